Background: an optimization exercise with open tools, aiming at small area. Do not read the settings as production practice. RTL that was checked went through simulation tests only; none was proved equivalent to the original. Order is by start time. A run may have started before the one above it ended, and the first run may already hold edits. Not every run is shown, and edits may drop behaviour that the tests do not exercise. Function not checked in runs 1, 4 and 20: the RTL went through the layout flow alone. The clock cells of runs 9 to 20 come from the design's own scripts or RTL, not from TritonCTS. The clock input has no modelled driver; a real chip could not lean on it and would need a root buffer or a full tree. No activity file was given, so power comes from the tool's default toggle rates.

==> flow/design.v <==
module mem512b
(
	input  wire clk,
	input  wire re,
	input  wire [8:0] rdaddr,
	output reg  [7:0] dataout,
	input  wire we,
	input  wire [8:0] wraddr,
	input  wire [7:0] datain
);
	reg [7:0] mem[0:15];  
	always @(posedge clk)
	if( re )
		dataout <= mem[rdaddr[3:0]];
	always @(posedge clk)
	if( we )
		mem[wraddr[3:0]] <= datain;
endmodule
module sound_dac(
	clock,          
	reset,          
	dac_clock,      
	dac_leftright,  
	dac_data,       
	load,           
	datain          
);
	input clock;
	input reset;
	output dac_clock;
	output dac_leftright;
	output dac_data;
	output reg load;
	input [15:0] datain;
	reg [16:0] data;  
	reg [2:0] fifth;  
	reg [6:0] sync;  
	wire load_int;
	always @(posedge clock)
	begin
		if( reset )
			fifth <= 3'b000;
		else if( fifth[2] )
			fifth <= 3'b000;
		else
			fifth <= fifth + 3'd1;
	end
	always @(posedge clock)
	begin
		if( reset )
			sync <= 7'd0;
		else if( fifth[2] )  sync <= sync + 7'd1;
	end
	assign load_int = fifth[2] & (&sync[5:0]);
	always @(posedge clock)
	begin
		if( reset )
			load <= 1'b0;
		else
			load <= load_int;
	end
	always @(posedge clock)
	begin
		if( reset )
			data <= 17'd0;
		else if( fifth[2] && sync[0] )
		begin
			if( load_int )
				data[15:0] <= datain;
			else
				data[15:0] <= { data[14:0], 1'b0 };  
			data[16] <= data[15];
		end
	end
	assign dac_leftright = sync[6];
	assign dac_clock = sync[0];
	assign dac_data  = data[16];
endmodule
module sound_mulacc(
	clock,    
	vol_in,   
	dat_in,   
	mode_inv7b,  
	load,     
	clr_sum,  
	ready,    
	sum_out   
);
	input clock;
	input [5:0] vol_in;
	input [7:0] dat_in;
	input mode_inv7b;
	input load;
	input clr_sum;
	output reg ready;
	output reg [15:0] sum_out;
	wire [5:0] add_data;
	wire [6:0] sum_unreg;
	reg [6:0] sum_reg;
	reg [7:0] shifter;
	reg [5:0] adder;
	wire   mul_out;
	reg [3:0] counter;
	reg clr_sum_reg;
	wire [1:0] temp_sum;
	wire carry_in;
	wire old_data_in;
	reg old_carry;
	always @(posedge clock)
	begin
		if( load )
			ready <= 1'b0;
		if( counter[3:0] == 4'd15 )
			ready <= 1'b1;
		if( load )
			counter <= 4'd0;
		else
			counter <= counter + 4'd1;
	end
	assign add_data = ( shifter[0] ) ? adder : 6'd0;  
	assign sum_unreg[6:0] = sum_reg[6:1] + add_data[5:0];  
	assign mul_out = sum_unreg[0];
	always @(posedge clock)
	begin
		if( !load )  
		begin
			sum_reg[6:0] <= sum_unreg[6:0];
			shifter[6:0] <= shifter[7:1];
		end
		else  
		begin
			sum_reg[6:0] <= 7'd0;
			shifter[7]   <= ~(mode_inv7b^dat_in[7]);    
			shifter[6:0] <=  dat_in[6:0];
			adder <= vol_in;
		end
	end
	always @(posedge clock)
	begin
		if( load )
			clr_sum_reg <= clr_sum;
	end
	assign carry_in = (counter==4'd0) ? 1'b0 : old_carry;
	assign old_data_in = (clr_sum_reg) ? 1'b0 : sum_out[0];
	assign temp_sum[1:0] = carry_in + mul_out + old_data_in;
	always @(posedge clock)
	begin
		if( !ready )
		begin
			sum_out[15:0] <= { temp_sum[0], sum_out[15:1] };
			old_carry <= temp_sum[1];
		end
	end
endmodule
module sound_main(
	clock,          
	reset,          
	mode_8chans,    
	mode_pan4ch,    
	mode_inv7b,     
	in_wrtoggle,    
	in_datnvol,    
	in_wraddr,     
	in_data,       
	dac_clock,      
	dac_leftright,  
	dac_data        
);
	input clock;
	input reset;
	input mode_8chans;
	input mode_pan4ch;
	input mode_inv7b;
	input in_wrtoggle;
	input in_datnvol;
	input [2:0] in_wraddr;
	input [7:0] in_data;
	output dac_clock;
	output dac_leftright;
	output dac_data;
	reg mem_read;  
	reg datnvol;
	reg [5:0] vol;  
	reg mem_we;  
	reg wrtgl1, wrtgl2, wrtgl3;  
	reg do_write;  
	reg [2:0] bf_wraddr;
	reg [7:0] bf_data;
	reg       bf_datnvol;
	wire dac_load;  
	wire [15:0] dac_pardata;  
	reg mulacc_load;    
	reg mulacc_clrsum;  
	wire mulacc_ready;  
	wire [7:0] mem_do;  
	reg [8:0] mem_rdaddr;   
	reg int_mode_8chans;   
	reg sync_mode_8chans; 
	reg int_mode_pan4ch,sync_mode_pan4ch;  
	reg int_mode_inv7b, sync_mode_inv7b;   
	reg [1:0] chanptr;  
	reg lrptr;          
	reg [2:0] cur_st,nxt_st;
	sound_dac my_dac( .clock(clock),
	                  .reset(reset),
	                  .dac_clock(dac_clock),
	                  .dac_leftright(dac_leftright),
	                  .dac_data(dac_data),
	                  .load(dac_load),
	                  .datain(dac_pardata) );
	sound_mulacc my_mulacc( .clock(clock),
	                        .vol_in(vol),
	                        .dat_in(mem_do),
	                        .mode_inv7b(int_mode_inv7b),
	                        .load(mulacc_load),
	                        .clr_sum(mulacc_clrsum),
	                        .ready(mulacc_ready),
	                        .sum_out(dac_pardata) );
	mem512b my_mem( .clk(clock),
	                .re(1'b1),
	                .rdaddr(mem_rdaddr),
	                .dataout(mem_do),
	                .wraddr({5'b0,bf_datnvol,bf_wraddr}),
	                .datain(bf_data),
	                .we(mem_we) );
	always @(posedge clock)
	begin
		{ int_mode_8chans,sync_mode_8chans } <= { sync_mode_8chans, mode_8chans };
		{ int_mode_pan4ch,sync_mode_pan4ch } <= { sync_mode_pan4ch, mode_pan4ch };
		{ int_mode_inv7b ,sync_mode_inv7b  } <= { sync_mode_inv7b,  mode_inv7b  };
	end
	always @(posedge clock)
	begin
		if( dac_load )
			lrptr <= ~dac_leftright;
	end
	always @*
	begin
		mem_rdaddr[8:4] <= 5'd0;
		if( int_mode_8chans )
		begin
			mem_rdaddr[3]   <= datnvol;
			mem_rdaddr[2]   <= chanptr[1];
			mem_rdaddr[1]   <= lrptr;
			mem_rdaddr[0]   <= chanptr[0];
		end
		else if( int_mode_pan4ch )
		begin
			mem_rdaddr[3] <= datnvol;
			if( datnvol )  
			begin
				mem_rdaddr[2] <= 1'b0;
				mem_rdaddr[1] <= chanptr[1];
				mem_rdaddr[0] <= chanptr[0];
			end
			else  
			begin
				mem_rdaddr[2]   <= chanptr[1];  
				mem_rdaddr[1]   <= lrptr;
				mem_rdaddr[0]   <= chanptr[0];
			end
		end
		else  
		begin
			mem_rdaddr[3]   <= datnvol;
			mem_rdaddr[2]   <= 1'b0;
			mem_rdaddr[1]   <= lrptr;
			mem_rdaddr[0]   <= chanptr[0];
		end
	end
	always @(posedge clock)
	begin
		if( dac_load )
			mulacc_clrsum <= 1'b1;      
		else if( mulacc_load )
			mulacc_clrsum <= 1'b0;      
	end
	localparam START      = 0;
	localparam LOAD_VOL   = 1;
	localparam LOAD_VOL2  = 2;
	localparam LOAD_DAT   = 3;
	localparam LOAD_DAT2  = 4;
	localparam START_MUL  = 5;
	localparam WAIT_STOP  = 6;
	localparam LOOP       = 7;
	always @(posedge clock)
	begin
		if( reset )
			cur_st <= START;
		else if( dac_load )
			cur_st <= START;
		else
			cur_st <= nxt_st;
	end
	always @*
	begin
		case( cur_st )
		START:
			nxt_st <= LOAD_VOL;
		LOAD_VOL:
			nxt_st <= LOAD_VOL2;
		LOAD_VOL2:
			nxt_st <= LOAD_DAT;
		LOAD_DAT:
			nxt_st <= LOAD_DAT2;
		LOAD_DAT2:
			nxt_st <= START_MUL;
		START_MUL:
			nxt_st <= WAIT_STOP;
		WAIT_STOP:
			if( (!mulacc_ready) || (chanptr == 2'd3) )
				nxt_st <= WAIT_STOP;
			else
				nxt_st <= LOOP;
		LOOP:
			nxt_st <= LOAD_VOL;
		endcase
	end
	always @(posedge clock)
	begin
		case( cur_st )
		START:
		begin
			chanptr <= 2'd0;
			mulacc_load <= 1'b0;
			mem_read <= 1'b0;
		end
		LOAD_VOL:
		begin
			mem_read <= 1'b1;
			datnvol <= 1'b0;
		end
		LOAD_VOL2:
		begin
			mem_read <= 1'b0;
		end
		LOAD_DAT:
		begin
			vol <= mem_do[5:0];
			mem_read <= 1'b1;
			datnvol <= 1'b1;
		end
		LOAD_DAT2:
		begin
			mem_read <= 1'b0;
			mulacc_load <= 1'b1;
		end
		START_MUL:
		begin
			mulacc_load <= 1'b0;
		end
		LOOP:
		begin
			chanptr <= chanptr + 2'd1;
		end
		endcase
	end
	always @(negedge clock)
		wrtgl1 <= in_wrtoggle;
	always @(posedge clock)
		{wrtgl3,wrtgl2} <= {wrtgl2,wrtgl1};
	always @(posedge clock)
	begin
		if( reset )
		begin
			bf_wraddr  <= 3'd0;
			bf_data    <= 8'd0;
			bf_datnvol <= 1'b0;
			do_write <= 1'b0;
		end
		else if( wrtgl3!=wrtgl2 )
		begin
			bf_wraddr  <= in_wraddr;
			bf_data    <= in_data;
			bf_datnvol <= in_datnvol;
			do_write <= 1'b1;
		end
		else if( mem_we )
		begin
			do_write <= 1'b0;
		end
	end
	always @*
	begin
		mem_we <= do_write & (~mem_read);
	end
endmodule
==> flow/run.sh <==
#!/bin/bash
# synth_recipe.tcl (not shown) runs the flow's synth.tcl, then flattens the netlist and writes it again
# the make line also repeats each setting of config.mk as NAME=value (left out here)
make -C /OpenROAD-flow-scripts/flow DESIGN_CONFIG=/design/flow/config.mk WORK_HOME=/design/flow/orfs CLKGATE_MAP_FILE= SYNTH_SCRIPT=/design/flow/synth_recipe.tcl finish
==> flow/config.mk <==
export PLATFORM = sky130hd
export DESIGN_NAME = sound_main
export DESIGN_NICKNAME = sound_main
export VERILOG_FILES = /design/flow/design.v
export SDC_FILE = /design/flow/constraint.sdc
export NUM_CORES = 4
export LEC_CHECK = 0
export CAP_MARGIN = 20
export CORE_MARGIN = 2
export CORE_UTILIZATION = 40
export SLEW_MARGIN = 20
==> flow/constraint.sdc <==
create_clock -name core_clock -period 5.0 [get_ports {clock}]
set_input_delay 1.0000 -clock core_clock [delete_from_list [all_inputs] [get_ports {clock}]]
set_output_delay 1.0000 -clock core_clock [all_outputs]
set_load 0.01 [all_outputs]
==> flow_summary_export.csv, run 1 <==
group,metric,value,unit
detailed_routing,drt_wl_total,19300,microns
synth,synth_seq_cells,245,
clocking,ctsResizeCount,0,
die,die_width,160,microns
critical_path,critical_path.max_stage_delay,400,ps
synth,ys.flop_type,"edfxtp_1",
pwr,ir_worst_vdd,0.264,mV
critical_path,path_max_fanout,1,
synth,ys_types,61,
global_routing,track_usage,0.151,
cells_and_area,syn2layout_area_growth,14.0,%
synth,synth_nets,734,
pwr,clockPowerShare,0.399,
clocking,clock_latency,580,ps
clocking,cts_made_buffers,26,
critical_path,slowest_stage,"clkdlybuf4s50_1",
synth,synth_area,0.00971,sq mm
critical_path,worstSetupStartpoint,"in_wrtoggle",
critical_path,critPathKind,"input pin to flip-flop",
sta,rsz0062_at_grt,"no",
cells_and_area,final_cell_area,0.0111,sq mm
die,core,0.0241,sq mm
cells_and_area,drive_gt1_frac,0.149,
clocking,root_buffer,"clkbuf_16",
critical_path,worst-r2r-cell-count,6,
clocking,cts_max_level,1,
synth,synth_cells,703,
detailed_routing,ant_nets,0,
hold_path,min_path_cells,0,
pwr,p_int,0.00370,W
critical_path,worstPathRequired,2960,ps
pwr,seqPwrFrac,0.519,
cells_and_area,antenna_cells,0,
global_routing,grt_overflow,0,
hold_path,hold_class,"flip-flop to flip-flop",
detailed_routing,drc,0,
sta,fin_setup_tns,0,ps
critical_path,rr_endpoint,"my_mem.dataout[3]$_DFF_P_",
global_routing,antenna_found_initial,0,
die,pin_count,21,
synth,synth_edf_count,165,
cells_and_area,layout_commonest_cell,"edfxtp_1",
cells_and_area,nFillCells,2175,
pwr,power_frac_comb,0.082,
detailed_routing,wire_per_inst,18.1,microns
die,die_area,0.0255,sq mm
placement,dpl_cell_area,0.0102,sq mm
global_routing,grt_max_degree,31,
synth,syn_avg_cell_area,13.8,sq um
die,die_h,160,microns
pwr,power_density,435,mW/mm^2
clocking,cts_tree,"built",
die,initial_core_util,0.403,
status,outcome,"no timing/DRC/antenna violations",
clocking,clockBufferDepth,3,
critical_path,cp.depth,1,
critical_path,endpoint,"wrtgl1$_DFF_N_",
flow_run,maxCapViolations,0,
sta,tightest_slew,1140,ps
synth,async_flop_share,0,
die,rows,57,
critical_path,r2r_setup_slack,2020,ps
placement,io_buffers,20,
placement,dpl.hpwl,12600,microns
sta,drv_slew,0,
critical_path,startpoint_type,"input pin",
detailed_routing,drt_iter0_markers,270,
sta,hold_viol,0,
synth,ys_seq_area_frac,0.675,
placement,place_congestion,0.805,
sta,relSlewSlack,0.242,
critical_path,cp_top_family,"buffers and inverters",
sta,setup_violations,0,
synth,ys_warn_count,4,
critical_path,arrival,1400,ps
cells_and_area,nets,755,
critical_path,path_buf_inv,1,
pwr,p_total,0.00482,W
cells_and_area,largest_reg_flops,128,
pwr,p_leak,3.91,nW
clocking,cts_num_sinks,245,
detailed_routing,vias_per_cell,5.17,
critical_path,worstReg2RegStart,"datnvol$_DFFE_PP_",
cells_and_area,finish.utilization,0.459,
clocking,cts_hold_buf,0,
critical_path,cp_cell_sequence,"clkdlybuf4s50_1",
clocking,clkTransAtPathRegs,60,ps
clocking,post_cts_buffers,0,
detailed_routing,firstDrtPassIters,4,
sta,fin_worst_skew,48.1,ps
detailed_routing,num_vias,5520,
pwr,p_sw_frac,0.232,
global_routing,first_global_vias,5618,
pwr,p_sw,0.00112,W
global_routing,grt_pass1_wl,30400,microns
critical_path,endpoint_kind,"flip-flop",
cells_and_area,final_cell_mix,"edfxtp_1, nand2_1, dfxtp_1, mux2i_1, nor2_1",
## cell usage after synthesis, types with 6 or more instances
cell type / number / area share
nor2_1: 41 / 0.016
clkbuf_1: 16 / 0.0062
buf_2: 9 / 0.0046
nand2_1: 82 / 0.032
a221o_1: 6 / 0.0062
dfxtp_1: 80 / 0.16
a32o_1: 7 / 0.0072
xnor2_1: 7 / 0.0063
mux2i_1: 45 / 0.046
o22ai_1: 6 / 0.0039
nand2b_1: 15 / 0.0097
a21oi_1: 21 / 0.011
mux2_2: 20 / 0.023
a221oi_1: 7 / 0.0063
nand3_1: 6 / 0.0031
mux2_4: 6 / 0.0093
ha_1: 11 / 0.014
a221oi_2: 8 / 0.012
xor2_1: 6 / 0.0054
edfxtp_1: 165 / 0.51
inv_1: 20 / 0.0077
nor4_2: 6 / 0.0077
nor3_1: 11 / 0.0057
o21ai_0: 28 / 0.014
## layer usage
metal | vias to the layer above | GRT usage | part of all wire
met4 | 0 | 0.0647 | 0.038
met3 | 45 | 0.0249 | 0.041
met5 | - | 0 | 0
met2 | 122 | 0.263 | 0.50
li1 | 2643 | - | -
met1 | 2710 | 0.187 | 0.42
## metrics by stage
step                      setup WS, ps  hold slack, ps  std cells
after global routing              1560             344       1068
after detailed placement           963             314       1020
final                             1560             330       1068
after floorplan                   1400             310        703
after CTS                         1560             335       1068
after global placement             988             320       1019
## logic make-up after synthesis
family / synth area share
mux: 0.0835
xor+xnor: 0.0117
fa+ha+maj: 0.0183
flops: 0.675
buf+inv: 0.0282
simple gates: 0.104
compound gates: 0.0790
## how the worst min path moves through the flow
stage	from	slack, ps	endpoint
after global placement	sync_mode_pan4ch$_DFF_P_	320	int_mode_pan4ch$_DFF_P_
final	sync_mode_pan4ch$_DFF_P_	330	int_mode_pan4ch$_DFF_P_
after global routing	sync_mode_pan4ch$_DFF_P_	340	int_mode_pan4ch$_DFF_P_
after detailed placement	sync_mode_pan4ch$_DFF_P_	310	int_mode_pan4ch$_DFF_P_
after floorplan	sync_mode_8chans$_DFF_P_	310	int_mode_8chans$_DFF_P_
after CTS	sync_mode_pan4ch$_DFF_P_	330	int_mode_pan4ch$_DFF_P_
## power groups by stage
stage               sequential, W   clock [W]  combinational [W]
floorplan                 0.00247  0.00000250           0.000317
global placement          0.00253  0.00000250           0.000371
detailed placement        0.00254  0.00000250           0.000396
CTS                       0.00250     0.00196           0.000400
global route              0.00253     0.00204           0.000440
finish                    0.00250     0.00192           0.000395
## final cells by class
cell class,count,area [sq um],area share
sequential,245,6560,0.592
multi-input combinational,402,2890,0.261
clock buffer,30,707,0.0639
tap,324,405,0.0366
timing repair buffer,29,268,0.0242
clock inverter,19,171,0.0155
inverter,19,71.3,0.00644
==> run 2: changes to the inputs <==
==> flow/design.v (replaced) <==
module sound_main(
	input  wire       clock,
	input  wire       reset,
	input  wire       mode_8chans,
	input  wire       mode_pan4ch,
	input  wire       mode_inv7b,
	input  wire       in_wrtoggle,
	input  wire       in_datnvol,
	input  wire [2:0] in_wraddr,
	input  wire [7:0] in_data,
	output wire       dac_clock,
	output wire       dac_leftright,
	output wire       dac_data
);
	reg [2:0] fifth;
	reg [6:0] sync;
	wire f4 = fifth[2];
	always @(posedge clock)
	if( reset )
		fifth <= 3'd0;
	else if( f4 )
		fifth <= 3'd0;
	else
		fifth <= fifth + 3'd1;
	always @(posedge clock)
	if( reset )
		sync <= 7'd0;
	else if( f4 )
		sync <= sync + 7'd1;
	assign dac_clock     = sync[0];
	assign dac_leftright = sync[6];
	wire [5:0] s   = sync[5:0];
	wire       lrp = ~sync[6];
	wire [1:0] c   = s[3:2];  
	wire [2:0] psi = {s[2]^s[0], s[1], s[0]} + fifth;
	wire ev_vol = (s[5:4]==2'd0) & (
	              (s[3:0]==4'd0  & fifth==3'd1) |
	              (s[3:0]==4'd4  & fifth==3'd4) |
	              (s[3:0]==4'd9  & fifth==3'd2) |
	              (s[3:0]==4'd14 & fifth==3'd0) );
	wire ev_dat = (s[5:4]==2'd0) & (
	              (s[3:0]==4'd0  & fifth==3'd3) |
	              (s[3:0]==4'd5  & fifth==3'd1) |
	              (s[3:0]==4'd9  & fifth==3'd4) |
	              (s[3:0]==4'd14 & fifth==3'd2) );
	wire ev_first = (s[5:4]==2'd0) & (
	              (s[3:0]==4'd0  & fifth==3'd4) |
	              (s[3:0]==4'd5  & fifth==3'd2) |
	              (s[3:0]==4'd10 & fifth==3'd0) |
	              (s[3:0]==4'd14 & fifth==3'd3) );
	wire active = (s < 6'd18);           
	wire clr0   = (s[5:2] == 4'd0);      
	wire load_int = f4 & (&s);
	reg        p1;
	reg        pend;
	reg [47:0] rv;  
	reg [63:0] rd;  
	wire       wreq = in_wrtoggle ^ p1;
	wire [2:0] tgt  = in_wraddr + psi;
	wire       at7  = (tgt == 3'd7);
	wire       land = (wreq | pend) & at7;
	always @(posedge clock)
	begin
		p1   <= in_wrtoggle;
		pend <= ~reset & (wreq | pend) & ~at7;
	end
	wire [5:0] ins_v = (land & ~in_datnvol) ? in_data[5:0] : rv[47:42];
	wire [7:0] ins_d = (land &  in_datnvol) ? in_data      : rd[63:56];
	always @(posedge clock)
	begin
		rv <= { rv[41:0], ins_v };
		rd <= { rd[55:0], ins_d };
	end
	wire       hv = c[1] & (mode_8chans | mode_pan4ch);
	wire [1:0] qv = {hv, 1'b0} + {1'b0, lrp} - {1'b0, c[1]};
	wire [1:0] qd = mode_8chans ? ( {1'b0, c[1]} + {1'b0, lrp} + 2'd1 ) :
	                mode_pan4ch ? 2'd1 :
	                              ( {1'b0, lrp} - {1'b0, c[1]} + 2'd1 );
	reg [5:0] vol_rd;
	reg [7:0] dat_rd;
	always @*
	begin
		case( qv )
		2'd0: vol_rd = rv[11:6];
		2'd1: vol_rd = rv[23:18];
		2'd2: vol_rd = rv[35:30];
		default: vol_rd = rv[47:42];
		endcase
		case( qd )
		2'd0: dat_rd = rd[15:8];
		2'd1: dat_rd = rd[31:24];
		2'd2: dat_rd = rd[47:40];
		default: dat_rd = rd[63:56];
		endcase
	end
	wire fwd_v = pend & ~in_datnvol & (tgt == {qv, 1'b1});
	wire fwd_d = pend &  in_datnvol & (tgt == {qd, 1'b1});
	reg  [5:0] vol;
	reg  [7:0] sh;
	reg  [6:0] sr;
	reg        cy;
	reg [22:0] ring;
	reg [15:0] word;
	always @(posedge clock)
	if( ev_vol )
		vol <= fwd_v ? in_data[5:0] : vol_rd;
	wire [5:0] add = sh[0] ? vol : 6'd0;
	wire [6:0] su  = sr[6:1] + add;
	wire sgn = sh[7] ^ (ev_first & ~mode_inv7b);
	always @(posedge clock)
	begin
		sr <= ev_dat ? 7'd0 : su;
		if( ev_dat )
			sh <= fwd_d ? in_data : dat_rd;
		else
			sh <= { sgn, sgn, sh[6:1] };
	end
	wire       mo = su[0] & active;
	wire       od = ring[0] & ~clr0;
	wire [1:0] ts = {1'b0, cy} + {1'b0, mo} + {1'b0, od};
	always @(posedge clock)
	begin
		ring <= { ts[0], ring[22:1] };
		cy   <= ts[1] & active & ~ev_dat;
	end
	always @(posedge clock)
	if( load_int )
		word <= ring[22:7];
	wire [4:0] j = sync[5:1];
	wire [3:0] bi = 4'd0 - j[3:0];
	assign dac_data = ( (j != 5'd0) && (j <= 5'd16) ) ? word[bi] : 1'b0;
endmodule
==> run 2 against run 1 <==
Synthesized cell count down 38%. Non-clock buffer count down 7. First-iteration DRC count down 66%. Flip-flop and latch count down 61. Register-to-register slack worse by 580 ps. Clock power down 34%. Clock skew down 42 ps. Combinational power up 9.9%. Clock-buffer cell count down 10. Sequential power down 16%. Sequential share of layout area down 2.8 points. Critical path depth up 6.
==> flow_summary_export.csv, run 2 <==
group,metric,value,unit
synth,synth_edf_count,22,
cells_and_area,nets,503,
critical_path,cp_cell_sequence,"inv_1, ha_1, mux4_2, mux2_2, nor2_1, a211oi_1, clkdlybuf4s50_1",
cells_and_area,final_cell_mix,"dfxtp_1, nor2_1, ha_1, edfxtp_1, nand2_1",
cells_and_area,layout_commonest_cell,"dfxtp_1",
sta,fin_worst_skew,6.20,ps
global_routing,grtUsageMet3,0.0413,
detailed_routing,drt_iter0_markers,91,
die,core,0.0146,sq mm
pwr,p_sw_frac,0.239,
global_routing,met2_usage,0.221,
synth,async_flop_share,0,
pwr,power_frac_comb,0.114,
clocking,clock_latency,420,ps
clocking,cts_num_sinks,184,
synth,synth_cells,433,
sta,period_share,0.817,
pwr,p_leak,2.75,nW
clocking,cts_hold_buf,0,
status,outcome,"no timing/DRC/antenna violations",
sta,drv_slew,0,
placement,dpl.hpwl,6910,microns
sta,setup_violations,0,
detailed_routing,vias_per_cell,4.86,
global_routing,grt_pass1_wl,17300,microns
hold_path,hold_class,"flip-flop to flip-flop",
synth,syn_avg_cell_area,13.8,sq um
critical_path,arrival,3080,ps
synth,yosys.area.top_type,"dfxtp_1",
cells_and_area,multiInputGateArea,0.00196,sq mm
cells_and_area,syn2layout_area_growth,15.6,%
clocking,cts_tree,"built",
clocking,post_cts_buffers,0,
global_routing,grt_max_degree,23,
synth,synth_most_common_cell,"dfxtp_1",
detailed_routing,ant_nets,0,
die,die_h,126,microns
cells_and_area,nFillCells,1268,
die,rows,44,
flow_run,maxCapViolations,0,
clocking,root_buffer,"clkbuf_16",
critical_path,path_max_fanout,9,
synth,synth_area_leaders,"dfxtp_1, edfxtp_1, ha_1",
sta,hold_viol,0,
critical_path,endpoint_kind,"output pin",
sta,fin_setup_tns,0,ps
placement,place_congestion,0.799,
sta,period_needed,4080,ps
global_routing,gr-usage-met1,0.180,
sta,rsz0062_at_grt,"no",
hold_path,holdCritStartpoint,"rd[37]$_DFF_P_",
clocking,cts_made_buffers,17,
placement,io_buffers,20,
synth,ys.flop_type,"dfxtp_1",
pwr,seqPwrFrac,0.554,
detailed_routing,wire_per_inst,15.8,microns
cells_and_area,antenna_cells,0,
die,die_width,126,microns
pwr,p_sw,0.000912,W
synth,ys_seq_area_frac,0.652,
clocking,ctsResizeCount,0,
pwr,p_int,0.00290,W
pwr,clockPowerShare,0.332,
cells_and_area,drive_gt1_frac,0.136,
sta,tightest_slew,992,ps
die,pin_count,21,
pwr,power_density,551,mW/mm^2
global_routing,first_global_vias,3324,
die,die_area,0.0160,sq mm
pwr,ir_worst_vdd,0.335,mV
detailed_routing,drc,0,
detailed_routing,num_vias,3188,
critical_path,critical_path.max_stage_delay,650,ps
synth,ys_types,49,
cells_and_area,finish.utilization,0.474,
clocking,clockBufferDepth,2,
critical_path,worstReg2RegStart,"sync[1]$_SDFFE_PP0P_",
global_routing,track_usage,0.141,
synth,synth_nets,477,
critical_path,r2r_setup_slack,1440,ps
sta,relSlewSlack,0.339,
global_routing,antenna_found_initial,0,
cells_and_area,seqCellArea,0.00390,sq mm
cells_and_area,largest_reg_flops,64,
global_routing,grt_overflow,0,
synth,synth_seq_cells,184,
synth,ys_warn_count,1,
detailed_routing,firstDrtPassIters,4,
hold_path,min_path_cells,0,
global_routing,busiest_layer,"met2",
critical_path,rr_endpoint,"vol[4]$_DFFE_PP_",
synth,synth_area,0.00599,sq mm
sta,fmax,245,MHz
synth,synthTopCellsByCount,"dfxtp_1, edfxtp_1, ha_1, nor2_1, nand2_1",
detailed_routing,drt_wl_total,10400,microns
critical_path,worstPathRequired,4000,ps
clocking,cts_max_level,4,
die,initial_core_util,0.411,
synth,synth_top_area_frac,0.541,
critical_path,worst-r2r-cell-count,9,
critical_path,critPathKind,"flip-flop to output pin",
clocking,clkTransAtPathRegs,70,ps
critical_path,startpoint_type,"flip-flop",
hold_path,hold_path_end,"rd[45]$_DFF_P_",
critical_path,slowest_stage,"dfxtp_1",
## run 2: kinds of logic (layout without fill, tap and decap cells)
group / count (synthesis) / in the layout / share of synthesized area
AND/OR/NAND/NOR: 82 / 82 / 0.0683
flip-flops: 184 / 184 / 0.652
XOR/XNOR: 21 / 21 / 0.0345
adder cells (fa/ha/maj): 26 / 26 / 0.0593
buffers and inverters: 29 / 68 / 0.0226
multiplexers: 34 / 34 / 0.0953
AO/OA/AOI/OAI: 57 / 57 / 0.0683
## run 2: worst max-delay path by stage
stage                         startpoint                to  slack (ps)  depth (start not counted)
floorplan                   in_wraddr[1]  vol[0]$_DFFE_PP_        1490                         10
global placement            in_wraddr[1]  vol[4]$_DFFE_PP_         860                         10
detailed placement          in_wraddr[1]  vol[4]$_DFFE_PP_         840                         10
CTS                 sync[1]$_SDFFE_PP0P_          dac_data         800                          7
global route        sync[1]$_SDFFE_PP0P_          dac_data         630                          7
finish              sync[1]$_SDFFE_PP0P_          dac_data         920                          7
## run 2: stage by stage
| step | instance area (sq um) | cells | worst slack [ps] | hold slack [ps] | total power, W |
|---|---|---|---|---|---|
| after floorplan | 5990 | 433 | 1490 | 310 | 0.00242 |
| after global placement | 6360 | 624 | 865 | 310 | 0.00255 |
| after detailed placement | 6360 | 624 | 842 | 312 | 0.00257 |
| after CTS | 6920 | 656 | 796 | 322 | 0.00385 |
| after global routing | 6920 | 656 | 629 | 324 | 0.00401 |
| final | 6920 | 656 | 915 | 320 | 0.00381 |
## run 2: worst max-delay path: cells and delay by family (launching register included)
kind / cells / cell delay (ps)
mux: 2 / 380
fa+ha+maj: 1 / 470
flops: 1 / 650
buf+inv: 2 / 860
simple gates: 1 / 40
compound gates: 1 / 270
## run 2: layout make-up
type	instances	area share
Inverter	14	0.00759
Multi-Input combinational cell	220	0.283
Sequential cell	184	0.564
Timing Repair Buffer	22	0.0311
Clock inverter	12	0.0170
Tap cell	184	0.0333
Clock buffer	20	0.0645
## run 2: power by group through the flow
stage / Combinational, W / Sequential (W) / Clock (W)
after floorplan: 0.000353 / 0.00207 / 0
after global placement: 0.000419 / 0.00213 / 0
after detailed placement: 0.000433 / 0.00214 / 0
after CTS: 0.000438 / 0.00212 / 0.00130
after global routing: 0.000491 / 0.00216 / 0.00136
final: 0.000434 / 0.00211 / 0.00127
## run 2: routing by layer
layer / share of wire / routed length, microns / vias to the layer above
li1: - / - / 1571
met1: 0.49 / 5110 / 1558
met2: 0.46 / 4740 / 39
met3: 0.027 / 283 / 20
met4: 0.022 / 230 / 0
met5: 0 / 0 / -
==> run 3: changes to the inputs <==
--- a/flow/config.mk
+++ b/flow/config.mk
@@ -5,7 +5,11 @@
 export SDC_FILE = /design/flow/constraint.sdc
 export NUM_CORES = 4
 export LEC_CHECK = 0
+export ABC_AREA = 1
 export CAP_MARGIN = 20
 export CORE_MARGIN = 2
-export CORE_UTILIZATION = 40
+export CORE_UTILIZATION = 60
+export CTS_BUF_LIST = sky130_fd_sc_hd__clkbuf_8
+export CTS_CLUSTER_DIAMETER = 100
+export CTS_CLUSTER_SIZE = 40
 export SLEW_MARGIN = 20
==> run 3 against run 2 <==
Worst hold slack improved by 12 ps. Non-clock buffer count did not move. Combinational power down 2%. Critical path type unchanged. Sequential share of layout area down 0.34 points. Synthesized area is 4.3% higher. Via count is 29% higher.
==> flow_summary_export.csv, run 3 <==
group,metric,value,unit
status,outcome,"no timing/DRC/antenna violations",
synth,ys.flop_type,"dfxtp_1",
pwr,ir_worst_vdd,0.367,mV
clocking,cts_made_buffers,17,
synth,ys_types,37,
flow_run,maxCapViolations,0,
synth,synth_most_common_cell,"dfxtp_1",
sta,fin_setup_tns,0,ps
detailed_routing,drc,0,
sta,period_needed,3980,ps
detailed_routing,drt_wl_total,11300,microns
detailed_routing,wire_per_inst,14.1,microns
sta,period_share,0.795,
critical_path,worstReg2RegStart,"sync[1]$_SDFFE_PP0P_",
placement,dpl.hpwl,8150,microns
synth,ys_seq_area_frac,0.625,
sta,rsz0062_at_grt,"no",
sta,drv_slew,0,
die,pin_count,21,
synth,yosys.area_share.adder,0.0569,
synth,async_flop_share,0,
synth,synthXorXnorAreaFrac,0.00561,
detailed_routing,vias_per_cell,5.12,
synth,yosys.area.top_type,"dfxtp_1",
synth,ys_warn_count,1,
sta,relSlewSlack,0.462,
sta,setup_violations,0,
clocking,ctsResizeCount,0,
sta,tightest_slew,803,ps
sta,finalWorstSetupSlack,1020,ps
clocking,cts_tree,"built",
synth,synth_top_family_by_area,"simple AND/OR/NAND/NOR gates",
detailed_routing,firstDrtPassIters,4,
clocking,clockBufferDepth,2,
global_routing,grt_pass1_wl,19400,microns
critical_path,endpoint_kind,"output pin",
global_routing,track_usage,0.226,
die,initial_core_util,0.610,
cells_and_area,final_cell_mix,"dfxtp_1, nand2_1, nand3_1, inv_1, nor2_1",
global_routing,grt_max_degree,19,
cells_and_area,syn2layout_area_growth,11.5,%
die,die_width,106,microns
clocking,cts_max_level,4,
cells_and_area,largest_reg_flops,64,
synth,synth_area_leaders,"dfxtp_1, edfxtp_1, nand2_1",
synth,syn_avg_cell_area,9.98,sq um
die,rows,37,
critical_path,r2r_setup_slack,2000,ps
global_routing,grt_overflow,0,
synth,synth_edf_count,22,
hold_path,hold_path_end,"rv[30]$_DFF_P_",
placement,dpl_cell_area,0.00656,sq mm
global_routing,first_global_vias,3994,
clocking,clkTransAtPathRegs,90,ps
pwr,p_sw,0.000936,W
clocking,root_buffer,"clkbuf_8",
synth,synth_nets,670,
critical_path,arrival,2980,ps
pwr,p_leak,3.01,nW
pwr,p_sw_frac,0.270,
cells_and_area,drive_gt1_frac,0.103,
critical_path,worst-r2r-cell-count,10,
die,die_h,106,microns
hold_path,holdCritStartpoint,"rv[24]$_DFF_P_",
placement,dp_slack,1390,ps
clocking,cts_num_sinks,184,
clocking,post_cts_buffers,0,
hold_path,hold_class,"flip-flop to flip-flop",
die,die_area,0.0112,sq mm
critical_path,startpoint_type,"flip-flop",
synth,synth_seq_cells,184,
detailed_routing,drt_iter0_markers,171,
synth,synth_cells,626,
hold_path,min_path_cells,0,
pwr,p_int,0.00253,W
sta,hold_viol,0,
cells_and_area,nets,700,
placement,io_buffers,20,
pwr,clockPowerShare,0.284,
critical_path,path_max_fanout,15,
synth,synth_compound_area_frac,0.0621,
global_routing,antenna_found_initial,0,
cells_and_area,final_cell_area,0.00696,sq mm
pwr,p_total,0.00346,W
placement,place_congestion,0.895,
die,core,0.0102,sq mm
detailed_routing,ant_nets,0,
critical_path,worstPathRequired,4000,ps
synth,synth_area,0.00624,sq mm
critical_path,worstSetupStartpoint,"sync[1]$_SDFFE_PP0P_",
pwr,power_density,498,mW/mm^2
clocking,clock_latency,460,ps
detailed_routing,num_vias,4122,
cells_and_area,layout_commonest_cell,"dfxtp_1",
pwr,seqPwrFrac,0.593,
clocking,cts_hold_buf,0,
critical_path,critPathKind,"flip-flop to output pin",
synth,synth_simple_gate_area_frac,0.201,
sta,fmax,251,MHz
critical_path,rr_endpoint,"sh[3]$_DFF_P_",
pwr,power_frac_comb,0.123,
cells_and_area,antenna_cells,0,
sta,fin_worst_skew,10.2,ps
synth,synthTopCellsByCount,"dfxtp_1, nand2_1, nand3_1, inv_1, nor2_1",
synth,synth_top_area_frac,0.519,
synth,synth_mux_area_frac,0,
==> run 3: cell count changes after synthesis, moves of 10 or more <==
cell     before  now
inv_1        14   59
mux2_4       14    0
nand2_1      21  124
nand3_1       3   67
nand4_1       1   13
nor2_1       22   45
o21ai_0       5   24
o21ai_2       1   14
xnor2_1      12    2
==> run 3: cell type report <==
class | instances | area, sq um
flip-flops and latches | 184 | 3900
multi-input cells | 368 | 2030
repair buffers | 22 | 215
fillers | 813 | 3270
clock inverters | 15 | 166
clock buffers | 17 | 234
well taps | 136 | 170
inverters | 63 | 241
==> run 3: worst max path at each step <==
stage | endpoint | slack [ps] | cells past startpoint
floorplan | dac_data | 2120 | 8
global placement | sh[0]$_DFF_P_ | 1410 | 11
detailed placement | sh[3]$_DFF_P_ | 1390 | 11
CTS | dac_data | 1030 | 7
global route | dac_data | 750 | 8
finish | dac_data | 1020 | 8
==> run 3: metrics by stage <==
stage	hold slack (ps)	utilization	instances
after CTS	330	0.681	805
after global routing	334	0.681	805
after detailed placement	312	0.642	773
after floorplan	310	-	626
after global placement	311	0.642	773
final	331	0.681	805
==> run 3: logic make-up after synthesis <==
| kind of cell | after synthesis |
|---|---|
| AO/OA/AOI/OAI | 63 |
| XOR/XNOR | 4 |
| adder cells (fa/ha/maj) | 26 |
| buffers and inverters | 74 |
| flip-flops | 184 |
| AND/OR/NAND/NOR | 275 |
==> run 3: metal layers <==
layer / global-route usage / wire, microns
met1: 0.302 / 5430
met2: 0.339 / 5250
met3: 0.0662 / 465
met4: 0.110 / 185
met5: 0 / 0
==> run 3: power groups by stage <==
stage	combinational, W	clock [W]	sequential, W
final	0.000427	0.000983	0.00205
after global routing	0.000491	0.00107	0.00210
after CTS	0.000429	0.00101	0.00206
after detailed placement	0.000424	0	0.00209
after global placement	0.000414	0	0.00207
after floorplan	0.000331	0	0.00203
==> run 3: critical path, cell delays in order, from the launching register on <==
cell and delay [ps]:
dfxtp_1 570, inv_1 330, ha_1 460, nor2_1 150, o21ai_0 100, o211ai_1 110
nand3_1 90, a21oi_1 160, clkdlybuf4s50_1 550
==> run 4: changes to the inputs <==
--- a/flow/design.v
+++ b/flow/design.v
@@ -56,8 +56,7 @@
 	reg [47:0] rv;  
 	reg [63:0] rd;  
 	wire       wreq = in_wrtoggle ^ p1;
-	wire [2:0] tgt  = in_wraddr + psi;
-	wire       at7  = (tgt == 3'd7);
+	wire       at7  = ((in_wraddr ^ psi) == 3'd7);  
 	wire       land = (wreq | pend) & at7;
 	always @(posedge clock)
 	begin
@@ -93,8 +92,12 @@
 		default: dat_rd = rd[63:56];
 		endcase
 	end
-	wire fwd_v = pend & ~in_datnvol & (tgt == {qv, 1'b1});
-	wire fwd_d = pend &  in_datnvol & (tgt == {qd, 1'b1});
+	wire [2:0] av = { hv, lrp, c[0] };
+	wire [2:0] ad = mode_8chans ? { c[1], lrp, c[0] } :
+	                mode_pan4ch ? { 1'b0, c[1], c[0] } :
+	                              { 1'b0, lrp, c[0] };
+	wire fwd_v = pend & ~in_datnvol & (in_wraddr == av);
+	wire fwd_d = pend &  in_datnvol & (in_wraddr == ad);
 	reg  [5:0] vol;
 	reg  [7:0] sh;
 	reg  [6:0] sr;
@@ -123,10 +126,11 @@
 		ring <= { ts[0], ring[22:1] };
 		cy   <= ts[1] & active & ~ev_dat;
 	end
+	integer m;
 	always @(posedge clock)
 	if( load_int )
-		word <= ring[22:7];
+		for( m=0; m<16; m=m+1 )
+			word[m] <= ring[7 + ((16-m)%16)];
 	wire [4:0] j = sync[5:1];
-	wire [3:0] bi = 4'd0 - j[3:0];
-	assign dac_data = ( (j != 5'd0) && (j <= 5'd16) ) ? word[bi] : 1'b0;
+	assign dac_data = ( (j != 5'd0) && (j <= 5'd16) ) ? word[j[3:0]] : 1'b0;
 endmodule
==> flow/config.mk (replaced) <==
export PLATFORM = sky130hd
export DESIGN_NAME = sound_main
export DESIGN_NICKNAME = sound_main
export VERILOG_FILES = /design/flow/design.v
export SDC_FILE = /design/flow/constraint.sdc
export NUM_CORES = 4
export LEC_CHECK = 0
export CAP_MARGIN = 20
export CORE_MARGIN = 2
export CORE_UTILIZATION = 40
export CTS_BUF_LIST = sky130_fd_sc_hd__clkbuf_8
export SLEW_MARGIN = 20
==> run 4 against run 3 <==
Still clean on timing, DRC and antenna. Via count fell by 22%. Highest routed layer unchanged. Wire length fell by 9.1%. Maximum frequency rose by 9.2%. Non-clock buffer count did not move. Synthesized cell count fell by 31%.
==> flow_summary_export.csv, run 4 <==
group,metric,value,unit
synth,ys_warn_count,1,
die,die_h,126,microns
cells_and_area,final_cell_mix,"dfxtp_1, edfxtp_1, inv_1, nor2_1",
detailed_routing,drt_iter0_markers,224,
global_routing,grt_pass1_wl,17200,microns
clocking,cts_max_level,4,
die,die_area,0.0158,sq mm
sta,hold_viol,0,
global_routing,grt_overflow,0,
critical_path,startpoint_type,"flip-flop",
critical_path,worstReg2RegStart,"sync[3]$_SDFFE_PP0P_",
clocking,cts_num_sinks,184,
synth,ys_seq_area_frac,0.657,
cells_and_area,largest_reg_flops,64,
critical_path,r2r_setup_slack,1780,ps
die,die_width,126,microns
critical_path,critPathKind,"flip-flop to output pin",
hold_path,hold_path_end,"rv[7]$_DFF_P_",
clocking,clkTransAtPathRegs,100,ps
critical_path,worstPathRequired,4000,ps
pwr,ir_worst_vdd,0.180,mV
cells_and_area,antenna_cells,0,
cells_and_area,syn2layout_area_growth,12.2,%
detailed_routing,ant_nets,0,
synth,synth_most_common_cell,"dfxtp_1",
synth,synth_compound_area_frac,0.0480,
detailed_routing,drc,0,
die,rows,44,
global_routing,antenna_found_initial,0,
synth,synth_edf_count,22,
pwr,p_leak,2.58,nW
clocking,clock_latency,460,ps
pwr,seqPwrFrac,0.609,
die,initial_core_util,0.409,
placement,dpl_cell_area,0.00631,sq mm
hold_path,holdCritStartpoint,"rv[1]$_DFF_P_",
pwr,p_int,0.00245,W
sta,rsz0062_at_grt,"no",
pwr,p_sw,0.000880,W
global_routing,gr-usage-met1,0.183,
synth,async_flop_share,0,
synth,synth_seq_cells,184,
sta,period_share,0.728,
synth,syn_avg_cell_area,13.8,sq um
global_routing,busiest_layer,"met2",
synth,ys.flop_type,"dfxtp_1",
synth,synth_top_family_by_area,"multiplexers",
clocking,clockBufferDepth,2,
cells_and_area,nFillCells,1328,
pwr,power_density,500,mW/mm^2
synth,synth_cells,430,
detailed_routing,num_vias,3197,
synth,synthXorXnorAreaFrac,0.0288,
synth,yosys.area_share.adder,0.0501,
synth,yosys.area.top_type,"dfxtp_1",
sta,setup_violations,0,
synth,synth_mux_area_frac,0.114,
pwr,p_total,0.00333,W
sta,relSlewSlack,0.283,
sta,drv_slew,0,
global_routing,grt_max_degree,23,
placement,dpl.hpwl,6970,microns
synth,synth_area_leaders,"dfxtp_1, edfxtp_1, ha_1",
synth,synthTopCellsByCount,"dfxtp_1, edfxtp_1, nor2_1, mux2_2",
die,pin_count,21,
synth,synth_area,0.00594,sq mm
pwr,power_frac_comb,0.124,
global_routing,first_global_vias,3274,
sta,period_needed,3640,ps
critical_path,worst-r2r-cell-count,6,
clocking,ctsResizeCount,0,
hold_path,min_path_cells,0,
placement,io_buffers,20,
cells_and_area,final_cell_area,0.00667,sq mm
global_routing,met2_usage,0.217,
clocking,post_cts_buffers,0,
critical_path,endpoint_kind,"output pin",
synth,synth_simple_gate_area_frac,0.0769,
synth,synth_top_area_frac,0.546,
critical_path,rr_endpoint,"sh[7]$_DFF_P_",
sta,fin_worst_skew,14.7,ps
cells_and_area,layout_commonest_cell,"dfxtp_1",
synth,synth_nets,470,
global_routing,grtUsageMet3,0.0476,
detailed_routing,wire_per_inst,15.8,microns
clocking,root_buffer,"clkbuf_8",
cells_and_area,nets,496,
sta,fmax,275,MHz
placement,place_congestion,0.820,
global_routing,track_usage,0.142,
clocking,cts_tree,"built",
flow_run,maxCapViolations,0,
cells_and_area,drive_gt1_frac,0.141,
detailed_routing,firstDrtPassIters,4,
synth,ys_types,48,
die,core,0.0145,sq mm
critical_path,arrival,2640,ps
clocking,cts_hold_buf,0,
pwr,clockPowerShare,0.267,
critical_path,path_max_fanout,21,
hold_path,hold_class,"flip-flop to flip-flop",
sta,fin_setup_tns,0,ps
status,outcome,"no timing/DRC/antenna violations",
sta,tightest_slew,1070,ps
detailed_routing,drt_wl_total,10300,microns
pwr,p_sw_frac,0.264,
detailed_routing,vias_per_cell,4.90,
clocking,cts_made_buffers,17,
==> run 4: changes by cell type after synthesis, sizes merged, moves of 6 or more <==
cell	before	now
mux4	0	17
inv	63	19
nor2	46	21
nand4	15	2
xor2	2	9
o21ai	42	18
xnor2	2	8
or2	6	0
mux2	0	20
nand3	70	13
nand2	131	12
a31oi	1	10
==> run 4: per-layer routing <==
layer	wire, microns	up-vias
li1	-	1570
met4	276	0
met1	5010	1554
met2	4670	50
met5	0	-
met3	352	23
==> run 4: through the flow <==
step                      instances  hold WS (ps)  utilization  worst slack, ps
final                           653           318        0.459             1360
after global routing            653           334        0.459             1190
after CTS                       653           327        0.459             1330
after detailed placement        621           312        0.434             1420
after global placement          621           310        0.434             1500
after floorplan                 430           310            -             2260
==> run 4: critical path, cell delays in order (launching register included) <==
cell	delay (ps)
dfxtp_1	870
mux4_2	420
nand3b_1	100
o21ai_0	100
o21a_1	210
clkdlybuf4s50_1	480
==> run 4: cell type report <==
class                   count  area (sq um)  area share
flip-flops and latches    184          3900       0.586
multi-input cells         212          1890       0.284
repair buffers             22           215      0.0323
clock buffers              17           234      0.0351
clock inverters            15           118      0.0176
inverters                  19          71.3      0.0107
well taps                 184           230      0.0345
==> run 4: logic make-up (layout without fill, tap and decap cells) <==
logic type	Yosys count	in the layout
XOR/XNOR	18	18
flip-flops	184	184
AND/OR/NAND/NOR	85	85
adder cells (fa/ha/maj)	22	22
multiplexers	41	41
AO/OA/AOI/OAI	46	46
buffers and inverters	34	73
==> run 4: worst max path at each step <==
stage,start,endpoint,slack (ps),cells after the start
6_report,sync[3]$_SDFFE_PP0P_,dac_data,1360,5
5_1_grt,sync[3]$_SDFFE_PP0P_,dac_data,1190,5
4_1_cts,sync[3]$_SDFFE_PP0P_,dac_data,1330,5
3_5_place_dp,mode_8chans,vol[3]$_DFFE_PP_,1420,5
3_3_place_gp,mode_pan4ch,vol[3]$_DFFE_PP_,1500,5
2_1_floorplan,mode_pan4ch,vol[0]$_DFFE_PP_,2260,4
==> run 4: power groups by stage <==
stage / Clock [W] / Sequential [W] / Combinational [W]
after floorplan: 0 / 0.00200 / 0.000322
after global placement: 0 / 0.00205 / 0.000393
after detailed placement: 0 / 0.00206 / 0.000410
after CTS: 0.000914 / 0.00203 / 0.000415
after global routing: 0.000979 / 0.00207 / 0.000466
final: 0.000891 / 0.00203 / 0.000414
==> run 5: changes to the inputs <==
--- a/flow/design.v
+++ b/flow/design.v
@@ -38,16 +38,13 @@
 	              (s[3:0]==4'd4  & fifth==3'd4) |
 	              (s[3:0]==4'd9  & fifth==3'd2) |
 	              (s[3:0]==4'd14 & fifth==3'd0) );
-	wire ev_dat = (s[5:4]==2'd0) & (
-	              (s[3:0]==4'd0  & fifth==3'd3) |
-	              (s[3:0]==4'd5  & fifth==3'd1) |
-	              (s[3:0]==4'd9  & fifth==3'd4) |
-	              (s[3:0]==4'd14 & fifth==3'd2) );
-	wire ev_first = (s[5:4]==2'd0) & (
-	              (s[3:0]==4'd0  & fifth==3'd4) |
-	              (s[3:0]==4'd5  & fifth==3'd2) |
-	              (s[3:0]==4'd10 & fifth==3'd0) |
-	              (s[3:0]==4'd14 & fifth==3'd3) );
+	reg ev_vol_d, ev_dat, ev_first;
+	always @(posedge clock)
+	begin
+		ev_vol_d <= ev_vol;
+		ev_dat   <= ev_vol_d;
+		ev_first <= ev_dat;
+	end
 	wire active = (s < 6'd18);           
 	wire clr0   = (s[5:2] == 4'd0);      
 	wire load_int = f4 & (&s);
--- a/flow/config.mk
+++ b/flow/config.mk
@@ -7,6 +7,6 @@
 export LEC_CHECK = 0
 export CAP_MARGIN = 20
 export CORE_MARGIN = 2
-export CORE_UTILIZATION = 40
+export CORE_UTILIZATION = 60
 export CTS_BUF_LIST = sky130_fd_sc_hd__clkbuf_8
 export SLEW_MARGIN = 20
==> run 5 against run 4 <==
Global-route usage rose by 5.3 points. Power decreased by 6.7%. Worst hold slack gained 11 ps. Via count shrank 7.8%. Flip-flop and latch count up 3. Sequential share of layout area increased by 2.1 points. Utilization rose by 24 points. Non-clock buffer count is 1 lower. First-iteration DRC count down 47%. Design area decreased by 2.0%. Cell count fell by 13%.
==> flow_summary_export.csv, run 5 <==
group,metric,value,unit
critical_path,critPathKind,"flip-flop to output pin",
cells_and_area,final_cells,568,
clocking,cts_num_sinks,187,
clocking,cts_made_buffers,17,
synth,synth_most_common_cell,"dfxtp_1",
clocking,root_buffer,"clkbuf_8",
placement,dp_cells,536,
synth,synth_top_area_frac,0.567,
critical_path,startpoint_type,"flip-flop",
pwr,p_leak,2.56,nW
critical_path,worstPathRequired,4000,ps
synth,ys_seq_area_frac,0.680,
placement,io_buffers,20,
die,die_width,103,microns
hold_path,hold_path_end,"rv[47]$_DFF_P_",
critical_path,r2r_setup_slack,1870,ps
detailed_routing,num_vias,2949,
pwr,power_frac_comb,0.074,
cells_and_area,nets,465,
critical_path,endpoint_kind,"output pin",
pwr,p_int,0.00236,W
cells_and_area,largest_reg_flops,64,
critical_path,slowest_stage,"dfxtp_1",
detailed_routing,vias_per_cell,5.19,
critical_path,arrival,2510,ps
cells_and_area,multiInputGateArea,0.00174,sq mm
hold_path,hold_class,"flip-flop to flip-flop",
sta,relSlewSlack,0.339,
sta,drv_slew,0,
clocking,ctsResizeCount,0,
clocking,post_cts_buffers,0,
sta,setup_violations,0,
synth,ys_types,44,
pwr,clockPowerShare,0.308,
cells_and_area,seqCellArea,0.00396,sq mm
detailed_routing,ant_nets,0,
detailed_routing,firstDrtPassIters,4,
synth,syn_avg_cell_area,14.6,sq um
synth,yosys.area.top_type,"dfxtp_1",
synth,async_flop_share,0,
critical_path,path_max_fanout,12,
synth,synth_edf_count,22,
die,pin_count,21,
placement,dpl.hpwl,6130,microns
critical_path,rr_endpoint,"sh[6]$_DFF_P_",
detailed_routing,drc,0,
sta,period_share,0.701,
sta,rsz0062_at_grt,"no",
cells_and_area,layout_commonest_cell,"dfxtp_1",
die,core,0.00933,sq mm
critical_path,cp_cell_sequence,"mux4_2, nand3b_1, o21ai_0, o21a_1, clkdlybuf4s50_1",
die,initial_core_util,0.625,
cells_and_area,syn2layout_area_growth,12.1,%
placement,place_congestion,0.706,
sta,fin_setup_tns,0,ps
die,rows,35,
clocking,clock_latency,440,ps
detailed_routing,drt_wl_total,9040,microns
sta,whs,329,ps
global_routing,first_global_vias,3009,
cells_and_area,antenna_cells,0,
clocking,clockBufferDepth,2,
clocking,cts_hold_buf,0,
synth,ys_warn_count,1,
global_routing,antenna_found_initial,0,
sta,fin_worst_skew,11.1,ps
status,outcome,"no timing/DRC/antenna violations",
pwr,seqPwrFrac,0.617,
hold_path,holdCritStartpoint,"rv[41]$_DFF_P_",
synth,synth_area_leaders,"dfxtp_1, edfxtp_1, mux4_2",
pwr,ir_worst_vdd,0.392,mV
critical_path,critical_path.max_stage_delay,660,ps
hold_path,min_path_cells,0,
flow_run,maxCapViolations,0,
sta,tightest_slew,987,ps
cells_and_area,final_cell_mix,"dfxtp_1, edfxtp_1, clkdlybuf4s50_1, inv_1, ha_1",
synth,synth_seq_cells,187,
cells_and_area,finish.utilization,0.700,
sta,fmax,285,MHz
clocking,cts_max_level,4,
global_routing,grt_pass1_wl,15000,microns
critical_path,worst-r2r-cell-count,5,
synth,synth_nets,438,
detailed_routing,drt_iter0_markers,118,
global_routing,grt_overflow,0,
detailed_routing,wire_per_inst,15.9,microns
pwr,p_sw,0.000752,W
global_routing,grt_max_degree,19,
synth,synth_cells,399,
sta,period_needed,3510,ps
clocking,cts_tree,"built",
die,die_h,103,microns
synth,synthTopCellsByCount,"dfxtp_1, edfxtp_1, ha_1, inv_1, mux4_2",
critical_path,worstReg2RegStart,"sync[3]$_SDFFE_PP0P_",
pwr,p_sw_frac,0.242,
die,die_area,0.0105,sq mm
sta,hold_viol,0,
global_routing,track_usage,0.195,
cells_and_area,drive_gt1_frac,0.150,
cells_and_area,nFillCells,654,
synth,synth_area,0.00583,sq mm
clocking,clkTransAtPathRegs,100,ps
synth,ys.flop_type,"dfxtp_1",
pwr,power_density,476,mW/mm^2
[run 5: layout make-up]
cell class	instances	area share
well taps	129	0.0247
inverters	19	0.0109
clock buffers	17	0.0358
clock inverters	15	0.0241
repair buffers	21	0.0318
flip-flops and latches	187	0.607
multi-input cells	180	0.266
[run 5: how the worst max path moves through the flow]
stage | from | to | slack [ps] | depth (start not counted)
after floorplan | mode_pan4ch | vol[0]$_DFFE_PP_ | 2360 | 4
after global placement | in_wraddr[2] | rd[3]$_DFF_P_ | 1650 | 6
after detailed placement | mode_8chans | vol[3]$_DFFE_PP_ | 1640 | 5
after CTS | sync[1]$_SDFFE_PP0P_ | dac_data | 1450 | 5
after global routing | sync[1]$_SDFFE_PP0P_ | dac_data | 1330 | 5
final | sync[1]$_SDFFE_PP0P_ | dac_data | 1490 | 5
[run 5: kinds of logic (layout without fill, tap and decap cells)]
group	count (synthesis)	count (layout)	share of synthesized area
buffers and inverters	32	72	0.0217
muxes	42	42	0.117
xor gates and xnor gates	18	18	0.0307
adders and majority gates	21	21	0.0490
and+or+nand+nor	68	68	0.0636
DFF	187	187	0.680
AOI/OAI and AO/OA	31	31	0.0378
[run 5: critical path: cells and delay by family (launching register included)]
family	cells	cell delay [ps]
AO/OA/AOI/OAI	2	280
multiplexers	1	580
AND/OR/NAND/NOR	1	90
buffers and inverters	1	470
flip-flops	1	660
[run 5: metrics by stage]
step | setup WS [ps] | power (W) | cell area [sq um]
floorplan | 2360 | 0.00208 | 5830
global placement | 1650 | 0.00217 | 6140
detailed placement | 1640 | 0.00218 | 6140
CTS | 1450 | 0.00314 | 6530
global route | 1330 | 0.00325 | 6530
finish | 1490 | 0.00311 | 6530
[run 5: power groups by stage]
stage / clock [W] / combinational [W] / sequential, W
6_report: 0.000958 / 0.000231 / 0.00192
5_1_grt: 0.00105 / 0.000257 / 0.00195
2_1_floorplan: 0 / 0.000176 / 0.00190
3_3_place_gp: 0 / 0.000223 / 0.00194
3_5_place_dp: 0 / 0.000231 / 0.00195
4_1_cts: 0.000983 / 0.000233 / 0.00192
[run 5: per-layer routing]
metal  vias to the layer above  track usage  share of wire
met5                         -            0              0
met4                         0       0.0974          0.018
met3                        14       0.0529          0.036
met2                        43        0.283           0.45
met1                      1452        0.274           0.50
li1                       1440            -              -
==> run 6: changes to the inputs <==
==> flow/flow/run.sh (new file) <==
#!/bin/bash
# Standard ORFS layout (standard.sh), with two changes:
#  - port buffers use the smallest buffer cell, buf_1
#  - CTS without dummy loads, clkbuf_8 buffers
set -euo pipefail
export BUFFER_PORTS_ARGS="-buffer_cell sky130_fd_sc_hd__buf_1"
export CTS_ARGS="-sink_clustering_enable -repair_clock_nets -dont_use_dummy_load -buf_list sky130_fd_sc_hd__clkbuf_8"
bash standard.sh > standard_flow.log 2>&1
==> flow/standard.sh (new file) <==
#!/bin/bash
# synth_recipe.tcl (not shown) runs the flow's synth.tcl, then flattens the netlist and writes it again
# the make line also repeats each setting of config.mk as NAME=value (left out here)
make -C /OpenROAD-flow-scripts/flow DESIGN_CONFIG=/design/flow/config.mk WORK_HOME=/design/flow/orfs CLKGATE_MAP_FILE= SYNTH_SCRIPT=/design/flow/synth_recipe.tcl "${@:-finish}"
--- a/flow/config.mk
+++ b/flow/config.mk
@@ -8,5 +8,4 @@
 export CAP_MARGIN = 20
 export CORE_MARGIN = 2
 export CORE_UTILIZATION = 60
-export CTS_BUF_LIST = sky130_fd_sc_hd__clkbuf_8
 export SLEW_MARGIN = 20
removed: flow/run.sh
==> run 6 against run 5 <==
Critical path depth unchanged. Utilization is 3.0 points lower. Via count shrank 2.8%. Synthesized area is the same. Non-clock buffer count is the same. Flip-flop and latch count stayed put. Largest cell class unchanged. Maximum frequency up 12%. Power shrank 8.3%. Clock power down 26%.
==> flow_summary_export.csv, run 6 <==
group,metric,value,unit
hold_path,min_path_cells,0,
detailed_routing,drt_wl_total,8840,microns
cells_and_area,nFillCells,706,
critical_path,worstPathRequired,4000,ps
synth,synth_most_common_cell,"dfxtp_1",
synth,syn_avg_cell_area,14.6,sq um
synth,synth_nets,438,
detailed_routing,num_vias,2865,
synth,synth_seq_cells,187,
clocking,ctsResizeCount,0,
global_routing,first_global_vias,2880,
placement,dp_slack,1980,ps
synth,yosys.area_share.adder,0.0490,
critical_path,startpoint_type,"flip-flop",
sta,setup_violations,0,
clocking,cts_num_sinks,187,
detailed_routing,drt_iter0_markers,81,
hold_path,hold_path_end,"rd[24]$_DFF_P_",
status,outcome,"no timing/DRC/antenna violations",
sta,whs,314,ps
synth,synth_edf_count,22,
sta,rsz0062_at_grt,"no",
pwr,p_total,0.00285,W
synth,synth_cells,399,
clocking,clockBufferDepth,2,
critical_path,critical_path.max_stage_delay,640,ps
synth,ys_types,44,
sta,drv_slew,0,
die,initial_core_util,0.625,
critical_path,cp_cell_sequence,"mux4_2, nand3b_1, o21ai_0, o21a_1, buf_1",
die,core,0.00933,sq mm
detailed_routing,ant_nets,0,
detailed_routing,drc,0,
sta,period_share,0.626,
placement,io_buffers,20,
cells_and_area,multiInputGateArea,0.00174,sq mm
pwr,ir_worst_vdd,0.401,mV
critical_path,slowest_stage,"dfxtp_1",
synth,yosys.area.top_type,"dfxtp_1",
die,die_h,103,microns
synth,synth_mux_area_frac,0.117,
cells_and_area,syn2layout_area_growth,7.35,%
clocking,post_cts_buffers,0,
cells_and_area,antenna_cells,0,
critical_path,path_buf_inv,1,
synth,synth_top_family_by_area,"multiplexers",
detailed_routing,wire_per_inst,16.0,microns
die,pin_count,21,
pwr,p_leak,2.43,nW
critical_path,worstReg2RegStart,"sync[3]$_SDFFE_PP0P_",
hold_path,hold_class,"flip-flop to flip-flop",
critical_path,path_max_fanout,12,
clocking,cts_max_level,4,
synth,synth_area,0.00583,sq mm
cells_and_area,final_cell_mix,"dfxtp_1, edfxtp_1, buf_1, inv_1, ha_1",
die,die_width,103,microns
placement,dpl.hpwl,6220,microns
cells_and_area,seqCellArea,0.00396,sq mm
global_routing,grt_pass1_wl,14700,microns
critical_path,cp_top_family,"flip-flops",
synth,synth_top_area_frac,0.567,
hold_path,holdCritStartpoint,"rd[16]$_DFF_P_",
sta,fin_worst_skew,29.7,ps
cells_and_area,nets,465,
critical_path,critPathKind,"flip-flop to output pin",
flow_run,maxCapViolations,0,
global_routing,track_usage,0.191,
critical_path,worst-r2r-cell-count,5,
synth,synth_simple_gate_area_frac,0.0636,
sta,fmax,320,MHz
critical_path,endpoint_kind,"output pin",
clocking,clock_latency,440,ps
sta,relSlewSlack,0.356,
sta,fin_setup_tns,0,ps
synth,synthXorXnorAreaFrac,0.0307,
clocking,cts_hold_buf,0,
synth,ys_warn_count,1,
synth,ys_seq_area_frac,0.680,
cells_and_area,largest_reg_flops,64,
critical_path,arrival,2130,ps
synth,synthTopCellsByCount,"dfxtp_1, edfxtp_1, ha_1, inv_1, mux4_2",
cells_and_area,drive_gt1_frac,0.125,
placement,place_congestion,0.721,
global_routing,antenna_found_initial,0,
clocking,root_buffer,"clkbuf_8",
pwr,power_density,456,mW/mm^2
synth,synth_compound_area_frac,0.0378,
critical_path,rr_endpoint,"sh[6]$_DFF_P_",
cells_and_area,layout_commonest_cell,"dfxtp_1",
detailed_routing,firstDrtPassIters,5,
global_routing,grt_overflow,0,
synth,async_flop_share,0,
synth,ys.flop_type,"dfxtp_1",
sta,tightest_slew,962,ps
detailed_routing,vias_per_cell,5.18,
critical_path,r2r_setup_slack,2000,ps
sta,period_needed,3130,ps
clocking,cts_tree,"built",
die,die_area,0.0105,sq mm
clocking,cts_made_buffers,17,
global_routing,grt_max_degree,20,
sta,hold_viol,0,
die,rows,35,
clocking,clkTransAtPathRegs,80,ps
sta,finalWorstSetupSlack,1870,ps
synth,synth_area_leaders,"dfxtp_1, edfxtp_1, mux4_2",
==> run 6: cell types whose count changed in the layout (fill, tap and decap cells not counted) <==
cell             before  now
inv_8                 4    0
clkinv_1              1    0
clkinv_2              2    0
bufinv_16             1    0
buf_1                 0   20
inv_6                 3    0
clkdlybuf4s50_1      20    0
nor3_1                6    5
clkinv_4              3    0
nor3_2                1    2
clkinv_8              1    0
==> run 6: area by class of cell <==
type	instances	area share
inverter	19	0.0114
clock buffer	17	0.0374
tap	129	0.0258
timing repair buffer	21	0.0132
multi-input combinational	180	0.278
sequential	187	0.634
==> run 6: worst register-to-register path, stage by stage, from the launching register on <==
cell and delay (ps):
dfxtp_1 700, inv_1 240, ha_1 490, nor2_1 700, mux4_2 420, a221o_1 350
==> run 6: worst max-delay path by stage <==
stage | start | endpoint | cells past startpoint | slack [ps]
after floorplan | mode_pan4ch | vol[0]$_DFFE_PP_ | 4 | 2360
after global placement | in_wraddr[2] | rd[4]$_DFF_P_ | 6 | 1980
after detailed placement | sync[3]$_SDFFE_PP0P_ | sh[6]$_DFF_P_ | 5 | 1980
after CTS | sync[1]$_SDFFE_PP0P_ | dac_data | 5 | 1840
after global routing | sync[1]$_SDFFE_PP0P_ | dac_data | 5 | 1700
final | sync[1]$_SDFFE_PP0P_ | dac_data | 5 | 1870
==> run 6: stage by stage <==
| stage | util | cells | instance area [sq um] |
|---|---|---|---|
| final | 0.670 | 553 | 6250 |
| after global placement | 0.645 | 536 | 6010 |
| after detailed placement | 0.645 | 536 | 6010 |
| after CTS | 0.670 | 553 | 6250 |
| after floorplan | - | 399 | 5830 |
| after global routing | 0.670 | 553 | 6250 |
==> run 6: power by group <==
group	internal (W)	total [W]	leakage, nW	switching (W)
sequential	0.00181	0.00192	1.56	0.000111
clock	0.000301	0.000709	0.122	0.000408
combinational	0.000123	0.000220	0.751	0.0000967
total	0.00223	0.00285	2.43	0.000615
==> run 6: cells by family after synthesis <==
kind of cell / Yosys count
AO/OA/AOI/OAI: 31
XOR/XNOR: 18
adder cells (fa/ha/maj): 21
buffers and inverters: 32
flip-flops: 187
multiplexers: 42
AND/OR/NAND/NOR: 68
==> run 6: per-layer routing <==
metal,share of wire,vias up,global-route usage,wire length [microns]
met5,0,-,0,0
met4,0.0092,0,0.0646,81
met3,0.024,7,0.0617,210
met2,0.46,33,0.284,4030
met1,0.51,1401,0.268,4520
li1,-,1424,-,-
==> run 7: changes to the inputs <==
--- a/flow/config.mk
+++ b/flow/config.mk
@@ -7,5 +7,5 @@
 export LEC_CHECK = 0
 export CAP_MARGIN = 20
 export CORE_MARGIN = 2
-export CORE_UTILIZATION = 60
+export CORE_UTILIZATION = 75
 export SLEW_MARGIN = 20
==> run 7 against run 6 <==
Still clean on timing, DRC and antenna. Register-to-register slack improved by 90 ps. Design area down 0.54%. Critical path depth unchanged. Clock-buffer cell count did not move. Utilization is 15 points higher. First-iteration DRC count rose to 2.8 times the previous value. Synthesized cell count unchanged. Clock skew increased by 27 ps. Die area shrank 19%. Via count grew 4.3%. Maximum frequency rose by 1.7%. Critical endpoint unchanged.
==> flow_summary_export.csv, run 7 <==
group,metric,value,unit
sta,fin_worst_skew,56.7,ps
critical_path,endpoint_kind,"output pin",
global_routing,track_usage,0.251,
synth,synth_nets,438,
die,die_area,0.00849,sq mm
synth,ys_seq_area_frac,0.680,
synth,synth_area_leaders,"dfxtp_1, edfxtp_1, mux4_2",
synth,ys_types,44,
synth,synth_seq_cells,187,
clocking,ctsResizeCount,0,
critical_path,startpoint_type,"flip-flop",
detailed_routing,drc,0,
detailed_routing,drt_wl_total,9560,microns
synth,synthTopCellsByCount,"dfxtp_1, edfxtp_1, ha_1, inv_1, mux4_2",
synth,synth_edf_count,22,
pwr,clockPowerShare,0.249,
cells_and_area,final_cell_area,0.00622,sq mm
synth,synth_cells,399,
clocking,post_cts_buffers,0,
status,outcome,"no timing/DRC/antenna violations",
pwr,p_total,0.00287,W
synth,syn_avg_cell_area,14.6,sq um
hold_path,hold_class,"flip-flop to flip-flop",
sta,drv_slew,0,
detailed_routing,wire_per_inst,18.2,microns
placement,io_buffers,20,
global_routing,grt_max_degree,22,
sta,period_share,0.615,
detailed_routing,drt_iter0_markers,230,
pwr,p_leak,2.43,nW
sta,period_needed,3080,ps
clocking,root_buffer,"clkbuf_8",
sta,hold_viol,0,
placement,dpl.hpwl,6580,microns
synth,yosys.area.top_type,"dfxtp_1",
die,initial_core_util,0.766,
clocking,clkTransAtPathRegs,110,ps
pwr,seqPwrFrac,0.673,
critical_path,r2r_setup_slack,2090,ps
pwr,p_sw_frac,0.221,
global_routing,antenna_found_initial,0,
synth,synth_most_common_cell,"dfxtp_1",
die,die_width,92.1,microns
clocking,cts_num_sinks,187,
critical_path,worstReg2RegStart,"sync[3]$_SDFFE_PP0P_",
detailed_routing,ant_nets,0,
clocking,cts_hold_buf,0,
synth,synth_area,0.00583,sq mm
clocking,cts_tree,"built",
critical_path,path_max_fanout,12,
global_routing,grt_pass1_wl,15700,microns
placement,place_congestion,0.812,
pwr,p_int,0.00224,W
sta,setup_violations,0,
synth,ys_warn_count,1,
critical_path,path_buf_inv,1,
critical_path,cp_top_family,"flip-flops",
critical_path,critPathKind,"flip-flop to output pin",
synth,async_flop_share,0,
die,pin_count,21,
sta,relSlewSlack,0.375,
clocking,clock_latency,440,ps
pwr,power_frac_comb,0.078,
cells_and_area,syn2layout_area_growth,6.77,%
critical_path,worstSetupStartpoint,"sync[1]$_SDFFE_PP0P_",
placement,dpl_cell_area,0.00598,sq mm
critical_path,slowest_stage,"dfxtp_1",
die,die_h,92.1,microns
cells_and_area,drive_gt1_frac,0.125,
hold_path,holdCritStartpoint,"rv[15]$_DFF_P_",
critical_path,endpoint,"dac_data",
clocking,cts_made_buffers,17,
global_routing,grt_overflow,0,
pwr,p_sw,0.000634,W
detailed_routing,firstDrtPassIters,4,
sta,fin_setup_tns,0,ps
cells_and_area,seqCellArea,0.00396,sq mm
cells_and_area,nFillCells,412,
clocking,cts_max_level,4,
critical_path,arrival,2080,ps
die,rows,32,
pwr,power_density,461,mW/mm^2
critical_path,cp_cell_sequence,"mux4_2, nand3b_1, o21ai_0, o21a_1, buf_1",
detailed_routing,num_vias,2989,
detailed_routing,vias_per_cell,5.68,
die,core,0.00761,sq mm
critical_path,cp.depth,5,
critical_path,worst-r2r-cell-count,5,
cells_and_area,multiInputGateArea,0.00174,sq mm
sta,finalWorstSetupSlack,1920,ps
critical_path,critical_path.max_stage_delay,620,ps
cells_and_area,nets,465,
cells_and_area,antenna_cells,0,
cells_and_area,final_cell_mix,"dfxtp_1, edfxtp_1, buf_1, inv_1, ha_1",
pwr,ir_worst_vdd,0.454,mV
cells_and_area,largest_reg_flops,64,
clocking,clockBufferDepth,2,
flow_run,maxCapViolations,0,
sta,fmax,325,MHz
cells_and_area,layout_commonest_cell,"dfxtp_1",
cells_and_area,finish.utilization,0.818,
synth,ys.flop_type,"dfxtp_1",
placement,dp_slack,2010,ps
synth,synth_top_area_frac,0.567,
sta,tightest_slew,933,ps
critical_path,worstPathRequired,4000,ps
sta,rsz0062_at_grt,"no",
critical_path,rr_endpoint,"sh[3]$_DFF_P_",
global_routing,first_global_vias,3084,
==> run 7: cell counts after synthesis <==
Identical to the previous run, type by type.
==> run 7: cell families after synthesis <==
group	share of synthesized area
DFF	0.680
and+or+nand+nor	0.0636
muxes	0.117
buffers and inverters	0.0217
AOI/OAI and AO/OA	0.0378
adders and majority gates	0.0490
xor gates and xnor gates	0.0307
==> run 7: worst min-delay path by stage <==
| stage | endpoint | slack, ps | cells past startpoint |
|---|---|---|---|
| after detailed placement | rd[45]$_DFF_P_ | 310 | 0 |
| after floorplan | ev_dat$_DFF_P_ | 310 | 0 |
| after CTS | rd[40]$_DFF_P_ | 310 | 0 |
| after global placement | rd[11]$_DFF_P_ | 310 | 0 |
| final | rv[21]$_DFF_P_ | 310 | 0 |
| after global routing | rv[21]$_DFF_P_ | 320 | 0 |
==> run 7: worst reg2reg max path, cell delays in order (launching register included) <==
cell and delay, ps:
dfxtp_1 710, inv_1 230, ha_1 480, nor2_1 640, mux4_2 420, a221o_1 320
==> run 7: power groups by stage <==
| stage | registers, W | logic (W) | clock network (W) |
|---|---|---|---|
| 2_1_floorplan | 0.00190 | 0.000176 | 0 |
| 3_3_place_gp | 0.00194 | 0.000211 | 0 |
| 3_5_place_dp | 0.00196 | 0.000221 | 0 |
| 4_1_cts | 0.00193 | 0.000225 | 0.000727 |
| 5_1_grt | 0.00196 | 0.000251 | 0.000788 |
| 6_report | 0.00193 | 0.000223 | 0.000714 |
==> run 7: layer usage <==
| metal | part of all wire | vias to the layer above | GRT usage |
|---|---|---|---|
| met1 | 0.48 | 1484 | 0.352 |
| met2 | 0.48 | 69 | 0.394 |
| met3 | 0.027 | 11 | 0.0551 |
| met4 | 0.014 | 0 | 0.0871 |
| met5 | 0 | - | 0 |
| li1 | - | 1425 | - |
==> run 7: per-stage QoR <==
step	hold slack (ps)	cells
after floorplan	310	399
after global placement	310	509
after detailed placement	312	509
after CTS	309	526
after global routing	317	526
final	309	526
==> run 7: final cells by class <==
cell class / count / share of cell area
repair buffers: 21 / 0.0133
clock buffers: 17 / 0.0376
inverters: 19 / 0.0115
flip-flops and latches: 187 / 0.637
well taps: 102 / 0.0205
multi-input cells: 180 / 0.280
==> run 8: changes to the inputs <==
--- a/flow/config.mk
+++ b/flow/config.mk
@@ -7,5 +7,6 @@
 export LEC_CHECK = 0
 export CAP_MARGIN = 20
 export CORE_MARGIN = 2
-export CORE_UTILIZATION = 75
+export CORE_UTILIZATION = 85
+export PLACE_DENSITY = 0.9
 export SLEW_MARGIN = 20
==> run 8 against run 7 <==
Clock-buffer cell count unchanged. Utilization increased by 10 points. Highest routed layer unchanged. Power increased by 3.4%. Clock skew decreased by 22 ps. Still clean. Combinational power increased by 12%. Flip-flop and latch count unchanged. Global-route usage increased by 15 points. Worst hold slack got worse by 8.0 ps. Non-clock buffer count unchanged.
==> flow_summary_export.csv, run 8 <==
group,metric,value,unit
global_routing,busiest_layer,"met2",
placement,io_buffers,20,
detailed_routing,drt_iter0_markers,409,
critical_path,path_max_fanout,12,
detailed_routing,drt_wl_total,13900,microns
clocking,post_cts_buffers,0,
critical_path,startpoint_type,"flip-flop",
clocking,cts_tree,"built",
synth,synth_most_common_cell,"dfxtp_1",
cells_and_area,final_cell_area,0.00619,sq mm
clocking,cts_made_buffers,17,
synth,synth_edf_count,22,
clocking,cts_max_level,4,
detailed_routing,drc,0,
global_routing,gr-usage-met1,0.511,
sta,setup_violations,0,
clocking,clkTransAtPathRegs,90,ps
critical_path,cp_cell_sequence,"mux4_2, nand3b_1, o21ai_0, o21a_1, buf_1",
die,die_width,86.8,microns
synth,yosys.area_share.adder,0.0490,
sta,period_needed,3350,ps
synth,ys_types,44,
status,outcome,"no timing/DRC/antenna violations",
global_routing,track_usage,0.400,
die,rows,30,
synth,syn_avg_cell_area,14.6,sq um
cells_and_area,largest_reg_flops,64,
clocking,clock_latency,450,ps
detailed_routing,firstDrtPassIters,5,
global_routing,grt_pass1_wl,21000,microns
sta,period_share,0.670,
detailed_routing,wire_per_inst,27.7,microns
synth,synth_top_family_by_area,"multiplexers",
global_routing,antenna_found_initial,0,
critical_path,arrival,2350,ps
cells_and_area,syn2layout_area_growth,6.29,%
sta,relSlewSlack,0.275,
cells_and_area,finish.utilization,0.922,
pwr,p_sw_frac,0.246,
pwr,ir_worst_vdd,0.399,mV
die,core,0.00672,sq mm
sta,hold_viol,0,
pwr,p_int,0.00224,W
pwr,p_leak,2.43,nW
synth,synth_simple_gate_area_frac,0.0636,
clocking,clockBufferDepth,2,
placement,dpl_cell_area,0.00595,sq mm
synth,synth_cells,399,
global_routing,grt_max_degree,20,
detailed_routing,num_vias,3418,
synth,synth_area,0.00583,sq mm
sta,fmax,299,MHz
placement,place_congestion,0.818,
synth,synthTopCellsByCount,"dfxtp_1, edfxtp_1, ha_1, inv_1, mux4_2",
die,die_area,0.00753,sq mm
clocking,ctsResizeCount,0,
cells_and_area,antenna_cells,0,
global_routing,grtUsageMet3,0.0933,
clocking,cts_num_sinks,187,
synth,async_flop_share,0,
critical_path,critical_path.max_stage_delay,700,ps
pwr,power_frac_comb,0.084,
die,initial_core_util,0.867,
pwr,clockPowerShare,0.252,
cells_and_area,nets,465,
pwr,seqPwrFrac,0.663,
synth,synth_top_area_frac,0.567,
critical_path,worstPathRequired,4000,ps
synth,ys_warn_count,1,
critical_path,endpoint_kind,"output pin",
sta,fin_worst_skew,34.5,ps
synth,synth_seq_cells,187,
critical_path,slowest_stage,"dfxtp_1",
synth,ys.flop_type,"dfxtp_1",
sta,drv_slew,0,
synth,synth_area_leaders,"dfxtp_1, edfxtp_1, mux4_2",
global_routing,met2_usage,0.643,
hold_path,hold_class,"flip-flop to flip-flop",
clocking,root_buffer,"clkbuf_8",
global_routing,first_global_vias,3526,
flow_run,maxCapViolations,0,
sta,fin_setup_tns,0,ps
cells_and_area,drive_gt1_frac,0.125,
sta,tightest_slew,1080,ps
placement,dpl.hpwl,8190,microns
synth,yosys.area.top_type,"dfxtp_1",
synth,synth_compound_area_frac,0.0378,
synth,synthXorXnorAreaFrac,0.0307,
cells_and_area,final_cell_mix,"dfxtp_1, edfxtp_1, buf_1, inv_1, ha_1",
synth,ys_seq_area_frac,0.680,
synth,synth_nets,438,
pwr,power_density,479,mW/mm^2
cells_and_area,layout_commonest_cell,"dfxtp_1",
detailed_routing,ant_nets,0,
pwr,p_sw,0.000729,W
detailed_routing,vias_per_cell,6.78,
critical_path,r2r_setup_slack,1770,ps
sta,rsz0062_at_grt,"no",
synth,synth_mux_area_frac,0.117,
global_routing,grt_overflow,0,
die,die_h,86.8,microns
critical_path,critPathKind,"flip-flop to output pin",
die,pin_count,21,
clocking,cts_hold_buf,0,
run 8: cell counts in the layout (fill, tap and decap cells not counted):
No cell type changed its count.
run 8: routing by layer:
layer  wire (microns)  vias to the layer above
li1                 -                     1427
met1             5090                     1621
met2             6730                      301
met3             1400                       69
met4              716                        0
met5                0                        -
run 8: power by group through the flow:
stage,logic [W],registers (W),clock network [W]
4_1_cts,0.000245,0.00196,0.000749
3_5_place_dp,0.000232,0.00197,0
6_report,0.000250,0.00197,0.000749
3_3_place_gp,0.000208,0.00194,0
5_1_grt,0.000263,0.00198,0.000797
2_1_floorplan,0.000176,0.00190,0
run 8: kinds of logic (layout without fill, tap and decap cells):
family / count (synthesis) / after routing
simple gates: 68 / 68
mux: 42 / 42
compound gates: 31 / 31
xor+xnor: 18 / 18
fa+ha+maj: 21 / 21
buf+inv: 32 / 57
flops: 187 / 187
run 8: through the flow:
step	hold WS (ps)	cells	power, W	setup WS, ps
final	301	504	0.00297	1650
after global routing	306	504	0.00304	1590
after CTS	303	504	0.00295	1670
after detailed placement	312	487	0.00220	1870
after global placement	310	487	0.00215	2050
after floorplan	310	399	0.00208	2360
run 8: final timing paths:
kind                        startpoint             to  cells after the start
hold reg to reg          rd[0]$_DFF_P_  rd[8]$_DFF_P_                      0
setup reg to reg  sync[3]$_SDFFE_PP0P_  sh[0]$_DFF_P_                      5
hold / removal           rd[0]$_DFF_P_  rd[8]$_DFF_P_                      0
setup / recovery  sync[1]$_SDFFE_PP0P_       dac_data                      5
run 8: area by class of cell:
type	instances	area, sq um
clock buffers	17	234
repair buffers	21	82.6
fillers	193	527
multi-input cells	180	1740
well taps	80	100
inverters	19	71.3
flip-flops and latches	187	3960
run 8: critical path: cells and delay by family (launching register included):
family	cells	cell delay (ps)
flip-flops	1	700
AND/OR/NAND/NOR	1	120
buffers and inverters	1	140
multiplexers	1	600
AO/OA/AOI/OAI	2	360
==> run 9: changes to the inputs <==
==> flow/flow/run.sh (replaced) <==
#!/bin/bash
# Standard ORFS layout (standard.sh) with three changes:
#  - port buffers use the smallest buffer cell, buf_1
#  - the clock tree is built by flow/cts.tcl instead of TritonCTS: the clock
#    port drives one clkbuf_16, which drives 12 clkbuf_8, each driving one
#    k-means cluster of registers
#  - everything else (synthesis, floorplan, placement, routing, finishing) is
#    standard.sh's
set -euo pipefail
export BUFFER_PORTS_ARGS="-buffer_cell sky130_fd_sc_hd__buf_1"
bash standard.sh place > flow_place.log 2>&1
openroad -no_init -exit flow/cts.tcl > flow_cts.log 2>&1
bash standard.sh finish > flow_finish.log 2>&1
==> flow/flow/cts.tcl (new file) <==
# Clock tree for the placed design: writes the CTS step's results, which
# standard.sh finish then routes.
set R orfs/results/sky130hd/sound_main/base
read_liberty $::env(FLOW_HOME)/platforms/sky130hd/lib/sky130_fd_sc_hd__tt_025C_1v80.lib
read_db $R/3_place.odb
read_sdc $R/3_place.sdc
source $::env(FLOW_HOME)/platforms/sky130hd/setRC.tcl
source flow/mycts.tcl
mycts_build 12 sky130_fd_sc_hd__clkbuf_8 sky130_fd_sc_hd__clkbuf_16
set_propagated_clock [all_clocks]
estimate_parasitics -placement
detailed_placement
check_placement -verbose
estimate_parasitics -placement
report_clock_skew
report_worst_slack -min
report_worst_slack -max
set worst 0
foreach pin [get_pins -hierarchical */CLK] { set s [get_property $pin slew_max]; if {$s > $worst} {set worst $s} }
puts "worst register clock pin slew: $worst"
write_db $R/4_1_cts.odb
write_sdc -no_timestamp $R/4_cts.sdc
==> flow/flow/mycts.tcl (new file) <==
# Manual clock tree: the clock port drives NLEAF clock buffers, each driving
# the registers of one k-means cluster of register positions.
proc mycts_build { nleaf master_name {root_name ""} } {
  set block [ord::get_db_block]
  set db [ord::get_db]
  set master [$db findMaster $master_name]
  set clknet [$block findNet clock]
  set sinks {}
  foreach it [$clknet getITerms] {
    set inst [$it getInst]
    set bb [$inst getBBox]
    set x [expr {([$bb xMin] + [$bb xMax]) / 2.0}]
    set y [expr {([$bb yMin] + [$bb yMax]) / 2.0}]
    lappend sinks [list $it $x $y]
  }
  set n [llength $sinks]
  # k-means, initial centres spread along the sorted x+y order
  set sorted [lsort -real -index 1 $sinks]
  set cx {}; set cy {}
  for {set k 0} {$k < $nleaf} {incr k} {
    set s [lindex $sorted [expr {int(($k + 0.5) * $n / $nleaf)}]]
    lappend cx [lindex $s 1]; lappend cy [lindex $s 2]
  }
  # grid-ish init: split by x then y for nleaf=4
  if {$nleaf == 4} {
    set xs [lsort -real [lmap s $sinks {lindex $s 1}]]
    set ys [lsort -real [lmap s $sinks {lindex $s 2}]]
    set x1 [lindex $xs [expr {$n/4}]]; set x3 [lindex $xs [expr {3*$n/4}]]
    set y1 [lindex $ys [expr {$n/4}]]; set y3 [lindex $ys [expr {3*$n/4}]]
    set cx [list $x1 $x3 $x1 $x3]; set cy [list $y1 $y1 $y3 $y3]
  }
  for {set iter 0} {$iter < 50} {incr iter} {
    set assign {}
    foreach s $sinks {
      set best 0; set bd 1e30
      for {set k 0} {$k < $nleaf} {incr k} {
        set d [expr {abs([lindex $s 1]-[lindex $cx $k]) + abs([lindex $s 2]-[lindex $cy $k])}]
        if {$d < $bd} {set bd $d; set best $k}
      }
      lappend assign $best
    }
    # balance: cap cluster size
    set ncx {}; set ncy {}
    for {set k 0} {$k < $nleaf} {incr k} {
      set sx 0; set sy 0; set c 0
      foreach s $sinks a $assign { if {$a == $k} { set sx [expr {$sx + [lindex $s 1]}]; set sy [expr {$sy + [lindex $s 2]}]; incr c } }
      if {$c > 0} { lappend ncx [expr {$sx/$c}]; lappend ncy [expr {$sy/$c}] } else { lappend ncx [lindex $cx $k]; lappend ncy [lindex $cy $k] }
    }
    set cx $ncx; set cy $ncy
  }
  set drv $clknet
  if {$root_name ne ""} {
    set rm [$db findMaster $root_name]
    set rinst [odb::dbInst_create $block $rm "mycts_root"]
    set sx 0; set sy 0
    for {set k 0} {$k < $nleaf} {incr k} { set sx [expr {$sx + [lindex $cx $k]}]; set sy [expr {$sy + [lindex $cy $k]}] }
    $rinst setLocation [expr {int($sx/$nleaf - [$rm getWidth]/2)}] [expr {int($sy/$nleaf - [$rm getHeight]/2)}]
    $rinst setPlacementStatus PLACED
    set drv [odb::dbNet_create $block "clknet_mycts_root"]
    $drv setSigType CLOCK
    [$rinst findITerm A] connect $clknet
    [$rinst findITerm X] connect $drv
  }
  for {set k 0} {$k < $nleaf} {incr k} {
    set inst [odb::dbInst_create $block $master "mycts_leaf_$k"]
    set w [$master getWidth]; set h [$master getHeight]
    $inst setLocation [expr {int([lindex $cx $k] - $w/2)}] [expr {int([lindex $cy $k] - $h/2)}]
    $inst setPlacementStatus PLACED
    set net [odb::dbNet_create $block "clknet_mycts_$k"]
    $net setSigType CLOCK
    [$inst findITerm A] connect $drv
    [$inst findITerm X] connect $net
    set c 0
    foreach s $sinks a $assign {
      if {$a == $k} { set it [lindex $s 0]; $it disconnect; $it connect $net; incr c }
    }
    puts "MYCTS leaf $k at [lindex $cx $k] [lindex $cy $k]: $c sinks"
  }
  $clknet setSigType CLOCK
}
--- a/flow/config.mk
+++ b/flow/config.mk
@@ -7,6 +7,5 @@
 export LEC_CHECK = 0
 export CAP_MARGIN = 20
 export CORE_MARGIN = 2
-export CORE_UTILIZATION = 85
-export PLACE_DENSITY = 0.9
+export CORE_UTILIZATION = 60
 export SLEW_MARGIN = 20
==> run 9 against run 8 <==
Still clean. Flip-flop and latch count did not move. Clock skew grew 8.6 ps. Via count fell by 17%. Power decreased by 6.1%. Critical path type unchanged. Largest power group unchanged.
==> flow_summary_export.csv, run 9 <==
group,metric,value,unit
critical_path,endpoint_kind,"output pin",
sta,fin_worst_skew,43.1,ps
detailed_routing,firstDrtPassIters,4,
die,core,0.00933,sq mm
pwr,power_density,449,mW/mm^2
synth,synth_edf_count,22,
synth,ys_warn_count,1,
detailed_routing,ant_nets,0,
die,die_width,103,microns
sta,tightest_slew,947,ps
global_routing,antenna_found_initial,0,
synth,async_flop_share,0,
global_routing,grt_pass1_wl,14300,microns
sta,rsz0062_at_grt,"no",
critical_path,arrival,2070,ps
flow_run,maxCapViolations,0,
sta,hold_viol,0,
synth,synth_area_leaders,"dfxtp_1, edfxtp_1, mux4_2",
hold_path,min_path_cells,0,
global_routing,grt_max_degree,22,
synth,synthTopCellsByCount,"dfxtp_1, edfxtp_1, ha_1, inv_1, mux4_2",
critical_path,critical_path.max_stage_delay,640,ps
global_routing,first_global_vias,2812,
critical_path,cp.depth,5,
die,die_area,0.0105,sq mm
global_routing,track_usage,0.172,
cells_and_area,final_cell_area,0.00621,sq mm
synth,yosys.area_share.adder,0.0490,
sta,finalWorstSetupSlack,1930,ps
synth,synth_nets,438,
sta,fin_setup_tns,0,ps
sta,whs,308,ps
die,rows,35,
synth,ys.flop_type,"dfxtp_1",
critical_path,path_buf_inv,1,
cells_and_area,nets,461,
die,die_h,103,microns
synth,synth_area,0.00583,sq mm
hold_path,hold_class,"flip-flop to flip-flop",
placement,io_buffers,20,
synth,synth_seq_cells,187,
die,initial_core_util,0.625,
cells_and_area,antenna_cells,0,
detailed_routing,drt_iter0_markers,102,
synth,synth_mux_area_frac,0.117,
cells_and_area,syn2layout_area_growth,6.59,%
detailed_routing,drt_wl_total,8700,microns
sta,relSlewSlack,0.366,
clocking,clock_latency,380,ps
detailed_routing,wire_per_inst,15.8,microns
critical_path,worst-r2r-cell-count,5,
placement,dpl_cell_area,0.00601,sq mm
status,outcome,"no timing/DRC/antenna violations",
critical_path,path_max_fanout,12,
sta,setup_violations,0,
placement,dp_slack,1980,ps
synth,synth_cells,399,
sta,drv_slew,0,
synth,yosys.area.top_type,"dfxtp_1",
synth,synth_top_family_by_area,"multiplexers",
placement,dpl.hpwl,6220,microns
cells_and_area,largest_reg_flops,64,
cells_and_area,final_cell_mix,"dfxtp_1, edfxtp_1, buf_1, inv_1, ha_1",
synth,ys_seq_area_frac,0.680,
detailed_routing,num_vias,2834,
synth,synth_top_area_frac,0.567,
pwr,p_leak,2.41,nW
sta,period_share,0.614,
detailed_routing,vias_per_cell,5.16,
detailed_routing,drc,0,
synth,ys_types,44,
synth,syn_avg_cell_area,14.6,sq um
global_routing,grt_overflow,0,
synth,synth_most_common_cell,"dfxtp_1",
placement,place_congestion,0.721,
die,pin_count,21,
critical_path,worstPathRequired,4000,ps
critical_path,critPathKind,"flip-flop to output pin",
critical_path,cp_top_family,"flip-flops",
cells_and_area,drive_gt1_frac,0.117,
synth,synthXorXnorAreaFrac,0.0307,
critical_path,cp_cell_sequence,"mux4_2, nand3b_1, o21ai_0, o21a_1, buf_1",
synth,synth_compound_area_frac,0.0378,
critical_path,startpoint_type,"flip-flop",
clocking,clkTransAtPathRegs,110,ps
pwr,ir_worst_vdd,0.399,mV
critical_path,slowest_stage,"dfxtp_1",
sta,period_needed,3070,ps
synth,synth_simple_gate_area_frac,0.0636,
cells_and_area,layout_commonest_cell,"dfxtp_1",
sta,fmax,326,MHz
[run 9: cell type report]
| class | count | area (sq um) |
|---|---|---|
| Buffer | 13 | 190 |
| Multi-Input combinational cell | 180 | 1740 |
| Fill cell | 709 | 3120 |
| Inverter | 19 | 71.3 |
| Timing Repair Buffer | 21 | 82.6 |
| Sequential cell | 187 | 3960 |
| Tap cell | 129 | 161 |
[run 9: path summary, 6_finish.rpt]
kind / end / slack (ps) / from
max reg2reg: sh[6]$_DFF_P_ / 2060 / sync[3]$_SDFFE_PP0P_
min reg2reg: rv[11]$_DFF_P_ / 310 / rv[5]$_DFF_P_
max: dac_data / 1930 / sync[1]$_SDFFE_PP0P_
min: rv[11]$_DFF_P_ / 310 / rv[5]$_DFF_P_
[run 9: power by group]
part           internal, W  total [W]  switching, W  leakage [nW]
Clock             0.000253   0.000649      0.000396        0.0986
Sequential         0.00181    0.00192      0.000109          1.56
Combinational     0.000123   0.000219     0.0000963         0.751
[run 9: metrics by stage]
step                      utilization  std cells  power, W
after global routing            0.666        549   0.00292
after detailed placement        0.645        536   0.00217
final                           0.666        549   0.00279
after floorplan                     -        399   0.00208
after global placement          0.645        536   0.00216
[run 9: per-layer routing]
metal | share of wire | up-vias | wire, microns | track usage
li1 | - | 1420 | - | -
met1 | 0.51 | 1368 | 4400 | 0.264
met2 | 0.44 | 35 | 3830 | 0.272
met3 | 0.035 | 11 | 305 | 0.0156
met4 | 0.019 | 0 | 167 | 0.0369
met5 | 0 | - | 0 | 0
[run 9: cells by family (layout without fill, tap and decap cells)]
family / after synthesis / count (layout)
XOR/XNOR: 18 / 18
AND/OR/NAND/NOR: 68 / 68
buffers and inverters: 32 / 53
adder cells (fa/ha/maj): 21 / 21
flip-flops: 187 / 187
AO/OA/AOI/OAI: 31 / 31
multiplexers: 42 / 42
==> run 10: changes to the inputs <==
==> flow/flow/run.sh (replaced) <==
#!/bin/bash
# Standard ORFS layout (standard.sh) with two changes:
#  - port buffers use the smallest buffer cell, buf_1
#  - the clock tree is built by flow/cts.tcl instead of TritonCTS: the clock
#    port drives one root clock buffer, which drives one leaf clock buffer per
#    k-means cluster of registers. The configurations below are tried from the
#    smallest up; the first whose worst register clock-pin slew (placement
#    estimate) is at most 115 ps is kept.
# Synthesis, floorplan, placement, routing and finishing are standard.sh's.
set -euo pipefail
export BUFFER_PORTS_ARGS="-buffer_cell sky130_fd_sc_hd__buf_1"
bash standard.sh place > flow_place.log 2>&1
ok=0
n=0
for cfg in \
  "12 sky130_fd_sc_hd__clkbuf_8 sky130_fd_sc_hd__clkbuf_4 sky130_fd_sc_hd__clkbuf_4 10" \
  "12 sky130_fd_sc_hd__clkbuf_8 sky130_fd_sc_hd__clkbuf_4 none 0" \
  "13 sky130_fd_sc_hd__clkbuf_8 sky130_fd_sc_hd__clkbuf_8 none 0" \
  "14 sky130_fd_sc_hd__clkbuf_8 sky130_fd_sc_hd__clkbuf_16 none 0" \
  "16 sky130_fd_sc_hd__clkbuf_8 sky130_fd_sc_hd__clkbuf_16 none 0" \
  "20 sky130_fd_sc_hd__clkbuf_8 sky130_fd_sc_hd__clkbuf_16 none 0" ; do
  n=$((n+1))
  if MYCTS_CFG="$cfg" MYCTS_MAX_SLEW=0.115 openroad -no_init -exit flow/cts.tcl > flow_cts_$n.log 2>&1; then
    ok=1
    break
  fi
done
if [ $ok = 0 ]; then
  # fall back to the standard clock tree
  export CTS_ARGS="-sink_clustering_enable -repair_clock_nets -dont_use_dummy_load -buf_list sky130_fd_sc_hd__clkbuf_8"
fi
bash standard.sh finish > flow_finish.log 2>&1
==> flow/flow/cts.tcl (replaced) <==
# Clock tree for the placed design (configuration in MYCTS_CFG: leaves, leaf
# buffer, root buffer, small-leaf buffer or none, largest cluster given the
# small buffer). Writes the CTS step's results only when the worst register
# clock-pin slew is at most MYCTS_MAX_SLEW (ns); exits with 3 otherwise.
set R orfs/results/sky130hd/sound_main/base
read_liberty $::env(FLOW_HOME)/platforms/sky130hd/lib/sky130_fd_sc_hd__tt_025C_1v80.lib
read_db $R/3_place.odb
read_sdc $R/3_place.sdc
source $::env(FLOW_HOME)/platforms/sky130hd/setRC.tcl
source flow/mycts.tcl
lassign $::env(MYCTS_CFG) nleaf leaf root small smax
if {$small eq "none"} { set small "" }
mycts_build $nleaf $leaf $root $small $smax
set_propagated_clock [all_clocks]
estimate_parasitics -placement
detailed_placement
check_placement -verbose
estimate_parasitics -placement
report_clock_skew
report_worst_slack -min
report_worst_slack -max
set worst 0
foreach pin [get_pins -hierarchical */CLK] { set s [get_property $pin slew_max]; if {$s > $worst} {set worst $s} }
puts "worst register clock pin slew: $worst"
if {$worst > $::env(MYCTS_MAX_SLEW)} {
  puts "slew above the limit: configuration refused"
  exit 3
}
write_db $R/4_1_cts.odb
write_sdc -no_timestamp $R/4_cts.sdc
--- a/flow/flow/mycts.tcl
+++ b/flow/flow/mycts.tcl
@@ -1,6 +1,6 @@
 # Manual clock tree: the clock port drives NLEAF clock buffers, each driving
 # the registers of one k-means cluster of register positions.
-proc mycts_build { nleaf master_name {root_name ""} } {
+proc mycts_build { nleaf master_name {root_name ""} {small_name ""} {small_max 0} } {
   set block [ord::get_db_block]
   set db [ord::get_db]
   set master [$db findMaster $master_name]
@@ -62,6 +62,10 @@
     [$rinst findITerm X] connect $drv
   }
   for {set k 0} {$k < $nleaf} {incr k} {
+    set cnt 0
+    foreach a $assign { if {$a == $k} { incr cnt } }
+    set master [$db findMaster $master_name]
+    if {$small_name ne "" && $cnt <= $small_max} { set master [$db findMaster $small_name] }
     set inst [odb::dbInst_create $block $master "mycts_leaf_$k"]
     set w [$master getWidth]; set h [$master getHeight]
     $inst setLocation [expr {int([lindex $cx $k] - $w/2)}] [expr {int([lindex $cy $k] - $h/2)}]
==> run 10 against run 9 <==
Still clean. Cell count stayed put. Sequential power hardly changed. Critical path depth stayed put. First-iteration DRC count is 0.98% lower. Worst setup slack worse by 210 ps. Synthesized cell count stayed put. Sequential share of layout area is 0.31 points higher. Power is 1.8% lower. Global-route usage hardly changed. Worst hold slack hardly changed. Critical path type unchanged. Largest cell class unchanged.
==> flow_summary_export.csv, run 10 <==
group,metric,value,unit
sta,fin_setup_tns,0,ps
critical_path,worstPathRequired,4000,ps
sta,rsz0062_at_grt,"no",
synth,ys.flop_type,"dfxtp_1",
sta,hold_viol,0,
synth,synth_top_area_frac,0.567,
critical_path,arrival,2270,ps
die,die_area,0.0105,sq mm
critical_path,cp_top_family,"flip-flops",
synth,ys_warn_count,1,
die,rows,35,
critical_path,path_max_fanout,12,
synth,yosys.area.top_type,"dfxtp_1",
synth,synth_edf_count,22,
global_routing,antenna_found_initial,0,
flow_run,maxCapViolations,0,
pwr,p_int,0.00214,W
pwr,p_sw,0.000598,W
global_routing,grt_overflow,0,
die,initial_core_util,0.625,
die,pin_count,21,
synth,synth_nets,438,
sta,period_needed,3270,ps
pwr,p_total,0.00273,W
pwr,p_leak,2.40,nW
pwr,ir_worst_vdd,0.380,mV
detailed_routing,drt_wl_total,8730,microns
sta,finalWorstSetupSlack,1730,ps
synth,synth_area,0.00583,sq mm
detailed_routing,vias_per_cell,5.17,
critical_path,startpoint_type,"flip-flop",
pwr,p_sw_frac,0.219,
detailed_routing,drt_iter0_markers,101,
synth,ys_types,44,
sta,tightest_slew,945,ps
critical_path,endpoint_kind,"output pin",
die,die_h,103,microns
critical_path,critPathKind,"flip-flop to output pin",
synth,synth_area_leaders,"dfxtp_1, edfxtp_1, mux4_2",
global_routing,grt_max_degree,22,
cells_and_area,layout_commonest_cell,"dfxtp_1",
placement,io_buffers,20,
die,die_width,103,microns
global_routing,track_usage,0.173,
cells_and_area,antenna_cells,0,
detailed_routing,drc,0,
cells_and_area,finish.utilization,0.663,
placement,dpl.hpwl,6220,microns
pwr,power_frac_comb,0.080,
placement,place_congestion,0.721,
sta,drv_slew,0,
sta,whs,309,ps
pwr,power_density,442,mW/mm^2
detailed_routing,firstDrtPassIters,4,
detailed_routing,num_vias,2841,
pwr,seqPwrFrac,0.701,
clocking,clock_latency,560,ps
hold_path,hold_class,"flip-flop to flip-flop",
status,outcome,"no timing/DRC/antenna violations",
sta,relSlewSlack,0.367,
cells_and_area,drive_gt1_frac,0.117,
sta,fmax,305,MHz
critical_path,critical_path.max_stage_delay,650,ps
critical_path,path_buf_inv,1,
synth,async_flop_share,0,
placement,dp_slack,1980,ps
synth,synth_cells,399,
synth,syn_avg_cell_area,14.6,sq um
cells_and_area,final_cell_mix,"dfxtp_1, edfxtp_1, buf_1, inv_1, ha_1",
clocking,clkTransAtPathRegs,110,ps
cells_and_area,syn2layout_area_growth,6.08,%
global_routing,first_global_vias,2829,
synth,ys_seq_area_frac,0.680,
cells_and_area,largest_reg_flops,64,
detailed_routing,wire_per_inst,15.9,microns
synth,synthTopCellsByCount,"dfxtp_1, edfxtp_1, ha_1, inv_1, mux4_2",
detailed_routing,ant_nets,0,
pwr,clockPowerShare,0.218,
cells_and_area,nets,461,
critical_path,cp_cell_sequence,"mux4_2, nand3b_1, o21ai_0, o21a_1, buf_1",
synth,synth_seq_cells,187,
synth,synth_most_common_cell,"dfxtp_1",
global_routing,grt_pass1_wl,14400,microns
sta,period_share,0.655,
die,core,0.00933,sq mm
sta,fin_worst_skew,30.6,ps
sta,setup_violations,0,
critical_path,slowest_stage,"dfxtp_1",
## run 10: cell counts after synthesis
Identical to the previous run, type by type.
## run 10: per-layer routing
layer  GRT usage  wire length (microns)  vias to the layer above
li1            -                      -                     1418
met1       0.262                   4360                     1374
met2       0.276                   3880                       36
met3      0.0203                    344                       13
met4      0.0277                    146                        0
met5           0                      0                        -
## run 10: final cells by class
cell class	count	area, sq um
inverters	19	71.3
fillers	714	3150
multi-input cells	180	1740
repair buffers	21	82.6
well taps	129	161
plain buffers	13	160
flip-flops and latches	187	3960
## run 10: power by group through the flow
stage	sequential, W	combinational (W)	clock [W]
floorplan	0.00190	0.000176	0
global placement	0.00194	0.000215	0
detailed placement	0.00195	0.000221	0
global route	0.00195	0.000247	0.000668
finish	0.00192	0.000219	0.000597
## run 10: kinds of logic after synthesis
| group | Yosys count | share of synthesized area |
|---|---|---|
| buffers and inverters | 32 | 0.0217 |
| AOI/OAI and AO/OA | 31 | 0.0378 |
| DFF | 187 | 0.680 |
| and+or+nand+nor | 68 | 0.0636 |
| xor gates and xnor gates | 18 | 0.0307 |
| muxes | 42 | 0.117 |
| adders and majority gates | 21 | 0.0490 |
## run 10: stage by stage
| stage | instance area (sq um) | cells |
|---|---|---|
| after floorplan | 5830 | 399 |
| after global placement | 6010 | 536 |
| after detailed placement | 6010 | 536 |
| after global routing | 6180 | 549 |
| final | 6180 | 549 |
## run 10: path summary, 6_finish.rpt
kind	start	endpoint	slack, ps	cells past startpoint
setup / recovery	sync[1]$_SDFFE_PP0P_	dac_data	1730	5
hold / removal	rv[5]$_DFF_P_	rv[11]$_DFF_P_	310	0
setup reg to reg	sync[3]$_SDFFE_PP0P_	sh[6]$_DFF_P_	2010	5
hold reg to reg	rv[5]$_DFF_P_	rv[11]$_DFF_P_	310	0
==> run 11: changes to the inputs <==
--- a/flow/design.v
+++ b/flow/design.v
@@ -98,31 +98,25 @@
 	reg  [5:0] vol;
 	reg  [7:0] sh;
 	reg  [6:0] sr;
-	reg        cy;
 	reg [22:0] ring;
 	reg [15:0] word;
 	always @(posedge clock)
 	if( ev_vol )
 		vol <= fwd_v ? in_data[5:0] : vol_rd;
-	wire [5:0] add = sh[0] ? vol : 6'd0;
-	wire [6:0] su  = sr[6:1] + add;
+	wire       od  = ring[0] & ~clr0;
+	wire [5:0] add = (sh[0] & active) ? vol : 6'd0;
+	wire [6:0] su  = sr[6:1] + add + {6'd0, od};
 	wire sgn = sh[7] ^ (ev_first & ~mode_inv7b);
 	always @(posedge clock)
 	begin
-		sr <= ev_dat ? 7'd0 : su;
+		sr <= (ev_dat | ~active) ? 7'd0 : su;
 		if( ev_dat )
 			sh <= fwd_d ? in_data : dat_rd;
 		else
 			sh <= { sgn, sgn, sh[6:1] };
 	end
-	wire       mo = su[0] & active;
-	wire       od = ring[0] & ~clr0;
-	wire [1:0] ts = {1'b0, cy} + {1'b0, mo} + {1'b0, od};
 	always @(posedge clock)
-	begin
-		ring <= { ts[0], ring[22:1] };
-		cy   <= ts[1] & active & ~ev_dat;
-	end
+		ring <= { su[0], ring[22:1] };
 	integer m;
 	always @(posedge clock)
 	if( load_int )
==> run 11 against run 10 <==
Worst hold slack better by 17 ps. First-iteration DRC count is 25% lower. Clock power is 3% higher. Synthesized cell count is 2.8% lower. Register-to-register slack worse by 80 ps. Maximum frequency is 1.9% lower. Cell count is 1.6% lower. Critical path type unchanged.
==> flow_summary_export.csv, run 11 <==
group,metric,value,unit
sta,rsz0062_at_grt,"no",
detailed_routing,drt_wl_total,9040,microns
status,outcome,"no timing/DRC/antenna violations",
synth,synthTopCellsByCount,"dfxtp_1, edfxtp_1, ha_1, mux4_2, nor2_1",
pwr,power_density,446,mW/mm^2
pwr,p_leak,2.41,nW
global_routing,antenna_found_initial,0,
detailed_routing,drc,0,
sta,fmax,300,MHz
pwr,ir_worst_vdd,0.328,mV
placement,place_congestion,0.758,
flow_run,maxCapViolations,0,
cells_and_area,final_cell_mix,"dfxtp_1, edfxtp_1, buf_1",
detailed_routing,firstDrtPassIters,4,
cells_and_area,layout_commonest_cell,"dfxtp_1",
clocking,clock_latency,570,ps
global_routing,first_global_vias,2829,
die,die_width,102,microns
sta,period_share,0.668,
critical_path,worstPathRequired,4000,ps
placement,dpl.hpwl,6380,microns
sta,period_needed,3340,ps
sta,fin_worst_skew,24.7,ps
synth,ys_seq_area_frac,0.681,
detailed_routing,vias_per_cell,5.19,
cells_and_area,nFillCells,718,
cells_and_area,largest_reg_flops,64,
cells_and_area,antenna_cells,0,
placement,dp_cells,527,
global_routing,grt_max_degree,22,
die,die_h,102,microns
sta,hold_viol,0,
synth,ys.flop_type,"dfxtp_1",
die,rows,35,
critical_path,cp_cell_sequence,"mux4_2, nand3b_1, o21ai_0, o21a_1, buf_1",
global_routing,track_usage,0.181,
synth,synth_most_common_cell,"dfxtp_1",
critical_path,critPathKind,"flip-flop to output pin",
synth,synth_seq_cells,186,
synth,async_flop_share,0,
synth,synth_edf_count,22,
cells_and_area,nets,451,
cells_and_area,drive_gt1_frac,0.124,
synth,yosys.area.top_type,"dfxtp_1",
cells_and_area,final_cells,540,
critical_path,endpoint_kind,"output pin",
synth,synth_area_leaders,"dfxtp_1, edfxtp_1, mux4_2",
die,pin_count,21,
critical_path,cp_top_family,"flip-flops",
die,initial_core_util,0.624,
detailed_routing,num_vias,2802,
cells_and_area,syn2layout_area_growth,6.20,%
pwr,p_total,0.00274,W
sta,fin_setup_tns,0,ps
critical_path,path_buf_inv,1,
synth,ys_warn_count,1,
die,die_area,0.0105,sq mm
detailed_routing,wire_per_inst,16.7,microns
critical_path,critical_path.max_stage_delay,700,ps
critical_path,arrival,2340,ps
global_routing,grt_pass1_wl,14600,microns
sta,tightest_slew,857,ps
detailed_routing,ant_nets,0,
sta,drv_slew,0,
clocking,clkTransAtPathRegs,110,ps
sta,setup_violations,0,
hold_path,hold_class,"flip-flop to flip-flop",
synth,synth_top_area_frac,0.567,
critical_path,startpoint_type,"flip-flop",
die,core,0.00928,sq mm
detailed_routing,drt_iter0_markers,76,
synth,synth_area,0.00579,sq mm
synth,synth_cells,388,
critical_path,path_max_fanout,12,
sta,relSlewSlack,0.426,
global_routing,grt_overflow,0,
placement,io_buffers,20,
synth,synth_nets,426,
synth,ys_types,42,
critical_path,slowest_stage,"dfxtp_1",
synth,syn_avg_cell_area,14.9,sq um
## run 11: cell count changes after synthesis, moves of 3 or more
cell / previous run / this run
mux2_4: 6 / 14
mux2_2: 6 / 0
and2_1: 5 / 0
and3_1: 2 / 6
inv_1: 18 / 14
nand3_1: 5 / 1
nand2_1: 8 / 11
## run 11: through the flow
| step | utilization | cell area (sq um) | hold slack [ps] | setup slack, ps |
|---|---|---|---|---|
| finish | 0.663 | 6150 | 325 | 1660 |
| global route | 0.663 | 6150 | 327 | 1440 |
| detailed placement | 0.645 | 5980 | 312 | 1880 |
| global placement | 0.644 | 5980 | 310 | 1930 |
| floorplan | - | 5790 | 310 | 2300 |
## run 11: final timing paths
kind / slack, ps / depth (start not counted) / start / to
worst min register to register: 330 / 0 / rd[22]$_DFF_P_ / rd[30]$_DFF_P_
worst min-delay path: 330 / 0 / rd[22]$_DFF_P_ / rd[30]$_DFF_P_
worst max-delay path: 1660 / 5 / sync[1]$_SDFFE_PP0P_ / dac_data
worst max register to register: 1930 / 5 / sync[3]$_SDFFE_PP0P_ / sh[6]$_DFF_P_
## run 11: cell type report
type / count / area (sq um) / area share
buffer: 13 / 166 / 0.0271
multi-input combinational: 176 / 1740 / 0.283
timing repair buffer: 22 / 87.6 / 0.0142
sequential: 186 / 3940 / 0.641
tap: 129 / 161 / 0.0262
inverter: 14 / 52.6 / 0.00854
## run 11: worst reg2reg max path, stage by stage, from the launching register on
cell and delay, ps:
dfxtp_1 750, inv_1 220, ha_1 500, nor2_1 730, mux4_2 410, a221o_1 340
## run 11: report_power, final
group / leakage [nW] / internal [W] / switching, W
clock: 0.0883 / 0.000212 / 0.000400
combinational: 0.771 / 0.000124 / 0.0000863
sequential: 1.55 / 0.00181 / 0.000114
## run 11: logic make-up after synthesis
family,share of synthesized area
compound gates,0.0404
fa+ha+maj,0.0471
flops,0.681
simple gates,0.0594
buf+inv,0.0188
xor+xnor,0.0324
mux,0.121
## run 11: routing by layer
layer | part of all wire | track usage | vias up | wire [microns]
met5 | 0 | 0 | - | 0
met1 | 0.50 | 0.279 | 1356 | 4520
met3 | 0.045 | 0.0267 | 14 | 404
li1 | - | - | 1395 | -
met4 | 0.020 | 0.0338 | 0 | 183
met2 | 0.43 | 0.278 | 37 | 3930
==> run 12: changes to the inputs <==
--- a/flow/flow/run.sh
+++ b/flow/flow/run.sh
@@ -1,6 +1,8 @@
 #!/bin/bash
-# Standard ORFS layout (standard.sh) with two changes:
+# Standard ORFS layout (standard.sh) with three changes:
 #  - port buffers use the smallest buffer cell, buf_1
+#  - after placement, combinational cells go back to their smallest size
+#    where that keeps slew and capacitance within limits (flow/downsize.tcl)
 #  - the clock tree is built by flow/cts.tcl instead of TritonCTS: the clock
 #    port drives one root clock buffer, which drives one leaf clock buffer per
 #    k-means cluster of registers. The configurations below are tried from the
--- a/flow/flow/cts.tcl
+++ b/flow/flow/cts.tcl
@@ -1,4 +1,4 @@
-# Clock tree for the placed design (configuration in MYCTS_CFG: leaves, leaf
+# Downsizing and clock tree for the placed design (configuration in MYCTS_CFG: leaves, leaf
 # buffer, root buffer, small-leaf buffer or none, largest cluster given the
 # small buffer). Writes the CTS step's results only when the worst register
 # clock-pin slew is at most MYCTS_MAX_SLEW (ns); exits with 3 otherwise.
@@ -8,6 +8,17 @@
 read_sdc $R/3_place.sdc
 source $::env(FLOW_HOME)/platforms/sky130hd/setRC.tcl
 source flow/mycts.tcl
+source flow/downsize.tcl
+
+# Area recovery: each combinational cell that synthesis or placement sized up
+# goes back to its family's smallest cell; repair_design then fixes any slew
+# or capacitance violation this makes.
+estimate_parasitics -placement
+puts "cell area before downsizing: [area]"
+downsize_all
+estimate_parasitics -placement
+repair_design -slew_margin 20 -cap_margin 20
+puts "cell area after downsizing: [area]"
 lassign $::env(MYCTS_CFG) nleaf leaf root small smax
 if {$small eq "none"} { set small "" }
 mycts_build $nleaf $leaf $root $small $smax
==> flow/flow/downsize.tcl (new file) <==
proc area {} { set a 0; foreach i [[ord::get_db_block] getInsts] { set m [$i getMaster]; if {[string match "*tap*" [$m getName]] || [string match "*fill*" [$m getName]]} continue; set a [expr $a + [$m getWidth]*[$m getHeight]/1e6] }; return $a }
# smallest-area master of each cell family (name without the _N drive suffix)
proc downsize_all {} {
  set db [ord::get_db]
  set fam [dict create]
  foreach lib [$db getLibs] {
    foreach m [$lib getMasters] {
      set n [$m getName]
      if {![regexp {^(sky130_fd_sc_hd__[a-z0-9]+)_([0-9]+)$} $n -> base drv]} continue
      set a [expr {[$m getWidth]*[$m getHeight]}]
      if {![dict exists $fam $base] || $a < [lindex [dict get $fam $base] 1]} { dict set fam $base [list $n $a] }
    }
  }
  set dont [list]
  catch { set dont $::env(DONT_USE_CELLS) }
  set count 0
  foreach inst [[ord::get_db_block] getInsts] {
    set m [$inst getMaster]; set n [$m getName]
    if {[$m isSequential] || [string match "*clkbuf*" $n] || [string match "*clkinv*" $n] || [string match "*tap*" $n] || [string match "*fill*" $n] || [string match "*decap*" $n]} continue
    if {![regexp {^(sky130_fd_sc_hd__[a-z0-9]+)_([0-9]+)$} $n -> base drv]} continue
    if {![dict exists $fam $base]} continue
    set best [lindex [dict get $fam $base] 0]
    if {$best ne $n} {
      replace_cell [$inst getName] $best
      incr count
    }
  }
  puts "downsized $count instances"
}
==> run 12 against run 11 <==
First-iteration DRC count fell by 2.6%. Design area down 1.4%. Maximum frequency fell by 0.19%. Critical path type unchanged. Synthesized area stayed put. Flip-flop and latch count did not move. Critical path depth stayed put. Clock power about the same. Utilization is 0.94 points lower. Combinational power decreased by 9%. Sequential share of layout area is 0.93 points higher. Still clean on timing, DRC and antenna. Via count up 0.39%. Sequential power is essentially flat.
==> flow_summary_export.csv, run 12 <==
group,metric,value,unit
status,outcome,"no timing/DRC/antenna violations",
sta,relSlewSlack,0.364,
critical_path,startpoint_type,"flip-flop",
detailed_routing,firstDrtPassIters,4,
hold_path,min_path_cells,0,
die,pin_count,21,
synth,synth_top_area_frac,0.567,
die,core,0.00928,sq mm
sta,rsz0062_at_grt,"no",
synth,synth_seq_cells,186,
synth,synth_cells,388,
synth,synth_nets,426,
detailed_routing,ant_nets,0,
detailed_routing,drt_iter0_markers,74,
synth,ys_seq_area_frac,0.681,
placement,dpl.hpwl,6380,microns
global_routing,grt_pass1_wl,14700,microns
clocking,clock_latency,570,ps
cells_and_area,nFillCells,741,
sta,tightest_slew,954,ps
die,die_h,102,microns
cells_and_area,layout_commonest_cell,"dfxtp_1",
die,die_area,0.0105,sq mm
sta,setup_violations,0,
cells_and_area,final_cell_mix,"dfxtp_1, buf_1, edfxtp_1, mux2_1",
cells_and_area,antenna_cells,0,
global_routing,grt_max_degree,22,
critical_path,worstSetupStartpoint,"sync[1]$_SDFFE_PP0P_",
sta,period_needed,3340,ps
sta,drv_slew,0,
placement,io_buffers,20,
critical_path,cp_cell_sequence,"mux4_2, nand3b_1, o21ai_0, o21a_1, buf_1",
cells_and_area,multiInputGateArea,0.00166,sq mm
placement,place_congestion,0.758,
cells_and_area,largest_reg_flops,64,
placement,dp_cells,527,
pwr,ir_worst_vdd,0.328,mV
cells_and_area,seqCellArea,0.00394,sq mm
detailed_routing,wire_per_inst,16.8,microns
cells_and_area,nets,451,
synth,ys.flop_type,"dfxtp_1",
die,initial_core_util,0.624,
synth,synth_area_leaders,"dfxtp_1, edfxtp_1, mux4_2",
critical_path,worst-r2r-cell-count,11,
global_routing,antenna_found_initial,0,
flow_run,maxCapViolations,0,
detailed_routing,vias_per_cell,5.21,
critical_path,rr_endpoint,"sr[6]$_SDFF_PP0_",
sta,fin_setup_tns,0,ps
synth,synth_edf_count,22,
cells_and_area,syn2layout_area_growth,4.69,%
pwr,power_density,450,mW/mm^2
synth,ys_warn_count,1,
detailed_routing,num_vias,2813,
sta,fmax,299,MHz
die,die_width,102,microns
detailed_routing,drt_wl_total,9070,microns
clocking,clkTransAtPathRegs,110,ps
critical_path,path_max_fanout,12,
synth,async_flop_share,0,
die,rows,35,
global_routing,first_global_vias,2852,
sta,fin_worst_skew,25.7,ps
critical_path,worstPathRequired,4000,ps
critical_path,endpoint_kind,"output pin",
global_routing,track_usage,0.181,
critical_path,critical_path.max_stage_delay,700,ps
synth,synth_most_common_cell,"dfxtp_1",
pwr,p_leak,2.37,nW
critical_path,r2r_setup_slack,1940,ps
synth,synthTopCellsByCount,"dfxtp_1, edfxtp_1, ha_1, mux4_2, nor2_1",
hold_path,holdCritStartpoint,"rd[22]$_DFF_P_",
sta,hold_viol,0,
synth,yosys.area.top_type,"dfxtp_1",
cells_and_area,drive_gt1_frac,0.0754,
cells_and_area,final_cells,540,
sta,period_share,0.669,
hold_path,hold_class,"flip-flop to flip-flop",
synth,syn_avg_cell_area,14.9,sq um
hold_path,hold_path_end,"rd[30]$_DFF_P_",
synth,ys_types,42,
synth,synth_area,0.00579,sq mm
critical_path,critPathKind,"flip-flop to output pin",
detailed_routing,drc,0,
critical_path,slowest_stage,"dfxtp_1",
critical_path,worstReg2RegStart,"sync[1]$_SDFFE_PP0P_",
critical_path,arrival,2340,ps
global_routing,grt_overflow,0,
[run 12: cell counts after synthesis]
Identical to the previous run, type by type.
[run 12: power by group]
part | switching (W) | total [W] | internal [W]
Combinational | 0.0000851 | 0.000193 | 0.000108
Sequential | 0.000114 | 0.00192 | 0.00181
Clock | 0.000400 | 0.000613 | 0.000212
Total | 0.000600 | 0.00273 | 0.00213
[run 12: worst max path at each step]
| stage | end | slack [ps] | cells after the start |
|---|---|---|---|
| 2_1_floorplan | sr[6]$_SDFF_PP0_ | 2300 | 12 |
| 3_3_place_gp | sr[6]$_SDFF_PP0_ | 1930 | 11 |
| 3_5_place_dp | sr[6]$_SDFF_PP0_ | 1880 | 11 |
| 5_1_grt | dac_data | 1440 | 5 |
| 6_report | dac_data | 1660 | 5 |
[run 12: per-stage QoR]
stage	utilization	hold slack (ps)	setup slack [ps]	power, W	cell area, sq um
global route	0.653	328	1440	0.00286	6060
floorplan	-	310	2300	0.00207	5790
global placement	0.644	310	1930	0.00215	5980
finish	0.653	325	1660	0.00273	6060
detailed placement	0.645	312	1880	0.00217	5980
[run 12: metal layers]
layer	vias to the layer above	share of wire	global-route usage
li1	1400	-	-
met1	1363	0.51	0.279
met2	36	0.43	0.278
met3	14	0.040	0.0267
met4	0	0.020	0.0338
met5	-	0	0
[run 12: critical path: cells and delay by family, from the launching register on]
kind / cells / cell delay (ps)
buffers and inverters: 1 / 130
and+or+nand+nor: 1 / 90
AOI/OAI and AO/OA: 2 / 270
muxes: 1 / 580
DFF: 1 / 700
[run 12: layout make-up]
cell class,instances,area share
multi-input cells,176,0.273
repair buffers,22,0.0136
flip-flops and latches,186,0.650
well taps,129,0.0266
plain buffers,13,0.0274
inverters,14,0.00867
[run 12: cell families (layout without fill, tap and decap cells)]
| family | Yosys count | count (layout) | synth area share |
|---|---|---|---|
| mux | 41 | 41 | 0.121 |
| flops | 186 | 186 | 0.681 |
| fa+ha+maj | 20 | 20 | 0.0471 |
| compound gates | 31 | 31 | 0.0404 |
| simple gates | 65 | 65 | 0.0594 |
| buf+inv | 26 | 49 | 0.0188 |
| xor+xnor | 19 | 19 | 0.0324 |
==> run 13: changes to the inputs <==
--- a/flow/flow/run.sh
+++ b/flow/flow/run.sh
@@ -1,5 +1,7 @@
 #!/bin/bash
-# Standard ORFS layout (standard.sh) with three changes:
+# Standard ORFS layout (standard.sh) with four changes:
+#  - after the floorplan, the combinational logic is re-mapped for area
+#    (flow/resynth.tcl); the registers are the standard synthesis's
 #  - port buffers use the smallest buffer cell, buf_1
 #  - after placement, combinational cells go back to their smallest size
 #    where that keeps slew and capacitance within limits (flow/downsize.tcl)
@@ -11,6 +13,8 @@
 # Synthesis, floorplan, placement, routing and finishing are standard.sh's.
 set -euo pipefail
 export BUFFER_PORTS_ARGS="-buffer_cell sky130_fd_sc_hd__buf_1"
+bash standard.sh floorplan > flow_floorplan.log 2>&1
+openroad -no_init -exit flow/resynth.tcl > flow_resynth.log 2>&1
 bash standard.sh place > flow_place.log 2>&1
 ok=0
 n=0
==> flow/flow/filter_lib.py (new file) <==
#!/usr/bin/env python3
"""Copy a liberty file without the cells whose names match the given patterns
(the platform's don't-use cells), for restructure's ABC run."""
import fnmatch, re, sys

src, dst, *patterns = sys.argv[1:]
text = open(src).read()
out = []
pos = 0
cell_re = re.compile(r'\n(\s*)cell\s*\(\s*"?([A-Za-z0-9_]+)"?\s*\)\s*\{')
removed = 0
while True:
    m = cell_re.search(text, pos)
    if not m:
        out.append(text[pos:])
        break
    name = m.group(2)
    # find the matching closing brace of this cell group
    depth = 0
    i = m.end() - 1
    while True:
        ch = text[i]
        if ch == '{':
            depth += 1
        elif ch == '}':
            depth -= 1
            if depth == 0:
                break
        i += 1
    end = i + 1
    if any(fnmatch.fnmatch(name, p) for p in patterns):
        out.append(text[pos:m.start()])
        removed += 1
    else:
        out.append(text[pos:end])
    pos = end
open(dst, 'w').write(''.join(out))
print(f"removed {removed} cells")
==> flow/flow/hafix.tcl (new file) <==
# Half adders whose SUM drives nothing compute only COUT = A & B: replace each
# with an and2 cell (same inputs, same output net).
proc fix_dangling_ha {} {
  set db [ord::get_db]
  set block [ord::get_db_block]
  set and2 [$db findMaster sky130_fd_sc_hd__and2_0]
  set n 0
  foreach inst [$block getInsts] {
    set m [$inst getMaster]
    if {![string match "sky130_fd_sc_hd__ha_*" [$m getName]]} continue
    set sum [$inst findITerm SUM]
    set snet [$sum getNet]
    set used 0
    if {$snet ne "NULL"} {
      foreach it [$snet getITerms] { if {$it ne $sum} { set used 1 } }
      if {[llength [$snet getBTerms]] > 0} { set used 1 }
    }
    if {$used} continue
    set a [[$inst findITerm A] getNet]
    set b [[$inst findITerm B] getNet]
    set co [[$inst findITerm COUT] getNet]
    set loc [$inst getLocation]
    set name [$inst getName]
    odb::dbInst_destroy $inst
    if {$snet ne "NULL"} { odb::dbNet_destroy $snet }
    set ni [odb::dbInst_create $block $and2 "${name}_and"]
    $ni setLocation [lindex $loc 0] [lindex $loc 1]
    $ni setPlacementStatus PLACED
    [$ni findITerm A] connect $a
    [$ni findITerm B] connect $b
    [$ni findITerm X] connect $co
    incr n
  }
  puts "replaced $n half adders with and2"
}
==> flow/flow/resynth.tcl (new file) <==
# Area recovery on the floorplanned netlist, before placement:
#  - half adders whose SUM output drives nothing become and2 cells
#  - OpenROAD's restructure re-maps the combinational logic between the
#    registers with ABC for area (registers, ports and nets to them unchanged)
set R orfs/results/sky130hd/sound_main/base
set LIB $::env(FLOW_HOME)/platforms/sky130hd/lib/sky130_fd_sc_hd__tt_025C_1v80.lib
read_liberty $LIB
read_db $R/2_floorplan.odb
read_sdc $R/2_floorplan.sdc
source $::env(FLOW_HOME)/platforms/sky130hd/setRC.tcl
source flow/downsize.tcl
source flow/hafix.tcl
puts "cell area from synthesis: [area]"
fix_dangling_ha
# ABC maps with a copy of the library without the platform's don't-use cells
file mkdir resynth_work
exec python3 flow/filter_lib.py $LIB resynth_work/abc.lib \
  sky130_fd_sc_hd__probe_p_8 sky130_fd_sc_hd__probec_p_8 sky130_fd_sc_hd__lpflow_*
set_dont_use [get_lib_cells {sky130_fd_sc_hd__probe_p_8 sky130_fd_sc_hd__probec_p_8 sky130_fd_sc_hd__lpflow_*}]
restructure -liberty_file resynth_work/abc.lib -target area \
  -tielo_port sky130_fd_sc_hd__conb_1/LO -tiehi_port sky130_fd_sc_hd__conb_1/HI \
  -work_dir resynth_work -abc_logfile resynth_work/abc.log
puts "cell area after restructure: [area]"
write_db $R/2_floorplan.odb
==> run 13 against run 12 <==
Still clean on timing, DRC and antenna. Register-to-register slack got worse by 620 ps. Sequential share of layout area increased by 2.5 points. Clock power grew 7.2%. Utilization is 2.4 points lower. Power down 0.97%. Maximum frequency down 12%. Sequential power is 3% lower. Critical path type unchanged. Critical endpoint unchanged. Largest cell class unchanged.
==> flow_summary_export.csv, run 13 <==
group,metric,value,unit
die,initial_core_util,0.624,
cells_and_area,syn2layout_area_growth,0.886,%
global_routing,grt_max_degree,20,
sta,hold_viol,0,
synth,yosys.area_share.adder,0.0471,
sta,period_needed,3790,ps
placement,place_congestion,0.814,
sta,period_share,0.758,
global_routing,grt_pass1_wl,15800,microns
detailed_routing,num_vias,3325,
die,rows,35,
clocking,clkTransAtPathRegs,90,ps
sta,relSlewSlack,0.332,
synth,synth_nets,426,
cells_and_area,antenna_cells,0,
synth,synth_top_family_by_area,"multiplexers",
placement,dp_cells,584,
synth,yosys.area.top_type,"dfxtp_1",
die,die_h,102,microns
placement,dpl.hpwl,6660,microns
global_routing,antenna_found_initial,0,
synth,synth_cells,388,
critical_path,path_buf_inv,2,
cells_and_area,nets,490,
detailed_routing,vias_per_cell,5.55,
synth,synth_seq_cells,186,
status,outcome,"no timing/DRC/antenna violations",
synth,synth_mux_area_frac,0.121,
critical_path,endpoint_kind,"output pin",
detailed_routing,drc,0,
detailed_routing,ant_nets,0,
clocking,clock_latency,450,ps
synth,synth_edf_count,22,
hold_path,min_path_cells,0,
cells_and_area,layout_commonest_cell,"dfxtp_1",
detailed_routing,drt_iter0_markers,155,
synth,ys_warn_count,1,
critical_path,critical_path.max_stage_delay,770,ps
pwr,p_leak,2.05,nW
sta,tightest_slew,993,ps
critical_path,r2r_setup_slack,1320,ps
critical_path,rr_endpoint,"vol[0]$_DFFE_PP_",
detailed_routing,wire_per_inst,16.3,microns
pwr,power_density,462,mW/mm^2
synth,synth_area,0.00579,sq mm
sta,fmax,264,MHz
die,pin_count,21,
flow_run,maxCapViolations,0,
hold_path,hold_path_end,"rv[20]$_DFF_P_",
global_routing,track_usage,0.190,
synth,ys.flop_type,"dfxtp_1",
critical_path,slowest_stage,"dfxtp_1",
critical_path,path_max_fanout,19,
synth,synthXorXnorAreaFrac,0.0324,
hold_path,holdCritStartpoint,"rv[14]$_DFF_P_",
die,die_area,0.0105,sq mm
cells_and_area,drive_gt1_frac,0.0319,
critical_path,critPathKind,"flip-flop to output pin",
critical_path,worst-r2r-cell-count,7,
sta,whs,313,ps
sta,drv_slew,0,
synth,async_flop_share,0,
synth,synth_compound_area_frac,0.0404,
sta,fin_setup_tns,0,ps
sta,setup_violations,0,
cells_and_area,largest_reg_flops,64,
critical_path,arrival,2790,ps
detailed_routing,firstDrtPassIters,4,
global_routing,first_global_vias,3243,
synth,synth_top_area_frac,0.567,
die,die_width,102,microns
critical_path,worstPathRequired,4000,ps
hold_path,hold_class,"flip-flop to flip-flop",
synth,synth_simple_gate_area_frac,0.0594,
detailed_routing,drt_wl_total,9790,microns
placement,io_buffers,20,
critical_path,cp_cell_sequence,"clkinv_1, a22o_1, o221ai_1, a31oi_1, o22a_1, buf_1",
pwr,ir_worst_vdd,0.325,mV
sta,rsz0062_at_grt,"no",
die,core,0.00928,sq mm
critical_path,worstReg2RegStart,"sync[3]$_SDFFE_PP0P_",
cells_and_area,final_cells,599,
synth,ys_types,42,
critical_path,cp_top_family,"compound AO/OA/AOI/OAI gates",
synth,synth_area_leaders,"dfxtp_1, edfxtp_1, mux4_2",
synth,syn_avg_cell_area,14.9,sq um
critical_path,startpoint_type,"flip-flop",
cells_and_area,final_cell_mix,"dfxtp_1, clkinv_1, o22ai_1, nor2_1, a22oi_1",
synth,synthTopCellsByCount,"dfxtp_1, edfxtp_1, ha_1, mux4_2, nor2_1",
synth,synth_most_common_cell,"dfxtp_1",
sta,fin_worst_skew,28.5,ps
synth,ys_seq_area_frac,0.681,
global_routing,grt_overflow,0,
## run 13: cell counts after synthesis
No cell type changed its count.
## run 13: worst max path at each step
stage / to / cells past startpoint / slack [ps] / start
after floorplan: sr[6]$_SDFF_PP0_ / 12 / 2300 / sync[1]$_SDFFE_PP0P_
after detailed placement: sh[4]$_DFF_P_ / 10 / 1020 / mode_8chans
after global placement: sh[2]$_DFF_P_ / 10 / 1370 / mode_8chans
after global routing: sh[0]$_DFF_P_ / 10 / 970 / sync[3]$_SDFFE_PP0P_
final: dac_data / 6 / 1210 / sync[3]$_SDFFE_PP0P_
## run 13: final cells by class
class	count	area [sq um]
Inverter	40	150
Sequential cell	186	3940
Fill cell	792	3440
Timing Repair Buffer	24	93.8
Tap cell	129	161
Buffer	14	193
Multi-Input combinational cell	206	1300
## run 13: metal layers
layer | GRT usage | share of wire | up-vias
li1 | - | - | 1677
met1 | 0.278 | 0.49 | 1574
met2 | 0.303 | 0.44 | 56
met3 | 0.0301 | 0.046 | 18
met4 | 0.0400 | 0.023 | 0
met5 | 0 | 0 | -
## run 13: cell families (layout without fill, tap and decap cells)
logic type | count (synthesis) | count (layout)
compound gates | 31 | 142
xor+xnor | 19 | 4
fa+ha+maj | 20 | 0
buf+inv | 26 | 78
flops | 186 | 186
mux | 41 | 0
simple gates | 65 | 60
## run 13: power by group
group	internal [W]	switching [W]
clock	0.000249	0.000407
combinational	0.0000762	0.0000938
sequential	0.00177	0.000104
## run 13: stage by stage
stage	power, W	setup WS (ps)	utilization	cell area, sq um
3_3_place_gp	0.00207	1370	0.609	5650
6_report	0.00270	1210	0.629	5840
5_1_grt	0.00282	968	0.629	5840
2_1_floorplan	0.00207	2300	-	5790
3_5_place_dp	0.00208	1020	0.609	5650
==> run 14: changes to the inputs <==
--- a/flow/flow/run.sh
+++ b/flow/flow/run.sh
@@ -19,6 +19,8 @@
 ok=0
 n=0
 for cfg in \
+  "10 sky130_fd_sc_hd__clkbuf_8 sky130_fd_sc_hd__clkbuf_4 sky130_fd_sc_hd__clkbuf_4 10" \
+  "11 sky130_fd_sc_hd__clkbuf_8 sky130_fd_sc_hd__clkbuf_4 sky130_fd_sc_hd__clkbuf_4 10" \
   "12 sky130_fd_sc_hd__clkbuf_8 sky130_fd_sc_hd__clkbuf_4 sky130_fd_sc_hd__clkbuf_4 10" \
   "12 sky130_fd_sc_hd__clkbuf_8 sky130_fd_sc_hd__clkbuf_4 none 0" \
   "13 sky130_fd_sc_hd__clkbuf_8 sky130_fd_sc_hd__clkbuf_8 none 0" \
--- a/flow/config.mk
+++ b/flow/config.mk
@@ -7,5 +7,5 @@
 export LEC_CHECK = 0
 export CAP_MARGIN = 20
 export CORE_MARGIN = 2
-export CORE_UTILIZATION = 60
+export CORE_UTILIZATION = 70
 export SLEW_MARGIN = 20
==> run 14 against run 13 <==
Synthesized area unchanged. Utilization rose by 8.3 points. Clock power is 7.6% lower. Wire length decreased by 0.81%. Combinational power about the same. Clock skew hardly changed. Cell count fell by 4.0%. Via count rose by 0.33%. Sequential share of layout area is 0.61 points higher. Maximum frequency is 1.5% lower. Worst setup slack got worse by 59 ps. Power fell by 1.7%. Largest cell class unchanged. Largest power group unchanged.
==> flow_summary_export.csv, run 14 <==
group,metric,value,unit
sta,fin_setup_tns,0,ps
die,initial_core_util,0.712,
die,rows,33,
global_routing,antenna_found_initial,0,
synth,synth_area,0.00579,sq mm
detailed_routing,num_vias,3336,
sta,rsz0062_at_grt,"no",
pwr,p_leak,2.04,nW
synth,synth_simple_gate_area_frac,0.0594,
pwr,power_density,459,mW/mm^2
detailed_routing,firstDrtPassIters,5,
cells_and_area,antenna_cells,0,
global_routing,first_global_vias,3163,
global_routing,grt_max_degree,21,
status,outcome,"no timing/DRC/antenna violations",
cells_and_area,finish.utilization,0.712,
sta,tightest_slew,927,ps
flow_run,maxCapViolations,0,
synth,ys.flop_type,"dfxtp_1",
die,core,0.00813,sq mm
placement,place_congestion,0.848,
cells_and_area,nets,490,
die,pin_count,21,
sta,fin_worst_skew,28.4,ps
sta,period_needed,3850,ps
critical_path,endpoint_kind,"output pin",
synth,synth_most_common_cell,"dfxtp_1",
sta,relSlewSlack,0.382,
global_routing,track_usage,0.215,
synth,ys_warn_count,1,
critical_path,critPathKind,"flip-flop to output pin",
synth,synth_top_family_by_area,"multiplexers",
synth,synth_edf_count,22,
detailed_routing,drc,0,
clocking,clkTransAtPathRegs,100,ps
critical_path,arrival,2850,ps
synth,syn_avg_cell_area,14.9,sq um
hold_path,hold_class,"flip-flop to flip-flop",
die,die_width,95.0,microns
synth,synth_seq_cells,186,
cells_and_area,final_cell_mix,"dfxtp_1, clkinv_1, o22ai_1, nor2_1",
detailed_routing,drt_wl_total,9710,microns
synth,yosys.area_share.adder,0.0471,
synth,synth_mux_area_frac,0.121,
die,die_h,95.0,microns
placement,dpl.hpwl,6700,microns
synth,yosys.area.top_type,"dfxtp_1",
placement,dp_slack,998,ps
synth,synth_compound_area_frac,0.0404,
global_routing,grt_pass1_wl,15500,microns
detailed_routing,ant_nets,0,
synth,synthXorXnorAreaFrac,0.0324,
synth,synth_nets,426,
synth,ys_types,42,
sta,finalWorstSetupSlack,1150,ps
critical_path,startpoint_type,"flip-flop",
synth,synthTopCellsByCount,"dfxtp_1, edfxtp_1, ha_1, mux4_2, nor2_1",
cells_and_area,largest_reg_flops,64,
detailed_routing,drt_iter0_markers,185,
clocking,clock_latency,540,ps
die,die_area,0.00902,sq mm
global_routing,grt_overflow,0,
synth,synth_area_leaders,"dfxtp_1, edfxtp_1, mux4_2",
synth,synth_top_area_frac,0.567,
cells_and_area,drive_gt1_frac,0.0298,
sta,period_share,0.769,
sta,hold_viol,0,
pwr,ir_worst_vdd,0.350,mV
detailed_routing,vias_per_cell,5.80,
synth,ys_seq_area_frac,0.681,
detailed_routing,wire_per_inst,16.9,microns
critical_path,path_max_fanout,19,
placement,io_buffers,20,
cells_and_area,nFillCells,586,
cells_and_area,syn2layout_area_growth,-0.0217,%
sta,setup_violations,0,
synth,async_flop_share,0,
synth,synth_cells,388,
critical_path,worstPathRequired,4000,ps
cells_and_area,layout_commonest_cell,"dfxtp_1",
sta,drv_slew,0,
sta,fmax,260,MHz
-- run 14: kinds of logic (layout without fill, tap and decap cells) --
group / count (synthesis) / in the layout
compound gates: 31 / 142
xor+xnor: 19 / 4
fa+ha+maj: 20 / 0
buf+inv: 26 / 78
flops: 186 / 186
mux: 41 / 0
simple gates: 65 / 60
-- run 14: final cells by class --
type | instances | area, sq um | share of cell area
plain buffers | 13 | 166 | 0.0287
inverters | 40 | 150 | 0.0259
multi-input cells | 206 | 1300 | 0.225
flip-flops and latches | 186 | 3940 | 0.681
well taps | 105 | 131 | 0.0227
repair buffers | 25 | 97.6 | 0.0169
-- run 14: layer usage --
| layer | global-route usage | share of wire | vias up |
|---|---|---|---|
| li1 | - | - | 1679 |
| met1 | 0.319 | 0.49 | 1558 |
| met2 | 0.327 | 0.43 | 81 |
| met3 | 0.0359 | 0.050 | 18 |
| met4 | 0.0652 | 0.030 | 0 |
| met5 | 0 | 0 | - |
-- run 14: worst max-delay path: stages, from the launching register on --
cell	delay (ps)
dfxtp_1	760
clkinv_1	570
a22o_1	340
o221ai_1	200
a31oi_1	110
o22a_1	210
buf_1	120
-- run 14: path summary, 6_finish.rpt --
kind                 endpoint            startpoint  cells past startpoint  slack [ps]
min            rv[31]$_DFF_P_        rv[25]$_DFF_P_                      0         310
max reg2reg  sr[6]$_SDFF_PP0_  sync[3]$_SDFFE_PP0P_                     13        1540
max                  dac_data  sync[3]$_SDFFE_PP0P_                      6        1150
min reg2reg    rv[31]$_DFF_P_        rv[25]$_DFF_P_                      0         310
-- run 14: stage by stage --
stage / hold WS (ps) / area (sq um) / power, W / cells
after global routing: 308 / 5790 / 0.00277 / 575
final: 308 / 5790 / 0.00266 / 575
after floorplan: 310 / 5790 / 0.00207 / 388
after detailed placement: 312 / 5630 / 0.00208 / 561
after global placement: 310 / 5630 / 0.00206 / 561
-- run 14: power by group --
part           switching (W)  internal (W)
registers           0.000105       0.00177
logic              0.0000957     0.0000763
clock network       0.000395      0.000213
==> run 15: changes to the inputs <==
--- a/flow/flow/run.sh
+++ b/flow/flow/run.sh
@@ -9,7 +9,7 @@
 #    port drives one root clock buffer, which drives one leaf clock buffer per
 #    k-means cluster of registers. The configurations below are tried from the
 #    smallest up; the first whose worst register clock-pin slew (placement
-#    estimate) is at most 115 ps is kept.
+#    estimate) is at most 120 ps is kept.
 # Synthesis, floorplan, placement, routing and finishing are standard.sh's.
 set -euo pipefail
 export BUFFER_PORTS_ARGS="-buffer_cell sky130_fd_sc_hd__buf_1"
@@ -28,7 +28,7 @@
   "16 sky130_fd_sc_hd__clkbuf_8 sky130_fd_sc_hd__clkbuf_16 none 0" \
   "20 sky130_fd_sc_hd__clkbuf_8 sky130_fd_sc_hd__clkbuf_16 none 0" ; do
   n=$((n+1))
-  if MYCTS_CFG="$cfg" MYCTS_MAX_SLEW=0.115 openroad -no_init -exit flow/cts.tcl > flow_cts_$n.log 2>&1; then
+  if MYCTS_CFG="$cfg" MYCTS_MAX_SLEW=0.12 openroad -no_init -exit flow/cts.tcl > flow_cts_$n.log 2>&1; then
     ok=1
     break
   fi
--- a/flow/config.mk
+++ b/flow/config.mk
@@ -7,5 +7,6 @@
 export LEC_CHECK = 0
 export CAP_MARGIN = 20
 export CORE_MARGIN = 2
-export CORE_UTILIZATION = 70
+export CORE_UTILIZATION = 88
+export PLACE_DENSITY = 0.92
 export SLEW_MARGIN = 20
==> run 15 against run 14 <==
Synthesized area did not move. Worst hold slack lost 26 ps. Clock power increased by 12%. Register-to-register slack got worse by 510 ps. Wire length is 46% higher. Design area decreased by 0.19%. Sequential share of layout area rose by 0.13 points. Critical path depth is the same.
==> flow_summary_export.csv, run 15 <==
group,metric,value,unit
placement,io_buffers,20,
synth,yosys.area.top_type,"dfxtp_1",
synth,ys_seq_area_frac,0.681,
global_routing,antenna_found_initial,0,
critical_path,cp_cell_sequence,"clkinv_1, a22o_1, o221ai_1, a31oi_1, o22a_1, buf_1",
sta,drv_slew,0,
cells_and_area,syn2layout_area_growth,-0.216,%
synth,synth_top_area_frac,0.567,
hold_path,holdCritStartpoint,"rv[13]$_DFF_P_",
critical_path,r2r_setup_slack,1030,ps
cells_and_area,largest_reg_flops,64,
placement,dpl.hpwl,8240,microns
global_routing,grt_max_degree,21,
die,initial_core_util,0.912,
sta,relSlewSlack,0.280,
critical_path,critPathKind,"flip-flop to output pin",
detailed_routing,ant_nets,0,
clocking,clock_latency,460,ps
hold_path,hold_class,"flip-flop to flip-flop",
detailed_routing,vias_per_cell,7.23,
synth,syn_avg_cell_area,14.9,sq um
detailed_routing,num_vias,3948,
cells_and_area,drive_gt1_frac,0.0341,
hold_path,hold_path_end,"rv[19]$_DFF_P_",
global_routing,first_global_vias,3925,
pwr,power_density,482,mW/mm^2
flow_run,maxCapViolations,0,
global_routing,grt_pass1_wl,21900,microns
synth,synth_seq_cells,186,
sta,finalWorstSetupSlack,1020,ps
sta,fin_worst_skew,42.9,ps
cells_and_area,antenna_cells,0,
placement,dpl_cell_area,0.00559,sq mm
synth,synth_edf_count,22,
status,outcome,"no timing/DRC/antenna violations",
sta,tightest_slew,1070,ps
synth,ys_warn_count,1,
critical_path,critical_path.max_stage_delay,790,ps
cells_and_area,layout_commonest_cell,"dfxtp_1",
critical_path,path_max_fanout,19,
sta,period_share,0.795,
global_routing,track_usage,0.392,
synth,synthTopCellsByCount,"dfxtp_1, edfxtp_1, ha_1, mux4_2, nor2_1",
cells_and_area,final_cell_area,0.00578,sq mm
critical_path,rr_endpoint,"vol[5]$_DFFE_PP_",
hold_path,min_path_cells,0,
die,pin_count,21,
synth,synth_cells,388,
pwr,p_total,0.00278,W
synth,ys_types,42,
die,core,0.00635,sq mm
cells_and_area,nets,489,
detailed_routing,drt_wl_total,14100,microns
critical_path,worstReg2RegStart,"sync[3]$_SDFFE_PP0P_",
critical_path,startpoint_type,"flip-flop",
cells_and_area,final_cell_mix,"dfxtp_1, clkinv_1, o22ai_1, nor2_1, a22oi_1",
synth,synth_most_common_cell,"dfxtp_1",
synth,synth_nets,426,
sta,hold_viol,0,
synth,async_flop_share,0,
synth,synth_area_leaders,"dfxtp_1, edfxtp_1, mux4_2",
detailed_routing,drc,0,
clocking,clkTransAtPathRegs,120,ps
critical_path,arrival,2980,ps
critical_path,worstPathRequired,4000,ps
sta,whs,282,ps
sta,period_needed,3980,ps
detailed_routing,firstDrtPassIters,8,
critical_path,worst-r2r-cell-count,7,
critical_path,endpoint_kind,"output pin",
sta,fmax,251,MHz
sta,fin_setup_tns,0,ps
detailed_routing,drt_iter0_markers,565,
die,die_width,85.1,microns
pwr,p_leak,2.05,nW
placement,dp_slack,942,ps
sta,setup_violations,0,
synth,ys.flop_type,"dfxtp_1",
synth,synth_area,0.00579,sq mm
detailed_routing,wire_per_inst,25.9,microns
pwr,ir_worst_vdd,0.426,mV
die,die_area,0.00725,sq mm
placement,place_congestion,0.862,
die,rows,29,
die,die_h,85.1,microns
critical_path,slowest_stage,"dfxtp_1",
sta,rsz0062_at_grt,"no",
global_routing,grt_overflow,0,
## run 15: cell types whose count changed in the layout (fill, tap and decap cells not counted)
cell,previous run,this run
clkbuf_8,11,14
clkbuf_4,2,0
buf_1,24,23
buf_4,1,0
nor2_1,28,27
nor2_2,0,1
nor4_1,7,6
nor4_2,0,1
## run 15: critical path: cells and delay by family, from the launching register on
kind            cells  cell delay, ps
compound gates      4             990
buf+inv             2             780
flops               1             790
## run 15: metrics by stage
step / util / cells
after floorplan: - / 388
after global placement: 0.880 / 532
after detailed placement: 0.880 / 532
after global routing: 0.910 / 546
final: 0.910 / 546
## run 15: cells by family after synthesis
kind of cell | synth area share
buffers and inverters | 0.0188
muxes | 0.121
AOI/OAI and AO/OA | 0.0404
xor gates and xnor gates | 0.0324
and+or+nand+nor | 0.0594
DFF | 0.681
adders and majority gates | 0.0471
## run 15: final cells by class
cell class                 instances  area [sq um]
multi-input combinational        206          1310
inverter                          40           150
sequential                       186          3940
timing repair buffer              23          86.3
fill                             220           571
buffer                            14           193
tap                               77          96.3
## run 15: worst max path at each step
stage,start,end,cells past startpoint
finish,sync[3]$_SDFFE_PP0P_,dac_data,6
global route,sync[3]$_SDFFE_PP0P_,sr[5]$_SDFF_PP0_,12
detailed placement,mode_8chans,sh[3]$_DFF_P_,10
global placement,mode_8chans,sh[3]$_DFF_P_,10
floorplan,sync[1]$_SDFFE_PP0P_,sr[6]$_SDFF_PP0_,12
## run 15: power breakdown
| group | switching, W | internal (W) |
|---|---|---|
| logic | 0.000122 | 0.0000759 |
| registers | 0.000136 | 0.00177 |
| clock network | 0.000427 | 0.000250 |
| total | 0.000684 | 0.00210 |
## run 15: per-layer routing
metal	global-route usage	routed length, microns
met1	0.518	5180
met2	0.630	6520
met3	0.0613	1440
met4	0.206	992
met5	0	0
==> run 16: changes to the inputs <==
--- a/flow/config.mk
+++ b/flow/config.mk
@@ -7,6 +7,5 @@
 export LEC_CHECK = 0
 export CAP_MARGIN = 20
 export CORE_MARGIN = 2
-export CORE_UTILIZATION = 88
-export PLACE_DENSITY = 0.92
+export CORE_UTILIZATION = 80
 export SLEW_MARGIN = 20
==> run 16 against run 15 <==
First-iteration DRC count is 48% lower. Worst setup slack got worse by 160 ps. Maximum frequency fell by 3.8%. Synthesized cell count unchanged. Sequential share of layout area is 0.16 points higher. Synthesized area unchanged. Sequential power hardly changed. Wire length fell by 27%. Cell count up 3.7%. Critical endpoint is now sh[3]$_DFF_P_. Highest routed layer unchanged.
==> flow_summary_export.csv, run 16 <==
group,metric,value,unit
status,outcome,"no timing/DRC/antenna violations",
die,pin_count,21,
critical_path,endpoint_kind,"flip-flop",
placement,dp_cells,553,
global_routing,grt_max_degree,23,
cells_and_area,drive_gt1_frac,0.0278,
synth,syn_avg_cell_area,14.9,sq um
critical_path,cp_cell_sequence,"clkinv_1, o22ai_1, buf_1, nor2_1, clkinv_1, a22oi_1, o22ai_1, a22oi_1, o21ai_0",
synth,yosys.area_share.adder,0.0471,
global_routing,track_usage,0.253,
die,rows,31,
cells_and_area,final_cell_mix,"dfxtp_1, clkinv_1, o22ai_1, nor2_1, a22oi_1",
global_routing,grt_pass1_wl,15700,microns
pwr,seqPwrFrac,0.706,
detailed_routing,drt_wl_total,10300,microns
detailed_routing,drc,0,
detailed_routing,vias_per_cell,6.08,
synth,synthXorXnorAreaFrac,0.0324,
die,die_h,89.1,microns
hold_path,min_path_cells,0,
synth,synth_nets,426,
sta,fmax,242,MHz
detailed_routing,num_vias,3444,
placement,place_congestion,0.850,
cells_and_area,syn2layout_area_growth,-0.454,%
placement,dp_slack,974,ps
die,initial_core_util,0.812,
synth,synthTopCellsByCount,"dfxtp_1, edfxtp_1, ha_1, mux4_2, nor2_1",
sta,drv_slew,0,
hold_path,hold_path_end,"rv[32]$_DFF_P_",
sta,rsz0062_at_grt,"no",
pwr,power_frac_comb,0.067,
hold_path,hold_class,"flip-flop to flip-flop",
synth,ys.flop_type,"dfxtp_1",
cells_and_area,nFillCells,438,
critical_path,critical_path.max_stage_delay,990,ps
synth,ys_seq_area_frac,0.681,
synth,synth_edf_count,22,
cells_and_area,multiInputGateArea,0.00130,sq mm
critical_path,worstReg2RegStart,"sync[3]$_SDFFE_PP0P_",
synth,synth_mux_area_frac,0.121,
cells_and_area,seqCellArea,0.00394,sq mm
cells_and_area,antenna_cells,0,
synth,async_flop_share,0,
clocking,clock_latency,550,ps
pwr,clockPowerShare,0.227,
sta,fin_worst_skew,24.2,ps
die,die_area,0.00794,sq mm
synth,yosys.area.top_type,"dfxtp_1",
sta,fin_setup_tns,0,ps
sta,whs,308,ps
critical_path,slowest_stage,"nor2_1",
synth,synth_area_leaders,"dfxtp_1, edfxtp_1, mux4_2",
global_routing,grt_overflow,0,
detailed_routing,ant_nets,0,
synth,synth_top_family_by_area,"multiplexers",
pwr,p_int,0.00205,W
synth,synth_seq_cells,186,
synth,synth_simple_gate_area_frac,0.0594,
sta,setup_violations,0,
pwr,p_sw,0.000610,W
synth,ys_warn_count,1,
pwr,ir_worst_vdd,0.476,mV
synth,synth_compound_area_frac,0.0404,
cells_and_area,layout_commonest_cell,"dfxtp_1",
critical_path,path_buf_inv,3,
critical_path,critPathKind,"flip-flop to flip-flop",
placement,dpl.hpwl,6950,microns
critical_path,cp_top_family,"buffers and inverters",
critical_path,arrival,4550,ps
cells_and_area,nets,487,
global_routing,first_global_vias,3147,
synth,synth_area,0.00579,sq mm
synth,synth_cells,388,
cells_and_area,final_cells,566,
sta,tightest_slew,1190,ps
pwr,p_leak,2.03,nW
sta,period_share,0.827,
critical_path,worst-r2r-cell-count,9,
pwr,p_sw_frac,0.229,
die,die_width,89.1,microns
synth,synth_top_area_frac,0.567,
synth,ys_types,42,
critical_path,worstPathRequired,5420,ps
synth,synth_most_common_cell,"dfxtp_1",
global_routing,antenna_found_initial,0,
cells_and_area,largest_reg_flops,64,
detailed_routing,wire_per_inst,18.1,microns
detailed_routing,firstDrtPassIters,5,
sta,relSlewSlack,0.205,
cells_and_area,finish.utilization,0.808,
sta,finalWorstSetupSlack,866,ps
critical_path,startpoint_type,"flip-flop",
critical_path,rr_endpoint,"sh[3]$_DFF_P_",
sta,period_needed,4130,ps
placement,io_buffers,20,
critical_path,path_max_fanout,19,
critical_path,r2r_setup_slack,870,ps
hold_path,holdCritStartpoint,"rv[26]$_DFF_P_",
sta,hold_viol,0,
die,core,0.00714,sq mm
clocking,clkTransAtPathRegs,110,ps
detailed_routing,drt_iter0_markers,296,
flow_run,maxCapViolations,0,
pwr,power_density,461,mW/mm^2
==> run 16: kinds of logic after synthesis <==
| family | count (synthesis) |
|---|---|
| AOI/OAI and AO/OA | 31 |
| adders and majority gates | 20 |
| muxes | 41 |
| DFF | 186 |
| and+or+nand+nor | 65 |
| buffers and inverters | 26 |
| xor gates and xnor gates | 19 |
==> run 16: layer usage <==
| metal | up-vias | GRT usage | wire, microns |
|---|---|---|---|
| li1 | 1672 | - | - |
| met1 | 1629 | 0.365 | 4730 |
| met2 | 119 | 0.417 | 4830 |
| met3 | 24 | 0.0351 | 502 |
| met4 | 0 | 0.0516 | 197 |
| met5 | - | 0 | 0 |
==> run 16: stage by stage <==
stage	area [sq um]	total power (W)
5_1_grt	5770	0.00275
3_5_place_dp	5610	0.00208
3_3_place_gp	5610	0.00206
6_report	5770	0.00266
2_1_floorplan	5790	0.00207
==> run 16: worst max path at each step <==
stage                    startpoint          endpoint  slack [ps]  cells past startpoint
6_report       sync[3]$_SDFFE_PP0P_     sh[3]$_DFF_P_         870                      9
5_1_grt        sync[3]$_SDFFE_PP0P_     sh[5]$_DFF_P_         580                      9
3_5_place_dp            mode_8chans     sh[3]$_DFF_P_         970                     10
3_3_place_gp            mode_8chans     sh[1]$_DFF_P_        1370                     10
2_1_floorplan  sync[1]$_SDFFE_PP0P_  sr[6]$_SDFF_PP0_        2300                     12
==> run 16: worst register-to-register path: stages, from the launching register on <==
cell and delay [ps]:
dfxtp_1 530, clkinv_1 370, o22ai_1 140, buf_1 340
nor2_1 990, clkinv_1 780, a22oi_1 420, o22ai_1 130
a22oi_1 220, o21ai_0 100
==> run 16: area by class of cell <==
| class | instances | area share |
|---|---|---|
| Sequential cell | 186 | 0.684 |
| Multi-Input combinational cell | 206 | 0.226 |
| Buffer | 12 | 0.0276 |
| Inverter | 40 | 0.0260 |
| Tap cell | 99 | 0.0215 |
| Timing Repair Buffer | 23 | 0.0152 |
==> run 16: power by group through the flow <==
stage,clock network [W],registers (W),logic (W)
floorplan,0,0.00190,0.000170
global placement,0,0.00189,0.000161
detailed placement,0,0.00191,0.000173
global route,0.000656,0.00190,0.000197
finish,0.000603,0.00188,0.000178
==> run 17: changes to the inputs <==
--- a/flow/flow/run.sh
+++ b/flow/flow/run.sh
@@ -7,7 +7,8 @@
 #    where that keeps slew and capacitance within limits (flow/downsize.tcl)
 #  - the clock tree is built by flow/cts.tcl instead of TritonCTS: the clock
 #    port drives one root clock buffer, which drives one leaf clock buffer per
-#    k-means cluster of registers. The configurations below are tried from the
+#    k-means cluster of registers (clusters of at most
+#    ceil(registers/leaves)+1). The configurations below are tried from the
 #    smallest up; the first whose worst register clock-pin slew (placement
 #    estimate) is at most 120 ps is kept.
 # Synthesis, floorplan, placement, routing and finishing are standard.sh's.
@@ -19,14 +20,13 @@
 ok=0
 n=0
 for cfg in \
-  "10 sky130_fd_sc_hd__clkbuf_8 sky130_fd_sc_hd__clkbuf_4 sky130_fd_sc_hd__clkbuf_4 10" \
-  "11 sky130_fd_sc_hd__clkbuf_8 sky130_fd_sc_hd__clkbuf_4 sky130_fd_sc_hd__clkbuf_4 10" \
-  "12 sky130_fd_sc_hd__clkbuf_8 sky130_fd_sc_hd__clkbuf_4 sky130_fd_sc_hd__clkbuf_4 10" \
-  "12 sky130_fd_sc_hd__clkbuf_8 sky130_fd_sc_hd__clkbuf_4 none 0" \
-  "13 sky130_fd_sc_hd__clkbuf_8 sky130_fd_sc_hd__clkbuf_8 none 0" \
+  "9 sky130_fd_sc_hd__clkbuf_8 sky130_fd_sc_hd__clkbuf_4 none 0" \
+  "10 sky130_fd_sc_hd__clkbuf_8 sky130_fd_sc_hd__clkbuf_4 none 0" \
+  "11 sky130_fd_sc_hd__clkbuf_8 sky130_fd_sc_hd__clkbuf_4 none 0" \
+  "12 sky130_fd_sc_hd__clkbuf_8 sky130_fd_sc_hd__clkbuf_8 none 0" \
   "14 sky130_fd_sc_hd__clkbuf_8 sky130_fd_sc_hd__clkbuf_16 none 0" \
   "16 sky130_fd_sc_hd__clkbuf_8 sky130_fd_sc_hd__clkbuf_16 none 0" \
-  "20 sky130_fd_sc_hd__clkbuf_8 sky130_fd_sc_hd__clkbuf_16 none 0" ; do
+  "20 sky130_fd_sc_hd__clkbuf_8 sky130_fd_sc_hd__clkbuf_16 none 0"; do
   n=$((n+1))
   if MYCTS_CFG="$cfg" MYCTS_MAX_SLEW=0.12 openroad -no_init -exit flow/cts.tcl > flow_cts_$n.log 2>&1; then
     ok=1
--- a/flow/flow/mycts.tcl
+++ b/flow/flow/mycts.tcl
@@ -29,17 +29,28 @@
     set y1 [lindex $ys [expr {$n/4}]]; set y3 [lindex $ys [expr {3*$n/4}]]
     set cx [list $x1 $x3 $x1 $x3]; set cy [list $y1 $y1 $y3 $y3]
   }
-  for {set iter 0} {$iter < 50} {incr iter} {
-    set assign {}
+  # k-means with a cap on the cluster size (greedy nearest-first assignment)
+  set cap [expr {int(ceil(double($n) / $nleaf)) + 1}]
+  for {set iter 0} {$iter < 30} {incr iter} {
+    set pairs {}
+    set idx 0
     foreach s $sinks {
-      set best 0; set bd 1e30
       for {set k 0} {$k < $nleaf} {incr k} {
         set d [expr {abs([lindex $s 1]-[lindex $cx $k]) + abs([lindex $s 2]-[lindex $cy $k])}]
-        if {$d < $bd} {set bd $d; set best $k}
+        lappend pairs [list $d $idx $k]
       }
-      lappend assign $best
+      incr idx
     }
-    # balance: cap cluster size
+    set pairs [lsort -real -index 0 $pairs]
+    set assign [lrepeat $n -1]
+    set size [lrepeat $nleaf 0]
+    foreach p $pairs {
+      lassign $p d i k
+      if {[lindex $assign $i] >= 0} continue
+      if {[lindex $size $k] >= $cap} continue
+      lset assign $i $k
+      lset size $k [expr {[lindex $size $k] + 1}]
+    }
     set ncx {}; set ncy {}
     for {set k 0} {$k < $nleaf} {incr k} {
       set sx 0; set sy 0; set c 0
==> run 17 against run 16 <==
Utilization down 0.35 points. Synthesized area unchanged. Power down 1.4%. Via count down 0.23%. Worst setup slack better by 260 ps. Die area unchanged. Design area down 0.43%. Register-to-register slack better by 430 ps. Flip-flop and latch count unchanged. Cell count down 0.35%. Sequential power about the same. Global-route usage down 0.14 points. Critical path type is now flip-flop to output pin. Critical endpoint is now dac_data.
==> flow_summary_export.csv, run 17 <==
group,metric,value,unit
global_routing,track_usage,0.252,
cells_and_area,drive_gt1_frac,0.0258,
synth,synth_top_area_frac,0.567,
pwr,power_density,457,mW/mm^2
detailed_routing,firstDrtPassIters,5,
flow_run,maxCapViolations,0,
sta,fmax,258,MHz
detailed_routing,vias_per_cell,6.09,
die,die_width,89.1,microns
critical_path,worstReg2RegStart,"sync[3]$_SDFFE_PP0P_",
synth,synth_cells,388,
critical_path,critical_path.max_stage_delay,780,ps
die,core,0.00714,sq mm
sta,tightest_slew,985,ps
synth,ys.flop_type,"dfxtp_1",
cells_and_area,syn2layout_area_growth,-0.886,%
die,die_area,0.00794,sq mm
detailed_routing,num_vias,3436,
clocking,clkTransAtPathRegs,120,ps
sta,drv_slew,0,
pwr,power_frac_comb,0.068,
synth,synth_seq_cells,186,
synth,synth_area_leaders,"dfxtp_1, edfxtp_1, mux4_2",
die,initial_core_util,0.812,
pwr,p_int,0.00202,W
detailed_routing,drc,0,
sta,period_share,0.776,
detailed_routing,drt_wl_total,10200,microns
critical_path,worstPathRequired,4000,ps
placement,place_congestion,0.850,
synth,syn_avg_cell_area,14.9,sq um
hold_path,holdCritStartpoint,"ev_vol_d$_DFF_P_",
hold_path,hold_class,"flip-flop to flip-flop",
detailed_routing,wire_per_inst,18.1,microns
critical_path,arrival,2880,ps
global_routing,first_global_vias,3087,
cells_and_area,largest_reg_flops,64,
cells_and_area,finish.utilization,0.804,
sta,fin_setup_tns,0,ps
die,die_h,89.1,microns
die,pin_count,21,
pwr,p_sw,0.000605,W
sta,relSlewSlack,0.337,
critical_path,startpoint_type,"flip-flop",
critical_path,critPathKind,"flip-flop to output pin",
pwr,p_sw_frac,0.231,
pwr,p_leak,2.02,nW
sta,setup_violations,0,
placement,dpl.hpwl,6950,microns
synth,synth_nets,426,
synth,synth_most_common_cell,"dfxtp_1",
critical_path,slowest_stage,"dfxtp_1",
synth,ys_warn_count,1,
synth,synth_area,0.00579,sq mm
sta,fin_worst_skew,27.1,ps
critical_path,path_buf_inv,2,
synth,synthTopCellsByCount,"dfxtp_1, edfxtp_1, ha_1, mux4_2, nor2_1",
critical_path,cp_top_family,"compound AO/OA/AOI/OAI gates",
global_routing,grt_overflow,0,
die,rows,31,
synth,ys_types,42,
sta,rsz0062_at_grt,"no",
critical_path,path_max_fanout,19,
cells_and_area,layout_commonest_cell,"dfxtp_1",
global_routing,antenna_found_initial,0,
global_routing,grt_pass1_wl,15500,microns
cells_and_area,antenna_cells,0,
synth,synth_edf_count,22,
status,outcome,"no timing/DRC/antenna violations",
critical_path,worstSetupStartpoint,"sync[3]$_SDFFE_PP0P_",
critical_path,cp_cell_sequence,"clkinv_1, a22o_1, o221ai_1, a31oi_1, o22a_1, buf_1",
synth,yosys.area.top_type,"dfxtp_1",
detailed_routing,ant_nets,0,
sta,hold_viol,0,
pwr,clockPowerShare,0.216,
placement,io_buffers,20,
detailed_routing,drt_iter0_markers,250,
global_routing,grt_max_degree,23,
sta,period_needed,3880,ps
pwr,ir_worst_vdd,0.487,mV
synth,async_flop_share,0,
cells_and_area,final_cell_mix,"dfxtp_1, clkinv_1, o22ai_1, nor2_1, a22oi_1",
critical_path,endpoint_kind,"output pin",
clocking,clock_latency,520,ps
synth,ys_seq_area_frac,0.681,
cells_and_area,nets,485,
pwr,seqPwrFrac,0.716,
## run 17: routing by layer
metal | vias up | GRT usage | part of all wire
met5 | - | 0 | 0
met2 | 117 | 0.410 | 0.46
met4 | 0 | 0.0543 | 0.023
met3 | 24 | 0.0332 | 0.049
li1 | 1665 | - | -
met1 | 1630 | 0.367 | 0.46
## run 17: kinds of logic after synthesis
| logic type | count (synthesis) | share of synthesized area |
|---|---|---|
| xor gates and xnor gates | 19 | 0.0324 |
| muxes | 41 | 0.121 |
| adders and majority gates | 20 | 0.0471 |
| buffers and inverters | 26 | 0.0188 |
| and+or+nand+nor | 65 | 0.0594 |
| DFF | 186 | 0.681 |
| AOI/OAI and AO/OA | 31 | 0.0404 |
## run 17: path summary, 6_finish.rpt
check        slack (ps)  cells after the start                to
max                1120                      6          dac_data
min reg2reg         330                      0    ev_dat$_DFF_P_
min                 330                      0    ev_dat$_DFF_P_
max reg2reg        1300                      7  vol[5]$_DFFE_PP_
## run 17: per-stage QoR
step	hold WS (ps)	setup WS (ps)	cells	power, W	cell area (sq um)
floorplan	310	2300	388	0.00207	5790
global placement	310	1370	553	0.00206	5610
detailed placement	312	974	553	0.00208	5610
global route	342	880	564	0.00271	5740
finish	334	1120	564	0.00262	5740
## run 17: cell type report
type | instances | area (sq um)
Sequential cell | 186 | 3940
Tap cell | 99 | 124
Multi-Input combinational cell | 206 | 1300
Buffer | 10 | 131
Fill cell | 448 | 1400
Inverter | 40 | 150
Timing Repair Buffer | 23 | 87.6
## run 17: power groups by stage
| stage | Combinational [W] | Clock [W] | Sequential, W |
|---|---|---|---|
| floorplan | 0.000170 | 0 | 0.00190 |
| global placement | 0.000161 | 0 | 0.00189 |
| detailed placement | 0.000173 | 0 | 0.00191 |
| global route | 0.000197 | 0.000613 | 0.00190 |
| finish | 0.000179 | 0.000565 | 0.00188 |
==> run 18: changes to the inputs <==
--- a/flow/flow/run.sh
+++ b/flow/flow/run.sh
@@ -10,7 +10,7 @@
 #    k-means cluster of registers (clusters of at most
 #    ceil(registers/leaves)+1). The configurations below are tried from the
 #    smallest up; the first whose worst register clock-pin slew (placement
-#    estimate) is at most 120 ps is kept.
+#    estimate) is at most 112 ps is kept (routing adds up to ~10 ps).
 # Synthesis, floorplan, placement, routing and finishing are standard.sh's.
 set -euo pipefail
 export BUFFER_PORTS_ARGS="-buffer_cell sky130_fd_sc_hd__buf_1"
@@ -28,7 +28,7 @@
   "16 sky130_fd_sc_hd__clkbuf_8 sky130_fd_sc_hd__clkbuf_16 none 0" \
   "20 sky130_fd_sc_hd__clkbuf_8 sky130_fd_sc_hd__clkbuf_16 none 0"; do
   n=$((n+1))
-  if MYCTS_CFG="$cfg" MYCTS_MAX_SLEW=0.12 openroad -no_init -exit flow/cts.tcl > flow_cts_$n.log 2>&1; then
+  if MYCTS_CFG="$cfg" MYCTS_MAX_SLEW=0.112 openroad -no_init -exit flow/cts.tcl > flow_cts_$n.log 2>&1; then
     ok=1
     break
   fi
==> run 18 against run 17 <==
Synthesized cell count unchanged. Largest cell class unchanged. Clock power up 2%. Largest power group unchanged. Worst setup slack better by 3.9 ps. Sequential share of layout area down 0.22 points. Cell count up 0.35%. Via count down 1.4%. Critical path type unchanged. Critical endpoint unchanged. Global-route usage up 0.21 points. Power up 0.32%. Design area up 0.33%.
==> flow_summary_export.csv, run 18 <==
group,metric,value,unit
critical_path,worstPathRequired,4000,ps
pwr,clockPowerShare,0.219,
sta,tightest_slew,986,ps
detailed_routing,num_vias,3387,
cells_and_area,largest_reg_flops,64,
synth,synth_area,0.00579,sq mm
global_routing,grt_overflow,0,
synth,synth_top_area_frac,0.567,
sta,period_needed,3870,ps
synth,ys.flop_type,"dfxtp_1",
cells_and_area,nFillCells,446,
synth,synth_mux_area_frac,0.121,
critical_path,startpoint_type,"flip-flop",
die,die_area,0.00794,sq mm
critical_path,critPathKind,"flip-flop to output pin",
placement,dpl_cell_area,0.00561,sq mm
hold_path,hold_class,"flip-flop to flip-flop",
detailed_routing,wl_met2,4700,microns
cells_and_area,antenna_cells,0,
synth,ys_warn_count,1,
die,pin_count,21,
cells_and_area,final_cell_mix,"dfxtp_1, clkinv_1, o22ai_1, nor2_1, a22oi_1",
synth,synth_simple_gate_area_frac,0.0594,
synth,async_flop_share,0,
synth,synth_area_leaders,"dfxtp_1, edfxtp_1, mux4_2",
critical_path,endpoint_kind,"output pin",
global_routing,grt_max_degree,21,
sta,relSlewSlack,0.337,
critical_path,critical_path.max_stage_delay,780,ps
die,rows,31,
sta,fin_setup_tns,0,ps
detailed_routing,drt_iter0_markers,260,
critical_path,arrival,2870,ps
synth,synthXorXnorAreaFrac,0.0324,
synth,yosys.area.top_type,"dfxtp_1",
synth,synth_nets,426,
sta,period_share,0.775,
pwr,p_sw_frac,0.227,
detailed_routing,wl_met1,4610,microns
cells_and_area,final_cell_area,0.00576,sq mm
clocking,clock_latency,520,ps
synth,synth_most_common_cell,"dfxtp_1",
flow_run,maxCapViolations,0,
synth,synthTopCellsByCount,"dfxtp_1, edfxtp_1, ha_1, mux4_2, nor2_1",
synth,yosys.area_share.adder,0.0471,
pwr,p_int,0.00203,W
pwr,power_frac_comb,0.068,
sta,rsz0062_at_grt,"no",
placement,dpl.hpwl,6950,microns
critical_path,slowest_stage,"dfxtp_1",
pwr,p_sw,0.000596,W
die,die_width,89.1,microns
cells_and_area,finish.utilization,0.807,
die,die_h,89.1,microns
sta,whs,334,ps
cells_and_area,drive_gt1_frac,0.0278,
die,initial_core_util,0.812,
critical_path,path_max_fanout,19,
cells_and_area,nets,487,
synth,synth_top_family_by_area,"multiplexers",
placement,place_congestion,0.850,
synth,synth_edf_count,22,
detailed_routing,drt_wl_total,10100,microns
detailed_routing,wire_per_inst,17.8,microns
synth,synth_seq_cells,186,
global_routing,antenna_found_initial,0,
detailed_routing,firstDrtPassIters,5,
synth,ys_types,42,
detailed_routing,ant_nets,0,
sta,hold_viol,0,
synth,ys_seq_area_frac,0.681,
synth,syn_avg_cell_area,14.9,sq um
sta,fin_worst_skew,8.88,ps
pwr,seqPwrFrac,0.713,
detailed_routing,wl_met3,561,microns
synth,synth_compound_area_frac,0.0404,
detailed_routing,top_layer,"met4",
global_routing,grt_pass1_wl,15700,microns
pwr,power_density,457,mW/mm^2
sta,drv_slew,0,
pwr,p_leak,2.03,nW
cells_and_area,syn2layout_area_growth,-0.562,%
cells_and_area,layout_commonest_cell,"dfxtp_1",
placement,io_buffers,20,
global_routing,first_global_vias,3111,
sta,fmax,258,MHz
critical_path,cp_cell_sequence,"clkinv_1, a22o_1, o221ai_1, a31oi_1, o22a_1, buf_1",
detailed_routing,vias_per_cell,5.98,
detailed_routing,drc,0,
clocking,clkTransAtPathRegs,110,ps
sta,finalWorstSetupSlack,1130,ps
die,core,0.00714,sq mm
sta,setup_violations,0,
placement,dp_slack,974,ps
status,outcome,"no timing/DRC/antenna violations",
global_routing,track_usage,0.254,
pwr,ir_worst_vdd,0.414,mV
synth,synth_cells,388,
[run 18: cell counts after synthesis]
No cell type changed its count.
[run 18: power by group through the flow]
| stage | Sequential (W) | Clock [W] | Combinational, W |
|---|---|---|---|
| after global placement | 0.00189 | 0 | 0.000161 |
| after detailed placement | 0.00191 | 0 | 0.000173 |
| after floorplan | 0.00190 | 0 | 0.000170 |
| after global routing | 0.00190 | 0.000641 | 0.000198 |
| final | 0.00188 | 0.000576 | 0.000178 |
[run 18: through the flow]
step	total power [W]	cells
after floorplan	0.00207	388
after global placement	0.00206	553
after detailed placement	0.00208	553
after global routing	0.00274	566
final	0.00263	566
[run 18: routing by layer]
layer,up-vias,track usage
li1,1674,-
met1,1597,0.379
met2,95,0.400
met3,21,0.0342
met4,0,0.0624
met5,-,0
[run 18: worst max-delay path, delay by kind of cell, from the launching register on]
family | cells | cell delay (ps)
buffers and inverters | 2 | 700
AOI/OAI and AO/OA | 4 | 880
DFF | 1 | 780
[run 18: logic make-up (layout without fill, tap and decap cells)]
group           Yosys count  in the layout
buf+inv                  26             75
compound gates           31            142
simple gates             65             60
xor+xnor                 19              4
fa+ha+maj                20              0
mux                      41              0
flops                   186            186
[run 18: area by class of cell]
class                           instances  area [sq um]  share of cell area
Timing Repair Buffer                   24          95.1              0.0165
Buffer                                 11           145              0.0252
Sequential cell                       186          3940               0.685
Multi-Input combinational cell        206          1300               0.226
Inverter                               40           150              0.0261
Tap cell                               99           124              0.0215
[run 18: path summary, 6_finish.rpt]
path | start | to | slack (ps) | cells past startpoint
worst min-delay path | rd[35]$_DFF_P_ | rd[43]$_DFF_P_ | 330 | 0
worst min register to register | rd[35]$_DFF_P_ | rd[43]$_DFF_P_ | 330 | 0
worst max register to register | sync[3]$_SDFFE_PP0P_ | vol[5]$_DFFE_PP_ | 1330 | 7
worst max-delay path | sync[3]$_SDFFE_PP0P_ | dac_data | 1130 | 6
==> run 19: changes to the inputs <==
--- a/flow/flow/cts.tcl
+++ b/flow/flow/cts.tcl
@@ -1,6 +1,6 @@
-# Downsizing and clock tree for the placed design (configuration in MYCTS_CFG: leaves, leaf
-# buffer, root buffer, small-leaf buffer or none, largest cluster given the
-# small buffer). Writes the CTS step's results only when the worst register
+# Downsizing and clock tree for the placed design (clock tree configuration in
+# MYCTS_CFG: leaves, leaf buffer, root buffer, small-leaf buffer or none,
+# largest cluster given the small buffer). Writes the CTS step's results only when the worst register
 # clock-pin slew is at most MYCTS_MAX_SLEW (ns); exits with 3 otherwise.
 set R orfs/results/sky130hd/sound_main/base
 read_liberty $::env(FLOW_HOME)/platforms/sky130hd/lib/sky130_fd_sc_hd__tt_025C_1v80.lib
--- a/flow/flow/mycts.tcl
+++ b/flow/flow/mycts.tcl
@@ -1,5 +1,9 @@
-# Manual clock tree: the clock port drives NLEAF clock buffers, each driving
-# the registers of one k-means cluster of register positions.
+# Manual clock tree: the clock port drives one root clock buffer (root_name),
+# which drives nleaf leaf clock buffers (master_name), each driving the
+# registers of one cluster. Clusters: k-means on register positions with at
+# most ceil(registers/nleaf)+1 registers each. Without root_name the clock port
+# drives the leaves directly. small_name, if given, replaces master_name for
+# clusters of at most small_max registers.
 proc mycts_build { nleaf master_name {root_name ""} {small_name ""} {small_max 0} } {
   set block [ord::get_db_block]
   set db [ord::get_db]
==> run 19 against run 18 <==
Worst setup slack unchanged. Synthesized cell count unchanged. Synthesized area is the same. Wire length unchanged. Worst hold slack is the same. Die area did not move. Flip-flop and latch count unchanged. Still clean on timing, DRC and antenna. Clock power about the same.
==> flow_summary_export.csv, run 19 <==
group,metric,value,unit
flow_run,maxCapViolations,0,
placement,dp_slack,974,ps
pwr,p_int,0.00203,W
synth,ys_seq_area_frac,0.681,
clocking,clkTransAtPathRegs,110,ps
global_routing,grt_pass1_wl,15700,microns
clocking,clock_latency,520,ps
detailed_routing,wl_met3,561,microns
synth,syn_avg_cell_area,14.9,sq um
placement,dpl.hpwl,6950,microns
critical_path,path_buf_inv,2,
cells_and_area,antenna_cells,0,
sta,fin_worst_skew,8.88,ps
sta,period_needed,3870,ps
detailed_routing,ant_nets,0,
pwr,p_sw,0.000596,W
pwr,p_leak,2.03,nW
placement,dpl_cell_area,0.00561,sq mm
cells_and_area,nets,487,
die,die_width,89.1,microns
die,pin_count,21,
synth,async_flop_share,0,
critical_path,r2r_setup_slack,1330,ps
cells_and_area,syn2layout_area_growth,-0.562,%
pwr,power_frac_comb,0.068,
sta,tightest_slew,986,ps
synth,synthTopCellsByCount,"dfxtp_1, edfxtp_1, ha_1, mux4_2, nor2_1",
detailed_routing,num_vias,3387,
critical_path,path_max_fanout,19,
die,initial_core_util,0.812,
synth,synth_edf_count,22,
sta,rsz0062_at_grt,"no",
global_routing,antenna_found_initial,0,
critical_path,critical_path.max_stage_delay,780,ps
synth,synth_most_common_cell,"dfxtp_1",
critical_path,endpoint_kind,"output pin",
sta,setup_violations,0,
sta,hold_viol,0,
pwr,p_total,0.00263,W
die,die_h,89.1,microns
critical_path,cp_top_family,"compound AO/OA/AOI/OAI gates",
sta,finalWorstSetupSlack,1130,ps
synth,ys_types,42,
detailed_routing,drt_wl_total,10100,microns
detailed_routing,wl_met2,4700,microns
synth,synth_area,0.00579,sq mm
cells_and_area,layout_commonest_cell,"dfxtp_1",
die,rows,31,
synth,yosys.area.top_type,"dfxtp_1",
detailed_routing,firstDrtPassIters,5,
placement,place_congestion,0.850,
pwr,seqPwrFrac,0.713,
pwr,clockPowerShare,0.219,
sta,relSlewSlack,0.337,
die,die_area,0.00794,sq mm
sta,drv_slew,0,
detailed_routing,drt_iter0_markers,260,
pwr,power_density,457,mW/mm^2
sta,fin_setup_tns,0,ps
synth,synth_top_area_frac,0.567,
critical_path,startpoint_type,"flip-flop",
die,core,0.00714,sq mm
cells_and_area,drive_gt1_frac,0.0278,
detailed_routing,wl_met1,4610,microns
placement,io_buffers,20,
global_routing,track_usage,0.254,
critical_path,worstPathRequired,4000,ps
critical_path,critPathKind,"flip-flop to output pin",
sta,period_share,0.775,
synth,ys_warn_count,1,
sta,fmax,258,MHz
detailed_routing,wire_per_inst,17.8,microns
detailed_routing,vias_per_cell,5.98,
synth,synth_nets,426,
cells_and_area,largest_reg_flops,64,
cells_and_area,nFillCells,446,
pwr,p_sw_frac,0.227,
hold_path,hold_class,"flip-flop to flip-flop",
cells_and_area,finish.utilization,0.807,
synth,synth_cells,388,
global_routing,first_global_vias,3111,
global_routing,grt_max_degree,21,
critical_path,cp_cell_sequence,"clkinv_1, a22o_1, o221ai_1, a31oi_1, o22a_1, buf_1",
critical_path,slowest_stage,"dfxtp_1",
global_routing,grt_overflow,0,
detailed_routing,top_layer,"met4",
detailed_routing,drc,0,
cells_and_area,final_cell_area,0.00576,sq mm
synth,ys.flop_type,"dfxtp_1",
cells_and_area,final_cell_mix,"dfxtp_1, clkinv_1, o22ai_1, nor2_1, a22oi_1",
synth,synth_area_leaders,"dfxtp_1, edfxtp_1, mux4_2",
status,outcome,"no timing/DRC/antenna violations",
pwr,ir_worst_vdd,0.414,mV
critical_path,arrival,2870,ps
synth,synth_seq_cells,186,
==> run 19: cell counts after synthesis <==
Identical to the previous run, type by type.
==> run 19: through the flow <==
step / hold slack [ps] / cells
global route: 333 / 566
global placement: 310 / 553
detailed placement: 312 / 553
finish: 334 / 566
floorplan: 310 / 388
==> run 19: layout make-up <==
cell class / count / area [sq um] / area share
plain buffers: 11 / 145 / 0.0252
inverters: 40 / 150 / 0.0261
multi-input cells: 206 / 1300 / 0.226
flip-flops and latches: 186 / 3940 / 0.685
well taps: 99 / 124 / 0.0215
repair buffers: 24 / 95.1 / 0.0165
==> run 19: cell families (layout without fill, tap and decap cells) <==
kind of cell,after synthesis,count (layout),synth area share
buffers and inverters,26,75,0.0188
muxes,41,0,0.121
AOI/OAI and AO/OA,31,142,0.0404
adders and majority gates,20,0,0.0471
and+or+nand+nor,65,60,0.0594
xor gates and xnor gates,19,4,0.0324
DFF,186,186,0.681
==> run 19: power by group through the flow <==
stage	sequential, W	clock, W	combinational [W]
global route	0.00190	0.000641	0.000198
floorplan	0.00190	0	0.000170
global placement	0.00189	0	0.000161
finish	0.00188	0.000576	0.000178
detailed placement	0.00191	0	0.000173
==> run 19: path summary, 6_finish.rpt <==
kind / cells after the start / startpoint / end
setup / recovery: 6 / sync[3]$_SDFFE_PP0P_ / dac_data
setup reg to reg: 7 / sync[3]$_SDFFE_PP0P_ / vol[5]$_DFFE_PP_
hold reg to reg: 0 / rd[35]$_DFF_P_ / rd[43]$_DFF_P_
hold / removal: 0 / rd[35]$_DFF_P_ / rd[43]$_DFF_P_
==> run 19: layer usage <==
| metal | vias to the layer above | global-route usage |
|---|---|---|
| li1 | 1674 | - |
| met1 | 1597 | 0.379 |
| met2 | 95 | 0.400 |
| met3 | 21 | 0.0342 |
| met4 | 0 | 0.0624 |
| met5 | - | 0 |
==> run 20: changes to the inputs <==
--- a/flow/design.v
+++ b/flow/design.v
@@ -58,7 +58,7 @@
 	always @(posedge clock)
 	begin
 		p1   <= in_wrtoggle;
-		pend <= ~reset & (wreq | pend) & ~at7;
+		pend <= (wreq | pend) & ~at7;
 	end
 	wire [5:0] ins_v = (land & ~in_datnvol) ? in_data[5:0] : rv[47:42];
 	wire [7:0] ins_d = (land &  in_datnvol) ? in_data      : rd[63:56];
@@ -104,19 +104,19 @@
 	if( ev_vol )
 		vol <= fwd_v ? in_data[5:0] : vol_rd;
 	wire       od  = ring[0] & ~clr0;
-	wire [5:0] add = (sh[0] & active) ? vol : 6'd0;
+	wire [5:0] add = sh[0] ? vol : 6'd0;
 	wire [6:0] su  = sr[6:1] + add + {6'd0, od};
 	wire sgn = sh[7] ^ (ev_first & ~mode_inv7b);
 	always @(posedge clock)
 	begin
-		sr <= (ev_dat | ~active) ? 7'd0 : su;
+		sr <= ev_dat ? 7'd0 : su;
 		if( ev_dat )
 			sh <= fwd_d ? in_data : dat_rd;
 		else
 			sh <= { sgn, sgn, sh[6:1] };
 	end
 	always @(posedge clock)
-		ring <= { su[0], ring[22:1] };
+		ring <= { (active ? su[0] : ring[0]), ring[22:1] };
 	integer m;
 	always @(posedge clock)
 	if( load_int )
==> run 20 against run 19 <==
Still clean. Synthesized cell count is 0.52% higher. Sequential power increased by 2%. Global-route usage is 2.0 points higher. Maximum frequency is 2.5% lower. Power rose by 2.7%. Cell count is 1.1% lower. Worst hold slack better by 0.55 ps. Register-to-register slack improved by 30 ps. Flip-flop and latch count unchanged. Utilization rose by 3.2 points. Largest power group unchanged.
==> flow_summary_export.csv, run 20 <==
group,metric,value,unit
cells_and_area,final_cell_area,0.00576,sq mm
detailed_routing,firstDrtPassIters,5,
die,initial_core_util,0.840,
synth,synth_edf_count,22,
cells_and_area,syn2layout_area_growth,-0.130,%
die,die_area,0.00791,sq mm
synth,synthTopCellsByCount,"dfxtp_1, edfxtp_1, mux4_2, nor2_1, ha_1",
hold_path,min_path_cells,0,
die,pin_count,21,
critical_path,worstPathRequired,4000,ps
placement,io_buffers,20,
synth,syn_avg_cell_area,14.8,sq um
sta,drv_slew,0,
critical_path,critPathKind,"flip-flop to output pin",
sta,whs,335,ps
synth,synth_most_common_cell,"dfxtp_1",
synth,async_flop_share,0,
sta,fmax,252,MHz
pwr,clockPowerShare,0.223,
synth,ys.flop_type,"dfxtp_1",
sta,rsz0062_at_grt,"no",
critical_path,r2r_setup_slack,1360,ps
detailed_routing,drc,0,
pwr,seqPwrFrac,0.709,
synth,synth_area_leaders,"dfxtp_1, edfxtp_1, mux4_2",
critical_path,endpoint_kind,"output pin",
die,die_h,88.9,microns
cells_and_area,nets,484,
placement,dpl.hpwl,7290,microns
global_routing,grt_max_degree,21,
global_routing,first_global_vias,3377,
sta,fin_worst_skew,33.2,ps
detailed_routing,ant_nets,0,
sta,period_share,0.795,
sta,relSlewSlack,0.359,
die,core,0.00687,sq mm
sta,hold_viol,0,
die,die_width,88.9,microns
synth,synth_top_area_frac,0.569,
detailed_routing,vias_per_cell,6.11,
detailed_routing,wire_per_inst,18.9,microns
cells_and_area,nFillCells,380,
sta,tightest_slew,954,ps
sta,period_needed,3970,ps
die,rows,30,
sta,setup_violations,0,
status,outcome,"no timing/DRC/antenna violations",
synth,yosys.area.top_type,"dfxtp_1",
cells_and_area,drive_gt1_frac,0.0280,
critical_path,startpoint_type,"flip-flop",
detailed_routing,drt_wl_total,10600,microns
sta,fin_setup_tns,0,ps
pwr,ir_worst_vdd,0.458,mV
synth,synth_seq_cells,186,
cells_and_area,final_cell_mix,"dfxtp_1, clkinv_1, o22ai_1, a22oi_1, buf_1",
global_routing,track_usage,0.274,
global_routing,antenna_found_initial,0,
cells_and_area,antenna_cells,0,
hold_path,hold_class,"flip-flop to flip-flop",
placement,dpl_cell_area,0.00562,sq mm
global_routing,grt_pass1_wl,16700,microns
pwr,p_leak,2.03,nW
detailed_routing,drt_iter0_markers,186,
detailed_routing,num_vias,3424,
synth,ys_seq_area_frac,0.683,
clocking,clock_latency,530,ps
cells_and_area,largest_reg_flops,64,
synth,ys_types,44,
synth,synth_cells,390,
synth,ys_warn_count,1,
global_routing,grt_overflow,0,
pwr,p_sw_frac,0.231,
clocking,clkTransAtPathRegs,90,ps
pwr,p_sw,0.000623,W
critical_path,path_max_fanout,20,
placement,place_congestion,0.860,
critical_path,arrival,2970,ps
flow_run,maxCapViolations,0,
pwr,p_int,0.00208,W
synth,synth_nets,428,
pwr,power_frac_comb,0.068,
cells_and_area,layout_commonest_cell,"dfxtp_1",
synth,synth_area,0.00577,sq mm
pwr,power_density,469,mW/mm^2
pwr,p_total,0.00270,W
cells_and_area,finish.utilization,0.839,
critical_path,worst-r2r-cell-count,7,
## run 20: cell types whose count changed in the layout (fill, tap and decap cells not counted), sizes merged, moves of 2 or more
| cell | previous run | this run |
|---|---|---|
| a22o | 2 | 0 |
| nor2 | 28 | 19 |
| o21a | 1 | 3 |
| nor2b | 0 | 3 |
| o22ai | 38 | 32 |
| nand3b | 2 | 0 |
| a22oi | 24 | 30 |
| a31o | 0 | 2 |
| o22a | 10 | 12 |
| nand2b | 0 | 3 |
## run 20: worst paths after layout
path,from,endpoint
worst max-delay path,sync[3]$_SDFFE_PP0P_,dac_data
worst min-delay path,rv[15]$_DFF_P_,rv[21]$_DFF_P_
worst min register to register,rv[15]$_DFF_P_,rv[21]$_DFF_P_
worst max register to register,sync[3]$_SDFFE_PP0P_,vol[3]$_DFFE_PP_
## run 20: area by class of cell
type | count | area [sq um] | share of cell area
timing repair buffer | 24 | 90.1 | 0.0156
sequential | 186 | 3940 | 0.684
buffer | 12 | 159 | 0.0276
multi-input combinational | 202 | 1300 | 0.226
tap | 96 | 120 | 0.0208
inverter | 40 | 150 | 0.0261
## run 20: metal layers
metal,part of all wire,vias up,GRT usage
li1,-,1664,-
met1,0.45,1633,0.381
met2,0.47,104,0.457
met3,0.052,23,0.0397
met4,0.025,0,0.0773
met5,0,-,0
## run 20: critical path, stage by stage, from the launching register on
cell	delay (ps)
dfxtp_1	800
clkinv_1	600
a22oi_1	350
o22a_1	200
o221ai_1	130
a31o_1	260
buf_1	130
## run 20: logic make-up after synthesis
| group | count (synthesis) | share of synthesized area |
|---|---|---|
| and+or+nand+nor | 69 | 0.0631 |
| AOI/OAI and AO/OA | 26 | 0.0343 |
| buffers and inverters | 28 | 0.0193 |
| adders and majority gates | 20 | 0.0473 |
| DFF | 186 | 0.683 |
| muxes | 42 | 0.120 |
| xor gates and xnor gates | 19 | 0.0325 |
## run 20: power by group through the flow
stage	clock (W)	sequential [W]	combinational (W)
floorplan	0	0.00191	0.000203
global placement	0	0.00192	0.000168
detailed placement	0	0.00194	0.000180
global route	0.000656	0.00194	0.000204
finish	0.000601	0.00192	0.000184
## run 20: stage by stage
stage          std cells  setup WS [ps]
2_1_floorplan        390           2360
3_3_place_gp         548           1400
3_5_place_dp         548           1090
5_1_grt              560            850
6_report             560           1030

==> separate check: timing with driven ports <==
In the flow no input, the clock included, has a driving cell. The finished layouts below were timed again as built, in two steps. Step 1 sets driving cells, clkbuf_16 on the clock port and buf_2 on the other inputs (assumed; they add their load-dependent delay and slew). Step 2 times the ports against the registers' clock, not the clock port: input delays grow and output delays shrink by t, the midpoint of the rising clock arrivals with the driver on. a / b / c = no drivers / after step 1 / after step 2; a / b = the first two.
run	t (ns)	slack for setup (ns)	slew at the worst register clock pin (ns)
run 2	0.459	0.915 / 0.874 / 0.830	0.07 / 0.07
run 3	0.492	1.024 / 0.989 / 1.402	0.09 / 0.09
run 4	0.497	1.358 / 1.316 / 1.427	0.10 / 0.10
run 5	0.468	1.493 / 1.457 / 1.661	0.10 / 0.10
run 6	0.453	1.871 / 1.839 / 1.993	0.10 / 0.10
run 7	0.448	1.924 / 1.889 / 1.957	0.11 / 0.11
run 8	0.468	1.652 / 1.620 / 1.706	0.10 / 0.10
run 9	0.392	1.932 / 1.900 / 2.020	0.11 / 0.11
run 10	0.568	1.726 / 1.699 / 2.015	0.11 / 0.11
run 11	0.582	1.662 / 1.634 / 1.926	0.11 / 0.11
run 12	0.584	1.656 / 1.627 / 1.569	0.11 / 0.11
run 13	0.475	1.212 / 1.177 / 1.322	0.10 / 0.10
run 14	0.554	1.153 / 1.123 / 1.545	0.11 / 0.11
run 15	0.469	1.023 / 0.990 / 0.936	0.12 / 0.12
run 16	0.571	0.866 / 0.866 / 0.824	0.11 / 0.11
run 17	0.536	1.122 / 1.092 / 1.302	0.12 / 0.12
run 18	0.550	1.126 / 1.095 / 1.332	0.11 / 0.11
run 19	0.550	1.126 / 1.095 / 1.332	0.11 / 0.11
run 20	0.542	1.027 / 1.000 / 1.360	0.11 / 0.11
After both steps setup and hold are still met in every run listed.
